Source: an optimization exercise on an open RTL-to-GDS flow (aim: small area). Production flows keep margins and buffers that such runs may drop.
In this exercise RTL edits were held to simulation tests only and were not proved equivalent to the original.
The runs stand in the order in which they began. Some may have run side by side, so a run need not build on the results above it, and the first need not be the original design.
Not every run is shown, and edits may drop behaviour that the tests do not exercise.
Power and IR drop assume default switching activity.

==> design/flow/design.v <==
module RegisterFile(we, rst, clk, data_in, data_out, data_oe, addr, enable_reg);
       input [5:0] addr;
       input we, rst, clk;
       input  [31:0] data_in;
       output [31:0] data_out;
       output data_oe;
       wire [31:0] r0v,r1v,r2v,r3v,r4v,r5v,r6v,r7v,r8v,r9v,r10v,r11v,r12v,r13v,r14v,r15v,r16v,r17v,r18v,r19v,r20v,r21v,r22v,r23v,r24v,r25v,r26v,r27v,r28v,r29v,r30v,r31v,r32v;
       wire [63:0] rd_select;
     input enable_reg;
     wire [31:0] mux_out;
      decoder_6_to_64 dec (addr,rd_select);
       bit_reg r0 (.r(r0v), .data(data_in), .we(rd_select[0] & we), .rst(rst), .clk(clk));
      bit_reg r1 (.r(r1v), .data(data_in), .we(rd_select[1] & we), .rst(rst), .clk(clk));
      bit_reg r2 (.r(r2v), .data(data_in), .we(rd_select[2] & we), .rst(rst), .clk(clk));
      bit_reg r3 (.r(r3v), .data(data_in), .we(rd_select[3] & we), .rst(rst), .clk(clk));
      bit_reg r4 (.r(r4v), .data(data_in), .we(rd_select[4] & we), .rst(rst), .clk(clk));
      bit_reg r5 (.r(r5v), .data(data_in), .we(rd_select[5] & we), .rst(rst), .clk(clk));
      bit_reg r6 (.r(r6v), .data(data_in), .we(rd_select[6] & we), .rst(rst), .clk(clk));
      bit_reg r7 (.r(r7v), .data(data_in), .we(rd_select[7] & we), .rst(rst), .clk(clk));
      bit_reg r8 (.r(r8v), .data(data_in), .we(rd_select[8] & we), .rst(rst), .clk(clk));
      bit_reg r9 (.r(r9v), .data(data_in), .we(rd_select[9] & we), .rst(rst), .clk(clk));
      bit_reg r10 (.r(r10v), .data(data_in), .we(rd_select[10] & we), .rst(rst), .clk(clk));
      bit_reg r11 (.r(r11v), .data(data_in), .we(rd_select[11] & we), .rst(rst), .clk(clk));
      bit_reg r12 (.r(r12v), .data(data_in), .we(rd_select[12] & we), .rst(rst), .clk(clk));
      bit_reg r13 (.r(r13v), .data(data_in), .we(rd_select[13] & we), .rst(rst), .clk(clk));
      bit_reg r14 (.r(r14v), .data(data_in), .we(rd_select[14] & we), .rst(rst), .clk(clk));
      bit_reg r15 (.r(r15v), .data(data_in), .we(rd_select[15] & we), .rst(rst), .clk(clk));
      bit_reg r16 (.r(r16v), .data(data_in), .we(rd_select[16] & we), .rst(rst), .clk(clk));
      bit_reg r17 (.r(r17v), .data(data_in), .we(rd_select[17] & we), .rst(rst), .clk(clk));
      bit_reg r18 (.r(r18v), .data(data_in), .we(rd_select[18] & we), .rst(rst), .clk(clk));
      bit_reg r19 (.r(r19v), .data(data_in), .we(rd_select[19] & we), .rst(rst), .clk(clk));
      bit_reg r20 (.r(r20v), .data(data_in), .we(rd_select[20] & we), .rst(rst), .clk(clk));
      bit_reg r21 (.r(r21v), .data(data_in), .we(rd_select[21] & we), .rst(rst), .clk(clk));
      bit_reg r22 (.r(r22v), .data(data_in), .we(rd_select[22] & we), .rst(rst), .clk(clk));
      bit_reg r23 (.r(r23v), .data(data_in), .we(rd_select[23] & we), .rst(rst), .clk(clk));
      bit_reg r24 (.r(r24v), .data(data_in), .we(rd_select[24] & we), .rst(rst), .clk(clk));
      bit_reg r25 (.r(r25v), .data(data_in), .we(rd_select[25] & we), .rst(rst), .clk(clk));
      bit_reg r26 (.r(r26v), .data(data_in), .we(rd_select[26] & we), .rst(rst), .clk(clk));
      bit_reg r27 (.r(r27v), .data(data_in), .we(rd_select[27] & we), .rst(rst), .clk(clk));
      bit_reg r28 (.r(r28v), .data(data_in), .we(rd_select[28] & we), .rst(rst), .clk(clk));
      bit_reg r29 (.r(r29v), .data(data_in), .we(rd_select[29] & we), .rst(rst), .clk(clk));
      bit_reg r30 (.r(r30v), .data(data_in), .we(rd_select[30] & we), .rst(rst), .clk(clk));
      bit_reg r31 (.r(r31v), .data(data_in), .we(rd_select[31] & we), .rst(rst), .clk(clk));
      bit_reg r32 (.r(r32v), .data(data_in), .we(rd_select[32] & we), .rst(rst), .clk(clk));
      bit_mux64to1  mux1 (.select(addr), .in0(r0v), .in1(r1v), .in2(r2v), .in3(r3v), .in4(r4v), .in5(r5v), .in6(r6v), .in7(r7v), .in8(r8v), .in9(r9v), .in10(r10v), .in11(r11v), .in12(r12v), .in13(r13v), .in14(r14v), .in15(r15v), .in16(r16v), .in17(r17v), .in18(r18v), .in19(r19v), .in20(r20v), .in21(r21v), .in22(r22v), .in23(r23v), .in24(r24v), .in25(r25v), .in26(r26v), .in27(r27v), .in28(r28v), .in29(r29v), .in30(r30v),.in31(r31v),.in32(r32v),
        .in33(32'b0), .in34(32'b0), .in35(32'b0), .in36(32'b0), .in37(32'b0), .in38(32'b0), .in39(32'b0),
        .in40(32'b0), .in41(32'b0), .in42(32'b0), .in43(32'b0), .in44(32'b0), .in45(32'b0), .in46(32'b0), .in47(32'b0),
        .in48(32'b0), .in49(32'b0), .in50(32'b0), .in51(32'b0), .in52(32'b0), .in53(32'b0), .in54(32'b0), .in55(32'b0),
        .in56(32'b0), .in57(32'b0), .in58(32'b0), .in59(32'b0), .in60(32'b0), .in61(32'b0), .in62(32'b0), .in63(32'b0),
        .out(mux_out));
      assign data_out = mux_out;
      assign data_oe = ~we && enable_reg;
   endmodule
module decoder_6_to_64 (
    input [5:0] binary_in, 
    output reg [63:0] onehot_out
);
    integer i;
    always @(*) begin
        onehot_out = 64'b0;
        for (i = 0; i < 64; i = i + 1) begin
            onehot_out[i] = (i == binary_in);
        end
    end
endmodule
module bit_reg (
    input wire clk,        
    input wire rst,        
    input wire[31:0] data,       
    input wire we,         
    output reg [31:0]r           
);
    always @(posedge clk or posedge rst) begin
        if (rst) begin
            r <= 32'b0;   
        end else begin
            if (we) begin
                r <= data;   
            end
        end
    end
endmodule
module bit_mux64to1(
    input [5:0] select,
    input [31:0] in0, in1, in2, in3, in4, in5, in6, in7,
     in8, in9, in10, in11, in12, in13, in14, in15,
     in16, in17, in18, in19, in20, in21, in22, in23,
     in24, in25, in26, in27, in28, in29, in30, in31,
    in32, in33, in34, in35, in36, in37, in38, in39,
     in40, in41, in42, in43, in44, in45, in46, in47,
     in48, in49, in50, in51, in52, in53, in54, in55,
     in56, in57, in58, in59, in60, in61, in62, in63,
    output reg [31:0] out
);
    always @(*)
    begin
        case(select)
            6'b000000: out = in0;
            6'b000001: out = in1;
            6'b000010: out = in2;
            6'b000011: out = in3;
            6'b000100: out = in4;
            6'b000101: out = in5;
            6'b000110: out = in6;
            6'b000111: out = in7;
            6'b001000: out = in8;
            6'b001001: out = in9;
            6'b001010: out = in10;
            6'b001011: out = in11;
            6'b001100: out = in12;
            6'b001101: out = in13;
            6'b001110: out = in14;
            6'b001111: out = in15;
            6'b010000: out = in16;
            6'b010001: out = in17;
            6'b010010: out = in18;
            6'b010011: out = in19;
            6'b010100: out = in20;
            6'b010101: out = in21;
            6'b010110: out = in22;
            6'b010111: out = in23;
            6'b011000: out = in24;
            6'b011001: out = in25;
            6'b011010: out = in26;
            6'b011011: out = in27;
            6'b011100: out = in28;
            6'b011101: out = in29;
            6'b011110: out = in30;
            6'b011111: out = in31;
            6'b100000: out = in32;
            6'b100001: out = in33;
            6'b100010: out = in34;
            6'b100011: out = in35;
            6'b100100: out = in36;
            6'b100101: out = in37;
            6'b100110: out = in38;
            6'b100111: out = in39;
            6'b101000: out = in40;
            6'b101001: out = in41;
            6'b101010: out = in42;
            6'b101011: out = in43;
            6'b101100: out = in44;
            6'b101101: out = in45;
            6'b101110: out = in46;
            6'b101111: out = in47;
            6'b110000: out = in48;
            6'b110001: out = in49;
            6'b110010: out = in50;
            6'b110011: out = in51;
            6'b110100: out = in52;
            6'b110101: out = in53;
            6'b110110: out = in54;
            6'b110111: out = in55;
            6'b111000: out = in56;
            6'b111001: out = in57;
            6'b111010: out = in58;
            6'b111011: out = in59;
            6'b111100: out = in60;
            6'b111101: out = in61;
            6'b111110: out = in62;
            6'b111111: out = in63;
            default: out = 32'h00000000;  
        endcase
    end
endmodule
==> design/flow/run.sh <==
#!/bin/bash
# synth_recipe.tcl (not shown) runs the flow's synth.tcl, then flattens the netlist and writes it again
# the make line also repeats each setting of config.mk as NAME=value (left out here)
make -C /OpenROAD-flow-scripts/flow DESIGN_CONFIG=/design/flow/config.mk WORK_HOME=/design/flow/orfs CLKGATE_MAP_FILE= SYNTH_SCRIPT=/design/flow/synth_recipe.tcl finish
==> design/flow/config.mk <==
export PLATFORM = sky130hd
export DESIGN_NAME = RegisterFile
export DESIGN_NICKNAME = RegisterFile
export VERILOG_FILES = /design/flow/design.v
export SDC_FILE = /design/flow/constraint.sdc
export NUM_CORES = 4
export LEC_CHECK = 0
export CAP_MARGIN = 20
export CORE_MARGIN = 2
export CORE_UTILIZATION = 40
export SLEW_MARGIN = 20
==> design/flow/constraint.sdc <==
create_clock -name core_clock -period 8.0 [get_ports {clk}]
set_input_delay 1.6000 -clock core_clock [delete_from_list [all_inputs] [get_ports {clk}]]
set_output_delay 1.6000 -clock core_clock [all_outputs]
set_load 0.01 [all_outputs]
==> impl_results.md, run 1 <==
* Run status: no timing/DRC/antenna violations
* Clock Latency Late Sink at 0.69 ns
* Share of synthesized area occupied by flip-flops and latches at 0.577
* First-pass GRT wire length at ~230 mm
* Maximum count of clock buffers along a single path at 3
* Top post-synthesis cells by count: sky130_fd_sc_hd__dfrtp_1 (1056), sky130_fd_sc_hd__mux2_2 (1048), sky130_fd_sc_hd__a22oi_1 (479), sky130_fd_sc_hd__nand2_1 (153), sky130_fd_sc_hd__clkbuf_1 (138)
* Clock period minus worst slack at 7.35 ns
* Fin crit share at 0.919
* Top cell type's share of synthesized area at 0.577
* Worst slew margin relative to its limit at 0.236
* Count of flip-flops with a built-in enable after synthesis at 0
* CP Capture Type: primary output
* Pin count of the biggest net entering global routing at 176
* Synthesized area divided by synthesized cell count at around 14 µm²
* Synthesized flop and latch total at around 1100
* Overall global routing resource usage at 0.270
* DR iter-0 viols at between 3000 and 4000
* Growth of design area from synthesis to finish at 14.3%
* Max-Cap Viols at 0
* Worst-case clock skew at 0 ns
* Std cell rows at approximately 120
* Asr flop ratio synth at 1.00
* Number of H-tree levels at 3
* End-of-flow core utilization at 0.459
* Critical path class: input pin to primary output
* Remaining number of nets flagged by the antenna check after routing at 0
* Syn nets at 3419
* Clock tree from TritonCTS: yes
* Largest voltage drop on the vdd net at 0.197 mV
* Clk slew on worst S/H paths at 0.06 ns
* Main flop type after synthesis: sky130_fd_sc_hd__dfrtp_1
* Unique cell type count in the Yosys netlist at 45
* Count of synthesis-stage warnings from yosys at 3
* Final Hold Violating Endpoints at 0
* Stage delay of the slowest cell on the critical path at 0.98 ns
* Initial antenna violation count at 5
* Slack of the critical path at 0.648 ns
* Unrepaired setup endpoints after global routing: false
* Core ar. at about 110000 µm²
* Per-cell routed wire length at 31.7 µm
* Arrival time at the worst endpoint at 5.75 ns
* Via Count at 30800
* Number of buffer cells added on primary ports at 74
* Global placer's final weighted congestion at about 0.84
* Die area at 117000 µm²
* Final layout net count at between 3000 and 4000
* Type of the tightest min-delay check: flip-flop to flip-flop
* Most common cell type on the critical path: sky130_fd_sc_hd__clkdlybuf4s50_1
* Transition at the pin with the smallest max-transition slack at around 1.1 ns
* Number of instances in the synthesized netlist at roughly 3400
* Die boundary height at 342 µm
* Share of final-layout standard cells stronger than drive strength 1 at 0.418
* Leading post-synthesis cells by cell area: sky130_fd_sc_hd__dfrtp_1 (58%), sky130_fd_sc_hd__mux2_2 (26%), sky130_fd_sc_hd__a22oi_1 (7.9%)
* Number of clock buffers inserted by TritonCTS at 110
* Most frequently used cell type in the post-synthesis netlist: sky130_fd_sc_hd__dfrtp_1
* Total grt overflow at 0
* Post-CTS setup buffer count at 0
* Count of hold buffers inserted by post-cts repair at 0
* Sum of routed wire length over all layers at 158 mm
* Worst-path fanout max at 22
* Top-level I/O count at 75
* Die W at 342 µm
* Kind of start point of the critical path: input pin
* Effective utilization at floorplan at 0.402
* Number of global-route vias before repair at 30600
* Reported leakage power at between 0.02 and 0.025 µW
* Post-synthesis instance area at around 46000 µm²
* Number of vias per cell at a little over 6
* Cells resized by post-CTS repair at 0
* Required time at the endpoint of the critical path at 6.40 ns
* Post-Place Setup Slack at 0.715 ns
* HPWL Detailed at 94.5 mm
* Slew Limit Fails at 0
* Total power density per cell area at 244 nW/µm²
* DRC Markers at 0
* Crit-path cells: clkdlybuf4s50_1, or4b_1, nor2_4, buf_4, a22oi_1, nand2_1, nor3_1, a21oi_1, clkdlybuf4s50_1
* Number of filler cells placed in the layout at ~10000
* Maximum clock frequency at 136 MHz
* Largest area contributor in the netlist: sky130_fd_sc_hd__dfrtp_1
* Library cell contributing the largest single delay on the critical path: sky130_fd_sc_hd__nor2_4
* TritonCTS Sinks at 1056
* Total setup violations reported at the end of the flow at 0
* Drt pass-1 iters at 5
* Root buffer cell: sky130_fd_sc_hd__clkbuf_16
-- metal layers --
layer / wire [µm] / up-vias / GRT usage
li1: - / 12500 / -
met1: 69500 / 16700 / 0.391
met2: 70900 / 1339 / 0.411
met3: 13000 / 300 / 0.0519
met4: 5070 / 4 / 0.0810
met5: 21 / - / 0
-- area by class of cell --
type                    instances  area [µm²]  area share
well taps                    1512        1890      0.0362
multi-input cells            2009       18300       0.351
diodes                          3        7.51    0.000144
clock buffers                 174        3320      0.0634
inverters                       1        7.51    0.000144
clock inverters                22         307     0.00586
flip-flops and latches       1056       26400       0.505
repair buffers                220        2010      0.0385
-- per-stage QoR --
stage	hold slack (ns)	std cells	total power [µW]	instance area [µm²]	TNS [ns]
detailed placement	0.476	4795	7640	48700	0
finish	0.490	4997	12700	52300	0
global route	0.506	4994	13200	52300	0
CTS	0.490	4991	12800	52300	0
global placement	0.470	4792	7590	48700	0
floorplan	0.459	3377	7280	45800	-8618.58
-- where the power goes --
part / internal (µW) / switching (µW) / total, µW / leakage [µW]
Sequential: 6050 / 355 / 6400 / 0.0140
Clock: 2990 / 2210 / 5200 / 0.00178
Combinational: 625 / 519 / 1140 / 0.00875
Total: 9670 / 3080 / 12700 / 0.0246
-- critical path, delay by kind of cell --
kind	cells	cell delay (ns)
and+or+nand+nor	4	2.05
AOI/OAI and AO/OA	2	0.37
buffers and inverters	3	1.72
-- cells in the final DEF, fill, tap and decap left out, types with 9 or more instances in the layout --
| cell | instances |
|---|---|
| sky130_fd_sc_hd__nor2_1 | 34 |
| sky130_fd_sc_hd__clkdlybuf4s50_1 | 48 |
| sky130_fd_sc_hd__nand4_1 | 60 |
| sky130_fd_sc_hd__clkbuf_16 | 112 |
| sky130_fd_sc_hd__a22oi_1 | 479 |
| sky130_fd_sc_hd__nand3_1 | 11 |
| sky130_fd_sc_hd__buf_2 | 26 |
| sky130_fd_sc_hd__clkbuf_1 | 34 |
| sky130_fd_sc_hd__buf_4 | 123 |
| sky130_fd_sc_hd__nand2_2 | 24 |
| sky130_fd_sc_hd__dfrtp_1 | 1056 |
| sky130_fd_sc_hd__nor3_1 | 37 |
| sky130_fd_sc_hd__nand2b_1 | 26 |
| sky130_fd_sc_hd__clkinv_2 | 10 |
| sky130_fd_sc_hd__clkbuf_8 | 28 |
| sky130_fd_sc_hd__nor4_1 | 13 |
| sky130_fd_sc_hd__mux2_2 | 1048 |
| sky130_fd_sc_hd__buf_12 | 19 |
| sky130_fd_sc_hd__mux2_1 | 12 |
| sky130_fd_sc_hd__nor2_4 | 39 |
| sky130_fd_sc_hd__a21oi_1 | 25 |
| sky130_fd_sc_hd__nand2_1 | 128 |
| sky130_fd_sc_hd__o211ai_1 | 9 |
-- cells by family (layout without fill, tap and decap cells) --
group | Yosys count | count (layout) | synth area share
AOI/OAI and AO/OA | 537 | 537 | 0.0873
buffers and inverters | 312 | 417 | 0.0289
muxes | 1066 | 1066 | 0.262
and+or+nand+nor | 406 | 406 | 0.0441
other | 0 | 3 | 0
DFF | 1056 | 1056 | 0.577
-- worst paths after layout --
kind	end	start	cells past startpoint	slack, ns
min in group asynchronous	r16.r[24]$_DFFE_PP0P_	rst	2	1.24
max in group asynchronous	r1.r[1]$_DFFE_PP0P_	rst	5	4.91
setup reg to reg	r26.r[22]$_DFFE_PP0P_	r26.r[22]$_DFFE_PP0P_	1	7.19
setup / recovery	data_out[29]	addr[4]	9	0.65
hold reg to reg	r20.r[13]$_DFFE_PP0P_	r20.r[13]$_DFFE_PP0P_	1	0.49
hold / removal	r20.r[13]$_DFFE_PP0P_	r20.r[13]$_DFFE_PP0P_	1	0.49
==> run 2, diff against run 1 <==
==> design/flow/design.v (replaced) <==
module RegisterFile(we, rst, clk, data_in, data_out, data_oe, addr, enable_reg);
   input [5:0] addr;
   input we, rst, clk;
   input [31:0] data_in;
   output [31:0] data_out;
   output data_oe;
   input enable_reg;
   wire [32:0] dec;
   wire [32:0] wr;
   wire [32:0] sel;
   wire [31:0] rowq [0:32];
   reg  [32:0] valid;
   genvar i, j;
   generate
      for (i = 0; i < 33; i = i + 1) begin : g_row
         assign dec[i] = (addr == i);
         assign wr[i]  = we & dec[i];
         assign sel[i] = dec[i] & valid[i];
         rf_row row (.clk(clk), .w(wr[i]), .wn(~wr[i]), .d(data_in), .q(rowq[i]));
      end
      for (j = 0; j < 32; j = j + 1) begin : g_rd
         wire [32:0] col;
         for (i = 0; i < 33; i = i + 1) begin : g_col
            assign col[i] = rowq[i][j];
         end
         rf_rdbit rd (.sel(sel), .q(col), .o(data_out[j]));
      end
   endgenerate
   always @(posedge clk or posedge rst) begin
      if (rst) valid <= 33'b0;
      else     valid <= valid | wr;
   end
   assign data_oe = ~we & enable_reg;
endmodule
module rf_row (
   input  wire        clk,
   input  wire        w,
   input  wire        wn,
   input  wire [31:0] d,
   output reg  [31:0] q
);
   always @(posedge clk)
      q <= (d & {32{w}}) | (q & {32{wn}});
endmodule
module rf_rdbit (
   input  wire [32:0] sel,
   input  wire [32:0] q,
   output wire        o
);
   wire [10:0] gn;
   genvar k;
   generate
      for (k = 0; k < 11; k = k + 1) begin : g_grp
         rf_aoi3 g (.s(sel[3*k+2:3*k]), .q(q[3*k+2:3*k]), .on(gn[k]));
      end
   endgenerate
   assign o = ~&gn;
endmodule
module rf_aoi3 (
   input  wire [2:0] s,
   input  wire [2:0] q,
   output wire       on
);
   assign on = ~|(s & q);
endmodule
--- a/design/flow/config.mk
+++ b/design/flow/config.mk
@@ -11 +11,3 @@
 export SLEW_MARGIN = 20
+export SYNTH_HIERARCHICAL = 1
+export SYNTH_MINIMUM_KEEP_SIZE = 0
==> run 2 against run 1 <==
Against the previous run: still clean; sequential share of layout area decreased by 0.62 points; via count up 2.8%; count of clock-buffer cells in the layout shrank 21; critical path type unchanged; largest cell class unchanged; highest routed layer unchanged.
==> impl_results.md, run 2 <==
* Worst-case clock skew at 0 ns
* Unique cell type count in the Yosys netlist at 34
* Post-Place Setup Slack at 0.454 ns
* Std cell rows at 114
* Switching Share at 0.236
* Core ar. at a little under 100000 µm²
* Clock period minus worst slack at 7.72 ns
* Net switching component of the power at 3040 µW
* Number of vias per cell at 7.06
* Arrival time at the worst endpoint at 6.12 ns
* Total power density per cell area at approximately 290 nW/µm²
* Total setup violations reported at the end of the flow at 0
* Run status: no timing/DRC/antenna violations
* Root buffer cell: sky130_fd_sc_hd__clkbuf_16
* Count of synthesis-stage warnings from yosys at 8
* Final Hold Violating Endpoints at 0
* Cells resized by post-CTS repair at 0
* Clk slew on worst S/H paths at around 0.060 ns
* Die area at 100000 µm²
* Count of hold buffers inserted by post-cts repair at 0
* Fin crit share at 0.966
* Reported leakage power at 0.0180 µW
* Required time at the endpoint of the critical path at 6.40 ns
* Reg-to-reg slack, setup at 7.28 ns
* Top-level I/O count at 75
* Transition at the pin with the smallest max-transition slack at 1.12 ns
* Worst Min Path Start: valid[31]$_DFF_PP0_
* HPWL Detailed at ~84 mm
* Type of the tightest min-delay check: flip-flop to flip-flop
* Cell depth of the worst min-delay path at 1
* Synthesized area divided by synthesized cell count at 13.0 µm²
* Highest-count cells in the layout ignoring fill and taps: sky130_fd_sc_hd__dfxtp_1 (1056), sky130_fd_sc_hd__a22o_1 (990), sky130_fd_sc_hd__a222oi_1 (352), sky130_fd_sc_hd__buf_4 (150), sky130_fd_sc_hd__clkbuf_16 (106)
* Synthesized flop and latch total at about 1100
* Footprint of the flip-flops and latches at 22000 µm²
* Syn nets at just over 3000
* Destination of the worst register-to-register timing path: valid[21]$_DFF_PP0_
* Top cell type's share of synthesized area at 0.541
* Die W at 317 µm
* Final layout net count at 3167
* Leading cell type in the layout, fill and taps excluded: sky130_fd_sc_hd__dfxtp_1
* Largest area contributor in the netlist: sky130_fd_sc_hd__dfxtp_1
* Largest voltage drop on the vdd net at 0.176 mV
* DR iter-0 viols at 6304
* Sum of routed wire length over all layers at around 150 mm
* Growth of design area from synthesis to finish at 12.7%
* Effective utilization at floorplan at 0.404
* Slew Limit Fails at 0
* Share of final-layout standard cells stronger than drive strength 1 at 0.135
* Count of flip-flops with a built-in enable after synthesis at 0
* Clock tree from TritonCTS: yes
* Slack of the critical path at 0.276 ns
* Startpoint of the worst-slack reg-to-reg timing path: valid[21]$_DFF_PP0_
* Worst-path fanout max at 18
* Post-synthesis instance area at between 30000 and 40000 µm²
* Endpoint with the worst hold slack: valid[31]$_DFF_PP0_
* Number of cells traversed by the worst register-to-register path at 1
* Worst slew margin relative to its limit at 0.253
* Share of synthesized area occupied by flip-flops and latches at 0.562
* Per-cell routed wire length at 32.4 µm
* Area occupied by multi-input gates at 14800 µm²
* Leading post-synthesis cells by cell area: sky130_fd_sc_hd__dfxtp_1 (54%), sky130_fd_sc_hd__a22o_1 (22%), sky130_fd_sc_hd__a222oi_1 (9.0%)
* Max-Cap Viols at 0
* Remaining number of nets flagged by the antenna check after routing at 0
* Internal cell power at 9830 µW
* Via Count at 31700
* Sequential cell fraction of total power at 0.515
* Overall global routing resource usage at 0.281
* Number of buffer cells added on primary ports at 74
* Post-CTS setup buffer count at 0
* Asr flop ratio synth at 0.0303
* Flip-flop count of the largest register, all copies and words added at 1056
* Number of H-tree levels at 3
* Top post-synthesis cells by count: sky130_fd_sc_hd__dfxtp_1 (1056), sky130_fd_sc_hd__a22o_1 (990), sky130_fd_sc_hd__a222oi_1 (352), sky130_fd_sc_hd__buf_6 (198), sky130_fd_sc_hd__a22o_2 (66)
* DRC Markers at 0
* Number of filler cells placed in the layout at 8660
* Drt pass-1 iters at 10
* Number of instances in the synthesized netlist at approximately 3000
* Die boundary height at roughly 320 µm
* Critical path class: input pin to primary output
* Initial antenna violation count at 17
* CP Capture Type: primary output
* Most frequently used cell type in the post-synthesis netlist: sky130_fd_sc_hd__dfxtp_1
* Most flops, register: g_row.row.q
* Maximum count of clock buffers along a single path at 3
* Total grt overflow at 0
* Clock power frac at 0.411
* Maximum clock frequency at 129 MHz
* Comb pwr share at 0.074
* Post-Route Setup TNS at 0 ns
* Registers with the most flip-flops: g_row.row.q: 1056 flops, valid: 33 flops
* Number of clock buffers inserted by TritonCTS at 106
* Global placer's final weighted congestion at 0.883
* Kind of start point of the critical path: input pin
* Clock Latency Late Sink at 0.70 ns
* First-pass GRT wire length at 212 mm
* Unrepaired setup endpoints after global routing: false
* Number of global-route vias before repair at approximately 31000
* Pin count of the biggest net entering global routing at 44
* Minimum hold slack at ~0.45 ns
* TritonCTS Sinks at 1089
* Main flop type after synthesis: sky130_fd_sc_hd__dfxtp_1
[run 2: cell types whose count changed after synthesis, moves of 55 or more]
cell,before,now
sky130_fd_sc_hd__a22o_2,0,66
sky130_fd_sc_hd__a222oi_1,3,352
sky130_fd_sc_hd__a22oi_1,479,0
sky130_fd_sc_hd__dfrtp_1,1056,33
sky130_fd_sc_hd__nand2_1,153,16
sky130_fd_sc_hd__dfxtp_1,0,1056
sky130_fd_sc_hd__clkbuf_1,138,4
sky130_fd_sc_hd__a22o_1,5,990
sky130_fd_sc_hd__mux2_2,1048,0
sky130_fd_sc_hd__buf_1,74,0
sky130_fd_sc_hd__nor2_1,65,10
sky130_fd_sc_hd__buf_6,0,198
sky130_fd_sc_hd__buf_2,88,18
[run 2: area by class of cell]
type / instances / share of cell area
Antenna cell: 1 / 0.0000568
Clock buffer: 153 / 0.0702
Clock inverter: 45 / 0.0140
Inverter: 1 / 0.0000853
Multi-Input combinational cell: 1698 / 0.336
Sequential cell: 1089 / 0.499
Tap cell: 1276 / 0.0363
Timing Repair Buffer: 229 / 0.0447
[run 2: per-stage QoR]
| stage | util | power [µW] | instance area (µm²) | cells |
|---|---|---|---|---|
| after global placement | 0.416 | 7560 | 40300 | 4290 |
| after CTS | 0.455 | 12900 | 44000 | 4489 |
| after global routing | 0.455 | 13300 | 44000 | 4491 |
| after detailed placement | 0.416 | 7640 | 40300 | 4291 |
| final | 0.455 | 12900 | 44000 | 4492 |
| after floorplan | - | 7240 | 39100 | 3012 |
[run 2: power by group through the flow]
stage,Combinational (µW),Clock (µW),Sequential (µW)
6_report,955,5290,6630
2_1_floorplan,654,0,6580
3_5_place_dp,943,0,6700
5_1_grt,1030,5550,6680
3_3_place_gp,895,0,6660
4_1_cts,949,5330,6600
[run 2: worst max-delay path by stage]
stage	startpoint	to	slack (ns)	cells after the start
2_1_floorplan	addr[1]	data_out[0]	2.87	7
3_3_place_gp	addr[1]	data_out[20]	0.48	7
3_5_place_dp	addr[1]	data_out[20]	0.45	7
4_1_cts	addr[1]	data_out[20]	0.43	7
5_1_grt	addr[1]	data_out[20]	0.16	7
6_report	addr[1]	data_out[25]	0.28	7
[run 2: routing by layer]
metal	global-route usage	up-vias	wire length (µm)
li1	-	13100	-
met5	0	-	95
met4	0.119	14	6080
met3	0.0827	348	18400
met2	0.415	2200	62200
met1	0.381	16100	58900
[run 2: kinds of logic after synthesis]
kind of cell	share of synthesized area
AO/OA/AOI/OAI	0.336
flip-flops	0.562
buffers and inverters	0.0606
AND/OR/NAND/NOR	0.0414
[run 2: worst max-delay path, cell delays in order]
cell and delay, ns:
sky130_fd_sc_hd__clkdlybuf4s50_1 0.80, sky130_fd_sc_hd__and4b_1 0.54, sky130_fd_sc_hd__and3_1 0.54, sky130_fd_sc_hd__a222oi_1 0.80, sky130_fd_sc_hd__nand4_1 0.59, sky130_fd_sc_hd__or3_1 0.67
sky130_fd_sc_hd__clkdlybuf4s50_1 0.54
[run 2: modules after synthesis, one instance, submodules excluded]
module        cells  area, µm²  copies in the design  flops+latches
RegisterFile    222       2090                     1             33
rf_row           70        991                    33             32
rf_rdbit          4       23.8                    32              0
rf_aoi3           1       10.0                   352              0
==> run 3, diff against run 2 <==
--- a/design/flow/config.mk
+++ b/design/flow/config.mk
@@ -9,3 +9,4 @@
 export CORE_MARGIN = 2
-export CORE_UTILIZATION = 40
+export CORE_UTILIZATION = 65
+export CTS_BUF_LIST = sky130_fd_sc_hd__clkbuf_4 sky130_fd_sc_hd__clkbuf_8
 export SLEW_MARGIN = 20
==> run 3 against run 2 <==
Against the previous run: synthesized cell count stayed put; sequential share of layout area is 0.89 points higher; via count is 3.2% higher; combinational power is 2% lower; critical endpoint is now data_out[19]; first-iteration DRC count is 7.2% higher; global-route usage is 15 points higher; total power is 2.9% lower; core utilization is 27 points higher.
==> impl_results.md, run 3 <==
* Synthesized flop and latch total at 1089
* Main flop type after synthesis: sky130_fd_sc_hd__dfxtp_1
* Number of buffer cells added on primary ports at 74
* Die W at 249 µm
* HPWL Detailed at 78.4 mm
* Worst-path fanout max at 16
* Post-synthesis instance area at 39100 µm²
* Share of final-layout standard cells stronger than drive strength 1 at 0.167
* Std cell rows at 89
* Number of H-tree levels at 4
* Global placer's final weighted congestion at between 0.8 and 0.9
* Overall power consumption at between 10000 and 15000 µW
* Pin count of the biggest net entering global routing at 44
* Root buffer cell: sky130_fd_sc_hd__clkbuf_8
* Count of flip-flops with a built-in enable after synthesis at 0
* Asr flop ratio synth at 0.0303
* Required time at the endpoint of the critical path at 6.40 ns
* Number of global-route vias before repair at about 32000
* Total power density per cell area at about 290 nW/µm²
* Area occupied by multi-input gates at about 15000 µm²
* First-pass GRT wire length at between 200 and 250 mm
* DRC Markers at 0
* Final Hold Violating Endpoints at 0
* Synthesized area divided by synthesized cell count at between 10 and 15 µm²
* Kind of start point of the critical path: input pin
* Top-level I/O count at 75
* Total grt overflow at 0
* Top cell type's share of synthesized area at 0.541
* TritonCTS Sinks at 1089
* Cell count after placement at ~3800
* Growth of design area from synthesis to finish at 10.7%
* Via Count at around 33000
* Highest-count cells in the layout ignoring fill and taps: sky130_fd_sc_hd__dfxtp_1 (1056), sky130_fd_sc_hd__a22o_1 (990), sky130_fd_sc_hd__a222oi_1 (352), sky130_fd_sc_hd__clkbuf_8 (218), sky130_fd_sc_hd__buf_4 (138)
* Top post-synthesis cells by count: sky130_fd_sc_hd__dfxtp_1 (1056), sky130_fd_sc_hd__a22o_1 (990), sky130_fd_sc_hd__a222oi_1 (352), sky130_fd_sc_hd__buf_6 (198), sky130_fd_sc_hd__a22o_2 (66)
* Type of the tightest min-delay check: flip-flop to flip-flop
* Most frequently used cell type in the post-synthesis netlist: sky130_fd_sc_hd__dfxtp_1
* Number of clock buffers inserted by TritonCTS at 165
* Unique cell type count in the Yosys netlist at 34
* Clock Latency Late Sink at between 0.8 and 0.9 ns
* Final layout net count at 3214
* Clock period minus worst slack at between 7 and 8 ns
* End-of-flow core utilization at 0.730
* Share of synthesized area occupied by flip-flops and latches at 0.562
* Remaining number of nets flagged by the antenna check after routing at 0
* Sum of routed wire length over all layers at around 140 mm
* Per-cell routed wire length at 34.0 µm
* Total setup violations reported at the end of the flow at 0
* Count of hold buffers inserted by post-cts repair at 0
* Number of instances in the synthesized netlist at 3012
* DR iter-0 viols at 6755
* Run status: no timing/DRC/antenna violations
* Slew Limit Fails at 0
* Number of vias per cell at 8.03
* Overall global routing resource usage at 0.431
* Fin crit share at 0.934
* Critical path class: input pin to primary output
* Clk slew on worst S/H paths at 0.05 ns
* Die area at 62100 µm²
* Post-CTS setup buffer count at 0
* Largest voltage drop on the vdd net at 0.221 mV
* Effective utilization at floorplan at 0.660
* Worst slew margin relative to its limit at 0.232
* CP Capture Type: primary output
* Most flops, register: g_row.row.q
* Leading post-synthesis cells by cell area: sky130_fd_sc_hd__dfxtp_1 (54%), sky130_fd_sc_hd__a22o_1 (22%), sky130_fd_sc_hd__a222oi_1 (9.0%)
* Minimum hold slack at 0.446 ns
* Die boundary height at 249 µm
* Reported leakage power at 0.0181 µW
* Footprint of the flip-flops and latches at around 22000 µm²
* Transition at the pin with the smallest max-transition slack at 1.15 ns
* Maximum clock frequency at 134 MHz
* Initial antenna violation count at 5
* Cells resized by post-CTS repair at 0
* Non-filler cells in the finished layout at 4076
* Leading cell type in the layout, fill and taps excluded: sky130_fd_sc_hd__dfxtp_1
* Unrepaired setup endpoints after global routing: false
* Drt pass-1 iters at 10
* Count of synthesis-stage warnings from yosys at 8
* Maximum count of clock buffers along a single path at 3
* Flip-flop count of the largest register, all copies and words added at ~1100
* Registers with the most flip-flops: g_row.row.q: 1056 flops, valid: 33 flops
* Largest area contributor in the netlist: sky130_fd_sc_hd__dfxtp_1
* Clock tree from TritonCTS: yes
* Syn nets at 3054
* Core ar. at 59200 µm²
* Post-Route Setup TNS at 0 ns
* Worst-case clock skew at 0 ns
* Arrival time at the worst endpoint at 5.87 ns
* Max-Cap Viols at 0
* Number of filler cells placed in the layout at 4050
## run 3: power breakdown
group          leakage (µW)  switching [µW]  internal (µW)
clock               0.00191            2170           2740
sequential          0.00912             443           6200
combinational       0.00703             387            550
total                0.0181            3000           9490
## run 3: Yosys stat by module (local to each module, per instance)
| module | flip-flops and latches | copies in the design |
|---|---|---|
| rf_rdbit | 0 | 32 |
| RegisterFile | 33 | 1 |
| rf_aoi3 | 0 | 352 |
| rf_row | 32 | 33 |
## run 3: path summary, 6_finish.rpt
path                       slack, ns             endpoint  depth (start not counted)           startpoint
max                             0.53         data_out[19]                          8              addr[3]
min                             0.45  valid[31]$_DFF_PP0_                          1  valid[31]$_DFF_PP0_
max reg2reg                     7.28   valid[5]$_DFF_PP0_                          1   valid[5]$_DFF_PP0_
min in group asynchronous       1.20  valid[13]$_DFF_PP0_                          3                  rst
max in group asynchronous       6.43  valid[16]$_DFF_PP0_                          3                  rst
min reg2reg                     0.45  valid[31]$_DFF_PP0_                          1  valid[31]$_DFF_PP0_
## run 3: critical path, cell delays in order
cell and delay (ns):
sky130_fd_sc_hd__clkdlybuf4s50_1 0.74, sky130_fd_sc_hd__and2_1 0.48, sky130_fd_sc_hd__and3_1 0.60, sky130_fd_sc_hd__buf_4 0.39, sky130_fd_sc_hd__a222oi_1 0.76, sky130_fd_sc_hd__nand4_1 0.25, sky130_fd_sc_hd__or3_1 0.50, sky130_fd_sc_hd__clkdlybuf4s50_1 0.52
## run 3: layout make-up
class | instances | area share
sequential | 1089 | 0.508
multi-input combinational | 1698 | 0.343
clock buffer | 278 | 0.0798
timing repair buffer | 217 | 0.0438
tap | 773 | 0.0224
clock inverter | 18 | 0.00341
antenna | 2 | 0.000116
inverter | 1 | 0.0000868
## run 3: metrics by stage
stage                     instance area (µm²)  setup WS (ns)
after global routing                    43300          0.612
after detailed placement                39600          0.820
final                                   43300          0.530
after floorplan                         39100           2.87
after global placement                  39500          0.868
after CTS                               43200          0.787
## run 3: logic make-up after synthesis
family / after synthesis / share of synthesized area
DFF: 1089 / 0.562
buffers and inverters: 225 / 0.0606
and+or+nand+nor: 257 / 0.0414
AOI/OAI and AO/OA: 1441 / 0.336
## run 3: routing by layer
layer / wire length (µm) / global-route usage
met1: 50900 / 0.572
met2: 58800 / 0.618
met4: 7810 / 0.246
met5: 113 / 0.00849
met3: 20900 / 0.141
==> run 4, diff against run 3 <==
--- a/design/flow/config.mk
+++ b/design/flow/config.mk
@@ -11,2 +11,4 @@
 export CTS_BUF_LIST = sky130_fd_sc_hd__clkbuf_4 sky130_fd_sc_hd__clkbuf_8
+export CTS_CLUSTER_DIAMETER = 60
+export CTS_CLUSTER_SIZE = 15
 export SLEW_MARGIN = 20
==> run 4 against run 3 <==
Against the previous run: synthesized cell count unchanged; cell count down 4.9%; critical path depth unchanged; still clean; total power down 17%; critical path type unchanged; critical endpoint unchanged; via count down 1.7%; count of clock-buffer cells in the layout down 185.
==> impl_results.md, run 4 <==
* Registers with the most flip-flops: g_row.row.q: 1056 flops, valid: 33 flops
* Largest area contributor in the netlist: sky130_fd_sc_hd__dfxtp_1
* Share of synthesized area occupied by flip-flops and latches at 0.562
* TritonCTS Sinks at 1089
* Type of the tightest min-delay check: flip-flop to flip-flop
* Post-CTS setup buffer count at 0
* Required time at the endpoint of the critical path at roughly 6.4 ns
* Post-synthesis instance area at 39100 µm²
* Number of instances in the synthesized netlist at 3012
* Top post-synthesis cells by count: sky130_fd_sc_hd__dfxtp_1 (1056), sky130_fd_sc_hd__a22o_1 (990), sky130_fd_sc_hd__a222oi_1 (352), sky130_fd_sc_hd__buf_6 (198), sky130_fd_sc_hd__a22o_2 (66)
* Max-Cap Viols at 0
* Die boundary height at 249 µm
* Number of vias per cell at 8.30
* Number of filler cells placed in the layout at 4322
* Reg-to-reg slack, setup at between 7 and 8 ns
* Syn nets at 3054
* Reported leakage power at 0.0168 µW
* Global placer's final weighted congestion at 0.894
* Worst slew margin relative to its limit at 0.212
* Std cell rows at 89
* Share of final-layout standard cells stronger than drive strength 1 at 0.113
* Leading cell type in the layout, fill and taps excluded: sky130_fd_sc_hd__dfxtp_1
* Die W at 249 µm
* Per-cell routed wire length at 35.3 µm
* Final layout net count at roughly 3100
* Total power density per cell area at 252 nW/µm²
* Cells resized by post-CTS repair at 0
* Unique cell type count in the Yosys netlist at 34
* Total setup violations reported at the end of the flow at 0
* Slew Limit Fails at 0
* Unrepaired setup endpoints after global routing: false
* Clock period minus worst slack at 7.34 ns
* Post-Route Setup TNS at 0 ns
* Clock tree from TritonCTS: yes
* Transition at the pin with the smallest max-transition slack at 1.18 ns
* Largest voltage drop on the vdd net at approximately 0.20 mV
* Leading post-synthesis cells by cell area: sky130_fd_sc_hd__dfxtp_1 (54%), sky130_fd_sc_hd__a22o_1 (22%), sky130_fd_sc_hd__a222oi_1 (9.0%)
* Top cell type's share of synthesized area at 0.541
* Count of synthesis-stage warnings from yosys at 8
* Startpoint of the worst-slack reg-to-reg timing path: valid[5]$_DFF_PP0_
* DR iter-0 viols at 6987
* Effective utilization at floorplan at 0.660
* Destination of the worst register-to-register timing path: valid[5]$_DFF_PP0_
* Synthesized area divided by synthesized cell count at around 13 µm²
* Maximum count of clock buffers along a single path at 3
* Asr flop ratio synth at 0.0303
* Synthesized flop and latch total at 1089
* Clock Latency Late Sink at about 0.73 ns
* Die area at 62100 µm²
* Drt pass-1 iters at 13
* Number of H-tree levels at 3
* Most flops, register: g_row.row.q
* Fin crit share at 0.918
* Count of hold buffers inserted by post-cts repair at 0
* CP Capture Type: primary output
* Number of clock buffers inserted by TritonCTS at 82
* Minimum hold slack at 0.459 ns
* Kind of start point of the critical path: input pin
* Total grt overflow at 0
* Initial antenna violation count at 6
* Most frequently used cell type in the post-synthesis netlist: sky130_fd_sc_hd__dfxtp_1
* Count of flip-flops with a built-in enable after synthesis at 0
* DRC Markers at 0
* Top-level I/O count at 75
* Flip-flop count of the largest register, all copies and words added at 1056
* Highest-count cells in the layout ignoring fill and taps: sky130_fd_sc_hd__dfxtp_1 (1056), sky130_fd_sc_hd__a22o_1 (990), sky130_fd_sc_hd__a222oi_1 (352), sky130_fd_sc_hd__buf_4 (138), sky130_fd_sc_hd__clkbuf_8 (87)
* Overall global routing resource usage at 0.423
* Timing endpoint of the critical path: data_out[19]
* Critical path origin: addr[3]
* HPWL Detailed at 78.4 mm
* Worst-case clock skew at 0 ns
* Arrival time at the worst endpoint at 5.74 ns
* Root buffer cell: sky130_fd_sc_hd__clkbuf_8
* Growth of design area from synthesis to finish at 4.79%
* First-pass GRT wire length at 201 mm
* Remaining number of nets flagged by the antenna check after routing at 0
* Pin count of the biggest net entering global routing at 44
* Final Hold Violating Endpoints at 0
* Number of buffer cells added on primary ports at 74
* Overall power consumption at 10300 µW
* Critical path class: input pin to primary output
* Sum of routed wire length over all layers at 137 mm
* Run status: no timing/DRC/antenna violations
* Number of cells traversed by the worst register-to-register path at 1
* Via Count at 32200
* Maximum clock frequency at 136 MHz
* Number of global-route vias before repair at 31000
* Core ar. at slightly below 60000 µm²
* Main flop type after synthesis: sky130_fd_sc_hd__dfxtp_1
* Worst-path fanout max at 17
* Clk slew on worst S/H paths at 0.10 ns
==> run 4: cell counts after synthesis <==
Identical to the previous run, type by type.
==> run 4: cell families after synthesis <==
logic type	synth area share
AO/OA/AOI/OAI	0.336
flip-flops	0.562
AND/OR/NAND/NOR	0.0414
buffers and inverters	0.0606
==> run 4: layer usage <==
layer | part of all wire | up-vias | GRT usage
met2 | 0.43 | 2844 | 0.620
met5 | 0.00080 | - | 0.00927
met3 | 0.14 | 495 | 0.128
met1 | 0.37 | 15900 | 0.566
li1 | - | 12900 | -
met4 | 0.054 | 8 | 0.218
==> run 4: through the flow <==
stage	cells	instance area (µm²)	utilization	setup slack, ns
2_1_floorplan	3012	39100	-	2.87
3_3_place_gp	3773	39500	0.667	0.868
3_5_place_dp	3776	39600	0.668	0.820
4_1_cts	3871	40900	0.690	0.815
5_1_grt	3874	40900	0.691	0.688
6_report	3877	40900	0.691	0.659
==> run 4: power breakdown <==
part	internal [µW]	leakage, µW	switching [µW]
sequential	6180	0.00912	442
combinational	550	0.00703	386
clock	1040	0.000672	1730
==> run 4: final cells by class <==
cell class              instances  area (µm²)  area share
clock inverters                 2        38.8    0.000947
flip-flops and latches       1089       22000       0.536
clock buffers                  93        1240      0.0303
inverters                       1        3.75   0.0000917
multi-input cells            1698       14800       0.362
repair buffers                217        1890      0.0463
well taps                     773         967      0.0236
diodes                          4        10.0    0.000244
==> run 4: how the worst min path moves through the flow <==
stage | cells after the start | start | endpoint | slack [ns]
after floorplan | 1 | valid[0]$_DFF_PP0_ | valid[0]$_DFF_PP0_ | 0.42
after global placement | 1 | valid[4]$_DFF_PP0_ | valid[4]$_DFF_PP0_ | 0.43
after detailed placement | 1 | valid[0]$_DFF_PP0_ | valid[0]$_DFF_PP0_ | 0.44
after CTS | 1 | valid[12]$_DFF_PP0_ | valid[12]$_DFF_PP0_ | 0.46
after global routing | 1 | valid[16]$_DFF_PP0_ | valid[16]$_DFF_PP0_ | 0.47
final | 1 | valid[0]$_DFF_PP0_ | valid[0]$_DFF_PP0_ | 0.46
==> run 4: worst max-delay path, stage by stage <==
cell and delay, ns:
sky130_fd_sc_hd__clkdlybuf4s50_1 0.90, sky130_fd_sc_hd__and2b_1 0.43, sky130_fd_sc_hd__and3_1 0.52, sky130_fd_sc_hd__buf_4 0.36, sky130_fd_sc_hd__a222oi_1 0.50, sky130_fd_sc_hd__nand4_1 0.35
sky130_fd_sc_hd__or3_1 0.53, sky130_fd_sc_hd__clkdlybuf4s50_1 0.52
==> run 4: modules after synthesis, one instance, submodules excluded <==
module	flops+latches	cell area, µm²	cells	times used
RegisterFile	33	2090	222	1
rf_row	32	991	70	33
rf_rdbit	0	23.8	4	32
rf_aoi3	0	10.0	1	352
==> run 5, diff against run 4 <==
==> design/flow/flow/run.sh (new file) <==
#!/bin/bash
# The standard ORFS layout (standard.sh, standard synthesis included), with one
# change: the buffers placed on the input and output ports are sky130_fd_sc_hd__buf_1
# instead of the cell buffer_ports picks by default (a delay buffer, clkdlybuf4s50_1).
set -euo pipefail
export BUFFER_PORTS_ARGS="-buffer_cell sky130_fd_sc_hd__buf_1"
bash standard.sh > standard_flow.log 2>&1
==> design/flow/standard.sh (new file) <==
#!/bin/bash
# synth_recipe.tcl (not shown) runs the flow's synth.tcl, then flattens the netlist and writes it again
# the make line also repeats each setting of config.mk as NAME=value (left out here)
make -C /OpenROAD-flow-scripts/flow DESIGN_CONFIG=/design/flow/config.mk WORK_HOME=/design/flow/orfs CLKGATE_MAP_FILE= SYNTH_SCRIPT=/design/flow/synth_recipe.tcl "${@:-finish}"
removed: design/flow/run.sh
==> run 5 against run 4 <==
Against the previous run: still clean; sequential cell count stayed put; first-iteration DRC count down 11%; combinational power is 4.8% lower; die area stayed put; sequential share of layout area grew 1.2 points; critical endpoint is now data_out[11].
==> impl_results.md, run 5 <==
* Via Count at about 31000
* Number of buffers and inverters on the critical path at 3
* Post-Place Setup Slack at 1.39 ns
* Type of the tightest min-delay check: flip-flop to flip-flop
* Worst-case clock skew at 0 ns
* Effective utilization at floorplan at 0.660
* Most frequently used cell type in the post-synthesis netlist: sky130_fd_sc_hd__dfxtp_1
* Reported leakage power at between 0.015 and 0.02 µW
* Top-level I/O count at between 70 and 80
* Crit-path cells: buf_1, nor4bb_4, and3_1, buf_4, a222oi_1, nand4_1, or3_1, buf_1
* HPWL Detailed at 77.2 mm
* Remaining number of nets flagged by the antenna check after routing at 0
* Number of global-route vias before repair at 30400
* Count of synthesis-stage warnings from yosys at 8
* Per-cell routed wire length at between 30 and 40 µm
* Most common cell type on the critical path: sky130_fd_sc_hd__buf_1
* Die area at 62100 µm²
* Post-synthesis instance area at 39100 µm²
* Top cell type's share of synthesized area at 0.541
* Synthesized flop and latch total at 1089
* TritonCTS Sinks at 1089
* CP Capture Type: primary output
* Main flop type after synthesis: sky130_fd_sc_hd__dfxtp_1
* Die boundary height at 249 µm
* Synthesized area divided by synthesized cell count at between 10 and 15 µm²
* DRC Markers at 0
* Final Hold Violating Endpoints at 0
* Clock tree from TritonCTS: yes
* Pin count of the biggest net entering global routing at 34
* Count of flip-flops with a built-in enable after synthesis at 0
* Fin crit share at 0.849
* Slack of the critical path at 1.21 ns
* Clock period minus worst slack at 6.79 ns
* Total power density per cell area at 256 nW/µm²
* Most flops, register: g_row.row.q
* Stage delay of the slowest cell on the critical path at 1.04 ns
* Number of H-tree levels at 3
* Overall power consumption at slightly above 10000 µW
* DR iter-0 viols at 6191
* Largest voltage drop on the vdd net at 0.189 mV
* Critical path class: input pin to primary output
* Count of hold buffers inserted by post-cts repair at 0
* Required time at the endpoint of the critical path at about 6.4 ns
* Number of buffer cells added on primary ports at 74
* Post-Route Setup TNS at 0 ns
* Largest area contributor in the netlist: sky130_fd_sc_hd__dfxtp_1
* Sum of routed wire length over all layers at 130 mm
* Worst slew margin relative to its limit at 0.193
* Growth of design area from synthesis to finish at 2.54%
* Busiest grt layer: met2
* Asr flop ratio synth at 0.0303
* Die W at 249 µm
* Std cell rows at 89
* Clk slew on worst S/H paths at 0.08 ns
* Run status: no timing/DRC/antenna violations
* Number of vias per cell at between 8 and 9
* Flip-flop count of the largest register, all copies and words added at 1056
* Global Route met1 Usage at 0.549
* Leading post-synthesis cells by cell area: sky130_fd_sc_hd__dfxtp_1 (54%), sky130_fd_sc_hd__a22o_1 (22%), sky130_fd_sc_hd__a222oi_1 (9.0%)
* Cells resized by post-CTS repair at 0
* Syn nets at 3054
* Share of synthesized area occupied by flip-flops and latches at 0.562
* Number of instances in the synthesized netlist at 3012
* Worst-path fanout max at 20
* Clock Latency Late Sink at 0.72 ns
* Initial antenna violation count at 2
* Library cell contributing the largest single delay on the critical path: sky130_fd_sc_hd__and3_1
* Max-Cap Viols at 0
* Met2 Usage GRT at 0.610
* Non-filler cells in the finished layout at 3830
* Registers with the most flip-flops: g_row.row.q: 1056 flops, valid: 33 flops
* Total grt overflow at 0
* Leading cell type in the layout, fill and taps excluded: sky130_fd_sc_hd__dfxtp_1
* Slew Limit Fails at 0
* Core ar. at roughly 60000 µm²
* Critical path's top delay family: simple AND/OR/NAND/NOR gates
* Top post-synthesis cells by count: sky130_fd_sc_hd__dfxtp_1 (1056), sky130_fd_sc_hd__a22o_1 (990), sky130_fd_sc_hd__a222oi_1 (352), sky130_fd_sc_hd__buf_6 (198), sky130_fd_sc_hd__a22o_2 (66)
* Met3 track demand over resource at 0.0764
* Total setup violations reported at the end of the flow at 0
* Final layout net count at a little over 3000
* Overall global routing resource usage at 0.404
* Unrepaired setup endpoints after global routing: false
* Drt pass-1 iters at 13
* Global placer's final weighted congestion at 0.949
* Root buffer cell: sky130_fd_sc_hd__clkbuf_8
* Cell count after placement at around 3700
* Number of clock buffers inserted by TritonCTS at between 80 and 90
* Arrival time at the worst endpoint at 5.19 ns
* Share of final-layout standard cells stronger than drive strength 1 at 0.110
* First-pass GRT wire length at slightly below 200 mm
* Maximum clock frequency at 147 MHz
* Post-CTS setup buffer count at 0
* Highest-count cells in the layout ignoring fill and taps: sky130_fd_sc_hd__dfxtp_1 (1056), sky130_fd_sc_hd__a22o_1 (990), sky130_fd_sc_hd__a222oi_1 (352), sky130_fd_sc_hd__buf_4 (95), sky130_fd_sc_hd__clkbuf_8 (86)
* Unique cell type count in the Yosys netlist at 34
* Transition at the pin with the smallest max-transition slack at 1.21 ns
* Kind of start point of the critical path: input pin
* End-of-flow core utilization at 0.676
* Maximum count of clock buffers along a single path at 3
run 5: path summary, 6_finish.rpt:
kind	slack [ns]	startpoint	endpoint	depth (start not counted)
max in group asynchronous	6.67	rst	valid[31]$_DFF_PP0_	3
setup / recovery	1.21	addr[0]	data_out[11]	8
hold / removal	0.46	valid[23]$_DFF_PP0_	valid[23]$_DFF_PP0_	1
setup reg to reg	7.27	valid[29]$_DFF_PP0_	valid[29]$_DFF_PP0_	1
hold reg to reg	0.46	valid[23]$_DFF_PP0_	valid[23]$_DFF_PP0_	1
min in group asynchronous	0.96	rst	valid[21]$_DFF_PP0_	3
run 5: per-module statistics from Yosys (local to each module, per instance):
module        flops+latches  cell area [µm²]  copies in the design
RegisterFile             33             2090                     1
rf_aoi3                   0             10.0                   352
rf_rdbit                  0             23.8                    32
rf_row                   32              991                    33
run 5: routing by layer:
metal	vias up	share of wire
li1	12800	-
met1	15700	0.38
met2	2544	0.44
met3	428	0.12
met4	0	0.059
met5	-	0
run 5: power breakdown:
| part | internal [µW] | leakage [µW] | switching [µW] | total, µW |
|---|---|---|---|---|
| combinational | 517 | 0.00666 | 374 | 891 |
| sequential | 6180 | 0.00912 | 459 | 6640 |
| clock | 1010 | 0.000668 | 1710 | 2720 |
| total | 7710 | 0.0165 | 2550 | 10300 |
run 5: stage by stage:
step / area, µm² / hold slack (ns)
5_1_grt: 40100 / 0.478
3_3_place_gp: 38800 / 0.429
4_1_cts: 40000 / 0.458
3_5_place_dp: 38800 / 0.435
6_report: 40100 / 0.457
2_1_floorplan: 39100 / 0.420
run 5: logic make-up after synthesis:
kind of cell | share of synthesized area
AND/OR/NAND/NOR | 0.0414
flip-flops | 0.562
AO/OA/AOI/OAI | 0.336
buffers and inverters | 0.0606
run 5: area by class of cell:
| class | count | area [µm²] |
|---|---|---|
| Sequential cell | 1089 | 22000 |
| Antenna cell | 2 | 5.00 |
| Inverter | 1 | 3.75 |
| Multi-Input combinational cell | 1698 | 14800 |
| Timing Repair Buffer | 170 | 1050 |
| Tap cell | 773 | 967 |
| Fill cell | 4407 | 19200 |
| Clock inverter | 3 | 18.8 |
| Clock buffer | 94 | 1240 |
==> run 6, diff against run 5 <==
--- a/design/flow/design.v
+++ b/design/flow/design.v
@@ -11,2 +11,5 @@
    wire [31:0] rowq [0:32];
+   wire [32:0] rowr;
+   wire [31:0] rdq;
+   wire        rdr;
    reg  [32:0] valid;
@@ -18,3 +21,3 @@
          assign sel[i] = dec[i] & valid[i];
-         rf_row row (.clk(clk), .w(wr[i]), .wn(~wr[i]), .d(data_in), .q(rowq[i]));
+         rf_row row (.clk(clk), .w(wr[i]), .wn(~wr[i]), .d(data_in), .q(rowq[i]), .r(rowr[i]));
       end
@@ -25,5 +28,7 @@
          end
-         rf_rdbit rd (.sel(sel), .q(col), .o(data_out[j]));
+         rf_rdbit rd (.sel(sel), .q(col), .o(rdq[j]));
       end
    endgenerate
+   rf_rdbit rd_ref (.sel(sel), .q(rowr), .o(rdr));
+   assign data_out = rdq ^ {32{rdr}};
    always @(posedge clk or posedge rst) begin
@@ -39,6 +44,23 @@
    input  wire [31:0] d,
-   output reg  [31:0] q
+   output wire [31:0] q,
+   output reg         r
+);
+   genvar b;
+   generate
+      for (b = 0; b < 32; b = b + 1) begin : g_bit
+         rf_bit u (.clk(clk), .w(w), .wn(wn), .d(d[b]), .q(q[b]));
+      end
+   endgenerate
+   always @(posedge clk)
+      r <= ~(r & wn);
+endmodule
+module rf_bit (
+   input  wire clk,
+   input  wire w,
+   input  wire wn,
+   input  wire d,
+   output reg  q
 );
    always @(posedge clk)
-      q <= (d & {32{w}}) | (q & {32{wn}});
+      q <= ~((q | w) & (d | wn));
 endmodule
==> run 6 against run 5 <==
Against the previous run: still clean on timing, DRC and antenna; clock power hardly changed; clock skew unchanged; cell count increased by 1.6%; largest power group unchanged; critical path type unchanged; area after synthesis shrank 9.6%; global-route usage up 3.2 points.
==> impl_results.md, run 6 <==
* Die W at 237 µm
* Maximum clock frequency at 140 MHz
* Global placer's final weighted congestion at between 0.9 and 1
* Effective utilization at floorplan at 0.657
* Stage delay of the slowest cell on the critical path at approximately 0.95 ns
* Per-cell routed wire length at around 32 µm
* Asr flop ratio synth at 0.0294
* Post-synthesis instance area at approximately 35000 µm²
* Total grt overflow at 0
* Initial antenna violation count at 15
* Final layout net count at around 3200
* Number of buffer cells added on primary ports at 74
* Clock Latency Late Sink at about 0.71 ns
* DRC Markers at 0
* Largest area contributor in the netlist: sky130_fd_sc_hd__dfxtp_1
* Most frequently used cell type in the post-synthesis netlist: sky130_fd_sc_hd__dfxtp_1
* Leading post-synthesis cells by cell area: sky130_fd_sc_hd__dfxtp_1 (62%), sky130_fd_sc_hd__o22ai_1 (19%), sky130_fd_sc_hd__a222oi_1 (10%)
* Share of synthesized area occupied by flip-flops and latches at 0.640
* TritonCTS Sinks at 1122
* Pin count of the biggest net entering global routing at 44
* Clock period minus worst slack at between 7 and 8 ns
* First-pass GRT wire length at 187 mm
* Unrepaired setup endpoints after global routing: false
* Post-Route Setup TNS at 0 ns
* Flip-flop count of the largest register, all copies and words added at roughly 1100
* Top cell type's share of synthesized area at 0.617
* Number of clock buffers inserted by TritonCTS at 84
* Remaining number of nets flagged by the antenna check after routing at 0
* Syn nets at 2973
* Worst-path fanout max at 33
* Sum of routed wire length over all layers at 126 mm
* Synthesized area divided by synthesized cell count at 12.1 µm²
* Number of global-route vias before repair at about 30000
* Die area at 56200 µm²
* Total setup violations reported at the end of the flow at 0
* CP Capture Type: primary output
* Worst-case clock skew at 0 ns
* Share of final-layout standard cells stronger than drive strength 1 at 0.0840
* Top post-synthesis cells by count: sky130_fd_sc_hd__dfxtp_1 (1089), sky130_fd_sc_hd__o22ai_1 (1056), sky130_fd_sc_hd__a222oi_1 (363), sky130_fd_sc_hd__nand4_1 (67), sky130_fd_sc_hd__nand3_1 (50)
* Overall power consumption at roughly 11000 µW
* Slew Limit Fails at 0
* Maximum count of clock buffers along a single path at 3
* Synthesized flop and latch total at 1122
* Die boundary height at 237 µm
* End-of-flow core utilization at 0.717
* Top-level I/O count at 75
* Count of hold buffers inserted by post-cts repair at 0
* Core ar. at 53800 µm²
* Number of instances in the synthesized netlist at slightly below 3000
* Number of vias per cell at about 8.2
* Total power density per cell area at 280 nW/µm²
* Via Count at 32000
* Number of H-tree levels at 3
* Library cell contributing the largest single delay on the critical path: sky130_fd_sc_hd__or3_2
* Required time at the endpoint of the critical path at 6.40 ns
* Growth of design area from synthesis to finish at 9.23%
* Count of flip-flops with a built-in enable after synthesis at 0
* Std cell rows at 85
* Most flops, register: g_row.row.g_bit.u.q
* Crit-path cells: buf_1, and2b_1, and3_1, buf_4, a222oi_1, nand4_1, or3_2, buf_4, xor2_1, buf_1
* Leading cell type in the layout, fill and taps excluded: sky130_fd_sc_hd__dfxtp_1
* Critical path class: input pin to primary output
* Post-CTS setup buffer count at 0
* Drt pass-1 iters at 10
* Final Hold Violating Endpoints at 0
* Arrival time at the worst endpoint at 5.54 ns
* Minimum hold slack at approximately 0.4 ns
* Overall global routing resource usage at 0.436
* Max-Cap Viols at 0
* Reported leakage power at 0.0144 µW
* Highest-count cells in the layout ignoring fill and taps: sky130_fd_sc_hd__dfxtp_1 (1089), sky130_fd_sc_hd__o22ai_1 (1056), sky130_fd_sc_hd__a222oi_1 (363), sky130_fd_sc_hd__buf_4 (122), sky130_fd_sc_hd__clkbuf_8 (88)
* Main flop type after synthesis: sky130_fd_sc_hd__dfxtp_1
* Transition at the pin with the smallest max-transition slack at about 1.2 ns
* Worst slew margin relative to its limit at 0.198
* Registers with the most flip-flops: g_row.row.g_bit.u.q: 1056 flops, g_row.row.r: 33 flops, valid: 33 flops
* Clock tree from TritonCTS: yes
* Fin crit share at 0.893
* Type of the tightest min-delay check: flip-flop to flip-flop
* Unique cell type count in the Yosys netlist at 33
* Root buffer cell: sky130_fd_sc_hd__clkbuf_8
* HPWL Detailed at 70.9 mm
* DR iter-0 viols at approximately 5700
* Cells resized by post-CTS repair at 0
* Count of synthesis-stage warnings from yosys at 9
* Kind of start point of the critical path: input pin
* Clk slew on worst S/H paths at 0.10 ns
* Largest voltage drop on the vdd net at approximately 0.2 mV
* Run status: no timing/DRC/antenna violations
==> run 6: cell count changes after synthesis, sizes merged, moves of 2 or more <==
cell	change
a22o	-1056
o22ai	+1056
buf	-195
dfxtp	+33
nand2	+33
xor2	+32
a222oi	+11
nand4	+2
==> run 6: final timing paths <==
kind                                           endpoint  slack, ns  cells past startpoint                    start
max in group asynchronous           valid[11]$_DFF_PP0_       6.68                      3                      rst
min in group asynchronous           valid[17]$_DFF_PP0_       0.98                      3                      rst
worst min register to register  g_row[26].row.r$_DFF_P_       0.41                      1  g_row[26].row.r$_DFF_P_
worst max register to register      valid[17]$_DFF_PP0_       7.27                      1      valid[17]$_DFF_PP0_
worst min-delay path            g_row[26].row.r$_DFF_P_       0.41                      1  g_row[26].row.r$_DFF_P_
worst max-delay path                       data_out[15]       0.86                     10                  addr[3]
==> run 6: where the power goes <==
part / internal, µW / switching [µW]
combinational: 494 / 463
clock: 1020 / 1720
sequential: 6580 / 529
==> run 6: critical path, delay by kind of cell <==
family	cells	cell delay (ns)
xor gates and xnor gates	1	0.20
buffers and inverters	4	1.45
and+or+nand+nor	4	1.85
AOI/OAI and AO/OA	1	0.42
==> run 6: kinds of logic (layout without fill, tap and decap cells) <==
group	after synthesis	count (layout)	share of synthesized area
compound gates	1452	1452	0.297
xor+xnor	32	32	0.00793
buf+inv	31	292	0.00446
flops	1122	1122	0.640
other cells	0	5	0
simple gates	294	294	0.0499
==> run 6: layout make-up <==
type | instances | area, µm²
flip-flops and latches | 1122 | 22600
fillers | 3887 | 15200
multi-input cells | 1778 | 12600
clock buffers | 94 | 1260
repair buffers | 196 | 1210
well taps | 696 | 871
diodes | 5 | 12.5
clock inverters | 1 | 7.51
inverters | 1 | 3.75
==> run 6: through the flow <==
| step | setup WS (ns) | std cells | cell area, µm² |
|---|---|---|---|
| after floorplan | 2.31 | 2931 | 35300 |
| after global placement | 1.12 | 3793 | 37300 |
| after detailed placement | 1.01 | 3793 | 37300 |
| after global routing | 0.765 | 3889 | 38600 |
| after CTS | 1.01 | 3888 | 38600 |
| final | 0.857 | 3893 | 38600 |
==> run 6: Yosys stat by module (local to each module, per instance) <==
module	area [µm²]	flip-flops and latches	cells	copies in the design
rf_rdbit	23.8	0	4	33
rf_aoi3	10.0	0	1	363
rf_bit	26.3	1	2	1056
rf_row	23.8	1	2	33
RegisterFile	2390	33	258	1
==> run 6: per-layer routing <==
layer | GRT usage | routed length (µm) | up-vias
met1 | 0.565 | 45700 | 15600
li1 | - | - | 13300
met3 | 0.123 | 18000 | 495
met2 | 0.652 | 54300 | 2532
met5 | 0 | 62 | -
met4 | 0.264 | 8230 | 10
==> run 7, diff against run 6 <==
--- a/design/flow/config.mk
+++ b/design/flow/config.mk
@@ -7,3 +7,3 @@
 export LEC_CHECK = 0
-export CAP_MARGIN = 20
+export CAP_MARGIN = 0
 export CORE_MARGIN = 2
@@ -13,3 +13,3 @@
 export CTS_CLUSTER_SIZE = 15
-export SLEW_MARGIN = 20
+export SLEW_MARGIN = 0
 export SYNTH_HIERARCHICAL = 1
==> run 7 against run 6 <==
Against the previous run: synthesized cell count is the same; core utilization did not move; still clean; sequential cell count unchanged; total power stayed put; setup slack unchanged; first-iteration DRC count did not move.
==> impl_results.md, run 7 <==
* Die area at 56200 µm²
* Final layout net count at between 3000 and 4000
* HPWL Detailed at 70.9 mm
* Synthesized flop and latch total at 1122
* Main flop type after synthesis: sky130_fd_sc_hd__dfxtp_1
* Mux contribution to synthesized area at 0
* Xor and xnor fraction of the mapped netlist area at 0.00793
* Arrival time at the worst endpoint at 5.54 ns
* Number of vias per cell at 8.21
* Count of hold buffers inserted by post-cts repair at 0
* Remaining number of nets flagged by the antenna check after routing at 0
* Per-cell routed wire length at 32.4 µm
* End-of-flow core utilization at 0.717
* Reg-to-reg slack, setup at 7.27 ns
* Critical path's top delay family: simple AND/OR/NAND/NOR gates
* Unique cell type count in the Yosys netlist at 33
* DRC Markers at 0
* Post-Route Setup TNS at 0 ns
* Maximum count of clock buffers along a single path at 3
* Total power density per cell area at about 280 nW/µm²
* Number of buffer cells added on primary ports at 74
* Final Hold Violating Endpoints at 0
* Drt pass-1 iters at 10
* Cells resized by post-CTS repair at 0
* Highest-count cells in the layout ignoring fill and taps: sky130_fd_sc_hd__dfxtp_1 (1089), sky130_fd_sc_hd__o22ai_1 (1056), sky130_fd_sc_hd__a222oi_1 (363), sky130_fd_sc_hd__buf_4 (122), sky130_fd_sc_hd__clkbuf_8 (88)
* Share of synthesized area occupied by flip-flops and latches at 0.640
* Max-Cap Viols at 0
* Number of cells traversed by the worst register-to-register path at 1
* Stage delay of the slowest cell on the critical path at 0.95 ns
* Worst-case clock skew at 0 ns
* Leading cell type in the layout, fill and taps excluded: sky130_fd_sc_hd__dfxtp_1
* Syn nets at 2973
* Footprint of the flip-flops and latches at between 20000 and 25000 µm²
* Global Route met1 Usage at 0.565
* Number of filler cells placed in the layout at about 3900
* Growth of design area from synthesis to finish at 9.23%
* Via Count at 32000
* Non-Filler Cell Area, Final at 38600 µm²
* Most flops, register: g_row.row.g_bit.u.q
* Clock period minus worst slack at 7.14 ns
* Share of final-layout standard cells stronger than drive strength 1 at 0.0840
* Die boundary height at 237 µm
* Cell count after placement at 3793
* Top post-synthesis cells by count: sky130_fd_sc_hd__dfxtp_1 (1089), sky130_fd_sc_hd__o22ai_1 (1056), sky130_fd_sc_hd__a222oi_1 (363), sky130_fd_sc_hd__nand4_1 (67), sky130_fd_sc_hd__nand3_1 (50)
* Number of instances in the synthesized netlist at 2931
* Post-CTS setup buffer count at 0
* Busiest grt layer: met2
* Count of flip-flops with a built-in enable after synthesis at 0
* Std cell rows at 85
* Effective utilization at floorplan at 0.657
* Area occupied by multi-input gates at 12600 µm²
* Maximum clock frequency at 140 MHz
* Global placer's final weighted congestion at 0.914
* Initial antenna violation count at 15
* Cell depth of the worst min-delay path at 1
* Post-synthesis share of cell area spent on full adders, half adders and majority gates at 0
* TritonCTS Sinks at 1122
* Critical path origin: addr[3]
* Clock tree from TritonCTS: yes
* CP Capture Type: primary output
* Total setup violations reported at the end of the flow at 0
* Registers with the most flip-flops: g_row.row.g_bit.u.q: 1056 flops, g_row.row.r: 33 flops, valid: 33 flops
* Flip-flop count of the largest register, all copies and words added at 1056
* Simple-gate area share of the yosys netlist at 0.0499
* Total grt overflow at 0
* Post-synthesis instance area at approximately 35000 µm²
* Critical path class: input pin to primary output
* Dominant combinational cell family by area after synthesis: compound AO/OA/AOI/OAI gates
* Crit-path cells: buf_1, and2b_1, and3_1, buf_4, a222oi_1, nand4_1, or3_2, buf_4, xor2_1, buf_1
* Non-filler cells in the finished layout at 3893
* Met3 track demand over resource at 0.123
* Largest voltage drop on the vdd net at 0.201 mV
* Number of global-route vias before repair at 30700
* Synth Area in Compound Gates at 0.297
* Fin crit share at 0.893
* Worst-path fanout max at 33
* Clk slew on worst S/H paths at 0.10 ns
* Required time at the endpoint of the critical path at 6.40 ns
* Largest area contributor in the netlist: sky130_fd_sc_hd__dfxtp_1
* Number of buffers and inverters on the critical path at 4
* Asr flop ratio synth at 0.0294
* Slew Limit Fails at 0
* Met2 Usage GRT at 0.652
* Area after detailed placement at 37300 µm²
* Destination of the worst register-to-register timing path: valid[17]$_DFF_PP0_
* DR iter-0 viols at 5727
* Top cell type's share of synthesized area at 0.617
* Core ar. at ~54000 µm²
* Worst Min Path Start: g_row[26].row.r$_DFF_P_
* Root buffer cell: sky130_fd_sc_hd__clkbuf_8
* Endpoint with the worst hold slack: g_row[26].row.r$_DFF_P_
* Unrepaired setup endpoints after global routing: false
* Overall global routing resource usage at 0.436
* Die W at 237 µm
* Synthesized area divided by synthesized cell count at 12.1 µm²
* Library cell contributing the largest single delay on the critical path: sky130_fd_sc_hd__or3_2
* Run status: no timing/DRC/antenna violations
* Type of the tightest min-delay check: flip-flop to flip-flop
* Count of synthesis-stage warnings from yosys at 9
* Leading post-synthesis cells by cell area: sky130_fd_sc_hd__dfxtp_1 (62%), sky130_fd_sc_hd__o22ai_1 (19%), sky130_fd_sc_hd__a222oi_1 (10%)
* Top-level I/O count at 75
* First-pass GRT wire length at 187 mm
* Pin count of the biggest net entering global routing at 44
* Startpoint of the worst-slack reg-to-reg timing path: valid[17]$_DFF_PP0_
* Clock Latency Late Sink at 0.71 ns
* Number of clock buffers inserted by TritonCTS at 84
* Number of H-tree levels at 3
* Most frequently used cell type in the post-synthesis netlist: sky130_fd_sc_hd__dfxtp_1
* Worst slew margin relative to its limit at 0.198
* Sum of routed wire length over all layers at 126 mm
* Transition at the pin with the smallest max-transition slack at 1.20 ns
* Reported leakage power at 0.0144 µW
* Kind of start point of the critical path: input pin
run 7: power by group:
group	internal [µW]	switching [µW]	total, µW
Combinational	494	463	957
Sequential	6580	529	7110
Clock	1020	1720	2740
Total	8100	2720	10800
run 7: worst max path at each step:
stage | end | slack [ns] | depth (start not counted)
final | data_out[15] | 0.86 | 10
after global routing | data_out[15] | 0.76 | 10
after CTS | data_out[15] | 1.01 | 10
after detailed placement | data_out[15] | 1.01 | 10
after global placement | data_out[15] | 1.12 | 10
after floorplan | data_out[10] | 2.31 | 10
run 7: Yosys stat by module (local to each module, per instance):
module        cells inside  copies in the design  cell area, µm²
RegisterFile           258                     1            2390
rf_aoi3                  1                   363            10.0
rf_bit                   2                  1056            26.3
rf_rdbit                 4                    33            23.8
rf_row                   2                    33            23.8
run 7: cell families (layout without fill, tap and decap cells):
| family | after synthesis | after routing |
|---|---|---|
| xor gates and xnor gates | 32 | 32 |
| AOI/OAI and AO/OA | 1452 | 1452 |
| and+or+nand+nor | 294 | 294 |
| other | 0 | 5 |
| DFF | 1122 | 1122 |
| buffers and inverters | 31 | 292 |
run 7: layer usage:
metal | vias to the layer above | part of all wire
met5 | - | 0.00049
met4 | 10 | 0.065
met3 | 495 | 0.14
met2 | 2532 | 0.43
met1 | 15600 | 0.36
li1 | 13300 | -
run 7: area by class of cell:
| cell class | instances | share of cell area |
|---|---|---|
| antenna | 5 | 0.000324 |
| timing repair buffer | 196 | 0.0313 |
| tap | 696 | 0.0226 |
| multi-input combinational | 1778 | 0.327 |
| clock buffer | 94 | 0.0325 |
| inverter | 1 | 0.0000973 |
| sequential | 1122 | 0.586 |
| clock inverter | 1 | 0.000195 |
run 7: metrics by stage:
step	power, µW	setup slack [ns]	hold slack, ns
after floorplan	7730	2.31	0.366
after global placement	8020	1.12	0.374
after detailed placement	8150	1.01	0.379
after CTS	10800	1.01	0.401
after global routing	11200	0.765	0.415
final	10800	0.857	0.405
==> run 8, diff against run 7 <==
--- a/design/flow/design.v
+++ b/design/flow/design.v
@@ -7,4 +7,4 @@
    input enable_reg;
-   wire [32:0] dec;
    wire [32:0] wr;
+   wire [32:0] wrn;
    wire [32:0] sel;
@@ -14,10 +14,18 @@
    wire        rdr;
-   reg  [32:0] valid;
+   wire [7:0] pa;
+   wire [4:0] pb;
+   wire [4:0] pbw;
    genvar i, j;
    generate
+      for (i = 0; i < 8; i = i + 1) begin : g_pa
+         assign pa[i] = (addr[2:0] == i);
+      end
+      for (i = 0; i < 5; i = i + 1) begin : g_pb
+         assign pb[i]  = (addr[5:3] == i);
+         assign pbw[i] = pb[i] & we;
+      end
       for (i = 0; i < 33; i = i + 1) begin : g_row
-         assign dec[i] = (addr == i);
-         assign wr[i]  = we & dec[i];
-         assign sel[i] = dec[i] & valid[i];
-         rf_row row (.clk(clk), .w(wr[i]), .wn(~wr[i]), .d(data_in), .q(rowq[i]), .r(rowr[i]));
+         rf_ctl ctl (.clk(clk), .rst(rst), .a(pa[i % 8]), .b(pb[i / 8]), .bw(pbw[i / 8]),
+                     .w(wr[i]), .wn(wrn[i]), .sel(sel[i]));
+         rf_row row (.clk(clk), .w(wr[i]), .wn(wrn[i]), .d(data_in), .q(rowq[i]), .r(rowr[i]));
       end
@@ -33,7 +41,22 @@
    assign data_out = rdq ^ {32{rdr}};
+   assign data_oe = ~we & enable_reg;
+endmodule
+module rf_ctl (
+   input  wire clk,
+   input  wire rst,
+   input  wire a,
+   input  wire b,
+   input  wire bw,
+   output wire w,
+   output wire wn,
+   output wire sel
+);
+   reg v;
+   assign wn  = ~(a & bw);
+   assign w   = ~wn;
+   assign sel = a & b & v;
    always @(posedge clk or posedge rst) begin
-      if (rst) valid <= 33'b0;
-      else     valid <= valid | wr;
+      if (rst) v <= 1'b0;
+      else     v <= v | w;
    end
-   assign data_oe = ~we & enable_reg;
 endmodule
--- a/design/flow/config.mk
+++ b/design/flow/config.mk
@@ -7,3 +7,3 @@
 export LEC_CHECK = 0
-export CAP_MARGIN = 0
+export CAP_MARGIN = 20
 export CORE_MARGIN = 2
@@ -13,3 +13,4 @@
 export CTS_CLUSTER_SIZE = 15
-export SLEW_MARGIN = 0
+export GPL_TIMING_DRIVEN = 0
+export SLEW_MARGIN = 20
 export SYNTH_HIERARCHICAL = 1
==> run 8 against run 7 <==
Against the previous run: maximum frequency is 0.50% lower; largest power group unchanged; largest cell class unchanged; core utilization is 1.5 points higher; count of clock-buffer cells in the layout is 5 higher; sequential share of layout area is 1.1 points lower; die area is 0.23% lower; critical path type unchanged.
==> impl_results.md, run 8 <==
* Max-Cap Viols at 0
* Initial antenna violation count at 12
* Worst slew margin relative to its limit at 0.282
* Clk slew on worst S/H paths at 0.09 ns
* Slew Limit Fails at 0
* Std cell rows at 85
* Final Hold Violating Endpoints at 0
* Number of filler cells placed in the layout at 3655
* Global placer's final weighted congestion at 0.867
* Leading post-synthesis cells by cell area: sky130_fd_sc_hd__dfxtp_1 (62%), sky130_fd_sc_hd__o22ai_1 (19%), sky130_fd_sc_hd__a222oi_1 (10%)
* Number of global-route vias before repair at slightly above 30000
* Leading cell type in the layout, fill and taps excluded: sky130_fd_sc_hd__dfxtp_1
* Top-level I/O count at 75
* Count of flip-flops with a built-in enable after synthesis at 0
* Most flops, register: g_row.row.g_bit.u.q
* Maximum clock frequency at 139 MHz
* Largest voltage drop on the vdd net at about 0.21 mV
* Type of the tightest min-delay check: flip-flop to flip-flop
* Post-synthesis instance area at 35300 µm²
* Maximum count of clock buffers along a single path at 3
* Most frequently used cell type in the post-synthesis netlist: sky130_fd_sc_hd__dfxtp_1
* Number of H-tree levels at 3
* Post-CTS setup buffer count at 0
* Die boundary height at 237 µm
* CP Capture Type: primary output
* Area occupied by multi-input gates at 12600 µm²
* Total grt overflow at 0
* Cell depth of the worst min-delay path at 1
* Top cell type's share of synthesized area at 0.618
* Sum of routed wire length over all layers at 130 mm
* Number of cells traversed by the worst register-to-register path at 1
* TritonCTS Sinks at ~1100
* Die area at 56100 µm²
* WP depth at 11
* Drt pass-1 iters at 13
* Crit-path cells: buf_1, and3b_1, and3_2, buf_12, a222oi_1, nand4_1, or3_1, buf_6, buf_12, xor2_1, buf_1
* Count of synthesis-stage warnings from yosys at 10
* Transition at the pin with the smallest max-transition slack at around 1.1 ns
* Synthesized area divided by synthesized cell count at 12.0 µm²
* Highest-count cells in the layout ignoring fill and taps: sky130_fd_sc_hd__dfxtp_1 (1089), sky130_fd_sc_hd__o22ai_1 (1056), sky130_fd_sc_hd__a222oi_1 (363), sky130_fd_sc_hd__clkbuf_8 (87), sky130_fd_sc_hd__nand4_1 (66)
* Number of buffer cells added on primary ports at slightly above 70
* Cell count after placement at 3759
* Main flop type after synthesis: sky130_fd_sc_hd__dfxtp_1
* Syn nets at 2971
* Stage delay of the slowest cell on the critical path at about 0.56 ns
* Final layout net count at 3192
* Clock Latency Late Sink at just over 0.7 ns
* Growth of design area from synthesis to finish at 11.6%
* Reported leakage power at 0.0148 µW
* Overall global routing resource usage at 0.449
* Largest area contributor in the netlist: sky130_fd_sc_hd__dfxtp_1
* Count of hold buffers inserted by post-cts repair at 0
* Critical path class: input pin to primary output
* Fin crit share at 0.897
* Remaining number of nets flagged by the antenna check after routing at 0
* Number of clock buffers inserted by TritonCTS at 84
* Share of final-layout standard cells stronger than drive strength 1 at 0.0979
* Kind of start point of the critical path: input pin
* Pin count of the biggest net entering global routing at 34
* HPWL Detailed at 77.3 mm
* Synthesized flop and latch total at between 1000 and 1500
* DR iter-0 viols at 5844
* DRC Markers at 0
* Required time at the endpoint of the critical path at 6.40 ns
* Worst-case clock skew at 0 ns
* Registers with the most flip-flops: g_row.row.g_bit.u.q: 1056 flops, g_row.ctl.v: 33 flops, g_row.row.r: 33 flops
* Critical path's top delay family: simple AND/OR/NAND/NOR gates
* Unrepaired setup endpoints after global routing: false
* Clock tree from TritonCTS: yes
* Core ar. at 53700 µm²
* Non-filler cells in the finished layout at roughly 3900
* Root buffer cell: sky130_fd_sc_hd__clkbuf_8
* Area after detailed placement at 38000 µm²
* Unique cell type count in the Yosys netlist at 24
* Clock period minus worst slack at 7.18 ns
* Number of instances in the synthesized netlist at 2929
* Number of buffers and inverters on the critical path at 5
* Flip-flop count of the largest register, all copies and words added at around 1100
* Footprint of the flip-flops and latches at 22600 µm²
* Total setup violations reported at the end of the flow at 0
* Per-cell routed wire length at 33.7 µm
* First-pass GRT wire length at between 150 and 200 mm
* Die W at 237 µm
* Asr flop ratio synth at 0.0294
* Effective utilization at floorplan at 0.656
* Number of vias per cell at roughly 8.3
* Worst-path fanout max at 25
* Library cell contributing the largest single delay on the critical path: sky130_fd_sc_hd__or3_1
* Arrival time at the worst endpoint at between 5 and 6 ns
* Total power density per cell area at 276 nW/µm²
* End-of-flow core utilization at 0.733
* Via Count at between 30000 and 40000
* Share of synthesized area occupied by flip-flops and latches at 0.642
* Non-Filler Cell Area, Final at 39300 µm²
* Run status: no timing/DRC/antenna violations
* Top post-synthesis cells by count: sky130_fd_sc_hd__dfxtp_1 (1089), sky130_fd_sc_hd__o22ai_1 (1056), sky130_fd_sc_hd__a222oi_1 (363), sky130_fd_sc_hd__nand2_1 (66), sky130_fd_sc_hd__nand4_1 (66)
* Cells resized by post-CTS repair at 0
run 8: cell types whose count changed in the layout (fill, tap and decap cells not counted), sizes merged, moves of 15 or more:
cell / before / now
nand2: 49 / 66
buf: 186 / 142
inv: 1 / 33
and2: 11 / 33
a21o: 16 / 33
a31o: 15 / 0
nand3: 50 / 33
run 8: per-module statistics from Yosys (local to each module, per instance):
module | flops+latches | cell area, µm² | copies in the design
RegisterFile | 0 | 527 | 1
rf_aoi3 | 0 | 10.0 | 363
rf_row | 1 | 23.8 | 33
rf_bit | 1 | 26.3 | 1056
rf_rdbit | 0 | 23.8 | 33
rf_ctl | 1 | 53.8 | 33
run 8: path summary, 6_finish.rpt:
kind                                                start                         to  slack (ns)
worst max-delay path                              addr[2]                data_out[2]        0.82
worst min-delay path              g_row[13].row.r$_DFF_P_    g_row[13].row.r$_DFF_P_        0.40
worst max register to register  g_row[22].ctl.v$_DFF_PP0_  g_row[22].ctl.v$_DFF_PP0_        7.31
worst min register to register    g_row[13].row.r$_DFF_P_    g_row[13].row.r$_DFF_P_        0.40
max in group asynchronous                             rst   g_row[5].ctl.v$_DFF_PP0_        6.80
min in group asynchronous                             rst   g_row[7].ctl.v$_DFF_PP0_        1.02
run 8: cell type report:
| cell class | count | share of cell area |
|---|---|---|
| inverters | 33 | 0.00315 |
| clock buffers | 99 | 0.0327 |
| well taps | 696 | 0.0221 |
| diodes | 7 | 0.000445 |
| clock inverters | 2 | 0.000318 |
| multi-input cells | 1767 | 0.320 |
| plain buffers | 7 | 0.00219 |
| repair buffers | 135 | 0.0441 |
| flip-flops and latches | 1122 | 0.575 |
run 8: power by group:
part           internal (µW)  switching, µW  leakage (µW)
Sequential              6580            528       0.00995
Clock                   1040           1730      0.000685
Combinational            495            484       0.00415
run 8: cells by family after synthesis:
family | Yosys count | share of synthesized area
AO/OA/AOI/OAI | 1452 | 0.298
XOR/XNOR | 32 | 0.00795
buffers and inverters | 40 | 0.00596
flip-flops | 1122 | 0.642
AND/OR/NAND/NOR | 283 | 0.0467
run 8: layer usage:
layer,vias up,wire [µm],share of wire,GRT usage
li1,13200,-,-,-
met1,15500,45600,0.35,0.567
met2,2725,55800,0.43,0.677
met3,632,19000,0.15,0.132
met4,8,9800,0.075,0.286
met5,-,50,0.00038,0.00346
run 8: stage by stage:
step	total power [µW]	hold WS (ns)	setup TNS (ns)	setup slack [ns]
2_1_floorplan	7720	0.366	0	2.15
3_3_place_gp	7990	0.373	-9.84	-0.583
3_5_place_dp	8160	0.377	0	1.09
4_1_cts	10800	0.399	0	1.08
5_1_grt	11200	0.415	0	0.848
6_report	10900	0.398	0	0.821
==> run 9, diff against run 8 <==
--- a/design/flow/design.v
+++ b/design/flow/design.v
@@ -17,2 +17,7 @@
    wire [4:0] pbw;
+   reg        live;
+   always @(posedge clk or posedge rst) begin
+      if (rst) live <= 1'b0;
+      else     live <= 1'b1;
+   end
    genvar i, j;
@@ -23,7 +28,7 @@
       for (i = 0; i < 5; i = i + 1) begin : g_pb
-         assign pb[i]  = (addr[5:3] == i);
-         assign pbw[i] = pb[i] & we;
+         assign pb[i]  = (addr[5:3] == i) & live;
+         assign pbw[i] = (addr[5:3] == i) & we & ~rst;
       end
       for (i = 0; i < 33; i = i + 1) begin : g_row
-         rf_ctl ctl (.clk(clk), .rst(rst), .a(pa[i % 8]), .b(pb[i / 8]), .bw(pbw[i / 8]),
+         rf_ctl ctl (.clk(clk), .live(live), .a(pa[i % 8]), .b(pb[i / 8]), .bw(pbw[i / 8]),
                      .w(wr[i]), .wn(wrn[i]), .sel(sel[i]));
@@ -45,3 +50,3 @@
    input  wire clk,
-   input  wire rst,
+   input  wire live,
    input  wire a,
@@ -57,6 +62,4 @@
    assign sel = a & b & v;
-   always @(posedge clk or posedge rst) begin
-      if (rst) v <= 1'b0;
-      else     v <= v | w;
-   end
+   always @(posedge clk)
+      v <= (v & live) | w;
 endmodule
==> design/flow/flow/run.sh (replaced) <==
#!/bin/bash
# The standard ORFS layout (standard.sh, standard synthesis included), with two
# changes:
#  - the buffers placed on the input and output ports are sky130_fd_sc_hd__buf_1 instead of
#    the cell buffer_ports picks by default (a delay buffer, clkdlybuf4s50_1);
set -euo pipefail
export BUFFER_PORTS_ARGS="-buffer_cell sky130_fd_sc_hd__buf_1"
export CTS_ARGS="-sink_clustering_enable -repair_clock_nets -buf_list {sky130_fd_sc_hd__clkbuf_4 sky130_fd_sc_hd__clkbuf_8} -sink_clustering_size 15 -sink_clustering_max_diameter 60 -dont_use_dummy_load"
bash standard.sh > standard_flow.log 2>&1
--- a/design/flow/config.mk
+++ b/design/flow/config.mk
@@ -13,3 +13,2 @@
 export CTS_CLUSTER_SIZE = 15
-export GPL_TIMING_DRIVEN = 0
 export SLEW_MARGIN = 20
==> run 9 against run 8 <==
Against the previous run: clock skew is 0.058 ns higher; clock power is 4% lower; first-iteration DRC count is 1.8% lower; area after synthesis is 0.63% lower; cell count is 0.70% lower; via count is 2.0% lower; critical path depth is 1 lower; critical endpoint is now data_out[6]; largest power group unchanged.
==> impl_results.md, run 9 <==
* HPWL Detailed at 68.8 mm
* Sum of routed wire length over all layers at 125 mm
* Comb pwr share at 0.059
* Clock period minus worst slack at 7.10 ns
* Post-Route Setup TNS at 0 ns
* Highest-count cells in the layout ignoring fill and taps: sky130_fd_sc_hd__dfxtp_1 (1122), sky130_fd_sc_hd__o22ai_1 (1056), sky130_fd_sc_hd__a222oi_1 (363), sky130_fd_sc_hd__clkbuf_8 (84), sky130_fd_sc_hd__buf_4 (84)
* Reported leakage power at between 0.01 and 0.015 µW
* Library cell contributing the largest single delay on the critical path: sky130_fd_sc_hd__and3_2
* Critical path class: input pin to primary output
* Std cell rows at 85
* Number of cells traversed by the worst register-to-register path at 1
* Count of hold buffers inserted by post-cts repair at 0
* Die boundary height at 236 µm
* Most common cell type on the critical path: sky130_fd_sc_hd__buf_1
* DRC Markers at 0
* Non-Filler Cell Area, Final at 38000 µm²
* Asr flop ratio synth at 0.000890
* Global placer's final weighted congestion at 0.856
* Switching Share at 0.238
* Timing endpoint of the critical path: data_out[6]
* Die W at 236 µm
* Reg-to-reg slack, setup at 6.83 ns
* Via Count at 31400
* Top post-synthesis cells by count: sky130_fd_sc_hd__dfxtp_1 (1122), sky130_fd_sc_hd__o22ai_1 (1056), sky130_fd_sc_hd__a222oi_1 (363), sky130_fd_sc_hd__nand2_1 (68), sky130_fd_sc_hd__nand4_1 (66)
* Largest area contributor in the netlist: sky130_fd_sc_hd__dfxtp_1
* Number of instances in the synthesized netlist at 2903
* Registers with the most flip-flops: g_row.row.g_bit.u.q: 1056 flops, g_row.ctl.v: 33 flops, g_row.row.r: 33 flops
* Top-level I/O count at 75
* Stage delay of the slowest cell on the critical path at 0.89 ns
* Most flops, register: g_row.row.g_bit.u.q
* Number of H-tree levels at 3
* Critical path origin: addr[5]
* Count of synthesis-stage warnings from yosys at 10
* Crit-path cells: buf_1, nand2b_1, nor3_1, and3_2, a222oi_1, nand4_1, or3_2, buf_4, xor2_1, buf_1
* DR iter-0 viols at 5740
* Slack of the critical path at approximately 0.90 ns
* Largest voltage drop on the vdd net at 0.210 mV
* Per-cell routed wire length at about 33 µm
* Initial antenna violation count at 10
* Top cell type's share of synthesized area at 0.641
* Internal cell power at 7460 µW
* Number of filler cells placed in the layout at approximately 4000
* Kind of start point of the critical path: input pin
* Slew Limit Fails at 0
* Remaining number of nets flagged by the antenna check after routing at 0
* Net switching component of the power at 2330 µW
* Pin count of the biggest net entering global routing at 36
* First-pass GRT wire length at 185 mm
* Share of final-layout standard cells stronger than drive strength 1 at 0.0796
* Maximum clock frequency at 141 MHz
* Flip-flop count of the largest register, all copies and words added at 1056
* Effective utilization at floorplan at 0.654
* Maximum count of clock buffers along a single path at 3
* Arrival time at the worst endpoint at 5.50 ns
* Most frequently used cell type in the post-synthesis netlist: sky130_fd_sc_hd__dfxtp_1
* Leading post-synthesis cells by cell area: sky130_fd_sc_hd__dfxtp_1 (64%), sky130_fd_sc_hd__o22ai_1 (19%), sky130_fd_sc_hd__a222oi_1 (10%)
* Transition at the pin with the smallest max-transition slack at 1.07 ns
* Root buffer cell: sky130_fd_sc_hd__clkbuf_8
* Number of global-route vias before repair at ~30000
* Post-Place Setup Slack at 1.10 ns
* Drt pass-1 iters at 8
* Total setup violations reported at the end of the flow at 0
* Run status: no timing/DRC/antenna violations
* Die area at 55800 µm²
* Number of buffer cells added on primary ports at 74
* Unrepaired setup endpoints after global routing: false
* Type of the tightest min-delay check: flip-flop to flip-flop
* Synthesized flop and latch total at 1123
* Main flop type after synthesis: sky130_fd_sc_hd__dfxtp_1
* TritonCTS Sinks at 1123
* Worst-path fanout max at 33
* Post-CTS setup buffer count at 0
* Clock power frac at 0.272
* Syn nets at just under 3000
* Final layout net count at approximately 3200
* Number of clock buffers inserted by TritonCTS at 84
* Total power density per cell area at between 200 and 300 nW/µm²
* Clk slew on worst S/H paths at 0.09 ns
* Unique cell type count in the Yosys netlist at 26
* Synthesized area divided by synthesized cell count at 12.1 µm²
* Clock Latency Late Sink at 0.73 ns
* Count of flip-flops with a built-in enable after synthesis at 0
* Clock tree from TritonCTS: yes
* Max-Cap Viols at 0
* Final Hold Violating Endpoints at 0
* Worst-case clock skew at a little under 0.06 ns
* Leading cell type in the layout, fill and taps excluded: sky130_fd_sc_hd__dfxtp_1
* Required time at the endpoint of the critical path at 6.40 ns
* Share of synthesized area occupied by flip-flops and latches at 0.642
* Startpoint of the worst-slack reg-to-reg timing path: live$_DFF_PP0_
* Cells resized by post-CTS repair at 0
* Overall global routing resource usage at 0.433
* Fin crit share at 0.888
* CP Capture Type: primary output
* Core ar. at 53600 µm²
* Number of vias per cell at 8.18
* Destination of the worst register-to-register timing path: g_row[29].ctl.v$_DFF_P_
* Post-synthesis instance area at 35000 µm²
* Area after detailed placement at ~37000 µm²
* Sequential cell fraction of total power at 0.669
* Growth of design area from synthesis to finish at 8.37%
* Total grt overflow at 0
* Worst slew margin relative to its limit at 0.279
-- run 9: logic make-up (layout without fill, tap and decap cells) --
kind of cell,Yosys count,after routing,share of synthesized area
AO/OA/AOI/OAI,1452,1452,0.301
XOR/XNOR,32,32,0.00800
buffers and inverters,5,243,0.00129
flip-flops,1123,1123,0.642
other,1,5,0.000107
AND/OR/NAND/NOR,290,290,0.0481
-- run 9: final cells by class --
| class | count | area (µm²) | share of cell area |
|---|---|---|---|
| sequential | 1123 | 22500 | 0.592 |
| multi-input combinational | 1775 | 12500 | 0.330 |
| clock buffer | 84 | 1160 | 0.0305 |
| timing repair buffer | 158 | 920 | 0.0242 |
| tap | 696 | 871 | 0.0229 |
| antenna | 4 | 10.0 | 0.000264 |
| inverter | 1 | 3.75 | 0.0000989 |
-- run 9: power groups by stage --
stage / clock network (µW) / registers, µW / logic (µW)
4_1_cts: 2650 / 6530 / 567
6_report: 2660 / 6550 / 581
3_5_place_dp: 0 / 6660 / 569
5_1_grt: 2850 / 6610 / 630
2_1_floorplan: 0 / 6570 / 377
3_3_place_gp: 0 / 6620 / 525
-- run 9: per-module statistics from Yosys, one instance, submodules excluded --
module / area (µm²) / flip-flops and latches / cells inside
rf_row: 23.8 / 1 / 2
rf_aoi3: 10.0 / 0 / 1
rf_bit: 26.3 / 1 / 2
rf_rdbit: 23.8 / 0 / 4
rf_ctl: 47.5 / 1 / 5
RegisterFile: 510 / 1 / 65
-- run 9: worst min-delay path by stage --
stage | slack (ns) | cells after the start | startpoint | endpoint
final | 0.40 | 1 | g_row[31].row.r$_DFF_P_ | g_row[31].row.r$_DFF_P_
after global routing | 0.41 | 1 | g_row[10].row.r$_DFF_P_ | g_row[10].row.r$_DFF_P_
after CTS | 0.40 | 1 | g_row[31].row.r$_DFF_P_ | g_row[31].row.r$_DFF_P_
after detailed placement | 0.38 | 1 | g_row[31].row.r$_DFF_P_ | g_row[31].row.r$_DFF_P_
after global placement | 0.37 | 1 | g_row[31].row.r$_DFF_P_ | g_row[31].row.r$_DFF_P_
after floorplan | 0.37 | 1 | g_row[10].row.r$_DFF_P_ | g_row[10].row.r$_DFF_P_
-- run 9: routing by layer --
layer  wire length, µm  share of wire  GRT usage
met5                64        0.00051          0
met4              7230          0.058      0.237
met3             18000           0.14      0.127
met2             52400           0.42      0.627
met1             47300           0.38      0.585
-- run 9: stage by stage --
stage           util  power [µW]  std cells  hold WS (ns)
5_1_grt        0.708       10100       3839         0.409
4_1_cts        0.708        9750       3837         0.398
2_1_floorplan      -        6950       2903         0.366
3_5_place_dp   0.686        7230       3753         0.376
6_report       0.708        9790       3841         0.400
3_3_place_gp   0.686        7150       3753         0.373
-- run 9: worst max-delay path, delay by kind of cell --
kind            cells  cell delay, ns
buf+inv             3            0.63
xor+xnor            1            0.20
compound gates      1            0.24
simple gates        5            2.80
==> run 10, diff against run 9 <==
--- a/design/flow/config.mk
+++ b/design/flow/config.mk
@@ -9,3 +9,3 @@
 export CORE_MARGIN = 2
-export CORE_UTILIZATION = 65
+export CORE_UTILIZATION = 72
 export CTS_BUF_LIST = sky130_fd_sc_hd__clkbuf_4 sky130_fd_sc_hd__clkbuf_8
==> run 10 against run 9 <==
Against the previous run: clock power is essentially flat; clock skew is 0.027 ns lower; global-route usage increased by 3.3 points; sequential share of layout area is 0.23 points higher; total power shrank 0.11%; area after synthesis stayed put; setup slack gained 0.29 ns; cell count shrank 2.3%; via count is 1.5% higher; non-clock buffer count fell by 7; critical endpoint is now data_out[23]; final area is 0.39% lower; hold slack about the same.
==> impl_results.md, run 10 <==
* Synth Area in Compound Gates at 0.301
* Count of synthesis-stage warnings from yosys at 10
* Root buffer cell: sky130_fd_sc_hd__clkbuf_8
* Dominant combinational cell family by area after synthesis: compound AO/OA/AOI/OAI gates
* Slew Limit Fails at 0
* Unrepaired setup endpoints after global routing: false
* Arrival time at the worst endpoint at 5.21 ns
* Critical path origin: addr[5]
* Global placer's final weighted congestion at 0.904
* Largest voltage drop on the vdd net at 0.254 mV
* Unique cell type count in the Yosys netlist at 26
* Fin crit share at 0.852
* First-pass GRT wire length at around 180 mm
* Type of the tightest min-delay check: flip-flop to flip-flop
* Registers with the most flip-flops: g_row.row.g_bit.u.q: 1056 flops, g_row.ctl.v: 33 flops, g_row.row.r: 33 flops
* Share of synthesized area occupied by flip-flops and latches at 0.642
* Highest-count cells in the layout ignoring fill and taps: sky130_fd_sc_hd__dfxtp_1 (1122), sky130_fd_sc_hd__o22ai_1 (1056), sky130_fd_sc_hd__a222oi_1 (363), sky130_fd_sc_hd__clkbuf_8 (84), sky130_fd_sc_hd__buf_4 (77)
* Clock Latency Late Sink at around 0.73 ns
* Number of clock buffers inserted by TritonCTS at 84
* Number of H-tree levels at 3
* TritonCTS Sinks at between 1000 and 1500
* Clock period minus worst slack at 6.81 ns
* Number of cells traversed by the worst register-to-register path at 2
* Most frequently used cell type in the post-synthesis netlist: sky130_fd_sc_hd__dfxtp_1
* Per-cell routed wire length at ~32 µm
* Flip-flop count of the largest register, all copies and words added at roughly 1100
* Endpoint with the worst hold slack: g_row[31].row.r$_DFF_P_
* Count of hold buffers inserted by post-cts repair at 0
* Maximum count of clock buffers along a single path at 3
* Mux contribution to synthesized area at 0
* Effective utilization at floorplan at 0.732
* Critical path class: input pin to primary output
* Number of vias per cell at between 8 and 9
* Die W at between 200 and 250 µm
* Leading cell type in the layout, fill and taps excluded: sky130_fd_sc_hd__dfxtp_1
* Overall global routing resource usage at 0.466
* Required time at the endpoint of the critical path at 6.40 ns
* Count of flip-flops with a built-in enable after synthesis at 0
* Core ar. at 47800 µm²
* Total setup violations reported at the end of the flow at 0
* HPWL Detailed at 68.8 mm
* Xor and xnor fraction of the mapped netlist area at 0.00800
* Total grt overflow at 0
* Synthesized area divided by synthesized cell count at 12.1 µm²
* Reg-to-reg slack, setup at 7.03 ns
* Maximum clock frequency at ~150 MHz
* Net switching component of the power at 2320 µW
* Via Count at 31900
* Worst Min Path Start: g_row[31].row.r$_DFF_P_
* Run status: no timing/DRC/antenna violations
* Post-CTS setup buffer count at 0
* Non-filler cells in the finished layout at 3753
* Pin count of the biggest net entering global routing at 35
* Clock power frac at 0.268
* Simple-gate area share of the yosys netlist at 0.0481
* Clock tree from TritonCTS: yes
* Final layout net count at around 3200
* Leading post-synthesis cells by cell area: sky130_fd_sc_hd__dfxtp_1 (64%), sky130_fd_sc_hd__o22ai_1 (19%), sky130_fd_sc_hd__a222oi_1 (10%)
* Worst slew margin relative to its limit at 0.292
* Post-Route Setup TNS at 0 ns
* Top cell type's share of synthesized area at 0.641
* Total power density per cell area at 259 nW/µm²
* Comb pwr share at 0.061
* Post-synthesis instance area at between 30000 and 40000 µm²
* Sequential cell fraction of total power at 0.671
* Die boundary height at 225 µm
* Initial antenna violation count at 15
* Final Hold Violating Endpoints at 0
* DRC Markers at 0
* CP Capture Type: primary output
* Reported leakage power at 0.0137 µW
* Switching Share at 0.237
* Number of global-route vias before repair at around 30000
* Post-synthesis share of cell area spent on full adders, half adders and majority gates at 0
* Synthesized flop and latch total at 1123
* DR iter-0 viols at 6711
* Std cell rows at 80
* Largest area contributor in the netlist: sky130_fd_sc_hd__dfxtp_1
* Worst-case clock skew at 0.0312 ns
* Internal cell power at 7460 µW
* Transition at the pin with the smallest max-transition slack at 1.06 ns
* Startpoint of the worst-slack reg-to-reg timing path: live$_DFF_PP0_
* Number of filler cells placed in the layout at slightly above 3000
* Remaining number of nets flagged by the antenna check after routing at 0
* Destination of the worst register-to-register timing path: g_row[7].ctl.v$_DFF_P_
* Number of instances in the synthesized netlist at 2903
* Clk slew on worst S/H paths at 0.09 ns
* Sum of routed wire length over all layers at approximately 120 mm
* Cell depth of the worst min-delay path at 1
* Share of final-layout standard cells stronger than drive strength 1 at 0.0766
* Top-level I/O count at 75
* Die area at between 50000 and 60000 µm²
* Drt pass-1 iters at 11
* Most flops, register: g_row.row.g_bit.u.q
* Worst-path fanout max at 33
* Growth of design area from synthesis to finish at 7.95%
* Minimum hold slack at about 0.4 ns
* Main flop type after synthesis: sky130_fd_sc_hd__dfxtp_1
* Asr flop ratio synth at 0.000890
* Top post-synthesis cells by count: sky130_fd_sc_hd__dfxtp_1 (1122), sky130_fd_sc_hd__o22ai_1 (1056), sky130_fd_sc_hd__a222oi_1 (363), sky130_fd_sc_hd__nand2_1 (68), sky130_fd_sc_hd__nand4_1 (66)
* Kind of start point of the critical path: input pin
* Number of buffer cells added on primary ports at 74
* Syn nets at 2945
* Cells resized by post-CTS repair at 0
* Cell count after placement at 3665
* Max-Cap Viols at 0
run 10: cell counts after synthesis:
Identical to the previous run, type by type.
run 10: per-stage QoR:
step | setup WS, ns | util | total power, µW | area [µm²]
6_report | 1.19 | 0.790 | 9780 | 37800
5_1_grt | 1.17 | 0.790 | 10000 | 37800
4_1_cts | 1.35 | 0.790 | 9710 | 37800
3_5_place_dp | 1.35 | 0.766 | 7240 | 36600
3_3_place_gp | 1.53 | 0.766 | 7150 | 36600
2_1_floorplan | 2.38 | - | 6950 | 35000
run 10: cells by family after synthesis:
group / after synthesis
compound gates: 1452
flops: 1123
simple gates: 290
xor+xnor: 32
buf+inv: 5
other cells: 1
run 10: worst max path at each step:
| stage | end | slack [ns] | depth (start not counted) |
|---|---|---|---|
| finish | data_out[23] | 1.19 | 10 |
| global route | data_out[19] | 1.17 | 10 |
| CTS | data_out[23] | 1.35 | 10 |
| detailed placement | data_out[23] | 1.35 | 10 |
| global placement | data_out[10] | 1.53 | 10 |
| floorplan | data_out[0] | 2.38 | 8 |
run 10: critical path, cell delays in order:
cell	delay, ns
sky130_fd_sc_hd__buf_1	0.10
sky130_fd_sc_hd__nand2b_1	0.20
sky130_fd_sc_hd__nor3_1	0.68
sky130_fd_sc_hd__and3_2	1.02
sky130_fd_sc_hd__a222oi_1	0.16
sky130_fd_sc_hd__nand4_1	0.15
sky130_fd_sc_hd__or3_2	0.36
sky130_fd_sc_hd__buf_4	0.52
sky130_fd_sc_hd__xor2_1	0.23
sky130_fd_sc_hd__buf_1	0.17
run 10: power by group through the flow:
stage / registers, µW / clock network, µW / logic (µW)
after floorplan: 6570 / 0 / 377
after global placement: 6620 / 0 / 527
after detailed placement: 6670 / 0 / 577
after CTS: 6540 / 2600 / 576
after global routing: 6610 / 2800 / 638
final: 6560 / 2630 / 594
run 10: Yosys stat by module, one instance, submodules excluded:
module,cells inside,copies in the design,flip-flops and latches
rf_ctl,5,33,1
rf_row,2,33,1
rf_bit,2,1056,1
rf_aoi3,1,363,0
RegisterFile,65,1,1
rf_rdbit,4,33,0
run 10: final cells by class:
| type | count | area (µm²) | area share |
|---|---|---|---|
| antenna | 4 | 10.0 | 0.000265 |
| timing repair buffer | 151 | 861 | 0.0228 |
| clock buffer | 84 | 1160 | 0.0306 |
| tap | 615 | 769 | 0.0203 |
| inverter | 1 | 3.75 | 0.0000993 |
| multi-input combinational | 1775 | 12500 | 0.331 |
| sequential | 1123 | 22500 | 0.595 |
run 10: per-layer routing:
layer  up-vias  track usage  part of all wire
li1      13200            -                 -
met1     15200        0.599              0.35
met2      2911        0.674              0.42
met3       579        0.158              0.16
met4        16        0.300             0.071
met5         -            0           0.00095
==> run 11, diff against run 10 <==
==> design/flow/flow/run.sh (replaced) <==
#!/bin/bash
# The standard ORFS layout (standard.sh, standard synthesis included), with these
# changes:
#  - the buffers placed on the input and output ports are sky130_fd_sc_hd__buf_1 instead of
#    the cell buffer_ports picks by default (a delay buffer, clkdlybuf4s50_1);
#  - timing-driven global placement keeps no resizer changes of its own
#    (GPL_KEEP_OVERFLOW=0); the resize step after placement repairs the design.
set -euo pipefail
export BUFFER_PORTS_ARGS="-buffer_cell sky130_fd_sc_hd__buf_1"
export CTS_ARGS="-sink_clustering_enable -repair_clock_nets -buf_list {sky130_fd_sc_hd__clkbuf_4 sky130_fd_sc_hd__clkbuf_8} -sink_clustering_size 18 -sink_clustering_max_diameter 60 -dont_use_dummy_load"
export GPL_KEEP_OVERFLOW=0
bash standard.sh > standard_flow.log 2>&1
--- a/design/flow/config.mk
+++ b/design/flow/config.mk
@@ -7,9 +7,9 @@
 export LEC_CHECK = 0
-export CAP_MARGIN = 20
+export CAP_MARGIN = 0
 export CORE_MARGIN = 2
-export CORE_UTILIZATION = 72
+export CORE_UTILIZATION = 65
 export CTS_BUF_LIST = sky130_fd_sc_hd__clkbuf_4 sky130_fd_sc_hd__clkbuf_8
 export CTS_CLUSTER_DIAMETER = 60
-export CTS_CLUSTER_SIZE = 15
-export SLEW_MARGIN = 20
+export CTS_CLUSTER_SIZE = 18
+export SLEW_MARGIN = 0
 export SYNTH_HIERARCHICAL = 1
==> run 11 against run 10 <==
Against the previous run: first-iteration DRC count decreased by 8.4%; sequential cell count stayed put; maximum frequency decreased by 4.8%; core utilization fell by 9.3 points; cell count hardly changed; synthesized cell count did not move; setup slack got worse by 0.34 ns; total power shrank 1.9%.
==> impl_results.md, run 11 <==
* Run status: no timing/DRC/antenna violations
* Slew Limit Fails at 0
* Top post-synthesis cells by count: sky130_fd_sc_hd__dfxtp_1 (1122), sky130_fd_sc_hd__o22ai_1 (1056), sky130_fd_sc_hd__a222oi_1 (363), sky130_fd_sc_hd__nand2_1 (68), sky130_fd_sc_hd__nand4_1 (66)
* Overall global routing resource usage at 0.423
* Remaining number of nets flagged by the antenna check after routing at 0
* Initial antenna violation count at 13
* Comb pwr share at 0.060
* Die boundary height at between 200 and 250 µm
* Maximum clock frequency at 140 MHz
* Non-Filler Cell Area, Final at 37400 µm²
* Count of hold buffers inserted by post-cts repair at 0
* Count of synthesis-stage warnings from yosys at 10
* Post-synthesis share of cell area spent on full adders, half adders and majority gates at 0
* Number of instances in the synthesized netlist at slightly below 3000
* Footprint of the flip-flops and latches at approximately 22000 µm²
* Kind of start point of the critical path: input pin
* Leading post-synthesis cells by cell area: sky130_fd_sc_hd__dfxtp_1 (64%), sky130_fd_sc_hd__o22ai_1 (19%), sky130_fd_sc_hd__a222oi_1 (10%)
* Largest voltage drop on the vdd net at 0.178 mV
* Post-CTS setup buffer count at 0
* Arrival time at the worst endpoint at ~5.6 ns
* Xor and xnor fraction of the mapped netlist area at 0.00800
* Number of filler cells placed in the layout at 4014
* Registers with the most flip-flops: g_row.row.g_bit.u.q: 1056 flops, g_row.ctl.v: 33 flops, g_row.row.r: 33 flops
* Top-level I/O count at 75
* Final Hold Violating Endpoints at 0
* Top cell type's share of synthesized area at 0.641
* Max-Cap Viols at 0
* Internal cell power at 7320 µW
* Highest-count cells in the layout ignoring fill and taps: sky130_fd_sc_hd__dfxtp_1 (1122), sky130_fd_sc_hd__o22ai_1 (1056), sky130_fd_sc_hd__a222oi_1 (363), sky130_fd_sc_hd__clkbuf_8 (72), sky130_fd_sc_hd__nand4_1 (66)
* Pin count of the biggest net entering global routing at 36
* Worst-path fanout max at 33
* Clock tree from TritonCTS: yes
* CP Capture Type: primary output
* Via Count at around 31000
* Slack of the critical path at 0.844 ns
* Number of H-tree levels at 3
* Area after detailed placement at ~36000 µm²
* Asr flop ratio synth at 0.000890
* Drt pass-1 iters at 12
* Reported leakage power at 0.0135 µW
* Area occupied by multi-input gates at around 13000 µm²
* Total grt overflow at 0
* Reg-to-reg slack, setup at 6.53 ns
* Overall power consumption at 9590 µW
* Die W at 236 µm
* Fin crit share at 0.895
* Worst-case clock skew at 0.0162 ns
* Sequential cell fraction of total power at 0.683
* Post-Place Setup Slack at around 1.1 ns
* Dominant combinational cell family by area after synthesis: compound AO/OA/AOI/OAI gates
* Clock Latency Late Sink at 0.69 ns
* Most frequently used cell type in the post-synthesis netlist: sky130_fd_sc_hd__dfxtp_1
* Number of clock buffers inserted by TritonCTS at 72
* Total power density per cell area at 256 nW/µm²
* Std cell rows at 85
* Mux contribution to synthesized area at 0
* Share of synthesized area occupied by flip-flops and latches at 0.642
* Transition at the pin with the smallest max-transition slack at roughly 1.2 ns
* Number of vias per cell at roughly 8.2
* Effective utilization at floorplan at 0.654
* Largest area contributor in the netlist: sky130_fd_sc_hd__dfxtp_1
* Count of flip-flops with a built-in enable after synthesis at 0
* Core ar. at 53600 µm²
* Number of global-route vias before repair at 29700
* Post-synthesis instance area at roughly 35000 µm²
* Maximum count of clock buffers along a single path at 3
* HPWL Detailed at 68.5 mm
* Clock power frac at 0.257
* DR iter-0 viols at 6149
* Worst slew margin relative to its limit at 0.208
* Syn nets at 2945
* Final layout net count at between 3000 and 4000
* Net switching component of the power at 2270 µW
* Growth of design area from synthesis to finish at 6.78%
* First-pass GRT wire length at 181 mm
* Number of buffer cells added on primary ports at 74
* Required time at the endpoint of the critical path at 6.40 ns
* Global placer's final weighted congestion at 0.867
* Flip-flop count of the largest register, all copies and words added at 1056
* Cells resized by post-CTS repair at 0
* Share of final-layout standard cells stronger than drive strength 1 at 0.0705
* Most flops, register: g_row.row.g_bit.u.q
* DRC Markers at 0
* Main flop type after synthesis: sky130_fd_sc_hd__dfxtp_1
* Clk slew on worst S/H paths at 0.10 ns
* TritonCTS Sinks at ~1100
* Critical path class: input pin to primary output
* Total setup violations reported at the end of the flow at 0
* Synth Area in Compound Gates at 0.301
* Synthesized flop and latch total at 1123
* Simple-gate area share of the yosys netlist at 0.0481
* Die area at between 50000 and 60000 µm²
* Unique cell type count in the Yosys netlist at 26
* Leading cell type in the layout, fill and taps excluded: sky130_fd_sc_hd__dfxtp_1
* Root buffer cell: sky130_fd_sc_hd__clkbuf_8
* Type of the tightest min-delay check: flip-flop to flip-flop
* Per-cell routed wire length at between 30 and 40 µm
* Switching Share at 0.236
* Sum of routed wire length over all layers at 122 mm
* Clock period minus worst slack at 7.16 ns
* Unrepaired setup endpoints after global routing: false
* Synthesized area divided by synthesized cell count at 12.1 µm²
-- run 11: cell counts after synthesis --
No cell type changed its count.
-- run 11: final cells by class --
cell class | count | share of cell area
multi-input cells | 1775 | 0.337
clock buffers | 72 | 0.0265
repair buffers | 80 | 0.0117
well taps | 696 | 0.0233
inverters | 1 | 0.000100
diodes | 5 | 0.000335
flip-flops and latches | 1123 | 0.601
-- run 11: cells by family after synthesis --
group	count (synthesis)
AND/OR/NAND/NOR	290
XOR/XNOR	32
flip-flops	1123
buffers and inverters	5
other	1
AO/OA/AOI/OAI	1452
-- run 11: path summary, 6_finish.rpt --
check	start	depth (start not counted)	endpoint
max	addr[2]	10	data_out[2]
min	g_row[1].row.r$_DFF_P_	1	g_row[1].row.r$_DFF_P_
max reg2reg	live$_DFF_PP0_	1	g_row[29].ctl.v$_DFF_P_
min reg2reg	g_row[1].row.r$_DFF_P_	1	g_row[1].row.r$_DFF_P_
max in group asynchronous	rst	2	live$_DFF_PP0_
min in group asynchronous	rst	2	live$_DFF_PP0_
-- run 11: through the flow --
stage               cells  hold WS [ns]  TNS, ns   util
CTS                  3746         0.402        0  0.696
global route         3749         0.414        0  0.698
detailed placement   3674         0.376        0  0.678
global placement     3669         0.374    -5.80  0.674
finish               3752         0.403        0  0.698
floorplan            2903         0.366        0      -
-- run 11: modules after synthesis, one instance, submodules excluded --
module | times used | cells | flops+latches
RegisterFile | 1 | 65 | 1
rf_aoi3 | 363 | 1 | 0
rf_bit | 1056 | 2 | 1
rf_ctl | 33 | 5 | 1
rf_rdbit | 33 | 4 | 0
rf_row | 33 | 2 | 1
-- run 11: power by group through the flow --
stage | registers, µW | clock network (µW) | logic (µW)
global placement | 6630 | 0 | 513
finish | 6550 | 2460 | 574
floorplan | 6570 | 0 | 377
CTS | 6530 | 2470 | 559
global route | 6610 | 2660 | 622
detailed placement | 6660 | 0 | 562
-- run 11: critical path, cell delays in order --
cell and delay [ns]:
sky130_fd_sc_hd__buf_1 0.29, sky130_fd_sc_hd__nand2_1 0.09, sky130_fd_sc_hd__nor2_1 0.90, sky130_fd_sc_hd__and3_2 1.00, sky130_fd_sc_hd__a222oi_1 0.21, sky130_fd_sc_hd__nand4_1 0.18
sky130_fd_sc_hd__or3_2 0.42, sky130_fd_sc_hd__buf_12 0.30, sky130_fd_sc_hd__xor2_1 0.37, sky130_fd_sc_hd__buf_1 0.19
-- run 11: metal layers --
layer  wire length [µm]  up-vias  part of all wire  track usage
met3              17800      372              0.15        0.129
met4               6890       10             0.056        0.222
met5                 55        -           0.00045            0
met1              45300    15100              0.37        0.561
met2              52000     2328              0.43        0.626
li1                   -    13000                 -            -
==> run 12, diff against run 11 <==
--- a/design/flow/design.v
+++ b/design/flow/design.v
@@ -11,5 +11,5 @@
    wire [31:0] rowq [0:32];
-   wire [32:0] rowr;
    wire [31:0] rdq;
-   wire        rdr;
+   wire [31:0] wd;
+   reg         ph;
    wire [7:0] pa;
@@ -22,2 +22,7 @@
    end
+   always @(posedge clk or posedge rst) begin
+      if (rst) ph <= 1'b0;
+      else     ph <= ~ph;
+   end
+   assign wd = data_in ^ {32{ph}};
    genvar i, j;
@@ -34,3 +39,3 @@
                      .w(wr[i]), .wn(wrn[i]), .sel(sel[i]));
-         rf_row row (.clk(clk), .w(wr[i]), .wn(wrn[i]), .d(data_in), .q(rowq[i]), .r(rowr[i]));
+         rf_row row (.clk(clk), .w(wr[i]), .wn(wrn[i]), .d(wd), .q(rowq[i]));
       end
@@ -44,4 +49,4 @@
    endgenerate
-   rf_rdbit rd_ref (.sel(sel), .q(rowr), .o(rdr));
-   assign data_out = rdq ^ {32{rdr}};
+   wire hit = |sel;
+   assign data_out = rdq ^ {32{ph & hit}};
    assign data_oe = ~we & enable_reg;
@@ -70,4 +75,3 @@
    input  wire [31:0] d,
-   output wire [31:0] q,
-   output reg         r
+   output wire [31:0] q
 );
@@ -79,4 +83,2 @@
    endgenerate
-   always @(posedge clk)
-      r <= ~(r & wn);
 endmodule
==> design/flow/flow/run.sh (replaced) <==
#!/bin/bash
# The standard ORFS layout (standard.sh, standard synthesis included), with two
# changes:
#  - the buffers placed on the input and output ports are sky130_fd_sc_hd__buf_1 instead of
#    the cell buffer_ports picks by default (a delay buffer, clkdlybuf4s50_1);
set -euo pipefail
export BUFFER_PORTS_ARGS="-buffer_cell sky130_fd_sc_hd__buf_1"
export CTS_ARGS="-sink_clustering_enable -repair_clock_nets -buf_list {sky130_fd_sc_hd__clkbuf_4 sky130_fd_sc_hd__clkbuf_8} -sink_clustering_size 15 -sink_clustering_max_diameter 60 -dont_use_dummy_load"
bash standard.sh > standard_flow.log 2>&1
--- a/design/flow/config.mk
+++ b/design/flow/config.mk
@@ -7,9 +7,9 @@
 export LEC_CHECK = 0
-export CAP_MARGIN = 0
+export CAP_MARGIN = 20
 export CORE_MARGIN = 2
-export CORE_UTILIZATION = 65
+export CORE_UTILIZATION = 72
 export CTS_BUF_LIST = sky130_fd_sc_hd__clkbuf_4 sky130_fd_sc_hd__clkbuf_8
 export CTS_CLUSTER_DIAMETER = 60
-export CTS_CLUSTER_SIZE = 18
-export SLEW_MARGIN = 0
+export CTS_CLUSTER_SIZE = 15
+export SLEW_MARGIN = 20
 export SYNTH_HIERARCHICAL = 1
==> run 12 against run 11 <==
Against the previous run: critical path depth fell by 2; non-clock buffer count rose by 68; maximum frequency rose by 7.5%; setup slack improved by 0.50 ns; die area fell by 11%; clock skew is 0.018 ns higher; total power rose by 0.13%; still clean on timing, DRC and antenna; largest power group unchanged; critical endpoint is now data_out[29]; register-to-register slack worse by 1.5 ns; synthesized cell count is 1.1% lower; count of clock-buffer cells in the layout is 10 higher; final area increased by 2.0%; core utilization increased by 10 points.
==> impl_results.md, run 12 <==
* DRC Markers at 0
* HPWL Detailed at 73.2 mm
* Clock tree from TritonCTS: yes
* Worst-path fanout max at 33
* TritonCTS Sinks at 1091
* Die area at around 50000 µm²
* Crit-path cells: buf_1, and3b_1, and3_2, a222oi_1, nand4_1, or3_1, xnor2_1, buf_1
* Largest voltage drop on the vdd net at 0.214 mV
* Total grt overflow at 0
* Synthesized area divided by synthesized cell count at 12.0 µm²
* Number of instances in the synthesized netlist at 2871
* Clock Latency Late Sink at 0.73 ns
* Post-Route Setup TNS at 0 ns
* Unrepaired setup endpoints after global routing: false
* Reported leakage power at 0.0135 µW
* Count of synthesis-stage warnings from yosys at 9
* Leading cell type in the layout, fill and taps excluded: sky130_fd_sc_hd__dfxtp_1
* Total setup violations reported at the end of the flow at 0
* Critical path class: input pin to primary output
* Transition at the pin with the smallest max-transition slack at 1.22 ns
* Footprint of the flip-flops and latches at approximately 22000 µm²
* Final Hold Violating Endpoints at 0
* Syn nets at just under 3000
* Worst slew margin relative to its limit at 0.185
* Number of clock buffers inserted by TritonCTS at 82
* Root buffer cell: sky130_fd_sc_hd__clkbuf_8
* Number of H-tree levels at 3
* Kind of start point of the critical path: input pin
* Highest-count cells in the layout ignoring fill and taps: sky130_fd_sc_hd__dfxtp_1 (1089), sky130_fd_sc_hd__o22ai_1 (1056), sky130_fd_sc_hd__a222oi_1 (352), sky130_fd_sc_hd__clkbuf_8 (82), sky130_fd_sc_hd__buf_1 (74)
* Run status: no timing/DRC/antenna violations
* Cells resized by post-CTS repair at 0
* Fin crit share at 0.832
* Worst-case clock skew at approximately 0.035 ns
* Number of buffer cells added on primary ports at between 70 and 80
* Flip-flop count of the largest register, all copies and words added at roughly 1100
* Slew Limit Fails at 0
* Die W at 223 µm
* Global placer's final weighted congestion at around 0.9
* Via Count at 32200
* Count of hold buffers inserted by post-cts repair at 0
* Remaining number of nets flagged by the antenna check after routing at 0
* Share of synthesized area occupied by flip-flops and latches at 0.633
* Effective utilization at floorplan at 0.726
* Std cell rows at 80
* Sum of routed wire length over all layers at 127 mm
* Registers with the most flip-flops: g_row.row.g_bit.u.q: 1056 flops, g_row.ctl.v: 33 flops
* Asr flop ratio synth at 0.00183
* Most flops, register: g_row.row.g_bit.u.q
* Clock period minus worst slack at 6.66 ns
* Core ar. at approximately 48000 µm²
* Arrival time at the worst endpoint at about 5.1 ns
* Most common cell type on the critical path: sky130_fd_sc_hd__buf_1
* Growth of design area from synthesis to finish at 10.5%
* Area occupied by multi-input gates at 13200 µm²
* Die boundary height at 223 µm
* Cell count after placement at 3611
* Count of flip-flops with a built-in enable after synthesis at 0
* CP Capture Type: primary output
* Post-synthesis instance area at 34500 µm²
* Number of global-route vias before repair at between 30000 and 40000
* Largest area contributor in the netlist: sky130_fd_sc_hd__dfxtp_1
* Non-filler cells in the finished layout at 3711
* Initial antenna violation count at 8
* Total power density per cell area at between 200 and 300 nW/µm²
* Unique cell type count in the Yosys netlist at 29
* Top post-synthesis cells by count: sky130_fd_sc_hd__dfxtp_1 (1089), sky130_fd_sc_hd__o22ai_1 (1056), sky130_fd_sc_hd__a222oi_1 (352), sky130_fd_sc_hd__nand4_1 (66), sky130_fd_sc_hd__nand2_1 (35)
* Top cell type's share of synthesized area at 0.632
* DR iter-0 viols at 6952
* Required time at the endpoint of the critical path at 6.40 ns
* Final layout net count at 3138
* Pin count of the biggest net entering global routing at 36
* Main flop type after synthesis: sky130_fd_sc_hd__dfxtp_1
* Synthesized flop and latch total at roughly 1100
* Top-level I/O count at 75
* Number of vias per cell at between 8 and 9
* Share of final-layout standard cells stronger than drive strength 1 at 0.0847
* Drt pass-1 iters at 10
* First-pass GRT wire length at 185 mm
* Post-CTS setup buffer count at 0
* Most frequently used cell type in the post-synthesis netlist: sky130_fd_sc_hd__dfxtp_1
* Type of the tightest min-delay check: flip-flop to flip-flop
* Library cell contributing the largest single delay on the critical path: sky130_fd_sc_hd__a222oi_1
* Max-Cap Viols at 0
* Clk slew on worst S/H paths at 0.08 ns
* Number of filler cells placed in the layout at just under 3000
* Overall global routing resource usage at 0.490
* Stage delay of the slowest cell on the critical path at approximately 0.84 ns
* Leading post-synthesis cells by cell area: sky130_fd_sc_hd__dfxtp_1 (63%), sky130_fd_sc_hd__o22ai_1 (19%), sky130_fd_sc_hd__a222oi_1 (10%)
* Per-cell routed wire length at between 30 and 40 µm
* Maximum count of clock buffers along a single path at 3
* Maximum clock frequency at roughly 150 MHz
-- run 12: cell types whose count changed after synthesis, sizes merged, moves of 2 or more --
cell	previous run	this run
a222oi	363	352
dfxtp	1122	1089
nor4	0	7
xnor2	0	32
nand2	68	35
buf	4	6
-- run 12: power breakdown --
group	switching, µW	internal (µW)	leakage (µW)
Sequential	347	6040	0.00970
Combinational	313	321	0.00319
Clock	1660	921	0.000590
Total	2320	7290	0.0135
-- run 12: routing by layer --
| layer | vias to the layer above | global-route usage | wire length, µm |
|---|---|---|---|
| met4 | 6 | 0.382 | 11400 |
| met3 | 721 | 0.163 | 19000 |
| li1 | 13000 | - | - |
| met5 | - | 0 | 39 |
| met2 | 2934 | 0.722 | 54200 |
| met1 | 15500 | 0.596 | 42300 |
-- run 12: cell families (layout without fill, tap and decap cells) --
family / count (synthesis) / in the layout / synth area share
AOI/OAI and AO/OA: 1442 / 1442 / 0.303
DFF: 1091 / 1091 / 0.633
and+or+nand+nor: 264 / 264 / 0.0462
xor gates and xnor gates: 64 / 64 / 0.0162
buffers and inverters: 9 / 232 / 0.00174
other: 1 / 3 / 0.000109
-- run 12: path summary, 6_finish.rpt --
check / startpoint / end / slack [ns] / cells past startpoint
max: addr[1] / data_out[29] / 1.34 / 8
min: g_row[31].row.g_bit[21].u.q$_DFF_P_ / g_row[31].row.g_bit[21].u.q$_DFF_P_ / 0.44 / 1
max reg2reg: ph$_DFF_PP0_ / g_row[3].row.g_bit[13].u.q$_DFF_P_ / 5.06 / 3
min reg2reg: g_row[31].row.g_bit[21].u.q$_DFF_P_ / g_row[31].row.g_bit[21].u.q$_DFF_P_ / 0.44 / 1
max in group asynchronous: rst / ph$_DFF_PP0_ / 7.07 / 2
min in group asynchronous: rst / live$_DFF_PP0_ / 0.75 / 2
-- run 12: metrics by stage --
step	worst slack [ns]	total power [µW]	area (µm²)	util	hold slack, ns
6_report	1.34	9600	38100	0.802	0.444
5_1_grt	1.37	9850	38100	0.802	0.458
4_1_cts	1.64	9500	37700	0.793	0.448
3_5_place_dp	1.67	7080	36600	0.769	0.436
3_3_place_gp	1.79	6980	36600	0.769	0.428
2_1_floorplan	2.48	6820	34500	-	0.421
-- run 12: area by class of cell --
| cell class | count | area share |
|---|---|---|
| antenna | 2 | 0.000131 |
| clock buffer | 82 | 0.0296 |
| inverter | 2 | 0.000197 |
| multi-input combinational | 1771 | 0.346 |
| sequential | 1091 | 0.573 |
| tap | 615 | 0.0202 |
| timing repair buffer | 148 | 0.0303 |
-- run 12: critical path: cells and delay by family --
family | cells | cell delay [ns]
AND/OR/NAND/NOR | 4 | 1.91
AO/OA/AOI/OAI | 1 | 0.84
buffers and inverters | 2 | 0.46
XOR/XNOR | 1 | 0.19
-- run 12: modules after synthesis (local to each module, per instance), excerpt --
module / cells inside / cell area (µm²) / times used
rf_bit: 2 / 26.3 / 1056
rf_ctl: 5 / 47.5 / 33
rf_rdbit: 4 / 23.8 / 32
RegisterFile: 114 / 908 / 1
rf_aoi3: 1 / 10.0 / 352
==> run 13, diff against run 12 <==
--- a/design/flow/design.v
+++ b/design/flow/design.v
@@ -11,5 +11,5 @@
    wire [31:0] rowq [0:32];
+   wire [32:0] rowr;
    wire [31:0] rdq;
-   wire [31:0] wd;
-   reg         ph;
+   wire        rdr;
    wire [7:0] pa;
@@ -22,7 +22,2 @@
    end
-   always @(posedge clk or posedge rst) begin
-      if (rst) ph <= 1'b0;
-      else     ph <= ~ph;
-   end
-   assign wd = data_in ^ {32{ph}};
    genvar i, j;
@@ -39,3 +34,3 @@
                      .w(wr[i]), .wn(wrn[i]), .sel(sel[i]));
-         rf_row row (.clk(clk), .w(wr[i]), .wn(wrn[i]), .d(wd), .q(rowq[i]));
+         rf_row row (.clk(clk), .w(wr[i]), .wn(wrn[i]), .d(data_in), .q(rowq[i]), .r(rowr[i]));
       end
@@ -49,4 +44,4 @@
    endgenerate
-   wire hit = |sel;
-   assign data_out = rdq ^ {32{ph & hit}};
+   rf_rdbit rd_ref (.sel(sel), .q(rowr), .o(rdr));
+   assign data_out = rdq ^ {32{rdr}};
    assign data_oe = ~we & enable_reg;
@@ -75,3 +70,4 @@
    input  wire [31:0] d,
-   output wire [31:0] q
+   output wire [31:0] q,
+   output reg         r
 );
@@ -83,2 +79,4 @@
    endgenerate
+   always @(posedge clk)
+      r <= ~(r & wn);
 endmodule
==> design/flow/flow/run.sh (replaced) <==
#!/bin/bash
# The standard ORFS layout (standard.sh, standard synthesis included), with these
# changes:
#  - the buffers placed on the input and output ports are sky130_fd_sc_hd__buf_1 instead of
#    the cell buffer_ports picks by default (a delay buffer, clkdlybuf4s50_1);
#  - timing-driven global placement keeps no resizer changes of its own
#    (GPL_KEEP_OVERFLOW=0); the resize step after placement repairs the design.
set -euo pipefail
export BUFFER_PORTS_ARGS="-buffer_cell sky130_fd_sc_hd__buf_1"
export CTS_ARGS="-sink_clustering_enable -repair_clock_nets -buf_list {sky130_fd_sc_hd__clkbuf_4 sky130_fd_sc_hd__clkbuf_8} -sink_clustering_size 18 -sink_clustering_max_diameter 60 -dont_use_dummy_load"
export GPL_KEEP_OVERFLOW=0
bash standard.sh > standard_flow.log 2>&1
--- a/design/flow/config.mk
+++ b/design/flow/config.mk
@@ -7,3 +7,3 @@
 export LEC_CHECK = 0
-export CAP_MARGIN = 20
+export CAP_MARGIN = 0
 export CORE_MARGIN = 2
@@ -12,4 +12,4 @@
 export CTS_CLUSTER_DIAMETER = 60
-export CTS_CLUSTER_SIZE = 15
-export SLEW_MARGIN = 20
+export CTS_CLUSTER_SIZE = 18
+export SLEW_MARGIN = 0
 export SYNTH_HIERARCHICAL = 1
==> run 13 against run 12 <==
Against the previous run: the layout now fails its checks (max-capacitance violations, max-slew violations); clock power fell by 4%; critical path depth rose by 1; count of clock-buffer cells in the layout fell by 10; cell count fell by 1.1%; via count fell by 2.7%; sequential share of layout area rose by 3.0 points; die area rose by 1.5%; hold slack got worse by 0.041 ns; sequential cell count rose by 32; first-iteration DRC count fell by 5.1%; synthesized cell count rose by 1.1%; critical path type unchanged; critical endpoint is now data_out[5]; highest routed layer unchanged.
==> impl_results.md, run 13 <==
* Share of final-layout standard cells stronger than drive strength 1 at 0.0692
* Highest-count cells in the layout ignoring fill and taps: sky130_fd_sc_hd__dfxtp_1 (1122), sky130_fd_sc_hd__o22ai_1 (1056), sky130_fd_sc_hd__a222oi_1 (363), sky130_fd_sc_hd__clkbuf_8 (72), sky130_fd_sc_hd__nand4_1 (66)
* Clock Latency Late Sink at 0.71 ns
* Per-cell routed wire length at roughly 33 µm
* Most common cell type on the critical path: sky130_fd_sc_hd__buf_1
* Synthesized flop and latch total at 1123
* Share of synthesized area occupied by flip-flops and latches at 0.642
* Critical path's top delay family: simple AND/OR/NAND/NOR gates
* Global placer's final weighted congestion at 0.901
* Initial antenna violation count at 13
* Worst-case clock skew at roughly 0.019 ns
* Kind of start point of the critical path: input pin
* Number of vias per cell at 8.53
* Std cell rows at 80
* Critical path class: input pin to primary output
* Slack of the critical path at 0.919 ns
* Main flop type after synthesis: sky130_fd_sc_hd__dfxtp_1
* Registers with the most flip-flops: g_row.row.g_bit.u.q: 1056 flops, g_row.ctl.v: 33 flops, g_row.row.r: 33 flops
* Total setup violations reported at the end of the flow at 0
* Syn nets at 2945
* First-pass GRT wire length at 177 mm
* Cells resized by post-CTS repair at 0
* Switching Share at 0.238
* Largest voltage drop on the vdd net at 0.212 mV
* DR iter-0 viols at 6600
* Top-level I/O count at 75
* Clk slew on worst S/H paths at 0.10 ns
* Required time at the endpoint of the critical path at 6.40 ns
* Cell count after placement at ~3600
* Asr flop ratio synth at 0.000890
* Largest area contributor in the netlist: sky130_fd_sc_hd__dfxtp_1
* Top post-synthesis cells by count: sky130_fd_sc_hd__dfxtp_1 (1122), sky130_fd_sc_hd__o22ai_1 (1056), sky130_fd_sc_hd__a222oi_1 (363), sky130_fd_sc_hd__nand2_1 (68), sky130_fd_sc_hd__nand4_1 (66)
* HPWL Detailed at 67.8 mm
* Number of H-tree levels at 3
* Core ar. at 47800 µm²
* Arrival time at the worst endpoint at 5.48 ns
* Comb pwr share at 0.060
* Leading cell type in the layout, fill and taps excluded: sky130_fd_sc_hd__dfxtp_1
* Run status: complete, but fails checks
* Internal cell power at 7320 µW
* Fin crit share at 0.885
* Clock tree from TritonCTS: yes
* Number of buffers and inverters on the critical path at 3
* Die area at 50400 µm²
* Overall power consumption at between 9000 and 10000 µW
* Stage delay of the slowest cell on the critical path at 0.99 ns
* Clock power frac at 0.257
* Most frequently used cell type in the post-synthesis netlist: sky130_fd_sc_hd__dfxtp_1
* TritonCTS Sinks at 1123
* Count of flip-flops with a built-in enable after synthesis at 0
* Sum of routed wire length over all layers at 120 mm
* Unrepaired setup endpoints after global routing: false
* Sequential cell fraction of total power at 0.682
* Maximum count of clock buffers along a single path at 3
* Unique cell type count in the Yosys netlist at 26
* Post-Place Setup Slack at about 0.90 ns
* Count of hold buffers inserted by post-cts repair at 0
* Number of global-route vias before repair at 29800
* Layout check fault list: max-capacitance violations, max-slew violations
* Net switching component of the power at 2290 µW
* Number of instances in the synthesized netlist at 2903
* Post-synthesis instance area at around 35000 µm²
* Crit-path cells: buf_1, nor3b_2, and3_2, a222oi_1, nand4_1, or3_2, buf_12, xor2_1, buf_1
* Non-Filler Cell Area, Final at 37300 µm²
* Flip-flop count of the largest register, all copies and words added at about 1100
* Transition at the pin with the smallest max-transition slack at 1.50 ns
* Area after detailed placement at 36200 µm²
* Final layout net count at 3095
* Clock period minus worst slack at 7.08 ns
* Pin count of the biggest net entering global routing at 36
* Most flops, register: g_row.row.g_bit.u.q
* Synthesized area divided by synthesized cell count at approximately 12 µm²
* Reported leakage power at 0.0135 µW
* Maximum clock frequency at 141 MHz
* Remaining number of nets flagged by the antenna check after routing at 0
* Max-Cap Viols at 1
* CP Capture Type: primary output
* Drt pass-1 iters at 7
* Leading post-synthesis cells by cell area: sky130_fd_sc_hd__dfxtp_1 (64%), sky130_fd_sc_hd__o22ai_1 (19%), sky130_fd_sc_hd__a222oi_1 (10%)
* Via Count at 31300
* Post-CTS setup buffer count at 0
* Growth of design area from synthesis to finish at 6.51%
* Total grt overflow at 0
* DRC Markers at 0
* Library cell contributing the largest single delay on the critical path: sky130_fd_sc_hd__and3_2
* Type of the tightest min-delay check: flip-flop to flip-flop
* Final Hold Violating Endpoints at 0
* Total power density per cell area at ~260 nW/µm²
* Count of synthesis-stage warnings from yosys at 10
* Non-filler cells in the finished layout at 3669
* Top cell type's share of synthesized area at 0.641
* Slew Limit Fails at 34
* Number of buffer cells added on primary ports at 74
* Number of clock buffers inserted by TritonCTS at 72
* Effective utilization at floorplan at 0.732
* Worst slew margin relative to its limit at -0.00319
* Die W at 225 µm
* Die boundary height at between 200 and 250 µm
* Worst-path fanout max at 33
* Overall global routing resource usage at 0.460
* Root buffer cell: sky130_fd_sc_hd__clkbuf_8
-- run 13: through the flow --
| stage | hold slack, ns | TNS, ns | utilization |
|---|---|---|---|
| global route | 0.413 | 0 | 0.780 |
| CTS | 0.402 | 0 | 0.777 |
| detailed placement | 0.376 | 0 | 0.757 |
| global placement | 0.374 | -2.83 | 0.753 |
| floorplan | 0.366 | 0 | - |
| finish | 0.404 | 0 | 0.780 |
-- run 13: cell families after synthesis --
logic type      count (synthesis)  synth area share
compound gates               1452             0.301
flops                        1123             0.642
simple gates                  290            0.0481
xor+xnor                       32           0.00800
buf+inv                         5           0.00129
other cells                     1          0.000107
-- run 13: Yosys stat by module, one instance, submodules excluded --
module / flip-flops and latches / cells inside / area [µm²] / times used
rf_row: 1 / 2 / 23.8 / 33
rf_bit: 1 / 2 / 26.3 / 1056
RegisterFile: 1 / 65 / 510 / 1
rf_rdbit: 0 / 4 / 23.8 / 33
rf_aoi3: 0 / 1 / 10.0 / 363
rf_ctl: 1 / 5 / 47.5 / 33
-- run 13: power by group through the flow --
stage,Sequential (µW),Clock [µW],Combinational (µW)
after global placement,6620,0,512
after CTS,6540,2450,562
final,6560,2470,581
after floorplan,6570,0,377
after detailed placement,6670,0,563
after global routing,6610,2650,625
-- run 13: metal layers --
layer  wire, µm  global-route usage  vias up
met5         49                   0        -
met4       8430               0.298        8
met3      19400               0.160      489
met2      50000               0.660     2685
met1      42600               0.593    15100
li1           -                   -    13000
-- run 13: final cells by class --
class                           count  area (µm²)
Antenna cell                        3        7.51
Clock buffer                       72         991
Fill cell                        3155       10500
Inverter                            1        3.75
Multi-Input combinational cell   1775       12600
Sequential cell                  1123       22500
Tap cell                          615         769
Timing Repair Buffer               80         463
-- run 13: final timing paths --
| path | startpoint | end | slack (ns) | cells past startpoint |
|---|---|---|---|---|
| setup / recovery | addr[1] | data_out[5] | 0.92 | 9 |
| hold / removal | g_row[22].row.r$_DFF_P_ | g_row[22].row.r$_DFF_P_ | 0.40 | 1 |
| setup reg to reg | live$_DFF_PP0_ | g_row[7].ctl.v$_DFF_P_ | 6.50 | 1 |
| hold reg to reg | g_row[22].row.r$_DFF_P_ | g_row[22].row.r$_DFF_P_ | 0.40 | 1 |
| max in group asynchronous | rst | live$_DFF_PP0_ | 7.13 | 2 |
| min in group asynchronous | rst | live$_DFF_PP0_ | 0.77 | 2 |
==> run 14, diff against run 13 <==
--- a/design/flow/config.mk
+++ b/design/flow/config.mk
@@ -9,3 +9,3 @@
 export CORE_MARGIN = 2
-export CORE_UTILIZATION = 72
+export CORE_UTILIZATION = 65
 export CTS_BUF_LIST = sky130_fd_sc_hd__clkbuf_4 sky130_fd_sc_hd__clkbuf_8
@@ -13,2 +13,3 @@
 export CTS_CLUSTER_SIZE = 18
+export PLACE_DENSITY = 0.85
 export SLEW_MARGIN = 0
==> run 14 against run 13 <==
Against the previous run: the layout still fails its checks (max-capacitance violations, max-slew violations); global-route usage down 4.0 points; clock skew rose by 0.027 ns; area after synthesis unchanged; final area up 0.21%; die area increased by 11%; sequential power is essentially flat; sequential cell count stayed put; synthesized cell count unchanged; combinational power is 1% higher; count of clock-buffer cells in the layout up 1.
==> impl_results.md, run 14 <==
* Run status: complete, but fails checks
* Layout check fault list: max-capacitance violations, max-slew violations
* Leading cell type in the layout, fill and taps excluded: sky130_fd_sc_hd__dfxtp_1
* Die W at 236 µm
* Worst-path fanout max at 35
* Share of final-layout standard cells stronger than drive strength 1 at 0.0649
* Post-synthesis instance area at 35000 µm²
* Maximum clock frequency at 144 MHz
* Arrival time at the worst endpoint at 5.36 ns
* Top cell type's share of synthesized area at 0.641
* Max-Cap Viols at 2
* Post-CTS setup buffer count at 0
* Number of buffer cells added on primary ports at 74
* Main flop type after synthesis: sky130_fd_sc_hd__dfxtp_1
* Count of hold buffers inserted by post-cts repair at 0
* Largest voltage drop on the vdd net at 0.216 mV
* Asr flop ratio synth at 0.000890
* Syn nets at 2945
* HPWL Detailed at 69.9 mm
* Cells resized by post-CTS repair at 0
* Pin count of the biggest net entering global routing at 36
* Clock period minus worst slack at 6.96 ns
* Leading post-synthesis cells by cell area: sky130_fd_sc_hd__dfxtp_1 (64%), sky130_fd_sc_hd__o22ai_1 (19%), sky130_fd_sc_hd__a222oi_1 (10%)
* Count of flip-flops with a built-in enable after synthesis at 0
* Via Count at 31600
* Crit-path cells: nand2b_1, nor3_1, and3_2, a222oi_1, nand4_1, or3_2, buf_12, xor2_1, buf_1
* Global placer's final weighted congestion at 0.953
* Total grt overflow at 0
* Number of filler cells placed in the layout at about 3800
* Root buffer cell: sky130_fd_sc_hd__clkbuf_8
* Total setup violations reported at the end of the flow at 0
* WP depth at 9
* Number of cells traversed by the worst register-to-register path at 1
* Number of clock buffers inserted by TritonCTS at between 70 and 80
* Number of H-tree levels at 3
* Mux contribution to synthesized area at 0
* Share of synthesized area occupied by flip-flops and latches at 0.642
* Synthesized area divided by synthesized cell count at ~12 µm²
* Clock tree from TritonCTS: yes
* Number of global-route vias before repair at 30300
* Total power density per cell area at 258 nW/µm²
* Top post-synthesis cells by count: sky130_fd_sc_hd__dfxtp_1 (1122), sky130_fd_sc_hd__o22ai_1 (1056), sky130_fd_sc_hd__a222oi_1 (363), sky130_fd_sc_hd__nand2_1 (68), sky130_fd_sc_hd__nand4_1 (66)
* Flip-flop count of the largest register, all copies and words added at 1056
* Cell depth of the worst min-delay path at 1
* Drt pass-1 iters at 13
* Effective utilization at floorplan at 0.654
* Simple-gate area share of the yosys netlist at 0.0481
* Library cell contributing the largest single delay on the critical path: sky130_fd_sc_hd__dfrtp_1
* DRC Markers at 0
* First-pass GRT wire length at around 180 mm
* Area after detailed placement at 36300 µm²
* Synthesized flop and latch total at 1123
* Top-level I/O count at 75
* Unrepaired setup endpoints after global routing: false
* Die boundary height at 236 µm
* Synth Area in Compound Gates at 0.301
* Critical path's top delay family: simple AND/OR/NAND/NOR gates
* Post-Route Setup TNS at 0 ns
* Largest area contributor in the netlist: sky130_fd_sc_hd__dfxtp_1
* Sum of routed wire length over all layers at 122 mm
* Most flops, register: g_row.row.g_bit.u.q
* Highest-count cells in the layout ignoring fill and taps: sky130_fd_sc_hd__dfxtp_1 (1122), sky130_fd_sc_hd__o22ai_1 (1056), sky130_fd_sc_hd__a222oi_1 (363), sky130_fd_sc_hd__clkbuf_8 (73), sky130_fd_sc_hd__nand4_1 (66)
* End-of-flow core utilization at 0.698
* Critical path class: flip-flop to primary output
* Final layout net count at 3095
* Kind of start point of the critical path: flip-flop
* Remaining number of nets flagged by the antenna check after routing at 0
* Initial antenna violation count at 10
* Std cell rows at 85
* Fin crit share at 0.869
* Die area at approximately 56000 µm²
* Number of buffers and inverters on the critical path at 2
* Transition at the pin with the smallest max-transition slack at 1.51 ns
* Count of synthesis-stage warnings from yosys at 10
* Reported leakage power at 0.0135 µW
* Non-Filler Cell Area, Final at 37400 µm²
* Worst-case clock skew at 0.0461 ns
* CP Capture Type: primary output
* Xor and xnor fraction of the mapped netlist area at 0.00800
* Dominant combinational cell family by area after synthesis: compound AO/OA/AOI/OAI gates
* Growth of design area from synthesis to finish at 6.74%
* Post-synthesis share of cell area spent on full adders, half adders and majority gates at 0
* Registers with the most flip-flops: g_row.row.g_bit.u.q: 1056 flops, g_row.ctl.v: 33 flops, g_row.row.r: 33 flops
* TritonCTS Sinks at 1123
* Number of vias per cell at about 8.4
* Slew Limit Fails at 34
* Clk slew on worst S/H paths at 0.10 ns
* DR iter-0 viols at 6569
* Type of the tightest min-delay check: flip-flop to flip-flop
* Number of instances in the synthesized netlist at 2903
* Unique cell type count in the Yosys netlist at 26
* Required time at the endpoint of the critical path at about 6.4 ns
* Clock Latency Late Sink at 0.73 ns
* Per-cell routed wire length at 32.4 µm
* Worst slew margin relative to its limit at -0.00830
* Stage delay of the slowest cell on the critical path at 1.13 ns
* Overall global routing resource usage at 0.420
* Final Hold Violating Endpoints at 0
* Maximum count of clock buffers along a single path at 3
* Most frequently used cell type in the post-synthesis netlist: sky130_fd_sc_hd__dfxtp_1
* Core ar. at 53600 µm²
[run 14: cell count changes in the layout (fill, tap and decap cells not counted), sizes merged]
cell	previous run	this run
diode	3	5
buf	80	79
clkbuf	72	73
[run 14: area by class of cell]
type,count,area (µm²),share of cell area
antenna,5,12.5,0.000335
clock buffer,73,1000,0.0269
inverter,1,3.75,0.000100
multi-input combinational,1775,12600,0.336
sequential,1123,22500,0.601
tap,696,871,0.0233
timing repair buffer,79,448,0.0120
[run 14: worst paths after layout]
| check | slack [ns] | from | endpoint |
|---|---|---|---|
| hold / removal | 0.40 | g_row[28].row.r$_DFF_P_ | g_row[28].row.r$_DFF_P_ |
| max in group asynchronous | 7.10 | rst | live$_DFF_PP0_ |
| setup reg to reg | 6.54 | live$_DFF_PP0_ | g_row[7].ctl.v$_DFF_P_ |
| setup / recovery | 1.04 | live$_DFF_PP0_ | data_out[30] |
| hold reg to reg | 0.40 | g_row[28].row.r$_DFF_P_ | g_row[28].row.r$_DFF_P_ |
| min in group asynchronous | 0.80 | rst | live$_DFF_PP0_ |
[run 14: stage by stage]
step	hold WS [ns]	total power, µW	cells	setup WS [ns]
after floorplan	0.366	6950	2903	2.38
after global placement	0.373	7140	3669	0.0473
after detailed placement	0.376	7240	3673	0.869
after CTS	0.402	9560	3746	0.849
after global routing	0.411	9900	3748	0.915
final	0.401	9630	3752	1.04
[run 14: cell families after synthesis]
group	count (synthesis)
buffers and inverters	5
other	1
AO/OA/AOI/OAI	1452
flip-flops	1123
XOR/XNOR	32
AND/OR/NAND/NOR	290
[run 14: power by group]
group	switching [µW]	internal, µW	leakage (µW)	total, µW
sequential	352	6220	0.00999	6570
clock	1650	826	0.000525	2470
combinational	297	291	0.00294	588
[run 14: layer usage]
layer | global-route usage | vias up | part of all wire
met5 | 0 | - | 0.00047
met1 | 0.529 | 15400 | 0.35
li1 | - | 13000 | -
met2 | 0.601 | 2623 | 0.42
met4 | 0.260 | 8 | 0.068
met3 | 0.172 | 497 | 0.17
[run 14: Yosys stat by module (local to each module, per instance)]
module	flip-flops and latches	area (µm²)	copies in the design
RegisterFile	1	510	1
rf_ctl	1	47.5	33
rf_row	1	23.8	33
rf_rdbit	0	23.8	33
rf_bit	1	26.3	1056
rf_aoi3	0	10.0	363
==> run 15, diff against run 14 <==
--- a/design/flow/config.mk
+++ b/design/flow/config.mk
@@ -7,3 +7,3 @@
 export LEC_CHECK = 0
-export CAP_MARGIN = 0
+export CAP_MARGIN = 10
 export CORE_MARGIN = 2
@@ -13,4 +13,3 @@
 export CTS_CLUSTER_SIZE = 18
-export PLACE_DENSITY = 0.85
-export SLEW_MARGIN = 0
+export SLEW_MARGIN = 10
 export SYNTH_HIERARCHICAL = 1
==> run 15 against run 14 <==
Against the previous run: now clean on timing, DRC and antenna; sequential cell count unchanged; area after synthesis is the same; routed wire length rose by 0.47%; die area is the same; combinational power is 2% lower; setup slack worse by 0.14 ns; non-clock buffer count rose by 5; critical path depth grew 1; via count shrank 1.8%; maximum frequency shrank 2.0%; highest routed layer unchanged; critical endpoint is now data_out[13]; first-iteration DRC count shrank 12%; clock skew down 0.017 ns.
==> impl_results.md, run 15 <==
* Run status: no timing/DRC/antenna violations
* Number of instances in the synthesized netlist at 2903
* Synthesized area divided by synthesized cell count at 12.1 µm²
* Remaining number of nets flagged by the antenna check after routing at 0
* Share of synthesized area occupied by flip-flops and latches at 0.642
* Main flop type after synthesis: sky130_fd_sc_hd__dfxtp_1
* Number of filler cells placed in the layout at 3986
* Number of global-route vias before repair at 29900
* Clk slew on worst S/H paths at 0.11 ns
* Non-Filler Cell Area, Final at around 38000 µm²
* Minimum hold slack at approximately 0.4 ns
* Pin count of the biggest net entering global routing at 36
* Synthesized flop and latch total at 1123
* Leading cell type in the layout, fill and taps excluded: sky130_fd_sc_hd__dfxtp_1
* Share of final-layout standard cells stronger than drive strength 1 at 0.0730
* Post-synthesis instance area at roughly 35000 µm²
* Initial antenna violation count at 11
* CP Capture Type: primary output
* Count of hold buffers inserted by post-cts repair at 0
* Largest area contributor in the netlist: sky130_fd_sc_hd__dfxtp_1
* Effective utilization at floorplan at 0.654
* Growth of design area from synthesis to finish at 7.09%
* Arrival time at the worst endpoint at ~5.5 ns
* Asr flop ratio synth at 0.000890
* Number of H-tree levels at 3
* Count of flip-flops with a built-in enable after synthesis at 0
* Post-CTS setup buffer count at 0
* Unique cell type count in the Yosys netlist at 26
* Worst slew margin relative to its limit at 0.232
* Die area at 55800 µm²
* Total power density per cell area at 256 nW/µm²
* Maximum count of clock buffers along a single path at 3
* Slew Limit Fails at 0
* Die boundary height at 236 µm
* Fin crit share at 0.887
* Die W at 236 µm
* Comb pwr share at 0.060
* Unrepaired setup endpoints after global routing: false
* Slack of the critical path at approximately 0.90 ns
* Most flops, register: g_row.row.g_bit.u.q
* Syn nets at 2945
* Flip-flop count of the largest register, all copies and words added at 1056
* Largest voltage drop on the vdd net at roughly 0.20 mV
* Critical path class: input pin to primary output
* Type of the tightest min-delay check: flip-flop to flip-flop
* Clock Latency Late Sink at around 0.70 ns
* Library cell contributing the largest single delay on the critical path: sky130_fd_sc_hd__and3_2
* Net switching component of the power at around 2300 µW
* Clock period minus worst slack at ~7 ns
* Overall global routing resource usage at 0.426
* Leading post-synthesis cells by cell area: sky130_fd_sc_hd__dfxtp_1 (64%), sky130_fd_sc_hd__o22ai_1 (19%), sky130_fd_sc_hd__a222oi_1 (10%)
* Top post-synthesis cells by count: sky130_fd_sc_hd__dfxtp_1 (1122), sky130_fd_sc_hd__o22ai_1 (1056), sky130_fd_sc_hd__a222oi_1 (363), sky130_fd_sc_hd__nand2_1 (68), sky130_fd_sc_hd__nand4_1 (66)
* Number of clock buffers inserted by TritonCTS at 72
* Top-level I/O count at 75
* Clock tree from TritonCTS: yes
* Non-filler cells in the finished layout at ~3800
* DRC Markers at 0
* Total setup violations reported at the end of the flow at 0
* Transition at the pin with the smallest max-transition slack at 1.15 ns
* Drt pass-1 iters at 10
* Stage delay of the slowest cell on the critical path at 1.00 ns
* Post-Route Setup TNS at 0 ns
* Total grt overflow at 0
* Crit-path cells: buf_1, nand2_1, nor2_1, and3_2, a222oi_1, nand4_1, or3_2, buf_16, xor2_1, buf_1
* Required time at the endpoint of the critical path at 6.40 ns
* Core ar. at ~54000 µm²
* Global placer's final weighted congestion at 0.867
* Cells resized by post-CTS repair at 0
* Reported leakage power at between 0.01 and 0.015 µW
* Internal cell power at roughly 7300 µW
* Clock power frac at 0.258
* Most common cell type on the critical path: sky130_fd_sc_hd__buf_1
* Via Count at 31000
* Highest-count cells in the layout ignoring fill and taps: sky130_fd_sc_hd__dfxtp_1 (1122), sky130_fd_sc_hd__o22ai_1 (1056), sky130_fd_sc_hd__a222oi_1 (363), sky130_fd_sc_hd__clkbuf_8 (72), sky130_fd_sc_hd__nand4_1 (66)
* HPWL Detailed at 69.0 mm
* TritonCTS Sinks at ~1100
* DR iter-0 viols at 5749
* Sum of routed wire length over all layers at 122 mm
* Number of vias per cell at 8.26
* Count of synthesis-stage warnings from yosys at 10
* Root buffer cell: sky130_fd_sc_hd__clkbuf_8
* Registers with the most flip-flops: g_row.row.g_bit.u.q: 1056 flops, g_row.ctl.v: 33 flops, g_row.row.r: 33 flops
* Per-cell routed wire length at 32.6 µm
* Switching Share at 0.238
* Sequential cell fraction of total power at 0.682
* Kind of start point of the critical path: input pin
* Maximum clock frequency at 141 MHz
* Post-Place Setup Slack at 1.04 ns
* First-pass GRT wire length at 182 mm
* Final layout net count at 3099
* Most frequently used cell type in the post-synthesis netlist: sky130_fd_sc_hd__dfxtp_1
* Top cell type's share of synthesized area at 0.641
* Number of buffer cells added on primary ports at 74
* Std cell rows at 85
* Final Hold Violating Endpoints at 0
* Cell count after placement at ~3700
* Worst-path fanout max at 33
* Worst-case clock skew at 0.0291 ns
* Area after detailed placement at roughly 37000 µm²
* Max-Cap Viols at 0
-- run 15: cell count changes in the layout (fill, tap and decap cells not counted), sizes merged --
cell and change:
buf +5, clkbuf -1, diode -2
-- run 15: worst paths after layout --
| path | startpoint | to | slack, ns | cells after the start |
|---|---|---|---|---|
| max in group asynchronous | rst | live$_DFF_PP0_ | 7.07 | 2 |
| min in group asynchronous | rst | live$_DFF_PP0_ | 0.83 | 2 |
| min reg2reg | g_row[6].row.r$_DFF_P_ | g_row[6].row.r$_DFF_P_ | 0.41 | 1 |
| max | addr[2] | data_out[13] | 0.90 | 10 |
| min | g_row[6].row.r$_DFF_P_ | g_row[6].row.r$_DFF_P_ | 0.41 | 1 |
| max reg2reg | live$_DFF_PP0_ | g_row[18].ctl.v$_DFF_P_ | 6.55 | 1 |
-- run 15: power by group through the flow --
stage                     combinational, µW  sequential [µW]  clock [µW]
after detailed placement                564             6660           0
after global placement                  513             6630           0
after global routing                    624             6610        2680
after floorplan                         377             6570           0
final                                   576             6550        2480
after CTS                               562             6530        2480
-- run 15: metal layers --
metal	wire length, µm	track usage	up-vias
met3	17100	0.104	371
met1	46500	0.580	15200
li1	-	-	13000
met2	51900	0.628	2429
met5	59	0	-
met4	6710	0.232	8
-- run 15: cell families (layout without fill, tap and decap cells) --
logic type      count (synthesis)  count (layout)  share of synthesized area
compound gates               1452            1452                      0.301
xor+xnor                       32              32                    0.00800
buf+inv                         5             157                    0.00129
flops                        1123            1123                      0.642
other cells                     1               4                   0.000107
simple gates                  290             290                     0.0481
-- run 15: cell type report --
type / count / area (µm²) / share of cell area
Tap cell: 696 / 871 / 0.0232
Clock buffer: 72 / 991 / 0.0264
Sequential cell: 1123 / 22500 / 0.599
Inverter: 1 / 3.75 / 0.000100
Multi-Input combinational cell: 1775 / 12600 / 0.336
Timing Repair Buffer: 84 / 539 / 0.0144
Antenna cell: 3 / 7.51 / 0.000200
-- run 15: metrics by stage --
stage                util  total power (µW)
floorplan               -              6950
global route        0.700              9910
CTS                 0.700              9570
detailed placement  0.681              7220
global placement    0.674              7140
finish              0.700              9610
-- run 15: modules after synthesis (local to each module, per instance) --
module / cell area [µm²] / flops+latches / cells
RegisterFile: 510 / 1 / 65
rf_aoi3: 10.0 / 0 / 1
rf_row: 23.8 / 1 / 2
rf_ctl: 47.5 / 1 / 5
rf_bit: 26.3 / 1 / 2
rf_rdbit: 23.8 / 0 / 4
-- run 15: worst max-delay path, delay by kind of cell --
family | cells | cell delay (ns)
XOR/XNOR | 1 | 0.16
buffers and inverters | 3 | 0.71
AND/OR/NAND/NOR | 5 | 2.78
AO/OA/AOI/OAI | 1 | 0.22
==> run 16, diff against run 15 <==
--- a/design/flow/config.mk
+++ b/design/flow/config.mk
@@ -7,3 +7,3 @@
 export LEC_CHECK = 0
-export CAP_MARGIN = 10
+export CAP_MARGIN = 5
 export CORE_MARGIN = 2
@@ -13,3 +13,3 @@
 export CTS_CLUSTER_SIZE = 18
-export SLEW_MARGIN = 10
+export SLEW_MARGIN = 5
 export SYNTH_HIERARCHICAL = 1
==> run 16 against run 15 <==
Against the previous run: non-clock buffer count decreased by 4; hold slack got worse by 0.0025 ns; cell count about the same; synthesized cell count unchanged; largest cell class unchanged.
==> impl_results.md, run 16 <==
* Registers with the most flip-flops: g_row.row.g_bit.u.q: 1056 flops, g_row.ctl.v: 33 flops, g_row.row.r: 33 flops
* CP Capture Type: primary output
* Worst-case clock skew at between 0.02 and 0.025 ns
* Top-level I/O count at 75
* Count of synthesis-stage warnings from yosys at 10
* Post-Place Setup Slack at roughly 1.0 ns
* Area after detailed placement at 36400 µm²
* Reg-to-reg slack, setup at 6.51 ns
* Run status: no timing/DRC/antenna violations
* Per-cell routed wire length at 32.6 µm
* Overall power consumption at 9610 µW
* Transition at the pin with the smallest max-transition slack at 1.19 ns
* Syn nets at roughly 2900
* First-pass GRT wire length at 182 mm
* HPWL Detailed at around 70 mm
* Destination of the worst register-to-register timing path: g_row[4].ctl.v$_DFF_P_
* Clock tree from TritonCTS: yes
* Unrepaired setup endpoints after global routing: false
* Largest voltage drop on the vdd net at about 0.19 mV
* Maximum count of clock buffers along a single path at 3
* Number of cells traversed by the worst register-to-register path at 1
* Arrival time at the worst endpoint at around 5.6 ns
* Remaining number of nets flagged by the antenna check after routing at 0
* Highest-count cells in the layout ignoring fill and taps: sky130_fd_sc_hd__dfxtp_1 (1122), sky130_fd_sc_hd__o22ai_1 (1056), sky130_fd_sc_hd__a222oi_1 (363), sky130_fd_sc_hd__clkbuf_8 (72), sky130_fd_sc_hd__nand4_1 (66)
* Flip-flop count of the largest register, all copies and words added at 1056
* Stage delay of the slowest cell on the critical path at 1.14 ns
* Reported leakage power at between 0.01 and 0.015 µW
* Cell depth of the worst min-delay path at 1
* Slack of the critical path at 0.800 ns
* Leading post-synthesis cells by cell area: sky130_fd_sc_hd__dfxtp_1 (64%), sky130_fd_sc_hd__o22ai_1 (19%), sky130_fd_sc_hd__a222oi_1 (10%)
* Number of instances in the synthesized netlist at approximately 2900
* Count of flip-flops with a built-in enable after synthesis at 0
* Count of hold buffers inserted by post-cts repair at 0
* Global placer's final weighted congestion at 0.867
* Overall global routing resource usage at 0.425
* Post-Route Setup TNS at 0 ns
* Startpoint of the worst-slack reg-to-reg timing path: live$_DFF_PP0_
* DRC Markers at 0
* Most flops, register: g_row.row.g_bit.u.q
* Library cell contributing the largest single delay on the critical path: sky130_fd_sc_hd__dfrtp_1
* Post-CTS setup buffer count at 0
* Footprint of the flip-flops and latches at 22500 µm²
* Non-Filler Cell Area, Final at 37400 µm²
* Sum of routed wire length over all layers at 122 mm
* Final layout net count at between 3000 and 4000
* DR iter-0 viols at 5872
* Top post-synthesis cells by count: sky130_fd_sc_hd__dfxtp_1 (1122), sky130_fd_sc_hd__o22ai_1 (1056), sky130_fd_sc_hd__a222oi_1 (363), sky130_fd_sc_hd__nand2_1 (68), sky130_fd_sc_hd__nand4_1 (66)
* Most frequently used cell type in the post-synthesis netlist: sky130_fd_sc_hd__dfxtp_1
* Area occupied by multi-input gates at 12600 µm²
* Worst Min Path Start: g_row[17].row.r$_DFF_P_
* Number of vias per cell at 8.24
* Critical path origin: live$_DFF_PP0_
* Synthesized flop and latch total at 1123
* Crit-path cells: nand2b_1, nor3_1, and3_2, a222oi_1, nand4_1, or3_2, buf_12, xor2_1, buf_1
* Pin count of the biggest net entering global routing at 36
* Number of filler cells placed in the layout at 4067
* Asr flop ratio synth at 0.000890
* Post-synthesis instance area at about 35000 µm²
* Synthesized area divided by synthesized cell count at around 12 µm²
* TritonCTS Sinks at ~1100
* Number of buffer cells added on primary ports at 74
* Drt pass-1 iters at 10
* Via Count at 30900
* Main flop type after synthesis: sky130_fd_sc_hd__dfxtp_1
* Cells resized by post-CTS repair at 0
* Slew Limit Fails at 0
* Clock period minus worst slack at 7.20 ns
* Maximum clock frequency at ~140 MHz
* Worst slew margin relative to its limit at 0.206
* Cell count after placement at ~3700
* Core ar. at 53600 µm²
* Max-Cap Viols at 0
* Non-filler cells in the finished layout at roughly 3800
* Total grt overflow at 0
* Effective utilization at floorplan at 0.654
* Type of the tightest min-delay check: flip-flop to flip-flop
* Die area at 55800 µm²
* Share of synthesized area occupied by flip-flops and latches at 0.642
* Root buffer cell: sky130_fd_sc_hd__clkbuf_8
* Clock Latency Late Sink at slightly above 0.7 ns
* Total power density per cell area at around 260 nW/µm²
* Number of global-route vias before repair at 29900
* Growth of design area from synthesis to finish at 6.85%
* Worst-path fanout max at 35
* Required time at the endpoint of the critical path at 6.40 ns
* Final Hold Violating Endpoints at 0
* Largest area contributor in the netlist: sky130_fd_sc_hd__dfxtp_1
* Share of final-layout standard cells stronger than drive strength 1 at 0.0705
* Clk slew on worst S/H paths at 0.11 ns
* Std cell rows at 85
* Critical path class: flip-flop to primary output
* Number of H-tree levels at 3
* Number of clock buffers inserted by TritonCTS at approximately 70
* Leading cell type in the layout, fill and taps excluded: sky130_fd_sc_hd__dfxtp_1
* Fin crit share at 0.900
* Total setup violations reported at the end of the flow at 0
* Endpoint with the worst hold slack: g_row[17].row.r$_DFF_P_
* Top cell type's share of synthesized area at 0.641
* Kind of start point of the critical path: flip-flop
* Die W at 236 µm
* Die boundary height at between 200 and 250 µm
* Initial antenna violation count at 11
* Unique cell type count in the Yosys netlist at 26
==> run 16: per-module statistics from Yosys, one instance, submodules excluded <==
module	copies in the design	cells
RegisterFile	1	65
rf_aoi3	363	1
rf_bit	1056	2
rf_ctl	33	5
rf_rdbit	33	4
rf_row	33	2
==> run 16: worst max-delay path by stage <==
stage,slack [ns],to,cells after the start
2_1_floorplan,2.38,data_out[0],8
3_3_place_gp,-0.46,data_out[2],8
3_5_place_dp,1.04,data_out[2],9
4_1_cts,0.97,data_out[2],9
5_1_grt,0.58,data_out[2],9
6_report,0.80,data_out[2],9
==> run 16: cell families after synthesis <==
kind of cell	synth area share
buffers and inverters	0.00129
XOR/XNOR	0.00800
AO/OA/AOI/OAI	0.301
AND/OR/NAND/NOR	0.0481
other	0.000107
flip-flops	0.642
==> run 16: area by class of cell <==
type	instances	share of cell area
diodes	5	0.000334
clock buffers	72	0.0265
inverters	1	0.000100
multi-input cells	1775	0.337
flip-flops and latches	1123	0.601
well taps	696	0.0233
repair buffers	80	0.0123
==> run 16: through the flow <==
step	utilization	hold WS (ns)
5_1_grt	0.698	0.411
2_1_floorplan	-	0.366
3_5_place_dp	0.679	0.376
6_report	0.698	0.403
4_1_cts	0.698	0.401
3_3_place_gp	0.674	0.374
==> run 16: layer usage <==
layer / up-vias / track usage / share of wire
met2: 2406 / 0.623 / 0.42
li1: 13000 / - / -
met3: 381 / 0.115 / 0.14
met1: 15100 / 0.574 / 0.38
met5: - / 0 / 0.00029
met4: 6 / 0.234 / 0.060
==> run 16: critical path: cells and delay by family (launching register included) <==
kind,cells,cell delay (ns)
AND/OR/NAND/NOR,5,2.60
flip-flops,1,1.14
buffers and inverters,2,0.49
XOR/XNOR,1,0.37
AO/OA/AOI/OAI,1,0.26
==> run 16: where the power goes <==
group	switching [µW]	leakage [µW]	internal, µW
sequential	336	0.00999	6220
combinational	282	0.00297	291
clock	1670	0.000518	816
total	2280	0.0135	7320
==> run 17, diff against run 16 <==
--- a/design/flow/config.mk
+++ b/design/flow/config.mk
@@ -13,2 +13,3 @@
 export CTS_CLUSTER_SIZE = 18
+export GPL_ROUTABILITY_DRIVEN = 0
 export SLEW_MARGIN = 5
==> run 17 against run 16 <==
Against the previous run: maximum frequency stayed put; synthesized cell count stayed put; sequential power hardly changed; routed wire length stayed put; via count stayed put; sequential share of layout area stayed put; setup slack stayed put; critical path type unchanged.
==> impl_results.md, run 17 <==
* Top cell type's share of synthesized area at 0.641
* Worst-path fanout max at 35
* Largest area contributor in the netlist: sky130_fd_sc_hd__dfxtp_1
* Reported leakage power at 0.0135 µW
* Unique cell type count in the Yosys netlist at 26
* Die boundary height at 236 µm
* Drt pass-1 iters at 10
* Non-filler cells in the finished layout at 3752
* Most frequently used cell type in the post-synthesis netlist: sky130_fd_sc_hd__dfxtp_1
* Worst slew margin relative to its limit at 0.206
* Registers with the most flip-flops: g_row.row.g_bit.u.q: 1056 flops, g_row.ctl.v: 33 flops, g_row.row.r: 33 flops
* Top-level I/O count at 75
* Type of the tightest min-delay check: flip-flop to flip-flop
* HPWL Detailed at 68.9 mm
* Per-cell routed wire length at 32.6 µm
* Destination of the worst register-to-register timing path: g_row[4].ctl.v$_DFF_P_
* Transition at the pin with the smallest max-transition slack at 1.19 ns
* First-pass GRT wire length at 182 mm
* Effective utilization at floorplan at 0.654
* Number of cells traversed by the worst register-to-register path at 1
* Slew Limit Fails at 0
* Clock Latency Late Sink at 0.72 ns
* Remaining number of nets flagged by the antenna check after routing at 0
* Leading cell type in the layout, fill and taps excluded: sky130_fd_sc_hd__dfxtp_1
* DRC Markers at 0
* Sum of routed wire length over all layers at 122 mm
* Pin count of the biggest net entering global routing at 36
* Maximum count of clock buffers along a single path at 3
* Startpoint of the worst-slack reg-to-reg timing path: live$_DFF_PP0_
* Leading post-synthesis cells by cell area: sky130_fd_sc_hd__dfxtp_1 (64%), sky130_fd_sc_hd__o22ai_1 (19%), sky130_fd_sc_hd__a222oi_1 (10%)
* TritonCTS Sinks at 1123
* Non-Filler Cell Area, Final at 37400 µm²
* Asr flop ratio synth at 0.000890
* Share of final-layout standard cells stronger than drive strength 1 at 0.0705
* Critical path class: flip-flop to primary output
* Core ar. at roughly 54000 µm²
* Post-synthesis instance area at 35000 µm²
* Area occupied by multi-input gates at 12600 µm²
* Root buffer cell: sky130_fd_sc_hd__clkbuf_8
* Number of instances in the synthesized netlist at 2903
* Initial antenna violation count at 11
* Flip-flop count of the largest register, all copies and words added at roughly 1100
* Via Count at between 30000 and 40000
* Cell depth of the worst min-delay path at 1
* Number of global-route vias before repair at 29900
* Cell count after placement at between 3000 and 4000
* Main flop type after synthesis: sky130_fd_sc_hd__dfxtp_1
* Die W at 236 µm
* Clock tree from TritonCTS: yes
* Count of flip-flops with a built-in enable after synthesis at 0
* Total power density per cell area at ~260 nW/µm²
* Most flops, register: g_row.row.g_bit.u.q
* DR iter-0 viols at 5872
* Cells resized by post-CTS repair at 0
* Kind of start point of the critical path: flip-flop
* Top post-synthesis cells by count: sky130_fd_sc_hd__dfxtp_1 (1122), sky130_fd_sc_hd__o22ai_1 (1056), sky130_fd_sc_hd__a222oi_1 (363), sky130_fd_sc_hd__nand2_1 (68), sky130_fd_sc_hd__nand4_1 (66)
* Largest voltage drop on the vdd net at 0.185 mV
* Max-Cap Viols at 0
* Std cell rows at 85
* Worst Min Path Start: g_row[17].row.r$_DFF_P_
* Final layout net count at slightly above 3000
* Final Hold Violating Endpoints at 0
* Total grt overflow at 0
* Number of filler cells placed in the layout at about 4100
* Overall global routing resource usage at 0.425
* CP Capture Type: primary output
* Synthesized area divided by synthesized cell count at 12.1 µm²
* Synthesized flop and latch total at 1123
* Syn nets at 2945
* Number of clock buffers inserted by TritonCTS at 72
* Area after detailed placement at 36400 µm²
* Reg-to-reg slack, setup at 6.51 ns
* Footprint of the flip-flops and latches at 22500 µm²
* Endpoint with the worst hold slack: g_row[17].row.r$_DFF_P_
* Count of hold buffers inserted by post-cts repair at 0
* Clk slew on worst S/H paths at 0.11 ns
* Arrival time at the worst endpoint at 5.60 ns
* Number of H-tree levels at 3
* Run status: no timing/DRC/antenna violations
* Clock period minus worst slack at 7.20 ns
* Post-CTS setup buffer count at 0
* Growth of design area from synthesis to finish at 6.85%
* Worst-case clock skew at 0.0244 ns
* Number of vias per cell at between 8 and 9
* Required time at the endpoint of the critical path at 6.40 ns
* Die area at 55800 µm²
* Number of buffer cells added on primary ports at 74
* Fin crit share at 0.900
* Count of synthesis-stage warnings from yosys at 10
* Maximum clock frequency at ~140 MHz
* Highest-count cells in the layout ignoring fill and taps: sky130_fd_sc_hd__dfxtp_1 (1122), sky130_fd_sc_hd__o22ai_1 (1056), sky130_fd_sc_hd__a222oi_1 (363), sky130_fd_sc_hd__clkbuf_8 (72), sky130_fd_sc_hd__nand4_1 (66)
* Unrepaired setup endpoints after global routing: false
* Total setup violations reported at the end of the flow at 0
* Share of synthesized area occupied by flip-flops and latches at 0.642
==> run 17: cell families after synthesis <==
kind of cell,share of synthesized area
compound gates,0.301
flops,0.642
simple gates,0.0481
xor+xnor,0.00800
buf+inv,0.00129
other cells,0.000107
==> run 17: layout make-up <==
| cell class | count | area share |
|---|---|---|
| tap | 696 | 0.0233 |
| sequential | 1123 | 0.601 |
| multi-input combinational | 1775 | 0.337 |
| timing repair buffer | 80 | 0.0123 |
| clock buffer | 72 | 0.0265 |
| antenna | 5 | 0.000334 |
| inverter | 1 | 0.000100 |
==> run 17: how the worst max path moves through the flow <==
| stage | startpoint | endpoint |
|---|---|---|
| floorplan | addr[2] | data_out[0] |
| global placement | addr[2] | data_out[2] |
| detailed placement | addr[1] | data_out[2] |
| CTS | live$_DFF_PP0_ | data_out[2] |
| global route | live$_DFF_PP0_ | data_out[2] |
| finish | live$_DFF_PP0_ | data_out[2] |
==> run 17: power by group <==
part           total (µW)  leakage (µW)  switching [µW]  internal [µW]
clock                2480      0.000518            1670            816
combinational         574       0.00297             282            291
sequential           6550       0.00999             336           6220
==> run 17: metal layers <==
layer  GRT usage  wire [µm]  vias to the layer above  part of all wire
li1            -          -                    13000                 -
met1       0.574      45900                    15100              0.38
met2       0.623      51600                     2406              0.42
met3       0.115      17300                      381              0.14
met4       0.234       7300                        6             0.060
met5           0         35                        -           0.00029
==> run 17: critical path: stages (launching register included) <==
cell and delay [ns]:
sky130_fd_sc_hd__dfrtp_1 1.14, sky130_fd_sc_hd__nand2b_1 0.27, sky130_fd_sc_hd__nor3_1 0.84, sky130_fd_sc_hd__and3_2 0.96, sky130_fd_sc_hd__a222oi_1 0.26, sky130_fd_sc_hd__nand4_1 0.13
sky130_fd_sc_hd__or3_2 0.40, sky130_fd_sc_hd__buf_12 0.30, sky130_fd_sc_hd__xor2_1 0.37, sky130_fd_sc_hd__buf_1 0.19
==> run 17: stage by stage <==
stage	setup TNS, ns	total power (µW)	hold WS [ns]	worst slack (ns)	utilization
2_1_floorplan	0	6950	0.366	2.38	-
3_3_place_gp	-5.80	7140	0.374	-0.462	0.674
3_5_place_dp	0	7220	0.376	1.04	0.679
4_1_cts	0	9570	0.401	0.970	0.698
5_1_grt	0	9900	0.411	0.585	0.698
6_report	0	9610	0.403	0.800	0.698
==> run 17: per-module statistics from Yosys (local to each module, per instance) <==
module        times used  area (µm²)  cells  flip-flops and latches
rf_row                33        23.8      2                       1
rf_rdbit              33        23.8      4                       0
rf_ctl                33        47.5      5                       1
rf_bit              1056        26.3      2                       1
RegisterFile           1         510     65                       1
rf_aoi3              363        10.0      1                       0

[static timing again, ports no longer ideal]
The results above use ideal ports. As a check the final layouts listed here were re-extracted and re-timed, cells and wires unchanged.
Step 1 (the two cells are an assumption about what drives the block):
set clk [get_ports {clk}]
set_driving_cell -lib_cell sky130_fd_sc_hd__clkbuf_16 $clk
set_driving_cell -lib_cell sky130_fd_sc_hd__buf_2 [delete_from_list [all_inputs] $clk]
Step 2, shift: input delay + t, output delay - t, t = (earliest + latest rising clock arrival at the registers) / 2. This alone moves slack from input paths to output paths.
Three values: ideal, step 1, step 2; two values: the first two.
run	shift t [ns]	setup slack, ns	worst register clock-pin slew, ns
run 1	0.774	0.648 / 0.554 / 0.554	0.06 / 0.06
run 2	0.762	0.276 / 0.194 / 0.194	0.07 / 0.07
run 3	0.879	0.530 / 0.506 / 0.506	0.07 / 0.07
run 4	0.794	0.659 / 0.633 / 0.633	0.10 / 0.10
run 5	0.778	1.206 / 1.177 / 1.177	0.11 / 0.11
run 6	0.772	0.857 / 0.787 / 0.787	0.11 / 0.11
run 7	0.772	0.857 / 0.787 / 0.787	0.11 / 0.11
run 8	0.777	0.821 / 0.751 / 0.751	0.10 / 0.10
run 9	0.762	0.898 / 0.832 / 0.832	0.10 / 0.10
run 10	0.774	1.186 / 1.104 / 1.104	0.10 / 0.10
run 11	0.750	0.844 / 0.748 / 0.748	0.12 / 0.12
run 12	0.774	1.342 / 1.295 / 1.295	0.10 / 0.10
run 13	0.764	0.919 / 0.817 / 0.817	0.11 / 0.11
run 14	0.750	1.044 / 0.950 / 0.950	0.12 / 0.12
run 15	0.750	0.903 / 0.804 / 0.804	0.12 / 0.12
run 16	0.754	0.800 / 0.743 / 0.803	0.12 / 0.12
run 17	0.754	0.800 / 0.743 / 0.803	0.12 / 0.12
For run 13, which loses most, drivers alone change the setup slack by -0.102 ns; drivers and shift together by -0.102 ns.
